Background: an optimization exercise with open tools, aiming at small area. Do not read the settings as production practice. At most, simulation tests tie the RTL to the original design; equivalence was not proved. Runs are listed by start time; runs that overlapped did not see each other's results, and the first one shown may already differ from the original design. Some runs may be left out. An edit can pass the tests and still lose a function that they never use. No functional check of the RTL was part of runs 3 and 4. Power and IR drop assume default switching activity.

## design/flow/design.v

```verilog
`timescale 1ns / 1ns
module breakout_debounce #(
    parameter DEBOUNCE_TIME = 10000
)(
    input wire clk,
    input wire reset,
    input wire left_in,
    input wire right_in,
    input wire start_in,
    output reg left_out,
    output reg right_out,
    output reg start_out
);
    reg [19:0] left_counter;
    reg [19:0] right_counter;
    reg [19:0] start_counter;
    reg left_prev;
    reg right_prev;
    reg start_prev;
    always @(posedge clk or negedge reset) begin
        if (!reset) begin 
            left_out <= 0;
            left_prev <= 0;
            left_counter <= 0;
        end else begin
            left_prev <= left_in;
            if (left_in != left_prev) begin
                left_counter <= 0;
            end else if (left_counter < DEBOUNCE_TIME) begin
                left_counter <= left_counter + 1;
            end else begin
                left_out <= left_in;
            end
        end
    end
    always @(posedge clk or negedge reset) begin
        if (!reset) begin 
            right_out <= 0;
            right_prev <= 0;
            right_counter <= 0;
        end else begin
            right_prev <= right_in;
            if (right_in != right_prev) begin
                right_counter <= 0;
            end else if (right_counter < DEBOUNCE_TIME) begin
                right_counter <= right_counter + 1;
            end else begin
                right_out <= right_in;
            end
        end
    end
    always @(posedge clk or negedge reset) begin
        if (!reset) begin 
            start_out <= 0;
            start_prev <= 0;
            start_counter <= 0;
        end else begin
            start_prev <= start_in;
            if (start_in != start_prev) begin
                start_counter <= 0;
            end else if (start_counter < DEBOUNCE_TIME) begin
                start_counter <= start_counter + 1;
            end else begin 
                start_out <= start_in;
            end
        end
    end
endmodule
`timescale 1ns/1ps
module breakout_fsm(
    input wire sys_clk,
    input wire sys_rst_n,
    input wire start_key,
    input wire lose_sig,
    input wire win_sig,
    output reg [1:0]  game_state,
    output reg        game_reset
);
    localparam S_IDLE = 2'b00;
    localparam S_PLAY = 2'b01;
    localparam S_WIN  = 2'b10;
    localparam S_END  = 2'b11;
    reg [1:0] next_state;
    localparam IDLE_DELAY_MAX = 20'd5000; 
    reg [19:0] idle_delay_counter;
    wire idle_delay_done = (idle_delay_counter == IDLE_DELAY_MAX);
    always @(posedge sys_clk or negedge sys_rst_n) begin
        if(!sys_rst_n) begin
            idle_delay_counter <= 20'h0;
        end else begin
            if (game_state == S_IDLE && !idle_delay_done) begin
                idle_delay_counter <= idle_delay_counter + 1'b1;
            end else if (game_state != S_IDLE) begin
                idle_delay_counter <= 20'h0;
            end
        end
    end
    always @(posedge sys_clk or negedge sys_rst_n) begin
        if (!sys_rst_n) begin
            game_state <= S_IDLE;
        end else begin
            game_state <= next_state;
        end
    end
    always @(*) begin
        next_state = game_state;
        game_reset = 1'b0;
        case(game_state)
            S_IDLE: begin
                if (idle_delay_done && start_key) begin
                    next_state = S_PLAY;
                    game_reset = 1'b1;
                end
            end
            S_PLAY: begin
                if (lose_sig) begin
                    next_state = S_END;
                    game_reset = 1'b1;
                end else if (win_sig) begin
                    next_state = S_WIN;
                    game_reset = 1'b1;
                end
            end
            S_WIN: begin
                if (start_key) begin
                    next_state = S_IDLE;
                    game_reset = 1'b1;
                end
            end
            S_END: begin
                if (start_key) begin
                    next_state = S_IDLE;
                    game_reset = 1'b1;
                end
            end
            default: next_state = S_IDLE;
        endcase
    end
endmodule
`timescale 1ns/1ps
module MoveBall_logic (
    input wire vga_clk,
    input wire sys_rst_n,
    input wire [9:0] pix_x,
    input wire [9:0] pix_y,
    input wire left,
    input wire right,
    input wire [49:0] brick_collision,
    input wire [1:0]  game_state, 
    input wire        game_reset, 
    output reg [15:0] pix_data,
    output reg [9:0] ball_x, 
    output reg [9:0] ball_y,
    output reg [9:0] racket_x,
    output reg [9:0] racket_y,
    output reg       lose_sig 
);
    parameter H_VALID = 10'd640, V_VALID = 10'd480;
    parameter BLUE = 16'h001F, BLACK = 16'h0000, GREEN = 16'h07E0;
    parameter BALL_RADIUS = 5; 
    parameter RACKET_WIDTH = 80, RACKET_HEIGHT = 10;
    parameter FRAC_BITS = 7; 
    parameter RACKET_X_WIDTH = 10 + FRAC_BITS; 
    parameter BALL_POS_WIDTH = 10 + FRAC_BITS; 
    parameter FRAC_ONE = 1 << FRAC_BITS; 
    parameter BALL_SPEED_FP_STEP = FRAC_ONE / 4; 
    parameter RACKET_SPEED_FP_STEP = FRAC_ONE / 2; 
    parameter RACKET_MOVE_DIV = 120; 
    parameter BALL_MOVE_DIV   = 500; 
    parameter DRAW_MOVE_DIV = 4; 
    parameter DRAW_FP_STEP = 1; 
    reg ball_dx; 
    reg ball_dy; 
    reg left_pressed, right_pressed;
    reg [11:0] racket_move_cnt;
    reg [14:0] ball_move_cnt;  
    reg [1:0] draw_move_cnt; 
    reg [BALL_POS_WIDTH-1:0] ball_x_fp, ball_y_fp;      
    reg [BALL_POS_WIDTH-1:0] ball_x_draw_fp, ball_y_draw_fp; 
    reg [RACKET_X_WIDTH-1:0] racket_x_fp;
    reg hit_occurred; 
    reg [9:0] next_racket_x_int;    
    reg [RACKET_X_WIDTH-1:0] temp_racket_x_fp;
    reg [9:0] next_ball_x_int;      
    reg [9:0] next_ball_y_int;      
    reg [9:0] racket_x_int_temp;    
    reg [BALL_POS_WIDTH-1:0] next_ball_x_fp, next_ball_y_fp;
    reg next_ball_dx, next_ball_dy;
	 reg [19:0] dist_sq;
    reg is_ball, is_racket;
    always @(*) begin
        ball_x = ball_x_draw_fp[BALL_POS_WIDTH-1 : FRAC_BITS]; 
        ball_y = ball_y_draw_fp[BALL_POS_WIDTH-1 : FRAC_BITS]; 
        racket_x = racket_x_fp[RACKET_X_WIDTH-1 : FRAC_BITS];
        racket_y = 10'd440;
    end
    always @(posedge vga_clk or negedge sys_rst_n) begin
        if (!sys_rst_n) begin
            left_pressed <= 0;
            right_pressed <= 0;
        end else begin
            left_pressed <= ~left; 
            right_pressed <= ~right;
        end
    end
    always @(posedge vga_clk or negedge sys_rst_n) begin
        if (!sys_rst_n) begin
            racket_x_fp <= 280 << FRAC_BITS;
            racket_move_cnt <= 0;
        end else if (game_reset) begin
             racket_x_fp <= 280 << FRAC_BITS; 
        end else if (game_state == 2'b01) begin 
            racket_move_cnt <= racket_move_cnt + 1;
            if (racket_move_cnt >= RACKET_MOVE_DIV) begin
                racket_move_cnt <= 0;
                temp_racket_x_fp = racket_x_fp;
                if (left_pressed) begin 
                    temp_racket_x_fp = racket_x_fp - RACKET_SPEED_FP_STEP;
                end else if (right_pressed) begin
                    temp_racket_x_fp = racket_x_fp + RACKET_SPEED_FP_STEP;
                end
                next_racket_x_int = temp_racket_x_fp[RACKET_X_WIDTH-1 : FRAC_BITS];
                if (next_racket_x_int < RACKET_WIDTH/2) begin
                    racket_x_fp <= (RACKET_WIDTH/2) << FRAC_BITS;
                end else if (next_racket_x_int > H_VALID - RACKET_WIDTH/2) begin
                    racket_x_fp <= (H_VALID - RACKET_WIDTH/2) << FRAC_BITS;
                end else begin
                    racket_x_fp <= temp_racket_x_fp;
                end
            end
        end
    end
    always @(posedge vga_clk or negedge sys_rst_n) begin
        if (!sys_rst_n) begin
            hit_occurred <= 0;
        end else begin
            if (brick_collision != 50'd0) begin
                hit_occurred <= 1'b1; 
            end else if (ball_move_cnt == 0) begin
                hit_occurred <= 1'b0; 
            end
        end
    end
    always @(posedge vga_clk or negedge sys_rst_n) begin
        if (!sys_rst_n) begin
            ball_x_fp <= 320 << FRAC_BITS;
            ball_y_fp <= 240 << FRAC_BITS;
            ball_x_draw_fp <= 320 << FRAC_BITS; 
            ball_y_draw_fp <= 240 << FRAC_BITS; 
            ball_dx <= 0; ball_dy <= 0;
            ball_move_cnt <= 0;
            draw_move_cnt <= 0; 
            lose_sig <= 0;
        end else if (game_reset) begin
            ball_x_fp <= 320 << FRAC_BITS;
            ball_y_fp <= 240 << FRAC_BITS;
            ball_x_draw_fp <= 320 << FRAC_BITS; 
            ball_y_draw_fp <= 240 << FRAC_BITS; 
            ball_dx <= 0; ball_dy <= 0; 
            lose_sig <= 0;
        end else if (game_state == 2'b01) begin 
            ball_move_cnt <= ball_move_cnt + 1;
            if (ball_move_cnt >= BALL_MOVE_DIV - 1) begin 
                ball_move_cnt <= 0;
                next_ball_x_fp = ball_x_fp + (ball_dx ? -BALL_SPEED_FP_STEP : BALL_SPEED_FP_STEP);
                next_ball_y_fp = ball_y_fp + (ball_dy ? -BALL_SPEED_FP_STEP : BALL_SPEED_FP_STEP);
                next_ball_dx = ball_dx;
                next_ball_dy = ball_dy;
                next_ball_x_int = next_ball_x_fp[BALL_POS_WIDTH-1 : FRAC_BITS];
                next_ball_y_int = next_ball_y_fp[BALL_POS_WIDTH-1 : FRAC_BITS];
                racket_x_int_temp = racket_x_fp[RACKET_X_WIDTH-1 : FRAC_BITS];
                if (next_ball_x_int <= BALL_RADIUS) next_ball_dx = 0; 
                else if (next_ball_x_int >= H_VALID - BALL_RADIUS) next_ball_dx = 1; 
                if (next_ball_y_int <= BALL_RADIUS) next_ball_dy = 0; 
                if (next_ball_y_int >= racket_y - BALL_RADIUS && 
                    next_ball_y_int <= racket_y + RACKET_HEIGHT &&
                    next_ball_x_int >= racket_x_int_temp - RACKET_WIDTH/2 && 
                    next_ball_x_int <= racket_x_int_temp + RACKET_WIDTH/2) begin
                    next_ball_dy = 1; 
                end
                if (hit_occurred) begin
                    next_ball_dy = ~ball_dy; 
                end
                if (next_ball_y_int >= V_VALID - BALL_RADIUS) begin
                    lose_sig <= 1; 
                end else begin
                    ball_x_fp <= next_ball_x_fp;
                    ball_y_fp <= next_ball_y_fp;
                    ball_dx <= next_ball_dx;
                    ball_dy <= next_ball_dy;
                end
            end
            draw_move_cnt <= draw_move_cnt + 1;
            if (draw_move_cnt >= DRAW_MOVE_DIV - 1) begin
                draw_move_cnt <= 0;
                if (ball_x_draw_fp != ball_x_fp) begin
                    if (ball_x_fp > ball_x_draw_fp) ball_x_draw_fp <= ball_x_draw_fp + DRAW_FP_STEP;
                    else ball_x_draw_fp <= ball_x_draw_fp - DRAW_FP_STEP;
                end
                if (ball_y_draw_fp != ball_y_fp) begin
                    if (ball_y_fp > ball_y_draw_fp) ball_y_draw_fp <= ball_y_draw_fp + DRAW_FP_STEP;
                    else ball_y_draw_fp <= ball_y_draw_fp - DRAW_FP_STEP;
                end
            end
        end
    end
    always @(*) begin
        is_ball = 1'b0;
        is_racket = 1'b0;
        dist_sq = 20'd0;
        if (game_state == 2'b01) begin 
            dist_sq = (pix_x - ball_x) * (pix_x - ball_x) + (pix_y - ball_y) * (pix_y - ball_y);
            if (dist_sq <= (BALL_RADIUS * BALL_RADIUS)) is_ball = 1'b1;
            if (pix_x >= racket_x - RACKET_WIDTH/2 && pix_x <= racket_x + RACKET_WIDTH/2 &&
                pix_y >= racket_y && pix_y <= racket_y + RACKET_HEIGHT) begin
                is_racket = 1'b1;
            end
            if (is_ball) pix_data = BLUE; 
            else if (is_racket) pix_data = GREEN; 
            else pix_data = BLACK; 
        end else begin
            pix_data = BLACK; 
        end
    end
endmodule
`timescale 1ns/1ps
module VGA_Pic(
    input  wire        vga_clk,
    input  wire        sys_rst_n,
    input  wire [9:0]  pix_x,
    input  wire [9:0]  pix_y,
    input  wire [9:0]  ball_x,     
    input  wire [9:0]  ball_y,
    input  wire [1:0]  game_state, 
    input  wire        game_reset, 
    input  wire        clear_key,  
    output reg  [15:0] brick_data,
    output reg  [49:0] brick_collision,
    output reg         win_sig     
);
    parameter BRICK_ROWS    = 5;
    parameter BRICK_COLS    = 10;
    parameter BRICK_WIDTH   = 60;
    parameter BRICK_HEIGHT  = 20;
    parameter BRICK_GAP     = 2;
    parameter BRICK_START_X = 10;
    parameter BRICK_START_Y = 30;
    parameter BG_COLOR      = 16'h0000;
    parameter TEXT_RADIUS   = 3; 
    wire [15:0] ROW_COLORS [0:4];
    assign ROW_COLORS[0] = 16'hF800; 
    assign ROW_COLORS[1] = 16'hFD20; 
    assign ROW_COLORS[2] = 16'hFFE0; 
    assign ROW_COLORS[3] = 16'h07E0; 
    assign ROW_COLORS[4] = 16'h001F; 
    reg [49:0] brick_status; 
    wire [9:0] brick_total_w = BRICK_WIDTH + BRICK_GAP;
    wire [9:0] brick_total_h = BRICK_HEIGHT + BRICK_GAP;
    wire [9:0] col_idx = (pix_x - BRICK_START_X) / brick_total_w;
    wire [9:0] row_idx = (pix_y - BRICK_START_Y) / brick_total_h;
    wire valid_region = (pix_x >= BRICK_START_X) && (pix_x < BRICK_START_X + BRICK_COLS * brick_total_w) &&
                        (pix_y >= BRICK_START_Y) && (pix_y < BRICK_START_Y + BRICK_ROWS * brick_total_h);
    wire on_brick_face = ((pix_x - BRICK_START_X) % brick_total_w < BRICK_WIDTH) &&
                         ((pix_y - BRICK_START_Y) % brick_total_h < BRICK_HEIGHT);
    wire [5:0] current_brick_id = row_idx * BRICK_COLS + col_idx;
    wire is_brick_pixel = valid_region && on_brick_face && brick_status[current_brick_id];
    integer i;
    always @(posedge vga_clk or negedge sys_rst_n) begin
        if (!sys_rst_n) begin
            brick_status <= {50{1'b1}}; 
            win_sig <= 1'b0;
        end else if (game_reset) begin
            brick_status <= {50{1'b1}}; 
            win_sig <= 1'b0;
        end else begin
            for (i = 0; i < 50; i = i + 1) begin
                if (brick_collision[i]) brick_status[i] <= 1'b0;
            end
            if (clear_key && game_state == 2'b01) brick_status <= 50'd0;
            if (brick_status == 50'd0) win_sig <= 1'b1;
            else win_sig <= 1'b0;
        end
    end
    integer r, c;
    always @(*) begin
        brick_collision = 50'b0; 
        if (game_state == 2'b01) begin
            for (r = 0; r < BRICK_ROWS; r = r + 1) begin
                for (c = 0; c < BRICK_COLS; c = c + 1) begin
                    if (brick_status[r * BRICK_COLS + c]) begin
                        if (ball_x + 8 >= BRICK_START_X + c * brick_total_w && 
                            ball_x - 8 <  BRICK_START_X + c * brick_total_w + BRICK_WIDTH && 
                            ball_y + 8 >= BRICK_START_Y + r * brick_total_h && 
                            ball_y - 8 <  BRICK_START_Y + r * brick_total_h + BRICK_HEIGHT) begin
                            brick_collision[r * BRICK_COLS + c] = 1'b1;
                        end
                    end
                end
            end
        end
    end
    function automatic is_round_rect;
        input [9:0] x_in, y_in;
        input [9:0] x1, y1, x2, y2; 
        input [9:0] R;
        reg is_rect;
        begin
            is_rect = 1'b1;
            if (x_in < x1 || x_in >= x2 || y_in < y1 || y_in >= y2) begin
                is_rect = 1'b0;
            end else if (R > 0) begin
                if (x_in < x1 + R && y_in < y1 + R) is_rect = 1'b0;
                else if (x_in >= x2 - R && y_in < y1 + R) is_rect = 1'b0;
                else if (x_in < x1 + R && y_in >= y2 - R) is_rect = 1'b0;
                else if (x_in >= x2 - R && y_in >= y2 - R) is_rect = 1'b0;
            end
            is_round_rect = is_rect;
        end
    endfunction
    reg is_text_pixel;
    wire [9:0] tx = pix_x; 
    wire [9:0] ty = pix_y;
    wire [11:0] diag_calc_lhs = (tx >= 320) ? ((tx - 320) * 3) : 12'd0; 
    wire [11:0] diag_calc_rhs = (ty >= 200) ? ((ty - 200) * 2) : 12'd0;
    wire [11:0] diag_calc_end_n_x = (tx >= 300) ? (tx - 300) : 12'd0;
    wire [11:0] diag_calc_end_n_y = (ty >= 200) ? (ty - 200) : 12'd0;
    wire [11:0] r_x_diff = (tx >= 340) ? (tx - 340) : 12'd0;
    wire [11:0] r_y_diff = (ty >= 235) ? (ty - 235) : 12'd0;
    wire [12:0] r_lhs = r_y_diff * 6;
    wire [12:0] r_rhs = r_x_diff * 5; 
    always @(*) begin
        is_text_pixel = 0;
        if (game_state == 2'b00) begin  
            if(is_round_rect(tx, ty, 180, 200, 220, 210, TEXT_RADIUS)) is_text_pixel = 1;  
            if(is_round_rect(tx, ty, 180, 225, 220, 235, TEXT_RADIUS)) is_text_pixel = 1;  
            if(is_round_rect(tx, ty, 180, 250, 220, 260, TEXT_RADIUS)) is_text_pixel = 1;  
            if(is_round_rect(tx, ty, 180, 200, 190, 235, TEXT_RADIUS)) is_text_pixel = 1;  
            if(is_round_rect(tx, ty, 210, 225, 220, 260, TEXT_RADIUS)) is_text_pixel = 1;  
            if(is_round_rect(tx, ty, 230, 200, 270, 210, TEXT_RADIUS)) is_text_pixel = 1;  
            if(is_round_rect(tx, ty, 245, 200, 255, 260, TEXT_RADIUS)) is_text_pixel = 1;  
            if(is_round_rect(tx, ty, 280, 200, 320, 210, TEXT_RADIUS)) is_text_pixel = 1;  
            if(is_round_rect(tx, ty, 280, 225, 320, 235, TEXT_RADIUS)) is_text_pixel = 1;  
            if(is_round_rect(tx, ty, 280, 200, 290, 260, TEXT_RADIUS)) is_text_pixel = 1;  
            if(is_round_rect(tx, ty, 310, 200, 320, 260, TEXT_RADIUS)) is_text_pixel = 1;  
            if(is_round_rect(tx, ty, 330, 200, 340, 260, TEXT_RADIUS)) is_text_pixel = 1; 
            if(is_round_rect(tx, ty, 340, 200, 370, 210, TEXT_RADIUS)) is_text_pixel = 1;  
            if(is_round_rect(tx, ty, 340, 225, 370, 235, TEXT_RADIUS)) is_text_pixel = 1;  
            if(is_round_rect(tx, ty, 360, 200, 370, 235, TEXT_RADIUS)) is_text_pixel = 1;  
            if(tx >= 340 && tx < 370 && ty >= 235 && ty < 260) begin
                if(r_lhs >= r_rhs - 30 && r_lhs <= r_rhs + 30) begin
                    is_text_pixel = 1;
                end
            end
            if(is_round_rect(tx, ty, 380, 200, 420, 210, TEXT_RADIUS)) is_text_pixel = 1;  
            if(is_round_rect(tx, ty, 395, 200, 405, 260, TEXT_RADIUS)) is_text_pixel = 1;  
        end
        else if (game_state == 2'b10) begin  
            if(is_round_rect(tx, ty, 240, 200, 250, 260, TEXT_RADIUS)) is_text_pixel = 1;  
            if(is_round_rect(tx, ty, 270, 200, 280, 260, TEXT_RADIUS)) is_text_pixel = 1;  
            if(is_round_rect(tx, ty, 250, 250, 270, 260, TEXT_RADIUS)) is_text_pixel = 1;  
            if(is_round_rect(tx, ty, 255, 230, 265, 250, TEXT_RADIUS)) is_text_pixel = 1;  
            if(is_round_rect(tx, ty, 295, 200, 305, 260, TEXT_RADIUS)) is_text_pixel = 1; 
            if(is_round_rect(tx, ty, 320, 200, 330, 260, TEXT_RADIUS)) is_text_pixel = 1;  
            if(is_round_rect(tx, ty, 350, 200, 360, 260, TEXT_RADIUS)) is_text_pixel = 1;  
            if(tx >= 330 && tx < 350 && ty >= 200 && ty < 260) begin
                if(diag_calc_lhs >= diag_calc_rhs - 5 && diag_calc_lhs <= diag_calc_rhs + 5) 
                    is_text_pixel = 1;
            end
        end
        else if (game_state == 2'b11) begin  
            if(is_round_rect(tx, ty, 240, 200, 250, 260, TEXT_RADIUS)) is_text_pixel = 1;  
            if(is_round_rect(tx, ty, 240, 200, 280, 210, TEXT_RADIUS)) is_text_pixel = 1;  
            if(is_round_rect(tx, ty, 240, 225, 270, 235, TEXT_RADIUS)) is_text_pixel = 1;  
            if(is_round_rect(tx, ty, 240, 250, 280, 260, TEXT_RADIUS)) is_text_pixel = 1;  
            if(is_round_rect(tx, ty, 290, 200, 300, 260, TEXT_RADIUS)) is_text_pixel = 1;  
            if(is_round_rect(tx, ty, 320, 200, 330, 260, TEXT_RADIUS)) is_text_pixel = 1;  
            if(tx >= 300 && tx < 320 && ty >= 200 && ty < 260) begin
                if( diag_calc_end_n_x * 3 >= diag_calc_end_n_y - 3 && diag_calc_end_n_x * 3 <= diag_calc_end_n_y + 3)
                    is_text_pixel = 1; 
            end
            if(is_round_rect(tx, ty, 340, 200, 350, 260, TEXT_RADIUS)) is_text_pixel = 1; 
            if(is_round_rect(tx, ty, 340, 200, 380, 260, 7)) begin 
                if(tx >= 350 && tx < 370 && ty >= 210 && ty < 250) begin
                    is_text_pixel = 0;
                end else begin
                    is_text_pixel = 1; 
                end
            end
        end
    end
    always @(posedge vga_clk or negedge sys_rst_n) begin
        if (!sys_rst_n) brick_data <= BG_COLOR;
        else begin
            if (game_state == 2'b01) begin 
                if (is_brick_pixel) begin
                    if(row_idx < 5) brick_data <= ROW_COLORS[row_idx];
                    else brick_data <= BG_COLOR;
                end else begin
                    brick_data <= BG_COLOR;
                end
            end
            else begin 
                case(game_state)
                    2'b00: brick_data <= is_text_pixel ? 16'h07E0 : BG_COLOR;
                    2'b10: brick_data <= is_text_pixel ? 16'h001F : BG_COLOR;
                    2'b11: brick_data <= is_text_pixel ? 16'hF800 : BG_COLOR;
                    default: brick_data <= BG_COLOR;
                endcase
            end
        end
    end
endmodule
`timescale 1ns/1ps
module VGA_Ctrl(
    input  wire        vga_clk,     
    input  wire        sys_rst_n,   
    input  wire [15:0] pix_data,    
    output wire [9:0]  pix_x,       
    output wire [9:0]  pix_y,       
    output wire        hsync,       
    output wire        vsync,       
    output wire [15:0] rgb          
);
localparam H_SYNC_PULSE  = 10'd96;
localparam H_BACK_PORCH  = 10'd40;
localparam H_LEFT_BORDER = 10'd8;
localparam H_ACTIVE      = 10'd640;
localparam H_RIGHT_BORDER= 10'd8;
localparam H_FRONT_PORCH = 10'd8;
localparam H_TOTAL_CYCLES= 10'd800;
localparam V_SYNC_PULSE  = 10'd2;
localparam V_BACK_PORCH  = 10'd25;
localparam V_TOP_BORDER  = 10'd8;
localparam V_ACTIVE      = 10'd480;
localparam V_BOTTOM_BORDER=10'd8;
localparam V_FRONT_PORCH = 10'd2;
localparam V_TOTAL_LINES = 10'd525;
localparam H_SYNC_END   = H_SYNC_PULSE;
localparam H_BP_END     = H_SYNC_END + H_BACK_PORCH;
localparam H_BORDER_END = H_BP_END + H_LEFT_BORDER;
localparam H_ACTIVE_END = H_BORDER_END + H_ACTIVE;
localparam H_FP_START   = H_ACTIVE_END + H_RIGHT_BORDER;
localparam V_SYNC_END   = V_SYNC_PULSE;
localparam V_BP_END     = V_SYNC_END + V_BACK_PORCH;
localparam V_BORDER_END = V_BP_END + V_TOP_BORDER;
localparam V_ACTIVE_END = V_BORDER_END + V_ACTIVE;
localparam V_FP_START   = V_ACTIVE_END + V_BOTTOM_BORDER;
reg [9:0] h_counter;
reg [9:0] v_counter;
wire in_h_active_region;
wire in_v_active_region;
wire in_active_display;
wire data_request_region;
always @(posedge vga_clk or negedge sys_rst_n) begin
    if (!sys_rst_n) begin
        h_counter <= 10'd0;
    end else begin
        if (h_counter == H_TOTAL_CYCLES - 1'd1) begin
            h_counter <= 10'd0;  
        end else begin
            h_counter <= h_counter + 1'd1;  
        end
    end
end
always @(posedge vga_clk or negedge sys_rst_n) begin
    if (!sys_rst_n) begin
        v_counter <= 10'd0;
    end else begin
        if (h_counter == H_TOTAL_CYCLES - 1'd1) begin
            if (v_counter == V_TOTAL_LINES - 1'd1) begin
                v_counter <= 10'd0;  
            end else begin
                v_counter <= v_counter + 1'd1;  
            end
        end
    end
end
assign hsync = (h_counter < H_SYNC_PULSE) ? 1'b1 : 1'b0;
assign vsync = (v_counter < V_SYNC_PULSE) ? 1'b1 : 1'b0;
assign in_h_active_region = (h_counter >= H_BORDER_END) && 
                           (h_counter < H_ACTIVE_END);
assign in_v_active_region = (v_counter >= V_BORDER_END) && 
                           (v_counter < V_ACTIVE_END);
assign in_active_display = in_h_active_region && in_v_active_region;
assign data_request_region = ((h_counter >= H_BORDER_END - 1'd1) && 
                             (h_counter < H_ACTIVE_END - 1'd1)) &&
                             in_v_active_region;
assign pix_x = data_request_region ? 
              (h_counter - (H_BORDER_END - 1'd1)) : 10'h3FF;
assign pix_y = data_request_region ? 
              (v_counter - V_BORDER_END) : 10'h3FF;
assign rgb = in_active_display ? pix_data : 16'h0000;
endmodule
`timescale 1ns/1ps
module breakout_top(
    input  wire sys_clk,
    input  wire sys_rst_n,
    input  wire left,
    input  wire right,
    input  wire up,
    input  wire clear_key,
    output wire hsync,
    output wire vsync,
    output wire [15:0] rgb
);
    wire vga_clk;
    wire [9:0] pix_x, pix_y;
    wire [15:0] ball_racket_data;
    wire [15:0] brick_data;
    wire [9:0] ball_x, ball_y;
    wire [9:0] racket_x, racket_y;
    wire [49:0] brick_collision;
    wire [1:0] game_state;
    wire win_sig;
    wire lose_sig;
    wire game_reset;
    wire [15:0] pix_data_mixed; 
    wire left_db;
    wire right_db;
    wire up_db;
    assign vga_clk = sys_clk;
    breakout_debounce #(.DEBOUNCE_TIME(200)) db_inst (
        .clk        (sys_clk),
        .reset      (sys_rst_n),
        .left_in    (left),
        .right_in   (right),
        .start_in   (up),
        .left_out   (left_db),
        .right_out  (right_db),
        .start_out  (up_db) 
    );
    breakout_fsm Game_Ctrl_inst(
        .sys_clk    (sys_clk),
        .sys_rst_n  (sys_rst_n),
        .start_key  (~up_db),
        .win_sig    (win_sig),
        .lose_sig   (lose_sig),
        .game_state (game_state),
        .game_reset (game_reset)
    );
    MoveBall_logic MoveBall_inst(
        .vga_clk    (vga_clk),
        .sys_rst_n  (sys_rst_n),
        .pix_x      (pix_x),
        .pix_y      (pix_y),
        .left       (left_db),
        .right      (right_db),
        .brick_collision(brick_collision),
        .game_state (game_state),
        .game_reset (game_reset),
        .pix_data   (ball_racket_data),
        .ball_x     (ball_x),
        .ball_y     (ball_y),
        .racket_x   (racket_x),
        .racket_y   (racket_y),
        .lose_sig   (lose_sig)
    );
    VGA_Pic vga_pic_inst(
        .vga_clk    (vga_clk),
        .sys_rst_n  (sys_rst_n),
        .pix_x      (pix_x),
        .pix_y      (pix_y),
        .ball_x     (ball_x),
        .ball_y     (ball_y),
        .game_state (game_state),
        .game_reset (game_reset),
        .clear_key  (clear_key),
        .brick_data (brick_data),
        .brick_collision(brick_collision),
        .win_sig    (win_sig)
    );
    assign pix_data_mixed = (brick_data != 16'h0000) ? brick_data : ball_racket_data;
    VGA_Ctrl vga_ctrl_inst(
        .vga_clk    (vga_clk),
        .sys_rst_n  (sys_rst_n),
        .pix_data   (pix_data_mixed),
        .pix_x      (pix_x),
        .pix_y      (pix_y),
        .hsync      (hsync),
        .vsync      (vsync),
        .rgb        (rgb)
    );
endmodule
```

## design/flow/run.sh

```bash
#!/bin/bash
# synth_recipe.tcl (not shown) runs the flow's synth.tcl, then flattens the netlist and writes it again
# the make line also repeats each setting of config.mk as NAME=value (left out here)
make -C /OpenROAD-flow-scripts/flow DESIGN_CONFIG=/design/flow/config.mk WORK_HOME=/design/flow/orfs CLKGATE_MAP_FILE= SYNTH_SCRIPT=/design/flow/synth_recipe.tcl finish
```

## design/flow/config.mk

```make
export PLATFORM = sky130hd
export DESIGN_NAME = breakout_top
export DESIGN_NICKNAME = breakout_top
export VERILOG_FILES = /design/flow/design.v
export SDC_FILE = /design/flow/constraint.sdc
export NUM_CORES = 4
export LEC_CHECK = 0
export CAP_MARGIN = 20
export CORE_MARGIN = 2
export CORE_UTILIZATION = 40
export SLEW_MARGIN = 20
```

## design/flow/constraint.sdc

```tcl
create_clock -name core_clock -period 25.0 [get_ports {sys_clk}]
set_input_delay 5.0000 -clock core_clock [delete_from_list [all_inputs] [get_ports {sys_clk}]]
set_output_delay 5.0000 -clock core_clock [all_outputs]
set_load 0.01 [all_outputs]
```

==> results.ini, run 1 <==
[outcome]
status=timing/DRC/antenna clean

[setup_path]
endpoint_kind=primary output
crit_path_start_kind=flip-flop
reg2reg_to=vga_pic_inst.brick_data[9]$_DFF_PN0_
crit_path_start=vga_ctrl_inst.v_counter[0]$_DFFE_PN0N_
reg2reg_setup_slack_ns=13.01
crit_arrival_ns=14.39
cpPeakStageDelay_ns=0.82
crit_end=rgb[1]
r2r_start=vga_ctrl_inst.v_counter[0]$_DFFE_PN0N_
path_max_fanout=19
slowest_stage=a21boi_0
worstRegToRegCells=36
cp.required_ns=20.00
cp_common_cell=fa_1
crit_type=flip-flop to primary output

[route]
viasPerCell=5.750
drt_iter0_markers=3126
drt_pass1_iterations=6
wirelength_um=117200
drcViolationCount=0
vias=34070
wl_per_cell_um=19.77
postRouteAntennaNets=0

[cts]
holdBufCountCts=0
cts.sinks=267
h-tree-depth=2
path_clk_slew_ns=0.06
ctsLongestPathBuffers=3
clk_latency_ns=0.59
post_cts_buffers=0
clockRootBuffer=clkbuf_16
cts_resized=0
cts_buffers=34
cts_tree=built

[layout]
regArea_mm2=0.006763
multi_input_area_mm2=0.02888
fillers=9674
utilization_pct=43.29
syn_to_final_growth_pct=7.275
drive_above_1_share_pct=5.709
final_nets=5350

[hold_path]
hold_path.class=flip-flop to flip-flop
whs_path_depth=1

[global_routing]
grt_pass1_vias=33400
grt_max_degree=162
gr-total-overflow=0
grt_pass1_wl_um=187300
antenna_found_initial=2
track_usage_pct=23.69

[die]
start_util_pct=40.35
std_cell_rows=113
fp.dieArea_mm2=0.09834
ios=24
die-height_um=313.6
coreArea_mm2=0.09501
die_x_um=313.6

[placed_design]
portBuffers=23
dp_hpwl_um=92420
place_congestion=0.9914

[run]
cap_viol_max_count=0

[sta]
setup_viol=0
skew_ns=0.04170
final_hold_viol_count=0
timing.final.crit_period_ns=19.39
rsz0062_at_grt=false
fmax_ghz=0.05157
relSlewSlack_pct=20.70
layout_worst_path_cycle_share_pct=77.56
tightest_slew_ns=1.180
drv_slew=0
fin_tns_setup_ns=0

[yosys]
syn_area_mm2=0.03834
yosysSeqAreaShare_pct=17.64
synth.avg_cell_area_um2=8.200
synth_area_leaders=ha_1, fa_1, dfrtp_1
synth_edf_count=0
synth_cells=4675
synth_largest_area_cell=ha_1
synth_most_common_cell=inv_1
async_reset_ff_share_pct=100.0
ys.flop_type=dfrtp_1
syn-num-nets=5391
ys_ff_latch=267
synth_cell_types=116
synth_top_area_share_pct=14.72
synth_commonest_cells=inv_1, nor2_1, ha_1, nand2_1, a21oi_1
yosysWarningCount=5

[how the worst min path moves through the flow]
stage                                       start                                    end
floorplan           db_inst.right_out$_DFFE_PN0P_  MoveBall_inst.right_pressed$_DFF_PN0_
global placement    db_inst.right_out$_DFFE_PN0P_  MoveBall_inst.right_pressed$_DFF_PN0_
detailed placement  db_inst.right_out$_DFFE_PN0P_  MoveBall_inst.right_pressed$_DFF_PN0_
CTS                 db_inst.right_out$_DFFE_PN0P_  MoveBall_inst.right_pressed$_DFF_PN0_
global route        db_inst.right_out$_DFFE_PN0P_  MoveBall_inst.right_pressed$_DFF_PN0_
finish              db_inst.right_out$_DFFE_PN0P_  MoveBall_inst.right_pressed$_DFF_PN0_
[cell type report]
| cell class | instances | area share, % |
|---|---|---|
| Multi-Input combinational cell | 3704 | 70.22 |
| Antenna cell | 1 | 0.006085 |
| Clock inverter | 19 | 0.5628 |
| Sequential cell | 267 | 16.44 |
| Timing Repair Buffer | 81 | 1.661 |
| Inverter | 546 | 4.996 |
| Tap cell | 1265 | 3.849 |
| Clock buffer | 42 | 2.264 |
[flip-flops by register name (all words and copies together), names as in the netlist, 2 cells and up]
signal / flops
vga_pic_inst.brick_data: 4
vga_ctrl_inst.h_counter: 10
Game_Ctrl_inst.idle_delay_counter: 20
MoveBall_inst.ball_y_fp: 12
db_inst.right_counter: 20
MoveBall_inst.racket_x_fp: 11
MoveBall_inst.racket_move_cnt: 12
MoveBall_inst.ball_y_draw_fp: 17
db_inst.start_counter: 20
Game_Ctrl_inst.game_state: 2
db_inst.left_counter: 20
MoveBall_inst.ball_move_cnt: 15
vga_ctrl_inst.v_counter: 10
vga_pic_inst.brick_status: 50
MoveBall_inst.draw_move_cnt: 2
MoveBall_inst.ball_x_draw_fp: 17
MoveBall_inst.ball_x_fp: 12
[cells by family (layout without fill, tap and decap cells)]
kind of cell | after synthesis | after routing | share of synthesized area (%)
adder cells (fa/ha/maj) | 711 | 711 | 28.27
buffers and inverters | 704 | 688 | 7.147
multiplexers | 56 | 56 | 1.642
other | 0 | 1 | 0
AND/OR/NAND/NOR | 1531 | 1531 | 19.18
AO/OA/AOI/OAI | 1075 | 1075 | 18.54
flip-flops | 267 | 267 | 17.64
XOR/XNOR | 331 | 331 | 7.582
[layer usage]
layer	global-route usage, %	wire, um	vias up
li1	-	-	16170
met1	33.02	53040	16630
met2	38.67	53650	1081
met3	2.547	6774	194
met4	7.101	3684	0
met5	0	0	-
[stage by stage]
step	cell area [um^2]	setup WS [ns]	instances	hold WS (ns)
after floorplan	38340	8.369	4675	0.4042
after detailed placement	39960	6.336	5863	0.4455
after global placement	39950	6.524	5862	0.4357
after global routing	41120	4.610	5924	0.4695
final	41130	5.609	5925	0.4373
after CTS	41120	5.639	5924	0.4475
[worst max-delay path, delay by kind of cell (launching register included)]
kind | cells | cell delay, ns
AO/OA/AOI/OAI | 15 | 3.78
XOR/XNOR | 1 | 0.14
adder cells (fa/ha/maj) | 11 | 5.24
buffers and inverters | 7 | 1.49
flip-flops | 1 | 0.59
AND/OR/NAND/NOR | 10 | 2.51
[placed cells by master, fill, tap and decap left out, types with 137 or more instances in the layout]
master	Yosys	layout
dfrtp_1	202	202
inv_1	531	531
nor2_1	462	460
nand2_1	378	378
ha_1	451	451
fa_1	259	259
xnor2_1	241	241
nand3_1	137	137
a21oi_1	304	304
o21ai_0	225	223
Power of run 1 is not shown: the default activity estimate is doubtful for this run.
==> run 2: changes to the inputs <==
==> design/flow/design.v (replaced) <==
`timescale 1ns / 1ns
module breakout_debounce #(
    parameter DEBOUNCE_TIME = 200
)(
    input  wire clk,
    input  wire reset,
    input  wire in,
    output reg  out
);
    reg [7:0] cnt;
    reg prev;
    always @(posedge clk or negedge reset) begin
        if (!reset) begin
            out <= 1'b0;
            prev <= 1'b0;
            cnt <= 8'd0;
        end else begin
            prev <= in;
            if (in != prev)
                cnt <= 8'd0;
            else if (cnt < DEBOUNCE_TIME)
                cnt <= cnt + 8'd1;
            else
                out <= in;
        end
    end
endmodule
`timescale 1ns/1ps
module breakout_fsm(
    input  wire       sys_clk,
    input  wire       sys_rst_n,
    input  wire       start_key,
    input  wire       lose_sig,
    input  wire       win_sig,
    output reg  [1:0] game_state,
    output reg        game_reset
);
    localparam S_IDLE = 2'b00;
    localparam S_PLAY = 2'b01;
    localparam S_WIN  = 2'b10;
    localparam S_END  = 2'b11;
    reg [12:0] idle_cnt;
    wire idle_done = (idle_cnt == 13'd5000);
    reg [1:0] next_state;
    always @(posedge sys_clk or negedge sys_rst_n) begin
        if (!sys_rst_n)
            idle_cnt <= 13'd0;
        else if (game_state != S_IDLE)
            idle_cnt <= 13'd0;
        else if (!idle_done)
            idle_cnt <= idle_cnt + 13'd1;
    end
    always @(posedge sys_clk or negedge sys_rst_n) begin
        if (!sys_rst_n)
            game_state <= S_IDLE;
        else
            game_state <= next_state;
    end
    always @(*) begin
        next_state = game_state;
        game_reset = 1'b0;
        case (game_state)
            S_IDLE: if (idle_done && start_key) begin next_state = S_PLAY; game_reset = 1'b1; end
            S_PLAY: if (lose_sig) begin next_state = S_END; game_reset = 1'b1; end
                    else if (win_sig) begin next_state = S_WIN; game_reset = 1'b1; end
            default: if (start_key) begin next_state = S_IDLE; game_reset = 1'b1; end
        endcase
    end
endmodule
`timescale 1ns/1ps
module MoveBall_logic (
    input  wire       vga_clk,
    input  wire       sys_rst_n,
    input  wire [9:0] hx,
    input  wire [9:0] vy,
    input  wire       last_col,
    input  wire       left,
    input  wire       right,
    input  wire       any_hit,
    input  wire [1:0] game_state,
    input  wire       game_reset,
    output wire [9:0] ball_x,
    output wire [9:0] ball_y,
    output wire       is_ball,
    output wire       is_racket,
    output reg        lose_sig
);
    wire play = (game_state == 2'b01);
    wire run  = play & ~game_reset;
    reg left_pressed, right_pressed;
    always @(posedge vga_clk) begin
        left_pressed  <= ~left;
        right_pressed <= ~right;
    end
    reg [6:0]  racket_cnt;
    reg [10:0] K;                        
    wire racket_step = (racket_cnt[6:3] == 4'b1111);    
    always @(posedge vga_clk or negedge sys_rst_n) begin
        if (!sys_rst_n)
            racket_cnt <= 7'd0;
        else if (run)
            racket_cnt <= racket_step ? 7'd0 : racket_cnt + 7'd1;
    end
    always @(posedge vga_clk) begin
        if (game_reset)
            K <= 11'd560;
        else if (run && racket_step) begin
            if (left_pressed) begin
                if (K != 11'd80) K <= K - 11'd1;
            end else if (right_pressed) begin
                if (K == 11'd1201) K <= 11'd1200;
                else K <= K + 11'd1;
            end
        end
    end
    wire [9:0] R = K[10:1];
    reg [8:0]  ball_cnt;
    reg [1:0]  draw_cnt;
    reg [11:0] X, Y;                     
    reg dx, dy;                          
    reg sx, sy;                          
    reg [5:0] k;                         
    reg hit_occurred;
    wire ball_step = (ball_cnt >= 9'd499);
    always @(posedge vga_clk or negedge sys_rst_n) begin
        if (!sys_rst_n) begin
            ball_cnt <= 9'd0;
            draw_cnt <= 2'd0;
        end else if (run) begin
            ball_cnt <= ball_step ? 9'd0 : ball_cnt + 9'd1;
            draw_cnt <= draw_cnt + 2'd1;
        end
    end
    always @(posedge vga_clk) begin
        if (any_hit) hit_occurred <= 1'b1;
        else if (ball_cnt == 9'd0) hit_occurred <= 1'b0;
    end
    wire [11:0] nX = dx ? X - 12'd1 : X + 12'd1;
    wire [11:0] nY = dy ? Y - 12'd1 : Y + 12'd1;
    wire [9:0] nxi = nX[11:2];
    wire [9:0] nyi = nY[11:2];
    wire [9:0] rdx = nxi - R;
    wire on_racket = (nyi >= 10'd435) && (nyi <= 10'd450) && ((rdx <= 10'd40) || (rdx >= 10'd984));
    reg ndx, ndy;
    always @(*) begin
        ndx = dx;
        if (nxi <= 10'd5) ndx = 1'b0;
        else if (nxi >= 10'd635) ndx = 1'b1;
        ndy = dy;
        if (nyi <= 10'd5) ndy = 1'b0;
        if (on_racket) ndy = 1'b1;
        if (hit_occurred) ndy = ~dy;
    end
    always @(posedge vga_clk) begin
        if (game_reset) begin
            X <= 12'd1280;
            Y <= 12'd960;
            dx <= 1'b0; dy <= 1'b0;
            k <= 6'd0;
            lose_sig <= 1'b0;
        end else if (run) begin
            if (ball_step) begin
                if (nyi >= 10'd475)
                    lose_sig <= 1'b1;
                else begin
                    X <= nX; Y <= nY;
                    dx <= ndx; dy <= ndy;
                    sx <= dx; sy <= dy;
                    k <= 6'd32;
                end
            end else if (draw_cnt == 2'd3 && k != 6'd0)
                k <= k - 6'd1;
        end
    end
    wire k_nz = (k != 6'd0);
    wire k_32 = k[5];
    wire ax = ~sx & (X[1:0] == 2'd0) & k_nz;
    wire bx = sx & (X[1:0] == 2'd3) & k_32;
    wire ay = ~sy & (Y[1:0] == 2'd0) & k_nz;
    wire by = sy & (Y[1:0] == 2'd3) & k_32;
    assign ball_x = X[11:2] + {{9{ax}}, ax | bx};
    assign ball_y = Y[11:2] + {{9{ay}}, ay | by};
    wire [9:0] cx = hx - ball_x;
    wire [9:0] cy = vy - ball_y;
    wire wx = (cx <= 10'd5) || (cx >= 10'd1019);
    wire wy = (cy <= 10'd5) || (cy >= 10'd1019);
    wire [2:0] ax3 = cx[3] ? 3'd0 - cx[2:0] : cx[2:0];
    wire [2:0] ay3 = cy[3] ? 3'd0 - cy[2:0] : cy[2:0];
    reg circ;
    always @(*) begin
        case (ax3)
            3'd0:    circ = 1'b1;
            3'd5:    circ = (ay3 == 3'd0);
            3'd4:    circ = (ay3 <= 3'd3);
            default: circ = (ay3 <= 3'd4);
        endcase
        circ = circ & wx & wy;
    end
    reg wrap_ball;
    always @(*) begin
        case ({ball_x, ball_y})
            {10'd167, 10'd461}, {10'd175, 10'd449}, {10'd202, 10'd411},
            {10'd205, 10'd407}, {10'd288, 10'd310}, {10'd310, 10'd288},
            {10'd407, 10'd205}, {10'd411, 10'd202}, {10'd449, 10'd175},
            {10'd461, 10'd167}, {10'd542, 10'd119}, {10'd631, 10'd77}:
                wrap_ball = 1'b1;
            default: wrap_ball = 1'b0;
        endcase
    end
    wire [9:0] rx = hx - R;
    assign is_ball   = play & (last_col ? wrap_ball : circ);
    assign is_racket = play & ~last_col & ((rx <= 10'd40) || (rx >= 10'd984)) & (vy >= 10'd440) & (vy <= 10'd450);
endmodule
`timescale 1ns/1ps
module VGA_Pic(
    input  wire       vga_clk,
    input  wire [9:0] hx,
    input  wire [9:0] vy,
    input  wire [9:0] ball_x,
    input  wire [9:0] ball_y,
    input  wire [1:0] game_state,
    input  wire       game_reset,
    input  wire       clear_key,
    output reg  [3:0] col,
    output wire       any_hit,
    output reg        win_sig
);
    wire play = (game_state == 2'b01);
    reg [49:0] brick_status;
    wire [9:0] bcol, brow;
    wire [4:0] hrow;
    genvar g;
    generate
        for (g = 0; g < 10; g = g + 1) begin : gc
            localparam integer LO = (62*g + 2 < 8) ? 8 : 62*g + 2;
            assign bcol[g] = (ball_x >= LO) && (ball_x <= 62*g + 77);
        end
        for (g = 0; g < 5; g = g + 1) begin : gr
            assign hrow[g] = (ball_y >= 22*g + 22) && (ball_y <= 22*g + 57);
        end
    endgenerate
    wire [49:0] brick_collision;
    generate
        for (g = 0; g < 50; g = g + 1) begin : gb
            assign brick_collision[g] = brick_status[g] & bcol[g % 10] & hrow[g / 10];
        end
    endgenerate
    assign any_hit = play & (|brick_collision);
    always @(posedge vga_clk) begin
        if (game_reset) begin
            brick_status <= {50{1'b1}};
            win_sig <= 1'b0;
        end else begin
            if (clear_key && play) brick_status <= 50'd0;
            else if (play) brick_status <= brick_status & ~brick_collision;
            win_sig <= (brick_status == 50'd0);
        end
    end
    wire [9:0] xf;
    wire [4:0] yf;
    generate
        for (g = 0; g < 10; g = g + 1) begin : gx
            assign xf[g] = (hx >= 62*g + 10) && (hx < 62*g + 70);
        end
        for (g = 0; g < 5; g = g + 1) begin : gy
            assign yf[g] = (vy >= 22*g + 30) && (vy < 22*g + 50);
        end
    endgenerate
    wire [4:0] row_on;
    generate
        for (g = 0; g < 5; g = g + 1) begin : gro
            assign row_on[g] = yf[g] & |(xf & brick_status[10*g+9:10*g]);
        end
    endgenerate
    function automatic is_round_rect;
        input [9:0] x_in, y_in;
        input [9:0] x1, y1, x2, y2;
        input [9:0] R;
        reg is_rect;
        begin
            is_rect = 1'b1;
            if (x_in < x1 || x_in >= x2 || y_in < y1 || y_in >= y2) begin
                is_rect = 1'b0;
            end else if (R > 0) begin
                if (x_in < x1 + R && y_in < y1 + R) is_rect = 1'b0;
                else if (x_in >= x2 - R && y_in < y1 + R) is_rect = 1'b0;
                else if (x_in < x1 + R && y_in >= y2 - R) is_rect = 1'b0;
                else if (x_in >= x2 - R && y_in >= y2 - R) is_rect = 1'b0;
            end
            is_round_rect = is_rect;
        end
    endfunction
    localparam TEXT_RADIUS = 3;
    reg is_text_pixel;
    wire [9:0] tx = hx;
    wire [9:0] ty = vy;
    wire [11:0] diag_calc_lhs = (tx >= 320) ? ((tx - 320) * 3) : 12'd0;
    wire [11:0] diag_calc_rhs = (ty >= 200) ? ((ty - 200) * 2) : 12'd0;
    wire [11:0] diag_calc_end_n_x = (tx >= 300) ? (tx - 300) : 12'd0;
    wire [11:0] diag_calc_end_n_y = (ty >= 200) ? (ty - 200) : 12'd0;
    wire [11:0] r_x_diff = (tx >= 340) ? (tx - 340) : 12'd0;
    wire [11:0] r_y_diff = (ty >= 235) ? (ty - 235) : 12'd0;
    wire [12:0] r_lhs = r_y_diff * 6;
    wire [12:0] r_rhs = r_x_diff * 5;
    always @(*) begin
        is_text_pixel = 0;
        if (game_state == 2'b00) begin
            if(is_round_rect(tx, ty, 180, 200, 220, 210, TEXT_RADIUS)) is_text_pixel = 1;
            if(is_round_rect(tx, ty, 180, 225, 220, 235, TEXT_RADIUS)) is_text_pixel = 1;
            if(is_round_rect(tx, ty, 180, 250, 220, 260, TEXT_RADIUS)) is_text_pixel = 1;
            if(is_round_rect(tx, ty, 180, 200, 190, 235, TEXT_RADIUS)) is_text_pixel = 1;
            if(is_round_rect(tx, ty, 210, 225, 220, 260, TEXT_RADIUS)) is_text_pixel = 1;
            if(is_round_rect(tx, ty, 230, 200, 270, 210, TEXT_RADIUS)) is_text_pixel = 1;
            if(is_round_rect(tx, ty, 245, 200, 255, 260, TEXT_RADIUS)) is_text_pixel = 1;
            if(is_round_rect(tx, ty, 280, 200, 320, 210, TEXT_RADIUS)) is_text_pixel = 1;
            if(is_round_rect(tx, ty, 280, 225, 320, 235, TEXT_RADIUS)) is_text_pixel = 1;
            if(is_round_rect(tx, ty, 280, 200, 290, 260, TEXT_RADIUS)) is_text_pixel = 1;
            if(is_round_rect(tx, ty, 310, 200, 320, 260, TEXT_RADIUS)) is_text_pixel = 1;
            if(is_round_rect(tx, ty, 330, 200, 340, 260, TEXT_RADIUS)) is_text_pixel = 1;
            if(is_round_rect(tx, ty, 340, 200, 370, 210, TEXT_RADIUS)) is_text_pixel = 1;
            if(is_round_rect(tx, ty, 340, 225, 370, 235, TEXT_RADIUS)) is_text_pixel = 1;
            if(is_round_rect(tx, ty, 360, 200, 370, 235, TEXT_RADIUS)) is_text_pixel = 1;
            if(tx >= 340 && tx < 370 && ty >= 235 && ty < 260) begin
                if(r_lhs >= r_rhs - 30 && r_lhs <= r_rhs + 30) is_text_pixel = 1;
            end
            if(is_round_rect(tx, ty, 380, 200, 420, 210, TEXT_RADIUS)) is_text_pixel = 1;
            if(is_round_rect(tx, ty, 395, 200, 405, 260, TEXT_RADIUS)) is_text_pixel = 1;
        end
        else if (game_state == 2'b10) begin
            if(is_round_rect(tx, ty, 240, 200, 250, 260, TEXT_RADIUS)) is_text_pixel = 1;
            if(is_round_rect(tx, ty, 270, 200, 280, 260, TEXT_RADIUS)) is_text_pixel = 1;
            if(is_round_rect(tx, ty, 250, 250, 270, 260, TEXT_RADIUS)) is_text_pixel = 1;
            if(is_round_rect(tx, ty, 255, 230, 265, 250, TEXT_RADIUS)) is_text_pixel = 1;
            if(is_round_rect(tx, ty, 295, 200, 305, 260, TEXT_RADIUS)) is_text_pixel = 1;
            if(is_round_rect(tx, ty, 320, 200, 330, 260, TEXT_RADIUS)) is_text_pixel = 1;
            if(is_round_rect(tx, ty, 350, 200, 360, 260, TEXT_RADIUS)) is_text_pixel = 1;
            if(tx >= 330 && tx < 350 && ty >= 200 && ty < 260) begin
                if(diag_calc_lhs >= diag_calc_rhs - 5 && diag_calc_lhs <= diag_calc_rhs + 5)
                    is_text_pixel = 1;
            end
        end
        else if (game_state == 2'b11) begin
            if(is_round_rect(tx, ty, 240, 200, 250, 260, TEXT_RADIUS)) is_text_pixel = 1;
            if(is_round_rect(tx, ty, 240, 200, 280, 210, TEXT_RADIUS)) is_text_pixel = 1;
            if(is_round_rect(tx, ty, 240, 225, 270, 235, TEXT_RADIUS)) is_text_pixel = 1;
            if(is_round_rect(tx, ty, 240, 250, 280, 260, TEXT_RADIUS)) is_text_pixel = 1;
            if(is_round_rect(tx, ty, 290, 200, 300, 260, TEXT_RADIUS)) is_text_pixel = 1;
            if(is_round_rect(tx, ty, 320, 200, 330, 260, TEXT_RADIUS)) is_text_pixel = 1;
            if(tx >= 300 && tx < 320 && ty >= 200 && ty < 260) begin
                if( diag_calc_end_n_x * 3 >= diag_calc_end_n_y - 3 && diag_calc_end_n_x * 3 <= diag_calc_end_n_y + 3)
                    is_text_pixel = 1;
            end
            if(is_round_rect(tx, ty, 340, 200, 350, 260, TEXT_RADIUS)) is_text_pixel = 1;
            if(is_round_rect(tx, ty, 340, 200, 380, 260, 7)) begin
                if(tx >= 350 && tx < 370 && ty >= 210 && ty < 250) is_text_pixel = 0;
                else is_text_pixel = 1;
            end
        end
    end
    always @(posedge vga_clk) begin
        case (game_state)
            2'b01: col <= {row_on[0] | row_on[1] | row_on[2],
                           row_on[1] | row_on[2] | row_on[3],
                           row_on[2] | row_on[3],
                           row_on[4]};
            2'b00: col <= is_text_pixel ? 4'b0110 : 4'b0000;
            2'b10: col <= is_text_pixel ? 4'b0001 : 4'b0000;
            default: col <= is_text_pixel ? 4'b1000 : 4'b0000;
        endcase
    end
endmodule
`timescale 1ns/1ps
module VGA_Ctrl(
    input  wire       vga_clk,
    input  wire       sys_rst_n,
    output reg  [9:0] hx,
    output reg  [9:0] vy,
    output wire       hsync,
    output wire       vsync,
    output wire       active,
    output wire       last_col
);
    always @(posedge vga_clk or negedge sys_rst_n) begin
        if (!sys_rst_n) begin
            hx <= 10'd657;
            vy <= 10'd490;
        end else begin
            hx <= (hx == 10'd799) ? 10'd0 : hx + 10'd1;
            if (hx == 10'd656)
                vy <= (vy == 10'd524) ? 10'd0 : vy + 10'd1;
        end
    end
    assign hsync    = (hx >= 10'd657) && (hx < 10'd753);
    assign vsync    = (vy == 10'd490) || (vy == 10'd491);
    assign active   = (hx != 10'd0) && (hx <= 10'd640) && (vy < 10'd480);
    assign last_col = (hx == 10'd640);
endmodule
`timescale 1ns/1ps
module breakout_top(
    input  wire sys_clk,
    input  wire sys_rst_n,
    input  wire left,
    input  wire right,
    input  wire up,
    input  wire clear_key,
    output wire hsync,
    output wire vsync,
    output wire [15:0] rgb
);
    wire [9:0] hx, vy;
    wire active, last_col;
    wire left_db, right_db, up_db;
    wire [1:0] game_state;
    wire game_reset, win_sig, lose_sig, any_hit;
    wire [9:0] ball_x, ball_y;
    wire is_ball, is_racket;
    wire [3:0] col;
    VGA_Ctrl vga_ctrl_inst(
        .vga_clk(sys_clk), .sys_rst_n(sys_rst_n), .hx(hx), .vy(vy),
        .hsync(hsync), .vsync(vsync), .active(active), .last_col(last_col)
    );
    breakout_debounce #(.DEBOUNCE_TIME(200)) db_left (
        .clk(sys_clk), .reset(sys_rst_n), .in(left), .out(left_db));
    breakout_debounce #(.DEBOUNCE_TIME(200)) db_right (
        .clk(sys_clk), .reset(sys_rst_n), .in(right), .out(right_db));
    breakout_debounce #(.DEBOUNCE_TIME(200)) db_up (
        .clk(sys_clk), .reset(sys_rst_n), .in(up), .out(up_db));
    breakout_fsm Game_Ctrl_inst(
        .sys_clk(sys_clk), .sys_rst_n(sys_rst_n), .start_key(~up_db),
        .win_sig(win_sig), .lose_sig(lose_sig),
        .game_state(game_state), .game_reset(game_reset)
    );
    MoveBall_logic MoveBall_inst(
        .vga_clk(sys_clk), .sys_rst_n(sys_rst_n), .hx(hx), .vy(vy),
        .last_col(last_col), .left(left_db), .right(right_db), .any_hit(any_hit),
        .game_state(game_state), .game_reset(game_reset),
        .ball_x(ball_x), .ball_y(ball_y), .is_ball(is_ball), .is_racket(is_racket),
        .lose_sig(lose_sig)
    );
    VGA_Pic vga_pic_inst(
        .vga_clk(sys_clk), .hx(hx), .vy(vy), .ball_x(ball_x), .ball_y(ball_y),
        .game_state(game_state), .game_reset(game_reset), .clear_key(clear_key),
        .col(col), .any_hit(any_hit), .win_sig(win_sig)
    );
    wire brick = |col;
    wire g_r  = col[3];
    wire g_ga = col[2] | (~brick & ~is_ball & is_racket);
    wire g_gb = col[1] | (~brick & ~is_ball & is_racket);
    wire g_b  = col[0] | (~brick & is_ball);
    wire [3:0] grp = active ? {g_r, g_ga, g_gb, g_b} : 4'b0000;
    assign rgb = {{5{grp[3]}}, grp[2], grp[1], grp[2], grp[1], grp[1], grp[2], {5{grp[0]}}};
endmodule
--- a/design/flow/config.mk
+++ b/design/flow/config.mk
@@ -9,3 +9,3 @@
 export CORE_MARGIN = 2
-export CORE_UTILIZATION = 40
+export CORE_UTILIZATION = 70
 export SLEW_MARGIN = 20
==> run 2 against run 1 <==
  * Sequential share of layout area is 2.1 points higher
  * Cell count shrank 46%
  * Critical path depth shrank 25
  * Clock skew decreased by 0.033 ns
  * Critical endpoint is now rgb[0]
==> results.ini, run 2 <==
[die]
coreArea_mm2=0.03035
fp.dieArea_mm2=0.03200
start_util_pct=70.55
std_cell_rows=64
die-height_um=178.9
ios=24
die_x_um=178.9

[sta]
tightest_slew_ns=1.186
skew_ns=0.008378
setup_viol=0
fmax_ghz=0.08233
fin_tns_setup_ns=0
layout_worst_path_cycle_share_pct=48.58
relSlewSlack_pct=20.95
rsz0062_at_grt=false
timing.final.crit_period_ns=12.15
final_hold_viol_count=0
drv_slew=0

[setup_path]
reg2reg_setup_slack_ns=16.13
cp_cell_sequence=nor4_2 > a21oi_2 > a41o_1 > ha_1 > fa_1 > a211oi_1 > nor2_1 > nor2_1 > clkinv_1 > ha_1 > and2_1 > a311o_1 > o311ai_0 > xor2_1 > or4b_2 > mux2i_1 > a31o_2 > a22o_1 > clkdlybuf4s50_1
path_max_fanout=12
worstRegToRegCells=26
endpoint_kind=primary output
crit_type=flip-flop to primary output
cpPeakStageDelay_ns=0.63
reg2reg_to=vga_pic_inst.col[1]$_DFF_P_
slowest_stage=or4b_2
path_delay_family=compound AO/OA/AOI/OAI gates
cp.required_ns=20.00
crit_path_start_kind=flip-flop
crit_buf_inv=2
r2r_start=vga_ctrl_inst.hx[0]$_DFF_PN1_
crit_arrival_ns=7.15

[layout]
syn_to_final_growth_pct=5.405
drive_above_1_share_pct=5.139
final_common_cell=nor2_1
reg_top3=vga_pic_inst.brick_status x50, Game_Ctrl_inst.idle_cnt x13
largest_reg_flops=50
regArea_mm2=0.004192
mostFrequentLayoutCells=nor2_1, nand2_1, ha_1, a21oi_1, o21ai_0
top_register=vga_pic_inst.brick_status
n_antenna_cell=0
multi_input_area_mm2=0.01625
final_nets=3053
fillers=2170

[cts]
cts_tree=built
path_clk_slew_ns=0.07
post_cts_buffers=0
holdBufCountCts=0
ctsLongestPathBuffers=2
cts_resized=0
clockRootBuffer=clkbuf_16
h-tree-depth=4
cts_buffers=17
cts.sinks=187
clk_latency_ns=0.46

[route]
drt_iter0_markers=3706
vias=23500
wirelength_um=76390
viasPerCell=7.350
postRouteAntennaNets=0
drcViolationCount=0
drt_pass1_iterations=14
wl_per_cell_um=23.89

[hold_path]
min_to=MoveBall_inst.left_pressed$_DFF_P_
hold_path.class=flip-flop to flip-flop
hold_start=db_left.out$_DFFE_PN0P_
whs_path_depth=1

[yosys]
synth_top_area_share_pct=14.38
synth.avg_cell_area_um2=7.547
synth_cells=2837
syn-num-nets=3101
synth_commonest_cells=nor2_1, nand2_1, ha_1, a21oi_1, o21ai_0
async_reset_ff_share_pct=44.39
yosysSeqAreaShare_pct=19.58
syn_area_mm2=0.02141
synth_largest_area_cell=ha_1
synth_most_common_cell=nor2_1
synth_edf_count=2
synth_cell_types=101
synth_area_leaders=ha_1, dfxtp_1, dfrtp_1
ys_ff_latch=187
yosysWarningCount=5
ys.flop_type=dfxtp_1

[global_routing]
grt_max_degree=61
antenna_found_initial=0
gr-total-overflow=0
track_usage_pct=46.25
grt_pass1_vias=21690
grt_pass1_wl_um=116100

[placed_design]
portBuffers=23
dp_hpwl_um=55170
place_congestion=1.120

[outcome]
status=timing/DRC/antenna clean

[run]
cap_viol_max_count=0

-- run 2: cell count changes in the layout (fill, tap and decap cells not counted), sizes merged, moves of 47 or more --
| cell | before | now |
|---|---|---|
| o211ai | 65 | 17 |
| nand2 | 379 | 263 |
| dfxtp | 0 | 102 |
| nor2 | 462 | 271 |
| dfrtp | 202 | 73 |
| inv | 540 | 138 |
| fa | 259 | 12 |
| xnor2 | 242 | 120 |
| nand3 | 137 | 90 |
| ha | 451 | 246 |
| a21oi | 306 | 233 |
| dfstp | 65 | 10 |
-- run 2: metal layers --
layer | part of all wire [%] | GRT usage (%)
met1 | 36 | 54.91
met2 | 44 | 73.40
met3 | 11 | 10.33
met4 | 8.5 | 33.81
met5 | 0 | 0.4808
-- run 2: worst max path at each step --
| stage | endpoint | from | cells after the start | slack (ns) |
|---|---|---|---|---|
| 6_report | rgb[0] | MoveBall_inst.k[5]$_SDFFE_PP0P_ | 19 | 12.85 |
| 5_1_grt | rgb[1] | MoveBall_inst.k[5]$_SDFFE_PP0P_ | 19 | 12.44 |
| 4_1_cts | rgb[0] | MoveBall_inst.k[5]$_SDFFE_PP0P_ | 19 | 12.94 |
| 3_5_place_dp | rgb[0] | MoveBall_inst.k[5]$_SDFFE_PP0P_ | 19 | 13.44 |
| 3_3_place_gp | rgb[0] | MoveBall_inst.k[5]$_SDFFE_PP0P_ | 19 | 13.57 |
| 2_1_floorplan | rgb[1] | MoveBall_inst.k[0]$_SDFFE_PP0P_ | 21 | 14.48 |
-- run 2: worst reg2reg max path, stage by stage (launching register included) --
cell	delay [ns]
dfstp_2	0.77
inv_1	0.42
ha_1	0.56
and4_1	0.30
a2111oi_0	0.56
o21a_1	0.55
nand2b_1	0.21
inv_1	0.09
ha_1	0.21
ha_1	0.28
a21o_1	0.19
a21oi_1	0.23
o21ai_0	0.14
a2111oi_0	0.81
nor2_1	0.14
xnor2_1	0.57
and3_1	0.28
xnor2_1	0.12
ha_1	0.27
a21oi_1	0.19
o21ai_0	0.12
a221oi_1	0.30
a21o_1	0.18
a41oi_1	0.07
o31ai_1	0.89
a21oi_1	0.15
nor2b_1	0.20
-- run 2: through the flow --
stage	hold slack (ns)	setup WS [ns]	utilization, %	cell area, um^2	cells
after floorplan	0.4038	14.48	-	21410	2837
after global placement	0.4139	13.57	72.14	21890	3166
after detailed placement	0.4300	13.44	72.14	21890	3166
after CTS	0.4404	12.94	74.21	22520	3198
after global routing	0.4528	12.44	74.37	22570	3198
final	0.4348	12.85	74.37	22570	3198
-- run 2: cells by family after synthesis --
logic type / share of synthesized area [%]
compound gates: 25.62
xor+xnor: 8.204
fa+ha+maj: 15.50
buf+inv: 4.873
flops: 19.58
mux: 1.806
simple gates: 24.42
-- run 2: final cells by class --
class | instances | area share, %
clock buffer | 18 | 1.946
multi-input combinational | 2387 | 72.00
clock inverter | 14 | 0.8316
sequential | 187 | 18.57
timing repair buffer | 57 | 2.140
inverter | 139 | 2.312
tap | 396 | 2.195
Power of run 2 is not shown: the default activity estimate is doubtful for this run.
==> run 3: changes to the inputs <==
==> design/flow/design.v (replaced) <==
`timescale 1ns / 1ns
module breakout_debounce #(
    parameter DEBOUNCE_TIME = 200
)(
    input  wire clk,
    input  wire reset,
    input  wire in,
    output reg  out
);
    localparam [7:0] CNT_END = 8'd11;
    reg [7:0] cnt;
    reg prev;
    always @(posedge clk or negedge reset) begin
        if (!reset) begin
            out <= 1'b0;
            prev <= 1'b0;
            cnt <= 8'd0;
        end else begin
            prev <= in;
            if (in != prev)
                cnt <= 8'd0;
            else if (cnt != CNT_END)
                cnt <= {cnt[6:0], ~(cnt[7] ^ cnt[5] ^ cnt[4] ^ cnt[3])};
            else
                out <= in;
        end
    end
endmodule
`timescale 1ns/1ps
module breakout_fsm(
    input  wire       sys_clk,
    input  wire       sys_rst_n,
    input  wire       start_key,
    input  wire       lose_sig,
    input  wire       win_sig,
    output reg  [1:0] game_state,
    output reg        game_reset
);
    localparam S_IDLE = 2'b00;
    localparam S_PLAY = 2'b01;
    localparam S_WIN  = 2'b10;
    localparam S_END  = 2'b11;
    reg [12:0] idle_cnt;
    wire idle_done = (idle_cnt == 13'd3458);
    reg [1:0] next_state;
    always @(posedge sys_clk or negedge sys_rst_n) begin
        if (!sys_rst_n)
            idle_cnt <= 13'd0;
        else if (game_state != S_IDLE)
            idle_cnt <= 13'd0;
        else if (!idle_done)
            idle_cnt <= {idle_cnt[11:0], ~(idle_cnt[12] ^ idle_cnt[3] ^ idle_cnt[2] ^ idle_cnt[0])};
    end
    always @(posedge sys_clk or negedge sys_rst_n) begin
        if (!sys_rst_n)
            game_state <= S_IDLE;
        else
            game_state <= next_state;
    end
    always @(*) begin
        next_state = game_state;
        game_reset = 1'b0;
        case (game_state)
            S_IDLE: if (idle_done && start_key) begin next_state = S_PLAY; game_reset = 1'b1; end
            S_PLAY: if (lose_sig) begin next_state = S_END; game_reset = 1'b1; end
                    else if (win_sig) begin next_state = S_WIN; game_reset = 1'b1; end
            default: if (start_key) begin next_state = S_IDLE; game_reset = 1'b1; end
        endcase
    end
endmodule
`timescale 1ns/1ps
module MoveBall_logic (
    input  wire       vga_clk,
    input  wire       sys_rst_n,
    input  wire [9:0] hx,
    input  wire [9:0] vy,
    input  wire       last_col,
    input  wire       left,
    input  wire       right,
    input  wire       any_hit,
    input  wire [1:0] game_state,
    input  wire       game_reset,
    output reg  [9:0] ball_x,       
    output reg  [9:0] ball_y,       
    output wire       is_ball,
    output wire       is_racket,
    output reg        lose_sig
);
    wire play = (game_state == 2'b01);
    wire run  = play & ~game_reset;
    reg left_pressed, right_pressed;
    always @(posedge vga_clk) begin
        left_pressed  <= ~left;
        right_pressed <= ~right;
    end
    reg [6:0]  racket_cnt;
    reg [10:0] Kr;
    wire racket_step = (racket_cnt == 7'd85);
    always @(posedge vga_clk or negedge sys_rst_n) begin
        if (!sys_rst_n)
            racket_cnt <= 7'd0;
        else if (run)
            racket_cnt <= racket_step ? 7'd0 : {racket_cnt[5:0], ~(racket_cnt[6] ^ racket_cnt[5])};
    end
    always @(posedge vga_clk) begin
        if (game_reset)
            Kr <= 11'd480;
        else if (run && racket_step) begin
            if (left_pressed) begin
                if (Kr != 11'd0) Kr <= Kr - 11'd1;
            end else if (right_pressed) begin
                if (Kr == 11'd1121) Kr <= 11'd1120;
                else Kr <= Kr + 11'd1;
            end
        end
    end
    wire [9:0] R = Kr[10:1];
    reg [8:0] ball_cnt;
    reg [1:0] qx, qy;
    reg px, py;
    reg dx, dy;                          
    reg hit_occurred;
    wire ball_step = (ball_cnt == 9'd33);
    always @(posedge vga_clk or negedge sys_rst_n) begin
        if (!sys_rst_n)
            ball_cnt <= 9'd0;
        else if (run)
            ball_cnt <= ball_step ? 9'd0 : {ball_cnt[7:0], ~(ball_cnt[8] ^ ball_cnt[4])};
    end
    always @(posedge vga_clk) begin
        if (any_hit) hit_occurred <= 1'b1;
        else if (ball_cnt == 9'd0) hit_occurred <= 1'b0;
    end
    wire cross_x = dx ? (qx == 2'd0) : (qx == 2'd3);
    wire cross_y = dy ? (qy == 2'd0) : (qy == 2'd3);
    wire copy_x = run & px & ((qx == 2'd0) ? (ball_cnt == 9'd447) : (ball_cnt == 9'd7));
    wire copy_y = run & py & ((qy == 2'd0) ? (ball_cnt == 9'd447) : (ball_cnt == 9'd7));
    wire stx = ball_step ? cross_x : 1'b1;
    wire sty = ball_step ? cross_y : 1'b1;
    wire decx = ball_step ? dx : (qx == 2'd3);
    wire decy = ball_step ? dy : (qy == 2'd3);
    wire [9:0] nxi = ball_x + {{9{stx & decx}}, stx};
    wire [9:0] nyi = ball_y + {{9{sty & decy}}, sty};
    wire [9:0] rdx = nxi - R;
    wire on_racket = (nyi >= 10'd430) && (nyi <= 10'd445) && ((rdx <= 10'd75) || (rdx >= 10'd1019));
    reg ndx, ndy;
    always @(*) begin
        ndx = dx;
        if (nxi == 10'd0) ndx = 1'b0;
        else if (nxi >= 10'd630) ndx = 1'b1;
        ndy = dy;
        if (nyi == 10'd0) ndy = 1'b0;
        if (on_racket) ndy = 1'b1;
        if (hit_occurred) ndy = ~dy;
    end
    always @(posedge vga_clk) begin
        if (game_reset) begin
            ball_x <= 10'd315;
            ball_y <= 10'd235;
            qx <= 2'd0; qy <= 2'd0;
            px <= 1'b0; py <= 1'b0;
            dx <= 1'b0; dy <= 1'b0;
            lose_sig <= 1'b0;
        end else begin
            if (copy_x) begin ball_x <= nxi; px <= 1'b0; end
            if (copy_y) begin ball_y <= nyi; py <= 1'b0; end
            if (run && ball_step) begin
                if (nyi >= 10'd470)
                    lose_sig <= 1'b1;
                else begin
                    qx <= dx ? qx - 2'd1 : qx + 2'd1;
                    qy <= dy ? qy - 2'd1 : qy + 2'd1;
                    px <= cross_x; py <= cross_y;
                    dx <= ndx; dy <= ndy;
                end
            end
        end
    end
    wire [9:0] cx = hx - ball_x;         
    wire [9:0] cy = vy - ball_y;
    reg circ;
    always @(*) begin
        case (cx[3:0])
            4'd5:        circ = 1'b1;
            4'd0, 4'd10: circ = (cy[3:0] == 4'd5);
            4'd1, 4'd9:  circ = (cy[3:0] >= 4'd2) && (cy[3:0] <= 4'd8);
            default:     circ = (cy[3:0] >= 4'd1) && (cy[3:0] <= 4'd9);
        endcase
        circ = circ & (cx <= 10'd10) & (cy <= 10'd10);
    end
    reg wrap_ball;
    always @(*) begin
        case ({ball_x, ball_y})
            {10'd162, 10'd456}, {10'd170, 10'd444}, {10'd197, 10'd406},
            {10'd200, 10'd402}, {10'd283, 10'd305}, {10'd305, 10'd283},
            {10'd402, 10'd200}, {10'd406, 10'd197}, {10'd444, 10'd170},
            {10'd456, 10'd162}, {10'd537, 10'd114}, {10'd626, 10'd72}:
                wrap_ball = 1'b1;
            default: wrap_ball = 1'b0;
        endcase
    end
    wire [9:0] rx = hx - R;
    assign is_ball   = play & (last_col ? wrap_ball : circ);
    assign is_racket = play & ~last_col & (rx <= 10'd80) & (vy >= 10'd440) & (vy <= 10'd450);
endmodule
`timescale 1ns/1ps
module VGA_Pic(
    input  wire       vga_clk,
    input  wire [9:0] hx,
    input  wire [9:0] vy,
    input  wire [9:0] ball_x,
    input  wire [9:0] ball_y,
    input  wire [1:0] game_state,
    input  wire       game_reset,
    input  wire       clear_key,
    output reg  [3:0] col,
    output wire       any_hit,
    output reg        win_sig
);
    wire play = (game_state == 2'b01);
    reg [49:0] brick_status;
    wire [9:0] bcol;
    wire [4:0] hrow;
    genvar g;
    generate
        for (g = 0; g < 10; g = g + 1) begin : gc
            localparam integer LO = (62*g - 3 < 3) ? 3 : 62*g - 3;
            assign bcol[g] = (ball_x >= LO) && (ball_x <= 62*g + 72);
        end
        for (g = 0; g < 5; g = g + 1) begin : gr
            assign hrow[g] = (ball_y >= 22*g + 17) && (ball_y <= 22*g + 52);
        end
    endgenerate
    wire [4:0] krow = hrow & {5{play}};
    wire kill_all = play & clear_key;
    wire [49:0] hit_mask;        
    generate
        for (g = 0; g < 50; g = g + 1) begin : gb
            assign hit_mask[g] = krow[g / 10] & bcol[g % 10];
        end
    endgenerate
    assign any_hit = |(brick_status & hit_mask);
    always @(posedge vga_clk) begin
        if (game_reset) begin
            brick_status <= {50{1'b1}};
            win_sig <= 1'b0;
        end else begin
            brick_status <= brick_status & ~hit_mask & {50{~kill_all}};
            win_sig <= (brick_status == 50'd0);
        end
    end
    wire [9:0] xf;
    wire [4:0] yf;
    generate
        for (g = 0; g < 10; g = g + 1) begin : gx
            assign xf[g] = (hx >= 62*g + 10) && (hx < 62*g + 70);
        end
        for (g = 0; g < 5; g = g + 1) begin : gy
            assign yf[g] = (vy >= 22*g + 30) && (vy < 22*g + 50);
        end
    endgenerate
    wire [4:0] row_on;
    generate
        for (g = 0; g < 5; g = g + 1) begin : gro
            assign row_on[g] = yf[g] & |(xf & brick_status[10*g+9:10*g]);
        end
    endgenerate
    wire is_text_pixel;
    text_fn text_inst(.tx(hx), .ty(vy), .st(game_state), .is_text(is_text_pixel));
    always @(posedge vga_clk) begin
        case (game_state)
            2'b01: col <= {row_on[0] | row_on[1] | row_on[2],
                           row_on[1] | row_on[2] | row_on[3],
                           row_on[2] | row_on[3],
                           row_on[4]};
            2'b00: col <= is_text_pixel ? 4'b0110 : 4'b0000;
            2'b10: col <= is_text_pixel ? 4'b0001 : 4'b0000;
            default: col <= is_text_pixel ? 4'b1000 : 4'b0000;
        endcase
    end
endmodule
module text_fn(
    input  wire [9:0] tx,
    input  wire [9:0] ty,
    input  wire [1:0] st,
    output wire       is_text
);
wire t_start_r = ((tx >= 10'd180 && tx < 10'd190) && ((ty >= 10'd210 && ty < 10'd225))) ||
   ((tx >= 10'd180 && tx < 10'd217) && ((ty >= 10'd207 && ty < 10'd210) || (ty >= 10'd225 && ty < 10'd228))) ||
   ((tx >= 10'd180 && tx < 10'd220) && ((ty >= 10'd203 && ty < 10'd207) || (ty >= 10'd228 && ty < 10'd232) || (ty >= 10'd253 && ty < 10'd257))) ||
   ((tx >= 10'd183 && tx < 10'd217) && ((ty >= 10'd200 && ty < 10'd203) || (ty >= 10'd257 && ty < 10'd260))) ||
   ((tx >= 10'd183 && tx < 10'd220) && ((ty >= 10'd232 && ty < 10'd235) || (ty >= 10'd250 && ty < 10'd253))) ||
   ((tx >= 10'd210 && tx < 10'd220) && ((ty >= 10'd235 && ty < 10'd250))) ||
   ((tx >= 10'd230 && tx < 10'd270) && ((ty >= 10'd203 && ty < 10'd207))) ||
   ((tx >= 10'd233 && tx < 10'd267) && ((ty >= 10'd200 && ty < 10'd203) || (ty >= 10'd207 && ty < 10'd210))) ||
   ((tx >= 10'd245 && tx < 10'd255) && ((ty >= 10'd210 && ty < 10'd257))) ||
   ((tx >= 10'd248 && tx < 10'd252) && ((ty >= 10'd257 && ty < 10'd260))) ||
   ((tx >= 10'd280 && tx < 10'd290) && ((ty >= 10'd210 && ty < 10'd225) || (ty >= 10'd235 && ty < 10'd257))) ||
   ((tx >= 10'd280 && tx < 10'd320) && ((ty >= 10'd203 && ty < 10'd210) || (ty >= 10'd225 && ty < 10'd235))) ||
   ((tx >= 10'd283 && tx < 10'd287) && ((ty >= 10'd257 && ty < 10'd260))) ||
   ((tx >= 10'd283 && tx < 10'd317) && ((ty >= 10'd200 && ty < 10'd203))) ||
   ((tx >= 10'd310 && tx < 10'd320) && ((ty >= 10'd210 && ty < 10'd225) || (ty >= 10'd235 && ty < 10'd257))) ||
   ((tx >= 10'd313 && tx < 10'd317) && ((ty >= 10'd257 && ty < 10'd260))) ||
   ((tx >= 10'd330 && tx < 10'd340) && ((ty >= 10'd207 && ty < 10'd228) || (ty >= 10'd232 && ty < 10'd257))) ||
   ((tx >= 10'd330 && tx < 10'd370) && ((ty >= 10'd203 && ty < 10'd207) || (ty >= 10'd228 && ty < 10'd232))) ||
   ((tx >= 10'd333 && tx < 10'd337) && ((ty >= 10'd200 && ty < 10'd203) || (ty >= 10'd257 && ty < 10'd260))) ||
   ((tx >= 10'd343 && tx < 10'd367) && ((ty >= 10'd200 && ty < 10'd203) || (ty >= 10'd232 && ty < 10'd235))) ||
   ((tx >= 10'd343 && tx < 10'd370) && ((ty >= 10'd207 && ty < 10'd210) || (ty >= 10'd225 && ty < 10'd228))) ||
   ((tx >= 10'd360 && tx < 10'd370) && ((ty >= 10'd210 && ty < 10'd225))) ||
   ((tx >= 10'd380 && tx < 10'd420) && ((ty >= 10'd203 && ty < 10'd207))) ||
   ((tx >= 10'd383 && tx < 10'd417) && ((ty >= 10'd200 && ty < 10'd203) || (ty >= 10'd207 && ty < 10'd210))) ||
   ((tx >= 10'd395 && tx < 10'd405) && ((ty >= 10'd210 && ty < 10'd257))) ||
   ((tx >= 10'd398 && tx < 10'd402) && ((ty >= 10'd257 && ty < 10'd260)));
wire t_win_r = ((tx >= 10'd240 && tx < 10'd250) && ((ty >= 10'd203 && ty < 10'd253))) ||
   ((tx >= 10'd240 && tx < 10'd280) && ((ty >= 10'd253 && ty < 10'd257))) ||
   ((tx >= 10'd243 && tx < 10'd247) && ((ty >= 10'd200 && ty < 10'd203) || (ty >= 10'd257 && ty < 10'd260))) ||
   ((tx >= 10'd253 && tx < 10'd267) && ((ty >= 10'd250 && ty < 10'd253) || (ty >= 10'd257 && ty < 10'd260))) ||
   ((tx >= 10'd255 && tx < 10'd265) && ((ty >= 10'd233 && ty < 10'd247))) ||
   ((tx >= 10'd258 && tx < 10'd262) && ((ty >= 10'd230 && ty < 10'd233) || (ty >= 10'd247 && ty < 10'd250))) ||
   ((tx >= 10'd270 && tx < 10'd280) && ((ty >= 10'd203 && ty < 10'd253))) ||
   ((tx >= 10'd273 && tx < 10'd277) && ((ty >= 10'd200 && ty < 10'd203) || (ty >= 10'd257 && ty < 10'd260))) ||
   ((tx >= 10'd295 && tx < 10'd305) && ((ty >= 10'd203 && ty < 10'd257))) ||
   ((tx >= 10'd298 && tx < 10'd302) && ((ty >= 10'd200 && ty < 10'd203) || (ty >= 10'd257 && ty < 10'd260))) ||
   ((tx >= 10'd320 && tx < 10'd330) && ((ty >= 10'd203 && ty < 10'd257))) ||
   ((tx >= 10'd323 && tx < 10'd327) && ((ty >= 10'd200 && ty < 10'd203) || (ty >= 10'd257 && ty < 10'd260))) ||
   ((tx >= 10'd350 && tx < 10'd360) && ((ty >= 10'd203 && ty < 10'd257))) ||
   ((tx >= 10'd353 && tx < 10'd357) && ((ty >= 10'd200 && ty < 10'd203) || (ty >= 10'd257 && ty < 10'd260)));
wire t_end_r = ((tx >= 10'd240 && tx < 10'd250) && ((ty >= 10'd210 && ty < 10'd225) || (ty >= 10'd235 && ty < 10'd250))) ||
   ((tx >= 10'd240 && tx < 10'd267) && ((ty >= 10'd225 && ty < 10'd228) || (ty >= 10'd232 && ty < 10'd235))) ||
   ((tx >= 10'd240 && tx < 10'd270) && ((ty >= 10'd228 && ty < 10'd232))) ||
   ((tx >= 10'd240 && tx < 10'd277) && ((ty >= 10'd207 && ty < 10'd210) || (ty >= 10'd250 && ty < 10'd253))) ||
   ((tx >= 10'd240 && tx < 10'd280) && ((ty >= 10'd203 && ty < 10'd207) || (ty >= 10'd253 && ty < 10'd257))) ||
   ((tx >= 10'd243 && tx < 10'd277) && ((ty >= 10'd200 && ty < 10'd203) || (ty >= 10'd257 && ty < 10'd260))) ||
   ((tx >= 10'd290 && tx < 10'd300) && ((ty >= 10'd203 && ty < 10'd257))) ||
   ((tx >= 10'd293 && tx < 10'd297) && ((ty >= 10'd200 && ty < 10'd203) || (ty >= 10'd257 && ty < 10'd260))) ||
   ((tx >= 10'd320 && tx < 10'd330) && ((ty >= 10'd203 && ty < 10'd257))) ||
   ((tx >= 10'd323 && tx < 10'd327) && ((ty >= 10'd200 && ty < 10'd203) || (ty >= 10'd257 && ty < 10'd260))) ||
   ((tx >= 10'd340 && tx < 10'd350) && ((ty >= 10'd210 && ty < 10'd250))) ||
   ((tx >= 10'd340 && tx < 10'd373) && ((ty >= 10'd203 && ty < 10'd207) || (ty >= 10'd253 && ty < 10'd257))) ||
   ((tx >= 10'd340 && tx < 10'd380) && ((ty >= 10'd207 && ty < 10'd210) || (ty >= 10'd250 && ty < 10'd253))) ||
   ((tx >= 10'd343 && tx < 10'd373) && ((ty >= 10'd200 && ty < 10'd203) || (ty >= 10'd257 && ty < 10'd260))) ||
   ((tx >= 10'd370 && tx < 10'd380) && ((ty >= 10'd210 && ty < 10'd250)));
wire [8:0] t3 = {tx[7:0],1'b0} + tx[8:0];
wire [6:0] ze = t3[6:0] - ty[6:0];
wire [7:0] zw = t3[7:0] - {ty[6:0],1'b0};
wire [8:0] q  = tx[8:0] - {ty[7:0],1'b0};
wire [8:0] zs = {zw[7:0]} + {q[7:0],1'b0};
wire d_end = (tx >= 300 && tx < 320 && ty >= 203 && ty < 260) && (ze >= 7'd57) && (ze <= 7'd63);
wire d_win = (tx >= 330 && tx < 350 && ty >= 203 && ty < 260) && (zw >= 8'd43) && (zw <= 8'd53);
wire d_start = (tx >= 346 && tx < 370 && ty >= 235 && ty < 260) && (zs >= 9'd260) && (zs <= 9'd320);
assign is_text = (st==2'b00) ? (t_start_r | d_start) : (st==2'b10) ? (t_win_r | d_win) : (st==2'b11) ? (t_end_r | d_end) : 1'b0;
endmodule
`timescale 1ns/1ps
module VGA_Ctrl(
    input  wire       vga_clk,
    input  wire       sys_rst_n,
    output reg  [9:0] hx,
    output reg  [9:0] vy,
    output wire       hsync,
    output wire       vsync,
    output wire       active,
    output wire       last_col
);
    always @(posedge vga_clk or negedge sys_rst_n) begin
        if (!sys_rst_n) begin
            hx <= 10'd657;
            vy <= 10'd490;
        end else begin
            hx <= (hx == 10'd799) ? 10'd0 : hx + 10'd1;
            if (hx == 10'd656)
                vy <= (vy == 10'd524) ? 10'd0 : vy + 10'd1;
        end
    end
    assign hsync    = (hx >= 10'd657) && (hx < 10'd753);
    assign vsync    = (vy == 10'd490) || (vy == 10'd491);
    assign active   = (hx != 10'd0) && (hx <= 10'd640) && (vy < 10'd480);
    assign last_col = (hx == 10'd640);
endmodule
`timescale 1ns/1ps
module breakout_top(
    input  wire sys_clk,
    input  wire sys_rst_n,
    input  wire left,
    input  wire right,
    input  wire up,
    input  wire clear_key,
    output wire hsync,
    output wire vsync,
    output wire [15:0] rgb
);
    wire [9:0] hx, vy;
    wire active, last_col;
    wire left_db, right_db, up_db;
    wire [1:0] game_state;
    wire game_reset, win_sig, lose_sig, any_hit;
    wire [9:0] ball_x, ball_y;
    wire is_ball, is_racket;
    wire [3:0] col;
    VGA_Ctrl vga_ctrl_inst(
        .vga_clk(sys_clk), .sys_rst_n(sys_rst_n), .hx(hx), .vy(vy),
        .hsync(hsync), .vsync(vsync), .active(active), .last_col(last_col)
    );
    breakout_debounce #(.DEBOUNCE_TIME(200)) db_left (
        .clk(sys_clk), .reset(sys_rst_n), .in(left), .out(left_db));
    breakout_debounce #(.DEBOUNCE_TIME(200)) db_right (
        .clk(sys_clk), .reset(sys_rst_n), .in(right), .out(right_db));
    breakout_debounce #(.DEBOUNCE_TIME(200)) db_up (
        .clk(sys_clk), .reset(sys_rst_n), .in(up), .out(up_db));
    breakout_fsm Game_Ctrl_inst(
        .sys_clk(sys_clk), .sys_rst_n(sys_rst_n), .start_key(~up_db),
        .win_sig(win_sig), .lose_sig(lose_sig),
        .game_state(game_state), .game_reset(game_reset)
    );
    MoveBall_logic MoveBall_inst(
        .vga_clk(sys_clk), .sys_rst_n(sys_rst_n), .hx(hx), .vy(vy),
        .last_col(last_col), .left(left_db), .right(right_db), .any_hit(any_hit),
        .game_state(game_state), .game_reset(game_reset),
        .ball_x(ball_x), .ball_y(ball_y), .is_ball(is_ball), .is_racket(is_racket),
        .lose_sig(lose_sig)
    );
    VGA_Pic vga_pic_inst(
        .vga_clk(sys_clk), .hx(hx), .vy(vy), .ball_x(ball_x), .ball_y(ball_y),
        .game_state(game_state), .game_reset(game_reset), .clear_key(clear_key),
        .col(col), .any_hit(any_hit), .win_sig(win_sig)
    );
    wire brick = |col;
    wire g_r  = col[3];
    wire g_ga = col[2] | (~brick & ~is_ball & is_racket);
    wire g_gb = col[1] | (~brick & ~is_ball & is_racket);
    wire g_b  = col[0] | (~brick & is_ball);
    wire [3:0] grp = active ? {g_r, g_ga, g_gb, g_b} : 4'b0000;
    assign rgb = {{5{grp[3]}}, grp[2], grp[1], grp[2], grp[1], grp[1], grp[2], {5{grp[0]}}};
endmodule
==> design/flow/flow/run.sh (new file) <==
#!/bin/bash
# Standard synthesis, then an area-oriented re-mapping of its combinational
# logic (flip-flops untouched), then the standard layout from floorplan on,
# with clock tree synthesis told not to add dummy loads and the ports
# buffered with the smallest buffer.
set -euo pipefail
W=$(pwd)
F=$W/flow
R=$W/orfs/results/$FLOW_PLATFORM/breakout_top/base
YOSYS=$(command -v yosys || echo "$FLOW_HOME/../tools/install/yosys/bin/yosys")

bash standard.sh synth > $W/log_synth.txt 2>&1

cp $R/1_2_yosys.v $W/std_1_2_yosys.v
RS_LIB=$FLOW_HOME/platforms/$FLOW_PLATFORM/lib/sky130_fd_sc_hd__tt_025C_1v80.lib \
RS_DONTUSE=$F/dont_use.txt RS_SCRIPT=$F/area.abc RS_TOP=$FLOW_TOP \
RS_IN=$W/std_1_2_yosys.v RS_OUT=$W/resynth.v \
  "$YOSYS" -c $F/resynth.tcl > $W/log_resynth.txt 2>&1

# hand the re-mapped netlist to the rest of the standard flow
cp $W/resynth.v $R/1_2_yosys.v
rm -f $R/1_synth.odb $R/1_synth.sdc
bash standard.sh "CTS_ARGS=$(cat $F/cts_args.txt)" "BUFFER_PORTS_ARGS=-buffer_cell sky130_fd_sc_hd__buf_1" finish > $W/log_layout.txt 2>&1
==> design/flow/flow/area.abc (new file) <==
strash
ifraig
scorr
dc2
&get -n
&deepsyn -T 120
&put
dc2
strash
&get -n
&dch -f
&nf -R 1000
&put
==> design/flow/flow/cts_args.txt (new file) <==
-sink_clustering_enable -repair_clock_nets -dont_use_dummy_load -root_buf sky130_fd_sc_hd__clkbuf_16 -buf_list {sky130_fd_sc_hd__clkbuf_8}
==> design/flow/flow/dont_use.txt (new file) <==
sky130_fd_sc_hd__probe_p_8 sky130_fd_sc_hd__probec_p_8 sky130_fd_sc_hd__lpflow_bleeder_1 sky130_fd_sc_hd__lpflow_clkbufkapwr_1 sky130_fd_sc_hd__lpflow_clkbufkapwr_16 sky130_fd_sc_hd__lpflow_clkbufkapwr_2 sky130_fd_sc_hd__lpflow_clkbufkapwr_4 sky130_fd_sc_hd__lpflow_clkbufkapwr_8 sky130_fd_sc_hd__lpflow_clkinvkapwr_1 sky130_fd_sc_hd__lpflow_clkinvkapwr_16 sky130_fd_sc_hd__lpflow_clkinvkapwr_2 sky130_fd_sc_hd__lpflow_clkinvkapwr_4 sky130_fd_sc_hd__lpflow_clkinvkapwr_8 sky130_fd_sc_hd__lpflow_decapkapwr_12 sky130_fd_sc_hd__lpflow_decapkapwr_3 sky130_fd_sc_hd__lpflow_decapkapwr_4 sky130_fd_sc_hd__lpflow_decapkapwr_6 sky130_fd_sc_hd__lpflow_decapkapwr_8 sky130_fd_sc_hd__lpflow_inputiso0n_1 sky130_fd_sc_hd__lpflow_inputiso0p_1 sky130_fd_sc_hd__lpflow_inputiso1n_1 sky130_fd_sc_hd__lpflow_inputiso1p_1 sky130_fd_sc_hd__lpflow_inputisolatch_1 sky130_fd_sc_hd__lpflow_isobufsrc_1 sky130_fd_sc_hd__lpflow_isobufsrc_16 sky130_fd_sc_hd__lpflow_isobufsrc_2 sky130_fd_sc_hd__lpflow_isobufsrc_4 sky130_fd_sc_hd__lpflow_isobufsrc_8 sky130_fd_sc_hd__lpflow_isobufsrckapwr_16 sky130_fd_sc_hd__lpflow_lsbuf_lh_hl_isowell_tap_1 sky130_fd_sc_hd__lpflow_lsbuf_lh_hl_isowell_tap_2 sky130_fd_sc_hd__lpflow_lsbuf_lh_hl_isowell_tap_4 sky130_fd_sc_hd__lpflow_lsbuf_lh_isowell_4 sky130_fd_sc_hd__lpflow_lsbuf_lh_isowell_tap_1 sky130_fd_sc_hd__lpflow_lsbuf_lh_isowell_tap_2 sky130_fd_sc_hd__lpflow_lsbuf_lh_isowell_tap_4
==> design/flow/flow/resynth.tcl (new file) <==
# Re-map the combinational logic of the standard synthesis netlist for area.
# The flip-flops are kept as they are (same instances, names and cell types).
yosys -import
set lib $::env(RS_LIB)
set du {}
foreach c [split [string trim [read [open $::env(RS_DONTUSE)]]]] {
  if {$c ne ""} { lappend du -dont_use $c }
}
read_liberty -ignore_miss_func -ignore_miss_dir -ignore_miss_data_latch $lib
foreach m {dfrtp dfxtp dfstp dfrbp dfsbp dfbbp dfbbn dfrtn dfxbp edfxtp edfxbp sdfxtp dlxtp dlrtp} {
  catch { blackbox sky130_fd_sc_hd__${m}_* }
}
read_verilog $::env(RS_IN)
hierarchy -top $::env(RS_TOP)
flatten
opt_clean -purge
opt -fast
abc -liberty $lib {*}$du -script $::env(RS_SCRIPT)
opt_clean -purge
hilomap -singleton -hicell sky130_fd_sc_hd__conb_1 HI -locell sky130_fd_sc_hd__conb_1 LO
insbuf -buf sky130_fd_sc_hd__buf_1 A X
splitnets
opt_clean -purge
tee -o $::env(RS_OUT).stat stat -liberty $lib
write_verilog -noattr -nohex -nodec $::env(RS_OUT)
==> design/flow/standard.sh (new file) <==
#!/bin/bash
# synth_recipe.tcl (not shown) runs the flow's synth.tcl, then flattens the netlist and writes it again
# the make line also repeats each setting of config.mk as NAME=value (left out here)
make -C /OpenROAD-flow-scripts/flow DESIGN_CONFIG=/design/flow/config.mk WORK_HOME=/design/flow/orfs CLKGATE_MAP_FILE= SYNTH_SCRIPT=/design/flow/synth_recipe.tcl "${@:-finish}"
--- a/design/flow/config.mk
+++ b/design/flow/config.mk
@@ -7,5 +7,5 @@
 export LEC_CHECK = 0
-export CAP_MARGIN = 20
+export CAP_MARGIN = 5
 export CORE_MARGIN = 2
-export CORE_UTILIZATION = 70
-export SLEW_MARGIN = 20
+export CORE_UTILIZATION = 60
+export SLEW_MARGIN = 5
removed: design/flow/run.sh
==> run 3 against run 2 <==
  * First-iteration DRC count down 44%
  * Routed wire length down 49%
  * Clock skew up 0.043 ns
  * Global-route usage down 8.0 points
  * Critical path depth down 8
  * Via count down 47%
  * Clock-buffer cell count down 1
  * Register-to-register slack better by 3.8 ns
  * Die area down 37%
  * Non-clock buffer count down 19
==> results.ini, run 3 <==
[yosys]
synth.avg_cell_area_um2=7.784
syn_area_mm2=0.01146
syn-num-nets=1478
yosysWarningCount=5
synth_cells=1472

[die]
die_x_um=142.2
ios=24
std_cell_rows=50
start_util_pct=61.26
coreArea_mm2=0.01871
die-height_um=142.2
fp.dieArea_mm2=0.02022

[placed_design]
place_area_mm2=0.01192
portBuffers=23
dp_hpwl_um=28100
place_congestion=1.060

[setup_path]
r2r_start=vga_ctrl_inst.hx[1]$_DFF_PN0_
cp_cell_sequence=clkinv_1 > nand2_1 > nor3b_1 > a221oi_1 > o22ai_1 > nand4_1 > nor4_1 > and3_1 > nor4_1 > o21a_1 > buf_1
slowest_stage=dfstp_2
cp.required_ns=20.00
crit_path_start_kind=flip-flop
crit_path_start=vga_ctrl_inst.hx[4]$_DFF_PN1_
crit_arrival_ns=3.93
path_max_fanout=26
endpoint_kind=primary output
cp_common_cell=nor4_1
cpPeakStageDelay_ns=0.87
crit_type=flip-flop to primary output

[layout]
top_register=vga_pic_inst.brick_status
drive_above_1_share_pct=2.970
reg_top3=vga_pic_inst.brick_status x50, Game_Ctrl_inst.idle_cnt x13, MoveBall_inst.Kr x11
mostFrequentLayoutCells=nand2_1, nor2_1, a21oi_1, o21ai_0, dfxtp_1
n_antenna_cell=0
syn_to_final_growth_pct=6.126
final_common_cell=nand2_1
final_nets=1523
largest_reg_flops=50
finalInstanceArea_mm2=0.01216

[global_routing]
track_usage_pct=38.21
antenna_found_initial=0
grt_pass1_vias=11300
grt_max_degree=68
grt_pass1_wl_um=61100
gr-total-overflow=0

[cts]
holdBufCountCts=0
post_cts_buffers=0
path_clk_slew_ns=0.10
ctsLongestPathBuffers=2
cts.sinks=179
clk_latency_ns=0.42
h-tree-depth=4
cts_tree=built
cts_resized=0
cts_buffers=17
clockRootBuffer=clkbuf_16

[sta]
drv_slew=0
final_hold_viol_count=0
rsz0062_at_grt=false
timing.final.crit_period_ns=8.931
tightest_slew_ns=1.288
skew_ns=0.05177
fmax_ghz=0.1120
relSlewSlack_pct=13.85
setup_viol=0
layout_worst_path_cycle_share_pct=35.72
fin_tns_setup_ns=0

[run]
cap_viol_max_count=0

[route]
drt_iter0_markers=2087
wirelength_um=38660
vias=12390
wl_per_cell_um=22.10
drcViolationCount=0
postRouteAntennaNets=0
viasPerCell=7.082
drt_pass1_iterations=8

[hold_path]
hold_start=db_left.cnt[6]$_DFFE_PN0N_
hold_path.class=flip-flop to flip-flop

[outcome]
status=timing/DRC/antenna clean

==> run 3: through the flow <==
stage / utilization, % / cells / hold slack [ns] / setup WS, ns
floorplan: - / 1472 / 0.4164 / 17.25
global placement: 63.70 / 1732 / 0.4506 / 16.72
detailed placement: 63.70 / 1732 / 0.4594 / 16.64
CTS: 65.01 / 1749 / 0.4755 / 16.20
global route: 65.01 / 1749 / 0.4988 / 15.85
finish: 65.01 / 1749 / 0.4673 / 16.07
==> run 3: layer usage <==
layer  share of wire, %  GRT usage, %
met1                 40         51.85
met2                 45         59.73
met3                 11         6.965
met4                4.7         17.11
met5                  0             0
==> run 3: worst paths after layout <==
check / end / slack, ns / cells past startpoint
setup / recovery: rgb[9] / 16.07 / 11
hold / removal: db_left.cnt[7]$_DFFE_PN0N_ / 0.47 / 1
setup reg to reg: vga_pic_inst.col[2]$_DFF_P_ / 19.97 / 20
hold reg to reg: db_left.cnt[7]$_DFFE_PN0N_ / 0.47 / 1
max in group asynchronous: db_left.cnt[6]$_DFFE_PN0N_ / 19.36 / 2
min in group asynchronous: vga_ctrl_inst.hx[8]$_DFF_PN0_ / 4.50 / 1
==> run 3: layout make-up <==
| cell class | count | area (um^2) |
|---|---|---|
| clock buffers | 17 | 245.2 |
| inverters | 43 | 161.4 |
| multi-input cells | 1238 | 7257 |
| well taps | 234 | 292.8 |
| flip-flops and latches | 179 | 4001 |
| repair buffers | 38 | 202.7 |
| fillers | 1644 | 6545 |
==> run 3: worst max-delay path: cells and delay by family (launching register included) <==
family / cells / cell delay [ns]
buffers and inverters: 2 / 0.75
and+or+nand+nor: 6 / 1.34
AOI/OAI and AO/OA: 3 / 0.58
DFF: 1 / 0.87
Power of run 3 is not shown: the default activity estimate is doubtful for this run.
==> run 4: changes to the inputs <==
==> design/flow/flow/cts_args.txt (replaced) <==
-sink_clustering_enable -repair_clock_nets -dont_use_dummy_load -root_buf sky130_fd_sc_hd__clkbuf_16 -buf_list {sky130_fd_sc_hd__clkbuf_4 sky130_fd_sc_hd__clkbuf_8}
==> run 4 against run 3 <==
  * Worst hold slack got worse by 0.0063 ns
  * Via count up 0.33%
  * Critical path type unchanged
  * Still clean on timing, DRC and antenna
  * Critical path depth rose by 1
  * Non-clock buffer count is 4 lower
  * Critical endpoint is now rgb[0]
  * Flip-flop and latch count unchanged
  * Worst setup slack better by 0.39 ns
  * Fmax grew 4.5%
  * Cell count stayed put
  * Sequential share of layout area up 0.42 points
  * Register-to-register slack worse by 0.73 ns
==> results.ini, run 4 <==
[outcome]
status=timing/DRC/antenna clean

[yosys]
syn-num-nets=1482
synth.avg_cell_area_um2=7.679
yosysWarningCount=5
synth_cells=1476
syn_area_mm2=0.01133

[cts]
ctsLongestPathBuffers=2
cts_buffers=17
h-tree-depth=4
holdBufCountCts=0
clockRootBuffer=clkbuf_16
cts_resized=0
cts.sinks=179
cts_tree=built
post_cts_buffers=0
clk_latency_ns=0.41
path_clk_slew_ns=0.10

[placed_design]
portBuffers=23
place_congestion=1.032
dp.cells=1732
dp_hpwl_um=27990
place_area_mm2=0.01176

[hold_path]
whs_path_depth=1
hold_start=db_right.out$_DFFE_PN0P_
hold_path.class=flip-flop to flip-flop

[route]
vias=12430
wl_per_cell_um=22.02
drt_iter0_markers=2209
viasPerCell=7.106
drt_pass1_iterations=11
wirelength_um=38520
postRouteAntennaNets=0
drcViolationCount=0

[setup_path]
worstRegToRegCells=20
slowest_stage=dfxtp_1
cp_common_cell=a21oi_1
r2r_start=vga_ctrl_inst.hx[1]$_DFF_PN0_
crit_path_start_kind=flip-flop
crit_path_start=MoveBall_inst.ball_y[5]$_SDFFE_PP1P_
endpoint_kind=primary output
path_max_fanout=19
crit_arrival_ns=3.54
crit_type=flip-flop to primary output
cp.required_ns=20.00
cp_cell_sequence=and2_0 > and3_1 > nand4_1 > a2111oi_0 > nand2_1 > o21ai_0 > nand3_1 > a21oi_1 > o31ai_1 > a21oi_1 > o21a_1 > buf_1
cpPeakStageDelay_ns=0.71

[run]
cap_viol_max_count=0

[die]
start_util_pct=60.80
die_x_um=141.4
coreArea_mm2=0.01864
ios=24
std_cell_rows=50
die-height_um=141.4
fp.dieArea_mm2=0.02001

[layout]
final_nets=1523
n_antenna_cell=0
mostFrequentLayoutCells=nand2_1, nor2_1, a21oi_1, o21ai_0, dfxtp_1
reg_top3=vga_pic_inst.brick_status x50, Game_Ctrl_inst.idle_cnt x13, MoveBall_inst.Kr x11
finalInstanceArea_mm2=0.01201
fillers=1619
syn_to_final_growth_pct=5.928
multi_input_area_mm2=0.007171
largest_reg_flops=50
top_register=vga_pic_inst.brick_status
final_common_cell=nand2_1
drive_above_1_share_pct=2.706
regArea_mm2=0.004001
finalNonFillerCells=1749

[global_routing]
track_usage_pct=38.56
antenna_found_initial=0
grt_pass1_vias=11430
grt_max_degree=68
gr-total-overflow=0
grt_pass1_wl_um=61640

[sta]
tightest_slew_ns=1.054
setup_viol=0
timing.final.crit_period_ns=8.544
drv_slew=0
skew_ns=0.05458
fin_tns_setup_ns=0
rsz0062_at_grt=false
final_hold_viol_count=0
layout_worst_path_cycle_share_pct=34.17
fmax_ghz=0.1170
relSlewSlack_pct=29.73

## run 4: worst max-delay path: cells and delay by family, from the launching register on
family,cells,cell delay [ns]
simple gates,5,0.90
flops,1,0.71
buf+inv,1,0.18
compound gates,6,1.36
## run 4: per-stage QoR
stage	hold WS [ns]	setup WS (ns)	util, %
2_1_floorplan	0.4164	17.35	-
3_3_place_gp	0.4247	17.09	63.09
3_5_place_dp	0.4356	16.98	63.09
4_1_cts	0.4618	16.58	64.40
5_1_grt	0.4757	16.17	64.40
6_report	0.4610	16.46	64.40
## run 4: final cells by class
class	instances	area share (%)
multi-input combinational	1252	59.72
timing repair buffer	34	1.438
tap	234	2.439
inverter	33	1.032
clock buffer	17	2.043
sequential	179	33.33
## run 4: final timing paths
| path | to | slack [ns] |
|---|---|---|
| min | MoveBall_inst.right_pressed$_DFF_P_ | 0.46 |
| max reg2reg | vga_pic_inst.col[2]$_DFF_P_ | 19.24 |
| max in group asynchronous | vga_ctrl_inst.vy[0]$_DFFE_PN0N_ | 19.33 |
| min in group asynchronous | MoveBall_inst.ball_cnt[7]$_DFFE_PN0P_ | 4.46 |
| max | rgb[0] | 16.46 |
| min reg2reg | MoveBall_inst.right_pressed$_DFF_P_ | 0.46 |
## run 4: metal layers
| metal | part of all wire (%) | track usage [%] |
|---|---|---|
| met4 | 5.4 | 18.05 |
| met3 | 11 | 6.885 |
| met5 | 0 | 0 |
| met1 | 39 | 50.66 |
| met2 | 45 | 62.08 |
Power of run 4 is not shown: the default activity estimate is doubtful for this run.
==> run 5: changes to the inputs <==
--- a/design/flow/design.v
+++ b/design/flow/design.v
@@ -76,2 +76,3 @@
     input  wire [9:0] vy,
+    input  wire       first_col,
     input  wire       last_col,
@@ -202,4 +203,4 @@
     wire [9:0] rx = hx - R;
-    assign is_ball   = play & (last_col ? wrap_ball : circ);
-    assign is_racket = play & ~last_col & (rx <= 10'd80) & (vy >= 10'd440) & (vy <= 10'd450);
+    assign is_ball   = play & ~first_col & (last_col ? wrap_ball : circ);
+    assign is_racket = play & ~first_col & ~last_col & (rx <= 10'd80) & (vy >= 10'd440) & (vy <= 10'd450);
 endmodule
@@ -208,2 +209,3 @@
     input  wire       vga_clk,
+    input  wire       sys_rst_n,
     input  wire [9:0] hx,
@@ -269,4 +271,6 @@
     text_fn text_inst(.tx(hx), .ty(vy), .st(game_state), .is_text(is_text_pixel));
-    always @(posedge vga_clk) begin
-        case (game_state)
+    always @(posedge vga_clk or negedge sys_rst_n) begin
+        if (!sys_rst_n)
+            col <= 4'b0000;
+        else case (game_state)
             2'b01: col <= {row_on[0] | row_on[1] | row_on[2],
@@ -360,3 +364,3 @@
     output wire       vsync,
-    output wire       active,
+    output wire       first_col,
     output wire       last_col
@@ -375,3 +379,3 @@
     assign vsync    = (vy == 10'd490) || (vy == 10'd491);
-    assign active   = (hx != 10'd0) && (hx <= 10'd640) && (vy < 10'd480);
+    assign first_col = (hx == 10'd0);       
     assign last_col = (hx == 10'd640);
@@ -391,3 +395,3 @@
     wire [9:0] hx, vy;
-    wire active, last_col;
+    wire first_col, last_col;
     wire left_db, right_db, up_db;
@@ -400,3 +404,3 @@
         .vga_clk(sys_clk), .sys_rst_n(sys_rst_n), .hx(hx), .vy(vy),
-        .hsync(hsync), .vsync(vsync), .active(active), .last_col(last_col)
+        .hsync(hsync), .vsync(vsync), .first_col(first_col), .last_col(last_col)
     );
@@ -415,3 +419,3 @@
         .vga_clk(sys_clk), .sys_rst_n(sys_rst_n), .hx(hx), .vy(vy),
-        .last_col(last_col), .left(left_db), .right(right_db), .any_hit(any_hit),
+        .first_col(first_col), .last_col(last_col), .left(left_db), .right(right_db), .any_hit(any_hit),
         .game_state(game_state), .game_reset(game_reset),
@@ -421,3 +425,3 @@
     VGA_Pic vga_pic_inst(
-        .vga_clk(sys_clk), .hx(hx), .vy(vy), .ball_x(ball_x), .ball_y(ball_y),
+        .vga_clk(sys_clk), .sys_rst_n(sys_rst_n), .hx(hx), .vy(vy), .ball_x(ball_x), .ball_y(ball_y),
         .game_state(game_state), .game_reset(game_reset), .clear_key(clear_key),
@@ -430,3 +434,3 @@
     wire g_b  = col[0] | (~brick & is_ball);
-    wire [3:0] grp = active ? {g_r, g_ga, g_gb, g_b} : 4'b0000;
+    wire [3:0] grp = {g_r, g_ga, g_gb, g_b};
     assign rgb = {{5{grp[3]}}, grp[2], grp[1], grp[2], grp[1], grp[1], grp[2], {5{grp[0]}}};
==> design/flow/flow/area.abc (replaced) <==
strash
ifraig
scorr
dc2
&get -n
&deepsyn -T 300
&put
dc2
strash
&get -n
&dch -f
&nf -R 1000
&put
==> design/flow/flow/cts_args.txt (replaced) <==
-sink_clustering_enable -repair_clock_nets -dont_use_dummy_load -root_buf sky130_fd_sc_hd__clkbuf_16 -buf_list {sky130_fd_sc_hd__clkbuf_8} -sink_clustering_size 12
==> run 5 against run 4 <==
  * Still clean on timing, DRC and antenna
  * Via count increased by 3.1%
  * Critical path depth decreased by 2
  * Flip-flop and latch count unchanged
  * Die area increased by 1.5%
  * Area after synthesis increased by 1.5%
  * Clock-buffer cell count unchanged
  * Critical endpoint is now rgb[3]
==> results.ini, run 5 <==
[outcome]
status=timing/DRC/antenna clean

[die]
start_util_pct=61.31
coreArea_mm2=0.01877
die-height_um=142.5
ios=24
fp.dieArea_mm2=0.02030
std_cell_rows=50
die_x_um=142.5

[run]
cap_viol_max_count=0

[sta]
tightest_slew_ns=1.216
final_hold_viol_count=0
relSlewSlack_pct=18.29
rsz0062_at_grt=false
holdWs_ns=0.4697
skew_ns=0.04528
timing.final.crit_period_ns=8.341
fin_tns_setup_ns=0
fmax_ghz=0.1199
layout_worst_path_cycle_share_pct=33.36
drv_slew=0
setup_viol=0

[placed_design]
place_area_mm2=0.01196
place_congestion=1.058
dp_hpwl_um=30890
portBuffers=23

[cts]
cts_buffers=17
cts_tree=built
clockRootBuffer=clkbuf_16
cts_resized=0
ctsLongestPathBuffers=2
cts.sinks=179
path_clk_slew_ns=0.12
h-tree-depth=4
holdBufCountCts=0
clk_latency_ns=0.41
post_cts_buffers=0

[yosys]
syn_area_mm2=0.01151
synth_cells=1483
syn-num-nets=1489
synth.avg_cell_area_um2=7.759
yosysWarningCount=5

[setup_path]
crit_type=flip-flop to primary output
crit_arrival_ns=3.34
cp_num_cells=10
reg2reg_setup_slack_ns=19.25
slowest_stage=dfrtp_1
cp.required_ns=20.00
path_max_fanout=24
crit_path_start_kind=flip-flop
cpPeakStageDelay_ns=0.92
cp_common_cell=o21ai_0
endpoint_kind=primary output
path_delay_family=flip-flops
crit_buf_inv=2
worstRegToRegCells=22
cp_cell_sequence=clkinv_1 > nand2_1 > o21ai_0 > o21ai_0 > mux2i_1 > nor4_1 > nand4_1 > o21ai_0 > a21o_1 > buf_1

[layout]
n_antenna_cell=0
top_register=vga_pic_inst.brick_status
finalInstanceArea_mm2=0.01221
largest_reg_flops=50
final_common_cell=nand2_1
reg_top3=vga_pic_inst.brick_status x50, Game_Ctrl_inst.idle_cnt x13, MoveBall_inst.Kr x11
multi_input_area_mm2=0.007316
syn_to_final_growth_pct=6.100
fillers=1612
mostFrequentLayoutCells=nand2_1, nor2_1, a21oi_1, o21ai_0, dfxtp_1
final_nets=1531
drive_above_1_share_pct=2.955
regArea_mm2=0.004021

[route]
drcViolationCount=0
wl_per_cell_um=23.88
wirelength_um=41960
drt_iter0_markers=1992
vias=12810
drt_pass1_iterations=14
viasPerCell=7.291
postRouteAntennaNets=0

[hold_path]
hold_path.class=flip-flop to flip-flop
whs_path_depth=1

[global_routing]
antenna_found_initial=0
grt_pass1_wl_um=65470
track_usage_pct=41.24
gr-total-overflow=0
grt_max_degree=53
grt_pass1_vias=11850

==> run 5: final timing paths <==
kind                                                  startpoint                              end
setup / recovery                 vga_ctrl_inst.vy[2]$_DFFE_PN0N_                           rgb[3]
hold / removal                          db_up.cnt[5]$_DFFE_PN0N_         db_up.cnt[0]$_DFFE_PN0N_
setup reg to reg           MoveBall_inst.ball_cnt[4]$_DFFE_PN0P_    MoveBall_inst.dy$_SDFFE_PP0P_
hold reg to reg                         db_up.cnt[5]$_DFFE_PN0N_         db_up.cnt[0]$_DFFE_PN0N_
max in group asynchronous                              sys_rst_n  vga_ctrl_inst.vy[0]$_DFFE_PN0N_
min in group asynchronous                              sys_rst_n         db_right.out$_DFFE_PN0P_
==> run 5: metal layers <==
| metal | track usage [%] | wire (um) | vias up |
|---|---|---|---|
| li1 | - | - | 5645 |
| met1 | 53.54 | 15840 | 5919 |
| met2 | 66.37 | 18820 | 997 |
| met3 | 8.614 | 4910 | 249 |
| met4 | 18.71 | 2392 | 0 |
| met5 | 0 | 0 | - |
==> run 5: final cells by class <==
| type | instances | share of cell area, % |
|---|---|---|
| repair buffers | 36 | 1.537 |
| inverters | 39 | 1.199 |
| multi-input cells | 1252 | 59.92 |
| flip-flops and latches | 179 | 32.94 |
| well taps | 234 | 2.398 |
| clock buffers | 17 | 2.009 |
==> run 5: per-stage QoR <==
step / instances / worst slack [ns] / util (%)
floorplan: 1483 / 17.72 / -
global placement: 1740 / 17.33 / 63.75
detailed placement: 1740 / 17.20 / 63.75
CTS: 1757 / 16.77 / 65.05
global route: 1757 / 16.45 / 65.05
finish: 1757 / 16.66 / 65.05
Power of run 5 is not shown: the default activity estimate is doubtful for this run.
==> run 6: changes to the inputs <==
--- a/design/flow/design.v
+++ b/design/flow/design.v
@@ -35,2 +35,3 @@
     input  wire       win_sig,
+    input  wire       idle_done,      
     output reg  [1:0] game_state,
@@ -42,4 +43,2 @@
     localparam S_END  = 2'b11;
-    reg [12:0] idle_cnt;
-    wire idle_done = (idle_cnt == 13'd3458);
     reg [1:0] next_state;
@@ -47,10 +46,2 @@
         if (!sys_rst_n)
-            idle_cnt <= 13'd0;
-        else if (game_state != S_IDLE)
-            idle_cnt <= 13'd0;
-        else if (!idle_done)
-            idle_cnt <= {idle_cnt[11:0], ~(idle_cnt[12] ^ idle_cnt[3] ^ idle_cnt[2] ^ idle_cnt[0])};
-    end
-    always @(posedge sys_clk or negedge sys_rst_n) begin
-        if (!sys_rst_n)
             game_state <= S_IDLE;
@@ -218,2 +209,3 @@
     output reg  [3:0] col,
+    output wire       idle_done,
     output wire       any_hit,
@@ -222,3 +214,7 @@
     wire play = (game_state == 2'b01);
-    reg [49:0] brick_status;
+    reg [12:0] gone_lo;
+    reg [49:13] gone_hi;
+    wire [49:0] gone = {gone_hi, gone_lo};
+    wire idle = (game_state == 2'b00);
+    assign idle_done = (gone_lo == 13'd3458);
     wire [9:0] bcol;
@@ -243,10 +239,21 @@
     endgenerate
-    assign any_hit = |(brick_status & hit_mask);
+    assign any_hit = |(~gone & hit_mask);
+    always @(posedge vga_clk or negedge sys_rst_n) begin
+        if (!sys_rst_n)
+            gone_lo <= 13'd0;
+        else if (game_reset)
+            gone_lo <= 13'd0;
+        else if (idle) begin
+            if (!idle_done)
+                gone_lo <= {gone_lo[11:0], ~(gone_lo[12] ^ gone_lo[3] ^ gone_lo[2] ^ gone_lo[0])};
+        end else
+            gone_lo <= gone_lo | hit_mask[12:0] | {13{kill_all}};
+    end
     always @(posedge vga_clk) begin
         if (game_reset) begin
-            brick_status <= {50{1'b1}};
+            gone_hi <= 37'd0;
             win_sig <= 1'b0;
         end else begin
-            brick_status <= brick_status & ~hit_mask & {50{~kill_all}};
-            win_sig <= (brick_status == 50'd0);
+            gone_hi <= gone_hi | hit_mask[49:13] | {37{kill_all}};
+            win_sig <= &gone;
         end
@@ -266,3 +273,3 @@
         for (g = 0; g < 5; g = g + 1) begin : gro
-            assign row_on[g] = yf[g] & |(xf & brick_status[10*g+9:10*g]);
+            assign row_on[g] = yf[g] & |(xf & ~gone[10*g+9:10*g]);
         end
@@ -398,3 +405,3 @@
     wire [1:0] game_state;
-    wire game_reset, win_sig, lose_sig, any_hit;
+    wire game_reset, win_sig, lose_sig, any_hit, idle_done;
     wire [9:0] ball_x, ball_y;
@@ -414,3 +421,3 @@
         .sys_clk(sys_clk), .sys_rst_n(sys_rst_n), .start_key(~up_db),
-        .win_sig(win_sig), .lose_sig(lose_sig),
+        .win_sig(win_sig), .lose_sig(lose_sig), .idle_done(idle_done),
         .game_state(game_state), .game_reset(game_reset)
@@ -427,3 +434,3 @@
         .game_state(game_state), .game_reset(game_reset), .clear_key(clear_key),
-        .col(col), .any_hit(any_hit), .win_sig(win_sig)
+        .col(col), .idle_done(idle_done), .any_hit(any_hit), .win_sig(win_sig)
     );
==> design/flow/flow/run.sh (replaced) <==
#!/bin/bash
# Standard synthesis, then an area-oriented re-mapping of its combinational
# logic (flip-flops untouched; four random seeds of ABC's &deepsyn, the
# smallest result kept), then the standard layout from floorplan on, with
# clock tree synthesis told not to add dummy loads and the ports buffered
# with the smallest buffer.
set -euo pipefail
W=$(pwd)
F=$W/flow
R=$W/orfs/results/$FLOW_PLATFORM/breakout_top/base
YOSYS=$(command -v yosys || echo "$FLOW_HOME/../tools/install/yosys/bin/yosys")
LIB=$FLOW_HOME/platforms/$FLOW_PLATFORM/lib/sky130_fd_sc_hd__tt_025C_1v80.lib

bash standard.sh synth > $W/log_synth.txt 2>&1

cp $R/1_2_yosys.v $W/std_1_2_yosys.v
for s in 1 2 3 4; do
  sed "s/@SEED@/$s/" $F/area.abc > $W/area_$s.abc
  RS_LIB=$LIB RS_DONTUSE=$F/dont_use.txt RS_SCRIPT=$W/area_$s.abc RS_TOP=$FLOW_TOP \
  RS_IN=$W/std_1_2_yosys.v RS_OUT=$W/resynth_$s.v \
    "$YOSYS" -c $F/resynth.tcl > $W/log_resynth_$s.txt 2>&1 &
done
wait || true

best=""
best_area=""
for s in 1 2 3 4; do
  [[ -s $W/resynth_$s.v && -s $W/resynth_$s.v.stat ]] || continue
  a=$(grep "Chip area" $W/resynth_$s.v.stat | awk '{print $NF}')
  [[ -n "$a" ]] || continue
  if [[ -z "$best" ]] || awk -v a="$a" -v b="$best_area" 'BEGIN{exit !(a < b)}'; then
    best=$s; best_area=$a
  fi
done
echo "resynth seeds: best $best area $best_area" > $W/log_pick.txt

# hand the re-mapped netlist to the rest of the standard flow
if [[ -n "$best" ]]; then
  cp $W/resynth_$best.v $R/1_2_yosys.v
  rm -f $R/1_synth.odb $R/1_synth.sdc
fi
bash standard.sh "CTS_ARGS=$(cat $F/cts_args.txt)" "BUFFER_PORTS_ARGS=-buffer_cell sky130_fd_sc_hd__buf_1" finish > $W/log_layout.txt 2>&1
==> design/flow/flow/area.abc (replaced) <==
strash
ifraig
scorr
dc2
&get -n
&deepsyn -T 120 -S @SEED@
&put
strash
&get -n
&st
&dch -f
&nf -R 2000 -E 1000
&put
mfs3 -ae
mfs3 -ae
topo
==> run 6 against run 5 <==
  * First-iteration DRC count fell by 17%
  * Largest cell class unchanged
  * Die area is 5.4% lower
  * Cell count fell by 2.7%
  * Clock skew decreased by 0.00080 ns
  * Critical endpoint is now rgb[2]
  * Synthesized cell count is 2.6% lower
  * Worst hold slack worse by 0.0070 ns
  * Utilization down 0.47 points
  * Routed wire length is 8.6% lower
  * Via count decreased by 4.9%
  * Area after synthesis is 5.6% lower
==> results.ini, run 6 <==
[sta]
rsz0062_at_grt=false
skew_ns=0.04447
layout_worst_path_cycle_share_pct=35.49
setup_viol=0
final_hold_viol_count=0
setup_ws_ns=16.13
timing.final.crit_period_ns=8.872
fmax_ghz=0.1127
relSlewSlack_pct=27.82
drv_slew=0
fin_tns_setup_ns=0
tightest_slew_ns=1.083

[route]
wl_per_cell_um=22.43
drt_pass1_iterations=6
postRouteAntennaNets=0
drcViolationCount=0
vias=12180
drt_iter0_markers=1651
viasPerCell=7.123
wirelength_um=38360

[layout]
final_nets=1489
finalInstanceArea_mm2=0.01152
largest_reg_flops=37
final_common_cell=nor2_1
drive_above_1_share_pct=2.768
n_antenna_cell=0
reg_top3=vga_pic_inst.gone_hi x37, vga_pic_inst.gone_lo x13, MoveBall_inst.Kr x11
mostFrequentLayoutCells=nor2_1, nand2_1, a21oi_1, o21ai_0, dfxtp_1
syn_to_final_growth_pct=6.033
top_register=vga_pic_inst.gone_hi
fillers=1565

[cts]
post_cts_buffers=0
clk_latency_ns=0.40
ctsLongestPathBuffers=2
cts.sinks=166
clockRootBuffer=clkbuf_16
path_clk_slew_ns=0.08
cts_tree=built
holdBufCountCts=0
h-tree-depth=4
cts_resized=0
cts_buffers=17

[die]
coreArea_mm2=0.01784
start_util_pct=60.91
die_x_um=138.6
std_cell_rows=49
fp.dieArea_mm2=0.01920
die-height_um=138.6
ios=24

[hold_path]
whs_path_depth=1
hold_start=db_left.cnt[6]$_DFFE_PN0N_
hold_path.class=flip-flop to flip-flop
min_to=db_left.cnt[7]$_DFFE_PN0N_

[placed_design]
place_area_mm2=0.01128
portBuffers=23
dp_hpwl_um=27840
pre_cts_ws_ns=16.66
place_congestion=1.030

[setup_path]
endpoint_kind=primary output
worstRegToRegCells=21
cp.required_ns=20.00
crit_arrival_ns=3.87
reg2reg_to=MoveBall_inst.dy$_SDFFE_PN0P_
crit_type=flip-flop to primary output
crit_path_start_kind=flip-flop
r2r_start=MoveBall_inst.ball_cnt[0]$_DFFE_PN0P_
reg2reg_setup_slack_ns=19.16
path_max_fanout=21

[yosys]
syn_area_mm2=0.01087
synth_cells=1445
yosysWarningCount=5
syn-num-nets=1451
synth.avg_cell_area_um2=7.520

[global_routing]
gr-total-overflow=0
grt_max_degree=74
grt_pass1_wl_um=61050
antenna_found_initial=0
track_usage_pct=39.40
grt_pass1_vias=11440

[power_and_ir_drop]
p_per_area_mw_per_mm2=39.01
p_seq_share_pct=62.3
p_sw_share_pct=23.64
worst_ir_drop_vdd_mv=0.03919
pwr-share-clk_pct=34.6
p_switching_uw=106.3
combPwrFrac_pct=3.1
internal_power_uw=343.3
leakage_nw=4.156

[run]
cap_viol_max_count=0

[outcome]
status=timing/DRC/antenna clean

-- run 6: how the worst max path moves through the flow --
stage | end | slack [ns] | cells after the start | start
after floorplan | rgb[1] | 17.28 | 8 | vga_ctrl_inst.hx[3]$_DFF_PN0_
after global placement | rgb[1] | 16.71 | 8 | vga_ctrl_inst.hx[3]$_DFF_PN0_
after detailed placement | rgb[1] | 16.66 | 8 | vga_ctrl_inst.hx[3]$_DFF_PN0_
after CTS | rgb[1] | 16.22 | 8 | vga_ctrl_inst.hx[3]$_DFF_PN0_
after global routing | rgb[4] | 15.86 | 8 | vga_ctrl_inst.hx[3]$_DFF_PN0_
final | rgb[2] | 16.13 | 8 | vga_ctrl_inst.hx[3]$_DFF_PN0_
-- run 6: final cells by class --
class	instances	area, um^2	area share (%)
clock buffers	17	245.2	2.128
well taps	229	286.5	2.487
flip-flops and latches	166	3761	32.64
repair buffers	32	157.7	1.368
inverters	62	232.7	2.020
multi-input cells	1204	6839	59.35
-- run 6: metal layers --
metal  routed length (um)  global-route usage [%]  vias to the layer above
li1                     -                       -                     5475
met1                14800                   51.32                     5643
met2                17350                   62.71                      876
met3                 4004                   7.182                      187
met4                 2209                   21.11                        0
met5                    0                       0                        -
-- run 6: critical path, cell delays in order, from the launching register on --
cell	delay [ns]
dfrtp_1	0.83
clkinv_1	0.37
maj3_1	0.44
a211oi_1	0.27
nand4_1	0.13
a2111oi_0	0.47
o211ai_1	0.21
o21ai_0	0.57
buf_1	0.21
-- run 6: power by group through the flow --
stage	logic, mW	clock network [mW]	registers [mW]
6_report	0.0140	0.155	0.280
5_1_grt	0.0164	0.163	0.281
4_1_cts	0.0142	0.156	0.280
3_5_place_dp	0.0142	0	0.285
3_3_place_gp	0.0134	0	0.285
2_1_floorplan	0.00880	0	0.283
-- run 6: metrics by stage --
step	std cells	power (mW)	util [%]	hold WS, ns
2_1_floorplan	1445	0.2916	-	0.4164
3_3_place_gp	1693	0.2985	63.21	0.4259
3_5_place_dp	1693	0.2994	63.21	0.4365
4_1_cts	1710	0.4498	64.58	0.4657
5_1_grt	1710	0.4602	64.58	0.4861
6_report	1710	0.4495	64.58	0.4627
==> run 7: changes to the inputs <==
--- a/design/flow/config.mk
+++ b/design/flow/config.mk
@@ -9,3 +9,3 @@
 export CORE_MARGIN = 2
-export CORE_UTILIZATION = 60
+export CORE_UTILIZATION = 70
 export SLEW_MARGIN = 5
==> run 7 against run 6 <==
  * Flip-flop and latch count stayed put
  * First-iteration DRC count grew 47%
  * Clock skew fell by 0.010 ns
  * Fmax rose by 4.3%
  * Cell count shrank 0.88%
  * Still clean
  * Utilization rose by 11 points
  * Combinational power barely moved
  * Final area up 0.36%
==> results.ini, run 7 <==
[outcome]
status=timing/DRC/antenna clean

[cts]
cts_tree=built
cts.sinks=166
h-tree-depth=4
holdBufCountCts=0
clockRootBuffer=clkbuf_16
ctsLongestPathBuffers=2
path_clk_slew_ns=0.10
clk_latency_ns=0.41
cts_buffers=17
post_cts_buffers=0
cts_resized=0

[setup_path]
cp_cell_sequence=clkinv_1 > nand2_1 > clkinv_1 > nand3_1 > nor4_1 > a21oi_1 > nand4b_1 > nand2b_1 > buf_1
endpoint_kind=primary output
reg2reg_setup_slack_ns=20.33
path_max_fanout=18
r2r_start=vga_ctrl_inst.hx[3]$_DFF_PN0_
cp_common_cell=clkinv_1
cpPeakStageDelay_ns=0.86
slowest_stage=dfrtp_1
crit_path_start_kind=flip-flop
cp.required_ns=20.00
crit_type=flip-flop to primary output
crit_path_start=vga_ctrl_inst.hx[2]$_DFF_PN0_
crit_arrival_ns=3.51

[yosys]
synth_cells=1448
yosysWarningCount=5
syn-num-nets=1454
syn_area_mm2=0.01093
synth.avg_cell_area_um2=7.550

[sta]
rsz0062_at_grt=false
tightest_slew_ns=1.427
drv_slew=0
timing.final.crit_period_ns=8.506
setup_viol=0
fmax_ghz=0.1176
relSlewSlack_pct=3.845
skew_ns=0.03442
fin_tns_setup_ns=0
final_hold_viol_count=0
layout_worst_path_cycle_share_pct=34.03

[power_and_ir_drop]
combPwrFrac_pct=3.1
pwr-share-clk_pct=35.1
p_per_area_mw_per_mm2=39.25
internal_power_uw=343.2
p_switching_uw=110.7
worst_ir_drop_vdd_mv=0.04554
total_power_uw=453.9
p_seq_share_pct=61.8
p_sw_share_pct=24.39
leakage_nw=4.214

[die]
std_cell_rows=45
die-height_um=129.0
coreArea_mm2=0.01526
fp.dieArea_mm2=0.01663
ios=24
die_x_um=129.0
start_util_pct=71.65

[layout]
regArea_mm2=0.003761
finalInstanceArea_mm2=0.01156
reg_top3=vga_pic_inst.gone_hi x37, vga_pic_inst.gone_lo x13, MoveBall_inst.Kr x11
multi_input_area_mm2=0.006950
fillers=1128
mostFrequentLayoutCells=nor2_1, nand2_1, a21oi_1, o21ai_0, dfxtp_1
final_common_cell=nor2_1
top_register=vga_pic_inst.gone_hi
syn_to_final_growth_pct=5.768
n_antenna_cell=0
finalNonFillerCells=1695
utilization_pct=75.79
drive_above_1_share_pct=2.695
final_nets=1492
largest_reg_flops=37

[route]
vias=12640
drcViolationCount=0
wl_per_cell_um=22.82
postRouteAntennaNets=0
drt_iter0_markers=2426
viasPerCell=7.457
drt_pass1_iterations=11
wirelength_um=38670

[placed_design]
place_area_mm2=0.01131
portBuffers=23
dp_hpwl_um=27160
dp.cells=1677
place_congestion=1.123

[global_routing]
grt_pass1_vias=11450
antenna_found_initial=1
gr-total-overflow=0
track_usage_pct=47.15
grt_pass1_wl_um=60840
grt_max_degree=64

[hold_path]
hold_start=db_left.cnt[2]$_DFFE_PN0N_
hold_path.class=flip-flop to flip-flop

[run]
cap_viol_max_count=0

==> run 7: worst max-delay path, delay by kind of cell, from the launching register on <==
kind	cells	cell delay, ns
compound gates	1	0.22
buf+inv	3	0.88
flops	1	0.86
simple gates	5	1.14
==> run 7: layout make-up <==
type | count | area share, %
clock buffers | 17 | 2.121
well taps | 211 | 2.283
repair buffers | 32 | 1.342
multi-input cells | 1219 | 60.11
inverters | 50 | 1.623
flip-flops and latches | 166 | 32.53
==> run 7: power by group through the flow <==
stage,combinational [mW],sequential [mW],clock (mW)
4_1_cts,0.0143,0.280,0.154
2_1_floorplan,0.00861,0.283,0
5_1_grt,0.0163,0.281,0.164
6_report,0.0142,0.280,0.159
3_5_place_dp,0.0140,0.285,0
3_3_place_gp,0.0132,0.285,0
==> run 7: through the flow <==
stage          setup slack, ns  hold slack, ns
2_1_floorplan            17.59          0.4164
3_3_place_gp             17.26          0.4227
3_5_place_dp             17.15          0.4313
4_1_cts                  16.71          0.4551
5_1_grt                  16.39          0.4647
6_report                 16.49          0.4494
==> run 7: metal layers <==
| layer | global-route usage (%) | up-vias | wire (um) |
|---|---|---|---|
| met4 | 29.09 | 2 | 2996 |
| met2 | 71.49 | 1140 | 16390 |
| li1 | - | 5502 | - |
| met5 | 0 | - | 44 |
| met1 | 59.06 | 5676 | 13910 |
| met3 | 14.55 | 319 | 5336 |
==> run 7: worst paths after layout <==
check | to | depth (start not counted)
worst max register to register | vga_pic_inst.col[2]$_DFF_PN0_ | 16
worst max-delay path | rgb[8] | 9
worst min-delay path | db_left.cnt[3]$_DFFE_PN0N_ | 2
max in group asynchronous | db_right.out$_DFFE_PN0P_ | 2
min in group asynchronous | MoveBall_inst.racket_cnt[6]$_DFFE_PN0P_ | 1
worst min register to register | db_left.cnt[3]$_DFFE_PN0N_ | 2
==> run 8: changes to the inputs <==
==> design/flow/flow/run.sh (replaced) <==
#!/bin/bash
# Standard synthesis, then an area-oriented re-mapping of its combinational
# logic (flip-flops untouched): ABC's &deepsyn with several random seeds,
# the smallest result kept.  Then the standard layout from floorplan on,
# with clock tree synthesis told not to add dummy loads and the ports
# buffered with the smallest buffer.
set -euo pipefail
W=$(pwd)
F=$W/flow
R=$W/orfs/results/$FLOW_PLATFORM/breakout_top/base
YOSYS=$(command -v yosys || echo "$FLOW_HOME/../tools/install/yosys/bin/yosys")
LIB=$FLOW_HOME/platforms/$FLOW_PLATFORM/lib/sky130_fd_sc_hd__tt_025C_1v80.lib

bash standard.sh synth > $W/log_synth.txt 2>&1
cp $R/1_2_yosys.v $W/std_1_2_yosys.v

# one re-mapping run: resynth TAG SEED POST (POST: extra ABC commands)
resynth() {
  sed -e "s/@SEED@/$2/" -e "s/@POST@/$3/" $F/area.abc > $W/area_$1.abc
  RS_LIB=$LIB RS_DONTUSE=$F/dont_use.txt RS_SCRIPT=$W/area_$1.abc RS_TOP=$FLOW_TOP \
  RS_IN=$W/std_1_2_yosys.v RS_OUT=$W/resynth_$1.v \
    "$YOSYS" -c $F/resynth.tcl > $W/log_resynth_$1.txt 2>&1 || true
}
# ABC's mfs3 sometimes stops on an internal assertion; runs without it
# are the fallback
for s in 1 2 3 4; do resynth m$s $s "topo; mfs3 -ae" & done
wait || true
for s in 5 6 7; do resynth m$s $s "topo; mfs3 -ae" & done
resynth p1 1 "" &
wait || true

best=""
best_area=""
for t in m1 m2 m3 m4 m5 m6 m7 p1; do
  [[ -s $W/resynth_$t.v && -s $W/resynth_$t.v.stat ]] || continue
  a=$(grep "Chip area" $W/resynth_$t.v.stat | awk '{print $NF}')
  [[ -n "$a" ]] || continue
  echo "$t $a" >> $W/log_pick.txt
  if [[ -z "$best" ]] || awk -v a="$a" -v b="$best_area" 'BEGIN{exit !(a < b)}'; then
    best=$t; best_area=$a
  fi
done
echo "best $best area $best_area" >> $W/log_pick.txt

# hand the re-mapped netlist to the rest of the standard flow
if [[ -n "$best" ]]; then
  cp $W/resynth_$best.v $R/1_2_yosys.v
  rm -f $R/1_synth.odb $R/1_synth.sdc
fi
bash standard.sh "CTS_ARGS=$(cat $F/cts_args.txt)" "BUFFER_PORTS_ARGS=-buffer_cell sky130_fd_sc_hd__buf_1" finish > $W/log_layout.txt 2>&1
--- a/design/flow/flow/area.abc
+++ b/design/flow/flow/area.abc
@@ -13,4 +13,3 @@
 &put
-mfs3 -ae
-mfs3 -ae
+@POST@
 topo
--- a/design/flow/config.mk
+++ b/design/flow/config.mk
@@ -9,3 +9,3 @@
 export CORE_MARGIN = 2
-export CORE_UTILIZATION = 70
+export CORE_UTILIZATION = 60
 export SLEW_MARGIN = 5
==> run 8 against run 7 <==
  * Fmax fell by 2.7%
  * Clock skew increased by 0.0067 ns
  * Combinational power about the same
  * Critical endpoint is now rgb[3]
  * Largest cell class unchanged
  * Largest power group unchanged
==> results.ini, run 8 <==
[layout]
final_common_cell=nor2_1
mostFrequentLayoutCells=nor2_1, nand2_1, a21oi_1, o21ai_0, dfxtp_1
drive_above_1_share_pct=2.953
syn_to_final_growth_pct=6.234
largest_reg_flops=37
n_antenna_cell=0
finalInstanceArea_mm2=0.01156
final_nets=1498
top_register=vga_pic_inst.gone_hi
reg_top3=vga_pic_inst.gone_hi x37, vga_pic_inst.gone_lo x13, MoveBall_inst.Kr x11
finalNonFillerCells=1719

[global_routing]
grt_pass1_wl_um=60690
grt_max_degree=54
track_usage_pct=38.84
gr-total-overflow=0
antenna_found_initial=0
grt_pass1_vias=11190

[placed_design]
dp_hpwl_um=27330
portBuffers=23
place_congestion=1.066
dp.cells=1702
place_area_mm2=0.01131

[cts]
clk_latency_ns=0.40
post_cts_buffers=0
path_clk_slew_ns=0.08
ctsLongestPathBuffers=2
clockRootBuffer=clkbuf_16
cts.sinks=166
holdBufCountCts=0
cts_tree=built
cts_resized=0
h-tree-depth=4
cts_buffers=17

[power_and_ir_drop]
leakage_nw=4.150
worst_ir_drop_vdd_mv=0.04062
total_power_uw=453.4
p_per_area_mw_per_mm2=39.24

[route]
drcViolationCount=0
viasPerCell=7.104
vias=12210
postRouteAntennaNets=0
wirelength_um=37670
drt_pass1_iterations=6
drt_iter0_markers=1723
wl_per_cell_um=21.92

[setup_path]
crit_type=flip-flop to primary output
cp.required_ns=20.00
slowest_stage=dfrtp_1
cpPeakStageDelay_ns=0.74
endpoint_kind=primary output
crit_path_start_kind=flip-flop
crit_arrival_ns=3.74
cp_cell_sequence=clkinv_1 > nand2_1 > and2_0 > nand2_1 > o211ai_1 > nor2_1 > nor2_1 > a21o_1 > o211ai_1 > o21ai_0 > buf_1
path_max_fanout=13

[die]
coreArea_mm2=0.01790
die_x_um=138.6
std_cell_rows=49
start_util_pct=60.76
ios=24
die-height_um=138.6
fp.dieArea_mm2=0.01922

[yosys]
synth_cells=1451
yosysWarningCount=5
syn_area_mm2=0.01088
synth.avg_cell_area_um2=7.497
syn-num-nets=1457

[outcome]
status=timing/DRC/antenna clean

[sta]
fin_tns_setup_ns=0
fmax_ghz=0.1144
setup_viol=0
final_hold_viol_count=0
timing.final.crit_period_ns=8.744
rsz0062_at_grt=false
drv_slew=0
tightest_slew_ns=1.078
layout_worst_path_cycle_share_pct=34.98
relSlewSlack_pct=28.17
skew_ns=0.04114

[run]
cap_viol_max_count=0

[hold_path]
hold_path.class=flip-flop to flip-flop

run 8: final timing paths:
check | end | cells past startpoint | startpoint | slack [ns]
worst max-delay path | rgb[3] | 11 | vga_ctrl_inst.hx[1]$_DFF_PN0_ | 16.26
worst min-delay path | MoveBall_inst.left_pressed$_DFF_P_ | 1 | db_left.out$_DFFE_PN0P_ | 0.44
worst max register to register | MoveBall_inst.dy$_SDFFE_PN0P_ | 21 | MoveBall_inst.ball_x[0]$_SDFFE_PN1P_ | 19.51
worst min register to register | MoveBall_inst.left_pressed$_DFF_P_ | 1 | db_left.out$_DFFE_PN0P_ | 0.44
max in group asynchronous | db_up.cnt[3]$_DFFE_PN0N_ | 2 | sys_rst_n | 19.32
min in group asynchronous | db_right.cnt[2]$_DFFE_PN0N_ | 1 | sys_rst_n | 4.63
run 8: worst max-delay path: cells and delay by family, from the launching register on:
kind | cells | cell delay, ns
simple gates | 5 | 1.03
compound gates | 4 | 0.89
flops | 1 | 0.74
buf+inv | 2 | 0.70
run 8: layout make-up:
| cell class | instances | area, um^2 |
|---|---|---|
| tap | 229 | 286.5 |
| inverter | 63 | 236.5 |
| fill | 1591 | 6346 |
| sequential | 166 | 3761 |
| clock buffer | 17 | 245.2 |
| multi-input combinational | 1209 | 6847 |
| timing repair buffer | 35 | 180.2 |
run 8: where the power goes:
part	switching (mW)	total [mW]	internal (mW)
combinational	0.00849	0.0140	0.00550
clock	0.0950	0.160	0.0645
sequential	0.00658	0.280	0.273
total	0.110	0.453	0.343
run 8: per-layer routing:
metal  routed length (um)  global-route usage (%)  part of all wire [%]  vias up
met1                14780                   52.75                    39     5628
li1                     -                       -                     -     5505
met3                 4507                   8.046                    12      198
met5                    0                       0                     0        -
met4                 1953                   18.29                   5.2        0
met2                16430                   59.80                    44      881
run 8: per-stage QoR:
stage          util [%]  setup WS (ns)  hold WS [ns]
2_1_floorplan         -          17.28        0.4164
3_3_place_gp      63.18          16.86        0.4310
3_5_place_dp      63.18          16.85        0.4302
4_1_cts           64.55          16.41        0.4410
5_1_grt           64.55          15.95        0.4512
6_report          64.55          16.26        0.4400
==> run 9: changes to the inputs <==
--- a/design/flow/flow/run.sh
+++ b/design/flow/flow/run.sh
@@ -16,5 +16,5 @@
 
-# one re-mapping run: resynth TAG SEED POST (POST: extra ABC commands)
+# one re-mapping run: resynth TAG SEED TIME POST (POST: extra ABC commands)
 resynth() {
-  sed -e "s/@SEED@/$2/" -e "s/@POST@/$3/" $F/area.abc > $W/area_$1.abc
+  sed -e "s/@SEED@/$2/" -e "s/@TIME@/$3/" -e "s/@POST@/$4/" $F/area.abc > $W/area_$1.abc
   RS_LIB=$LIB RS_DONTUSE=$F/dont_use.txt RS_SCRIPT=$W/area_$1.abc RS_TOP=$FLOW_TOP \
@@ -25,6 +25,6 @@
 # are the fallback
-for s in 1 2 3 4; do resynth m$s $s "topo; mfs3 -ae" & done
+for s in 1 2 3 4; do resynth m$s $s 300 "topo; mfs3 -ae" & done
 wait || true
-for s in 5 6 7; do resynth m$s $s "topo; mfs3 -ae" & done
-resynth p1 1 "" &
+for s in 5 6 7; do resynth m$s $s 300 "topo; mfs3 -ae" & done
+resynth p1 1 120 "" &
 wait || true
==> design/flow/flow/area.abc (replaced) <==
strash
ifraig
scorr
dc2
&get -n
&deepsyn -T @TIME@ -S @SEED@
&put
strash
&get -n
&st
&dch -f
&nf -R 2000 -E 1000
&put
@POST@
topo
--- a/design/flow/config.mk
+++ b/design/flow/config.mk
@@ -9,3 +9,3 @@
 export CORE_MARGIN = 2
-export CORE_UTILIZATION = 60
+export CORE_UTILIZATION = 65
 export SLEW_MARGIN = 5
==> run 9 against run 8 <==
  * Power down 2.9%
  * Combinational power decreased by 16%
  * Worst hold slack better by 0.018 ns
  * Register-to-register slack worse by 0.02 ns
  * Clock power down 3%
  * Sequential power fell by 2%
  * Die area decreased by 7.4%
  * Largest power group unchanged
==> results.ini, run 9 <==
[global_routing]
grt_max_degree=71
grt_pass1_wl_um=62120
antenna_found_initial=0
grt_pass1_vias=11690
track_usage_pct=44.05
gr-total-overflow=0

[layout]
top_register=vga_pic_inst.gone_hi
drive_above_1_share_pct=2.591
fillers=1379
final_nets=1513
largest_reg_flops=37
finalNonFillerCells=1725
reg_top3=vga_pic_inst.gone_hi x37, vga_pic_inst.gone_lo x13, MoveBall_inst.Kr x11
final_common_cell=nor2_1
mostFrequentLayoutCells=nor2_1, nand2_1, o21ai_0, a21oi_1, dfxtp_1
n_antenna_cell=0
syn_to_final_growth_pct=5.896

[cts]
path_clk_slew_ns=0.08
h-tree-depth=4
clk_latency_ns=0.40
holdBufCountCts=0
cts.sinks=166
cts_resized=0
cts_buffers=17
clockRootBuffer=clkbuf_16
ctsLongestPathBuffers=2
cts_tree=built
post_cts_buffers=0

[die]
start_util_pct=66.12
std_cell_rows=47
coreArea_mm2=0.01647
die-height_um=133.4
fp.dieArea_mm2=0.01780
ios=24
die_x_um=133.4

[outcome]
status=timing/DRC/antenna clean

[sta]
drv_slew=0
rsz0062_at_grt=false
final_hold_viol_count=0
holdWs_ns=0.4577
relSlewSlack_pct=20.27
fin_tns_setup_ns=0
skew_ns=0.04189
layout_worst_path_cycle_share_pct=36.41
tightest_slew_ns=1.166
setup_ws_ns=15.90
setup_viol=0
timing.final.crit_period_ns=9.103
fmax_ghz=0.1099

[placed_design]
place_congestion=1.074
portBuffers=23
dp_hpwl_um=28510
dp.cells=1708
pre_cts_ws_ns=16.49

[route]
drt_pass1_iterations=8
wirelength_um=39400
drcViolationCount=0
viasPerCell=7.282
postRouteAntennaNets=0
wl_per_cell_um=22.84
vias=12560
drt_iter0_markers=2144

[power_and_ir_drop]
combPwrFrac_pct=2.7
internal_power_uw=338.4
p_sw_share_pct=23.13
pwr-share-clk_pct=35.2
p_per_area_mw_per_mm2=38.19
total_power_uw=440.3
worst_ir_drop_vdd_mv=0.03854
p_switching_uw=101.8
leakage_nw=4.460
p_seq_share_pct=62.1

[setup_path]
crit_path_start_kind=flip-flop
endpoint_kind=primary output
crit_type=flip-flop to primary output
path_max_fanout=23
slowest_stage=dfrtp_1
cp.required_ns=20.00
r2r_start=vga_ctrl_inst.hx[2]$_DFF_PN0_
cp_common_cell=nor2_1
crit_arrival_ns=4.10
cpPeakStageDelay_ns=0.66
cp_cell_sequence=or2_0 > nor2_1 > clkinv_1 > nor2_1 > nand2_1 > o31ai_1 > nand3_1 > nor2_1 > a31oi_1 > o21ai_0 > buf_1
crit_path_start=vga_ctrl_inst.hx[2]$_DFF_PN0_

[yosys]
synth_cells=1468
syn-num-nets=1474
synth.avg_cell_area_um2=7.416
syn_area_mm2=0.01089
yosysWarningCount=5

[hold_path]
hold_start=db_right.out$_DFFE_PN0P_
hold_path.class=flip-flop to flip-flop

[run]
cap_viol_max_count=0

-- run 9: path summary, 6_finish.rpt --
kind,endpoint,slack [ns],depth (start not counted)
worst max-delay path,rgb[2],15.90,11
max in group asynchronous,db_left.cnt[0]$_DFFE_PN0N_,19.27,2
worst min-delay path,MoveBall_inst.right_pressed$_DFF_P_,0.46,1
worst max register to register,vga_pic_inst.col[2]$_DFF_PN0_,19.49,19
worst min register to register,MoveBall_inst.right_pressed$_DFF_P_,0.46,1
min in group asynchronous,vga_ctrl_inst.hx[1]$_DFF_PN0_,4.52,1
-- run 9: critical path: cells and delay by family (launching register included) --
family	cells	cell delay (ns)
flip-flops	1	0.66
AND/OR/NAND/NOR	6	1.76
AO/OA/AOI/OAI	3	0.84
buffers and inverters	2	0.44
-- run 9: area by class of cell --
type	instances	area, um^2	area share [%]
Inverter	56	210.2	1.823
Sequential cell	166	3761	32.62
Timing Repair Buffer	33	165.2	1.433
Tap cell	220	275.3	2.388
Multi-Input combinational cell	1233	6872	59.60
Clock buffer	17	245.2	2.127
-- run 9: per-stage QoR --
step                util, %  area [um^2]
detailed placement    68.53        11280
global placement      68.53        11280
global route          70.02        11530
CTS                   70.02        11530
finish                70.02        11530
floorplan                 -        10890
-- run 9: power groups by stage --
stage	Clock [mW]	Combinational, mW	Sequential (mW)
finish	0.155	0.0118	0.273
global route	0.163	0.0134	0.273
CTS	0.153	0.0119	0.273
detailed placement	0	0.0118	0.279
global placement	0	0.0110	0.278
floorplan	0	0.00637	0.277
-- run 9: routing by layer --
metal  vias to the layer above  GRT usage, %  wire, um  part of all wire [%]
met5                         -             0         0                     0
met4                         0         21.93      2269                   5.8
met3                       241         10.08      5115                    13
met2                      1076         70.50     17570                    45
met1                      5761         56.38     14440                    37
li1                       5484             -         -                     -
==> run 10: changes to the inputs <==
--- a/design/flow/config.mk
+++ b/design/flow/config.mk
@@ -7,5 +7,6 @@
 export LEC_CHECK = 0
-export CAP_MARGIN = 5
+export CAP_MARGIN = 0
 export CORE_MARGIN = 2
 export CORE_UTILIZATION = 65
-export SLEW_MARGIN = 5
+export GPL_TIMING_DRIVEN = 0
+export SLEW_MARGIN = 0
==> run 10 against run 9 <==
  * Global-route usage fell by 0.54 points
  * Flip-flop and latch count stayed put
  * Routed wire length is 1.6% lower
  * Final area rose by 0.52%
  * Sequential share of layout area fell by 0.17 points
  * Worst hold slack worse by 0.013 ns
  * Clock skew rose by 0.012 ns
  * Critical path depth increased by 2
  * Via count rose by 0.49%
  * First-iteration DRC count down 8.2%
  * Area after synthesis did not move
  * Combinational power grew 5%
  * Largest power group unchanged
==> results.ini, run 10 <==
[yosys]
synth.avg_cell_area_um2=7.416
syn_area_mm2=0.01089
syn-num-nets=1474
yosysWarningCount=5
synth_cells=1468

[route]
vias=12620
drt_pass1_iterations=12
wirelength_um=38780
postRouteAntennaNets=0
viasPerCell=7.284
drcViolationCount=0
wl_per_cell_um=22.38
drt_iter0_markers=1969

[placed_design]
pre_cts_ws_ns=15.90
dp.cells=1716
place_congestion=1.039
place_area_mm2=0.01134
portBuffers=23
dp_hpwl_um=28030

[setup_path]
reg2reg_setup_slack_ns=19.40
slowest_stage=o311ai_0
r2r_start=vga_ctrl_inst.vy[1]$_DFFE_PN1N_
path_max_fanout=21
cpPeakStageDelay_ns=1.00
crit_arrival_ns=4.66
cp_cell_sequence=clkinv_1 > nand2_1 > o221ai_1 > o2bb2ai_1 > nor3_1 > nor3_1 > a21oi_1 > nand2_1 > a21oi_1 > o311ai_0 > nand2b_1 > buf_1 > buf_1
worstRegToRegCells=21
crit_type=flip-flop to primary output
crit_path_start_kind=flip-flop
endpoint_kind=primary output
reg2reg_to=vga_pic_inst.col[2]$_DFF_PN0_
cp.required_ns=20.00

[power_and_ir_drop]
leakage_nw=4.472
total_power_uw=442.6
worst_ir_drop_vdd_mv=0.04503
p_per_area_mw_per_mm2=38.19

[sta]
final_hold_viol_count=0
fin_tns_setup_ns=0
fmax_ghz=0.1035
timing.final.crit_period_ns=9.660
setup_ws_ns=15.34
relSlewSlack_pct=14.87
setup_viol=0
drv_slew=0
skew_ns=0.05341
rsz0062_at_grt=false
layout_worst_path_cycle_share_pct=38.64
tightest_slew_ns=1.264

[cts]
holdBufCountCts=0
post_cts_buffers=0
h-tree-depth=4
cts.sinks=166
ctsLongestPathBuffers=2
clk_latency_ns=0.40
clockRootBuffer=clkbuf_16
cts_resized=0
cts_tree=built
cts_buffers=17
path_clk_slew_ns=0.08

[layout]
finalNonFillerCells=1733
n_antenna_cell=0
finalInstanceArea_mm2=0.01159
largest_reg_flops=37
mostFrequentLayoutCells=nor2_1, nand2_1, o21ai_0, a21oi_1, dfxtp_1
syn_to_final_growth_pct=6.447
fillers=1373
drive_above_1_share_pct=2.379
top_register=vga_pic_inst.gone_hi
final_nets=1521
reg_top3=vga_pic_inst.gone_hi x37, vga_pic_inst.gone_lo x13, MoveBall_inst.Kr x11
final_common_cell=nor2_1

[hold_path]
whs_path_depth=1
hold_path.class=flip-flop to flip-flop
min_to=MoveBall_inst.right_pressed$_DFF_P_
hold_start=db_right.out$_DFFE_PN0P_

[global_routing]
grt_pass1_wl_um=61530
track_usage_pct=43.51
gr-total-overflow=0
grt_pass1_vias=11780
antenna_found_initial=0
grt_max_degree=45

[run]
cap_viol_max_count=0

[die]
coreArea_mm2=0.01647
die-height_um=133.4
die_x_um=133.4
fp.dieArea_mm2=0.01780
std_cell_rows=47
start_util_pct=66.12
ios=24

[outcome]
status=timing/DRC/antenna clean

-- run 10: cell count changes in the layout (fill, tap and decap cells not counted), sizes merged --
| cell | delta |
|---|---|
| buf | +9 |
| clkbuf | -1 |
-- run 10: how the worst max path moves through the flow --
stage	cells after the start	to	from	slack (ns)
2_1_floorplan	11	rgb[1]	vga_ctrl_inst.hx[1]$_DFF_PN0_	17.32
3_3_place_gp	1	db_left.out$_DFFE_PN0P_	sys_rst_n	15.44
3_5_place_dp	12	rgb[8]	vga_ctrl_inst.hx[3]$_DFF_PN0_	15.90
4_1_cts	12	rgb[8]	vga_ctrl_inst.hx[3]$_DFF_PN0_	15.47
5_1_grt	13	rgb[9]	vga_ctrl_inst.hx[3]$_DFF_PN0_	15.22
6_report	13	rgb[8]	vga_ctrl_inst.hx[3]$_DFF_PN0_	15.34
-- run 10: metrics by stage --
stage,hold slack [ns],utilization [%]
global route,0.4634,70.38
floorplan,0.4164,-
detailed placement,0.4405,68.89
finish,0.4449,70.38
global placement,0.4235,68.31
CTS,0.4558,70.38
-- run 10: worst max-delay path: cells and delay by family, from the launching register on --
kind	cells	cell delay (ns)
simple gates	5	0.86
flops	1	0.92
buf+inv	3	0.92
compound gates	5	1.58
-- run 10: cell type report --
cell class / count / area (um^2) / area share, %
Multi-Input combinational cell: 1233 / 6877 / 59.34
Sequential cell: 166 / 3761 / 32.46
Tap cell: 220 / 275.3 / 2.375
Clock buffer: 17 / 245.2 / 2.116
Inverter: 56 / 210.2 / 1.814
Timing Repair Buffer: 28 / 171.4 / 1.479
Buffer: 13 / 48.80 / 0.4211
-- run 10: report_power, final --
group          internal [mW]  switching [mW]
Clock                 0.0646          0.0925
Sequential             0.270         0.00305
Combinational        0.00430         0.00810
Total                  0.339           0.104
-- run 10: per-layer routing --
metal / vias to the layer above / global-route usage, % / part of all wire, %
li1: 5517 / - / -
met1: 5822 / 55.90 / 37
met2: 1026 / 68.67 / 44
met3: 259 / 9.475 / 13
met4: 0 / 23.82 / 6.3
met5: - / 0 / 0

-- what the ideal ports hide --
No port has a modelled driver above. Below, the same layouts with a new extraction and two added sets of constraints.
Step 1 (the two cells are an assumption about what drives the block):
set clk [get_ports {sys_clk}]
set_driving_cell -lib_cell sky130_fd_sc_hd__clkbuf_16 $clk
set_driving_cell -lib_cell sky130_fd_sc_hd__buf_2 [delete_from_list [all_inputs] $clk]
Step 2 adds t to the input delays and takes it off the output delays; t is the mean of the earliest and latest rising clock arrival at the registers after step 1. Input paths then give back, and output paths get back, about the clock's delay inside the block.
a / b / c = ideal ports / drivers / drivers and shift; a / b = the first two.
run | t (ns) | slack for setup (ns) | worst setup path after step 2 | slew at the worst register clock pin (ns)
run 1 | 0.633 | 5.609 / 5.549 / 6.181 | register to output | 0.07 / 0.07
run 2 | 0.506 | 12.854 / 12.803 / 13.308 | register to output | 0.08 / 0.08
run 3 | 0.440 | 16.069 / 16.021 / 16.460 | register to output | 0.12 / 0.12
run 4 | 0.434 | 16.456 / 16.408 / 16.843 | register to output | 0.12 / 0.12
run 5 | 0.430 | 16.659 / 16.615 / 17.045 | register to output | 0.12 / 0.12
run 6 | 0.427 | 16.129 / 16.081 / 16.508 | register to output | 0.11 / 0.11
run 7 | 0.435 | 16.493 / 16.446 / 16.882 | register to output | 0.10 / 0.10
run 8 | 0.433 | 16.256 / 16.205 / 16.639 | register to output | 0.11 / 0.11
run 9 | 0.427 | 15.897 / 15.848 / 16.275 | register to output | 0.10 / 0.10
run 10 | 0.418 | 15.340 / 15.293 / 15.711 | register to output | 0.11 / 0.11
After both steps setup and hold are still met in every run listed.
